Source: an optimization exercise on an open RTL-to-GDS flow (aim: small area). Production flows keep margins and buffers that such runs may drop. Where RTL was checked, it was by simulation tests only, not by an equivalence proof against the original. Order is by start time. A run may have started before the one above it ended, and the first run may already hold edits. Some runs may be left out. An edit can pass the tests and still lose a function that they never use. No functional check of the RTL was part of run 3. No activity file was given, so power comes from the tool's default toggle rates.

## flow/design.v

```verilog
module seg7 (in,out);
	input wire [3:0] in;
	output reg [7:0] out;
	wire [1:0] wire_part;
	reg [5:0] reg_part;
	assign wire_part[1] = 1; 
	assign wire_part[0] = (in[3]&in[2]&(~in[1])&(~in[0])) | ((~in[3])&in[2]&in[1]&in[0]) | ((~in[3])&(~in[2])&(~in[1]));
	always @ (in[3:0]) begin
		case ({in[3],in[2],in[1],in[0]})
			4'b0000: begin
				reg_part = 6'b000000;
				out = {wire_part,reg_part};
			end
			4'b0001: begin
				reg_part = 6'b111001;
				out = {wire_part,reg_part};
			end
			4'b0010: begin
				reg_part = 6'b100100;
				out = {wire_part,reg_part};
			end
			4'b0011: begin
				reg_part = 6'b110000;
				out = {wire_part,reg_part};
			end
			4'b0100: begin
				reg_part = 6'b011001;
				out = {wire_part,reg_part};
			end
			4'b0101: begin
				reg_part = 6'b010010;
				out = {wire_part,reg_part};
			end
			4'b0110: begin
				reg_part = 6'b000010;
				out = {wire_part,reg_part};
			end
			4'b0111: begin
				reg_part = 6'b111000;
				out = {wire_part,reg_part};
			end
			4'b1000: begin
				reg_part = 6'b000000;
				out = {wire_part,reg_part};
			end
			4'b1001: begin
				reg_part = 6'b011000;
				out = {wire_part,reg_part};
			end
			4'b1010: begin
				reg_part = 6'b001000;
				out = {wire_part,reg_part};
			end
			4'b1011: begin
				reg_part = 6'b000011;
				out = {wire_part,reg_part};
			end
			4'b1100: begin
				reg_part = 6'b000110;
				out = {wire_part,reg_part};
			end
			4'b1101: begin
				reg_part = 6'b100001;
				out = {wire_part,reg_part};
			end
			4'b1110: begin
				reg_part = 6'b000110;
				out = {wire_part,reg_part};
			end
			4'b1111: begin
				reg_part = 6'b001110;
				out = {wire_part,reg_part};
			end
		endcase
	end
endmodule
module BCDconvert (bin, nothing, sign, hunBCD, tenBCD, oneBCD);
	input [9:0] bin;
	input [0:0] nothing;
	output reg [7:0] hunBCD, tenBCD, oneBCD;
	output reg [7:0] sign;
	wire [21:0] word;
	reg [21:0] bin2shift;
	reg [9:0] posbin;
	reg [3:0] hun, ten, one;
	wire [7:0] hunD, tenD, oneD;
	assign word = {4'b0000, 4'b0000, 4'b0000, posbin};
	seg7 a0 (.in(one), .out(oneD));
	seg7 a1 (.in(ten), .out(tenD));
	seg7 a2 (.in(hun), .out(hunD));
	always @(*) begin
		posbin = 10'd0;
		bin2shift = 22'd0;
		one = 4'd0;
		ten = 4'd0;
		hun = 4'd0;
		if (! nothing) begin
			if (bin[9] == 1'b1) begin
				sign = 8'b10111111;
				posbin = -bin;
			end else begin
				posbin = bin;
				sign = 8'd255;
			end
			bin2shift = word;
			if (bin2shift[21:18] >= 4'd5) 
				bin2shift[21:18] = bin2shift[21:18] + 4'd3;
			if (bin2shift[17:14] >= 4'd5)
				bin2shift[17:14] = bin2shift[17:14] + 4'd3;
			if (bin2shift[13:10] >= 4'd5)
				bin2shift[13:10] = bin2shift[13:10] + 4'd3;
			bin2shift = bin2shift << 1;
			if (bin2shift[21:18] >= 4'd5) 
				bin2shift[21:18] = bin2shift[21:18] + 4'd3;
			if (bin2shift[17:14] >= 4'd5)
				bin2shift[17:14] = bin2shift[17:14] + 4'd3;
			if (bin2shift[13:10] >= 4'd5)
				bin2shift[13:10] = bin2shift[13:10] + 4'd3;
			bin2shift = bin2shift << 1;
			if (bin2shift[21:18] >= 4'd5) 
				bin2shift[21:18] = bin2shift[21:18] + 4'd3;
			if (bin2shift[17:14] >= 4'd5)
				bin2shift[17:14] = bin2shift[17:14] + 4'd3;
			if (bin2shift[13:10] >= 4'd5)
				bin2shift[13:10] = bin2shift[13:10] + 4'd3;
			bin2shift = bin2shift << 1;
			if (bin2shift[21:18] >= 4'd5) 
				bin2shift[21:18] = bin2shift[21:18] + 4'd3;
			if (bin2shift[17:14] >= 4'd5)
				bin2shift[17:14] = bin2shift[17:14] + 4'd3;
			if (bin2shift[13:10] >= 4'd5)
				bin2shift[13:10] = bin2shift[13:10] + 4'd3;
			bin2shift = bin2shift << 1;
			if (bin2shift[21:18] >= 4'd5) 
				bin2shift[21:18] = bin2shift[21:18] + 4'd3;
			if (bin2shift[17:14] >= 4'd5)
				bin2shift[17:14] = bin2shift[17:14] + 4'd3;
			if (bin2shift[13:10] >= 4'd5)
				bin2shift[13:10] = bin2shift[13:10] + 4'd3;
			bin2shift = bin2shift << 1;
			if (bin2shift[21:18] >= 4'd5) 
				bin2shift[21:18] = bin2shift[21:18] + 4'd3;
			if (bin2shift[17:14] >= 4'd5)
				bin2shift[17:14] = bin2shift[17:14] + 4'd3;
			if (bin2shift[13:10] >= 4'd5)
				bin2shift[13:10] = bin2shift[13:10] + 4'd3;
			bin2shift = bin2shift << 1;
			if (bin2shift[21:18] >= 4'd5) 
				bin2shift[21:18] = bin2shift[21:18] + 4'd3;
			if (bin2shift[17:14] >= 4'd5)
				bin2shift[17:14] = bin2shift[17:14] + 4'd3;
			if (bin2shift[13:10] >= 4'd5)
				bin2shift[13:10] = bin2shift[13:10] + 4'd3;
			bin2shift = bin2shift << 1;
			if (bin2shift[21:18] >= 4'd5) 
				bin2shift[21:18] = bin2shift[21:18] + 4'd3;
			if (bin2shift[17:14] >= 4'd5)
				bin2shift[17:14] = bin2shift[17:14] + 4'd3;
			if (bin2shift[13:10] >= 4'd5)
				bin2shift[13:10] = bin2shift[13:10] + 4'd3;
			bin2shift = bin2shift << 1;
			if (bin2shift[21:18] >= 4'd5) 
				bin2shift[21:18] = bin2shift[21:18] + 4'd3;
			if (bin2shift[17:14] >= 4'd5)
				bin2shift[17:14] = bin2shift[17:14] + 4'd3;
			if (bin2shift[13:10] >= 4'd5)
				bin2shift[13:10] = bin2shift[13:10] + 4'd3;
			bin2shift = bin2shift << 1;
			if (bin2shift[21:18] >= 4'd5) 
				bin2shift[21:18] = bin2shift[21:18] + 4'd3;
			if (bin2shift[17:14] >= 4'd5)
				bin2shift[17:14] = bin2shift[17:14] + 4'd3;
			if (bin2shift[13:10] >= 4'd5)
				bin2shift[13:10] = bin2shift[13:10] + 4'd3;
			bin2shift = bin2shift << 1;
			one = bin2shift[13:10];
			ten = bin2shift[17:14];
			hun = bin2shift[21:18];
			hunBCD = hunD;
			tenBCD = tenD;
			oneBCD = oneD;
		end
		else begin
			 sign = 8'b10111111;
			 hunBCD = 8'b10111111;
			 tenBCD = 8'b10111111;
			 oneBCD = 8'b10111111;
	   end
	end
endmodule
module ram( clock, address, data_out);
	input clock;
	input [7:0] address;  
	output reg [11:0] data_out;
	reg [11:0] mem[255:0];
	initial begin
		mem[0]    = 12'b0010_0100_0111;
		mem[1]    = 12'b0010_0100_0111;
		mem[2]    = 12'b0010_0100_0111;
		mem[3]    = 12'b0010_0100_0111;
		mem[4]    = 12'b0010_0100_0111;
		mem[5]    = 12'b0010_0100_0111;
		mem[6]    = 12'b0010_0100_0111;
		mem[7]    = 12'b0010_0100_0111;
		mem[8]    = 12'b0010_0100_0111;
		mem[9]    = 12'b0010_0100_0111;
		mem[10]    = 12'b0010_0100_0111;
		mem[11]    = 12'b0010_0100_0111;
		mem[12]    = 12'b0010_0100_0111;
		mem[13]    = 12'b0010_0100_0111;
		mem[14]    = 12'b0010_0100_0111;
		mem[15]    = 12'b0010_0100_0111;
		mem[16]    = 12'b0010_0100_0111;
		mem[17]    = 12'b0010_0100_0111;
		mem[18]    = 12'b0010_0100_0111;
		mem[19]    = 12'b0010_0100_0111;
		mem[20]    = 12'b0010_0100_0111;
		mem[21]    = 12'b0010_0100_0111;
		mem[22]    = 12'b0010_0100_0111;
		mem[23]    = 12'b0010_0100_0111;
		mem[24]    = 12'b0010_0100_0111;
		mem[25]    = 12'b0010_0100_0111;
		mem[26]    = 12'b0010_0100_0111;
		mem[27]    = 12'b0010_0100_0111;
		mem[28]    = 12'b0010_0100_0111;
		mem[29]    = 12'b0010_0100_0111;
		mem[30]    = 12'b0010_0100_0111;
		mem[31]    = 12'b0010_0100_0111;
		mem[32]    = 12'b0010_0100_0111;
		mem[33]    = 12'b0010_0100_0111;
		mem[34]    = 12'b0010_0100_0111;
		mem[35]    = 12'b0010_0100_0111;
		mem[36]    = 12'b0010_0100_0111;
		mem[37]    = 12'b0010_0100_0111;
		mem[38]    = 12'b0010_0100_0111;
		mem[39]    = 12'b0010_0100_0111;
		mem[40]    = 12'b0010_0100_0111;
		mem[41]    = 12'b0010_0100_0111;
		mem[42]    = 12'b0010_0100_0111;
		mem[43]    = 12'b0010_0100_0111;
		mem[44]    = 12'b0010_0100_0111;
		mem[45]    = 12'b0010_0100_0111;
		mem[46]    = 12'b0010_0100_0111;
		mem[47]    = 12'b0010_0100_0111;
		mem[48]    = 12'b0010_0100_0111;
		mem[49]    = 12'b0010_0100_0111;
		mem[50]    = 12'b0010_0100_0111;
		mem[51]    = 12'b0010_0100_0111;
		mem[52]    = 12'b0010_0100_0111;
		mem[53]    = 12'b0010_0100_0111;
		mem[54]    = 12'b0010_0100_0111;
		mem[55]    = 12'b0010_0100_0111;
		mem[56]    = 12'b0010_0100_0111;
		mem[57]    = 12'b0010_0100_0111;
		mem[58]    = 12'b0010_0100_0111;
		mem[59]    = 12'b0010_0100_0111;
		mem[60]    = 12'b0010_0100_0111;
		mem[61]    = 12'b0010_0100_0111;
		mem[62]    = 12'b0010_0100_0111;
		mem[63]    = 12'b0010_0100_0111;
		mem[64]    = 12'b1000_1000_1000;
		mem[65]    = 12'b1000_1000_1000;
		mem[66]    = 12'b1000_1000_1000;
		mem[67]    = 12'b1000_1000_1000;
		mem[68]    = 12'b1000_1000_1000;
		mem[69]    = 12'b1000_1000_1000;
		mem[70]    = 12'b0010_0100_0111;
		mem[71]    = 12'b0010_0100_0111;
		mem[72]    = 12'b0010_0100_0111;
		mem[73]    = 12'b0010_0100_0111;
		mem[74]    = 12'b1000_1000_1000;
		mem[75]    = 12'b1000_1000_1000;
		mem[76]    = 12'b1000_1000_1000;
		mem[77]    = 12'b1000_1000_1000;
		mem[78]    = 12'b1000_1000_1000;
		mem[79]    = 12'b1000_1000_1000;
		mem[80]    = 12'b1000_1000_1000;
		mem[81]    = 12'b1000_1000_1000;
		mem[82]    = 12'b1000_1000_1000;
		mem[83]    = 12'b1000_1000_1000;
		mem[84]    = 12'b1000_1000_1000;
		mem[85]    = 12'b1000_1000_1000;
		mem[86]    = 12'b0010_0100_0111;
		mem[87]    = 12'b0010_0100_0111;
		mem[88]    = 12'b0010_0100_0111;
		mem[89]    = 12'b0010_0100_0111;
		mem[90]    = 12'b1000_1000_1000;
		mem[91]    = 12'b1000_1000_1000;
		mem[92]    = 12'b1000_1000_1000;
		mem[93]    = 12'b1000_1000_1000;
		mem[94]    = 12'b1000_1000_1000;
		mem[95]    = 12'b1000_1000_1000;
		mem[96]    = 12'b1000_1000_1000;
		mem[97]    = 12'b1000_1000_1000;
		mem[98]    = 12'b1000_1000_1000;
		mem[99]    = 12'b1000_1000_1000;
		mem[100]    = 12'b1000_1000_1000;
		mem[101]    = 12'b1000_1000_1000;
		mem[102]    = 12'b0010_0100_0111;
		mem[103]    = 12'b0010_0100_0111;
		mem[104]    = 12'b0010_0100_0111;
		mem[105]    = 12'b0010_0100_0111;
		mem[106]    = 12'b1000_1000_1000;
		mem[107]    = 12'b1000_1000_1000;
		mem[108]    = 12'b1000_1000_1000;
		mem[109]    = 12'b1000_1000_1000;
		mem[110]    = 12'b1000_1000_1000;
		mem[111]    = 12'b1000_1000_1000;
		mem[112]    = 12'b1000_1000_1000;
		mem[113]    = 12'b1000_1000_1000;
		mem[114]    = 12'b1000_1000_1000;
		mem[115]    = 12'b1000_1000_1000;
		mem[116]    = 12'b1000_1000_1000;
		mem[117]    = 12'b1000_1000_1000;
		mem[118]    = 12'b0010_0100_0111;
		mem[119]    = 12'b0010_0100_0111;
		mem[120]    = 12'b0010_0100_0111;
		mem[121]    = 12'b0010_0100_0111;
		mem[122]    = 12'b1000_1000_1000;
		mem[123]    = 12'b1000_1000_1000;
		mem[124]    = 12'b1000_1000_1000;
		mem[125]    = 12'b1000_1000_1000;
		mem[126]    = 12'b1000_1000_1000;
		mem[127]    = 12'b1000_1000_1000;
		mem[128]    = 12'b1000_1000_1000;
		mem[129]    = 12'b1000_1000_1000;
		mem[130]    = 12'b1000_1000_1000;
		mem[131]    = 12'b1000_1000_1000;
		mem[132]    = 12'b1000_1000_1000;
		mem[133]    = 12'b1000_1000_1000;
		mem[134]    = 12'b0010_0100_0111;
		mem[135]    = 12'b0010_0100_0111;
		mem[136]    = 12'b0010_0100_0111;
		mem[137]    = 12'b0010_0100_0111;
		mem[138]    = 12'b1000_1000_1000;
		mem[139]    = 12'b1000_1000_1000;
		mem[140]    = 12'b1000_1000_1000;
		mem[141]    = 12'b1000_1000_1000;
		mem[142]    = 12'b1000_1000_1000;
		mem[143]    = 12'b1000_1000_1000;
		mem[144]    = 12'b1000_1000_1000;
		mem[145]    = 12'b1000_1000_1000;
		mem[146]    = 12'b1000_1000_1000;
		mem[147]    = 12'b1000_1000_1000;
		mem[148]    = 12'b1000_1000_1000;
		mem[149]    = 12'b1000_1000_1000;
		mem[150]    = 12'b0010_0100_0111;
		mem[151]    = 12'b0010_0100_0111;
		mem[152]    = 12'b0010_0100_0111;
		mem[153]    = 12'b0010_0100_0111;
		mem[154]    = 12'b1000_1000_1000;
		mem[155]    = 12'b1000_1000_1000;
		mem[156]    = 12'b1000_1000_1000;
		mem[157]    = 12'b1000_1000_1000;
		mem[158]    = 12'b1000_1000_1000;
		mem[159]    = 12'b1000_1000_1000;
		mem[160]    = 12'b1000_1000_1000;
		mem[161]    = 12'b1000_1000_1000;
		mem[162]    = 12'b1000_1000_1000;
		mem[163]    = 12'b1000_1000_1000;
		mem[164]    = 12'b1000_1000_1000;
		mem[165]    = 12'b1000_1000_1000;
		mem[166]    = 12'b0010_0100_0111;
		mem[167]    = 12'b0010_0100_0111;
		mem[168]    = 12'b0010_0100_0111;
		mem[169]    = 12'b0010_0100_0111;
		mem[170]    = 12'b1000_1000_1000;
		mem[171]    = 12'b1000_1000_1000;
		mem[172]    = 12'b1000_1000_1000;
		mem[173]    = 12'b1000_1000_1000;
		mem[174]    = 12'b1000_1000_1000;
		mem[175]    = 12'b1000_1000_1000;
		mem[176]    = 12'b1000_1000_1000;
		mem[177]    = 12'b1000_1000_1000;
		mem[178]    = 12'b1000_1000_1000;
		mem[179]    = 12'b1000_1000_1000;
		mem[180]    = 12'b1000_1000_1000;
		mem[181]    = 12'b1000_1000_1000;
		mem[182]    = 12'b0010_0100_0111;
		mem[183]    = 12'b0010_0100_0111;
		mem[184]    = 12'b0010_0100_0111;
		mem[185]    = 12'b0010_0100_0111;
		mem[186]    = 12'b1000_1000_1000;
		mem[187]    = 12'b1000_1000_1000;
		mem[188]    = 12'b1000_1000_1000;
		mem[189]    = 12'b1000_1000_1000;
		mem[190]    = 12'b1000_1000_1000;
		mem[191]    = 12'b1000_1000_1000;
		mem[192]    = 12'b0010_0100_0111;
		mem[193]    = 12'b0010_0100_0111;
		mem[194]    = 12'b0010_0100_0111;
		mem[195]    = 12'b0010_0100_0111;
		mem[196]    = 12'b0010_0100_0111;
		mem[197]    = 12'b0010_0100_0111;
		mem[198]    = 12'b0010_0100_0111;
		mem[199]    = 12'b0010_0100_0111;
		mem[200]    = 12'b0010_0100_0111;
		mem[201]    = 12'b0010_0100_0111;
		mem[202]    = 12'b1000_1000_1000;
		mem[203]    = 12'b1000_1000_1000;
		mem[204]    = 12'b1000_1000_1000;
		mem[205]    = 12'b1000_1000_1000;
		mem[206]    = 12'b1000_1000_1000;
		mem[207]    = 12'b1000_1000_1000;
		mem[208]    = 12'b0010_0100_0111;
		mem[209]    = 12'b0010_0100_0111;
		mem[210]    = 12'b0010_0100_0111;
		mem[211]    = 12'b0010_0100_0111;
		mem[212]    = 12'b0010_0100_0111;
		mem[213]    = 12'b0010_0100_0111;
		mem[214]    = 12'b0010_0100_0111;
		mem[215]    = 12'b0010_0100_0111;
		mem[216]    = 12'b0010_0100_0111;
		mem[217]    = 12'b0010_0100_0111;
		mem[218]    = 12'b1000_1000_1000;
		mem[219]    = 12'b1000_1000_1000;
		mem[220]    = 12'b1000_1000_1000;
		mem[221]    = 12'b1000_1000_1000;
		mem[222]    = 12'b1000_1000_1000;
		mem[223]    = 12'b1000_1000_1000;
		mem[224]    = 12'b0010_0100_0111;
		mem[225]    = 12'b0010_0100_0111;
		mem[226]    = 12'b0010_0100_0111;
		mem[227]    = 12'b0010_0100_0111;
		mem[228]    = 12'b0010_0100_0111;
		mem[229]    = 12'b0010_0100_0111;
		mem[230]    = 12'b0010_0100_0111;
		mem[231]    = 12'b0010_0100_0111;
		mem[232]    = 12'b0010_0100_0111;
		mem[233]    = 12'b0010_0100_0111;
		mem[234]    = 12'b1000_1000_1000;
		mem[235]    = 12'b1000_1000_1000;
		mem[236]    = 12'b1000_1000_1000;
		mem[237]    = 12'b1000_1000_1000;
		mem[238]    = 12'b1000_1000_1000;
		mem[239]    = 12'b1000_1000_1000;
		mem[240]    = 12'b0010_0100_0111;
		mem[241]    = 12'b0010_0100_0111;
		mem[242]    = 12'b0010_0100_0111;
		mem[243]    = 12'b0010_0100_0111;
		mem[244]    = 12'b0010_0100_0111;
		mem[245]    = 12'b0010_0100_0111;
		mem[246]    = 12'b0010_0100_0111;
		mem[247]    = 12'b0010_0100_0111;
		mem[248]    = 12'b0010_0100_0111;
		mem[249]    = 12'b0010_0100_0111;
		mem[250]    = 12'b1000_1000_1000;
		mem[251]    = 12'b1000_1000_1000;
		mem[252]    = 12'b1000_1000_1000;
		mem[253]    = 12'b1000_1000_1000;
		mem[254]    = 12'b1000_1000_1000;
		mem[255]    = 12'b1000_1000_1000;
	end
	always @(posedge clock) begin
		data_out <= mem[address];  
	end
endmodule 
module vga_controller (pixel_clk, reset_n, h_sync, v_sync, disp_ena, column, row);
	input pixel_clk;
	input reset_n;
	output reg h_sync;
	output reg v_sync;
	output reg disp_ena;
	output reg [9:0] column;
	output reg [9:0] row;
	reg  [9:0] h_count, v_count;
	wire [9:0] h_next, v_next;
	assign h_next = (h_count < 10'd799) ? h_count + 10'd1 : 10'd0;
	assign v_next = (h_count < 10'd799) ? v_count :
	                ((v_count < 10'd524) ? v_count + 10'd1 : 10'd0);
	always @(posedge pixel_clk) begin
		if (!reset_n) begin
			h_count  <= 10'd0;
			v_count  <= 10'd0;
			h_sync   <= 1'b1;
			v_sync   <= 1'b1;
			disp_ena <= 1'b0;
			column   <= 10'd0;
			row      <= 10'd0;
		end else begin
			h_count <= h_next;
			v_count <= v_next;
			h_sync  <= (h_next < 10'd656) || (h_next >= 10'd752);
			v_sync  <= (v_next < 10'd490) || (v_next >= 10'd492);
			if (h_next < 10'd640) column <= h_next;
			if (v_next < 10'd480) row    <= v_next;
			disp_ena <= (h_next < 10'd640) && (v_next < 10'd480);
		end
	end
endmodule
module smoothFilter (clock, reset_n, enable, select, data_x, data_update, smooth_out);
	input clock;
	input reset_n;
	input enable;
	input [1:0] select;
	input [15:0] data_x;
	input [0:0] data_update;
	output reg [32:0] smooth_out;
	reg [32:0] sum;
	reg [32:0] smooth_c, smooth_hold;
	reg [255:0] shiftreg, shiftreg_c;
	always @(posedge clock) begin
		if (!reset_n) begin
			shiftreg    <= 256'd0;
			smooth_hold <= 33'd0;
		end else begin
			shiftreg <= shiftreg_c;
			if (enable == 1'b0)
				smooth_hold <= smooth_c;
		end
	end
	always @(*) begin
	   if (data_update) begin
			shiftreg_c = (shiftreg << 16) + {240'd0, data_x}; 
		end
		else begin
			shiftreg_c = shiftreg;
		end
	end
	always @(*) begin
		sum = 33'd0;
		case (select) 
			2'b00: smooth_c = shiftreg[15:0]; 
			2'b01: begin 
				sum = shiftreg[15:0] + shiftreg[31:16];
				smooth_c = sum >> 1; end
			2'b10: begin
				sum = shiftreg[15:0] + shiftreg[31:16] + shiftreg[47:32] + shiftreg[63:48];
				smooth_c = sum >> 2; end
			default: begin
				sum = shiftreg[15:0] + shiftreg[31:16] + shiftreg[47:32] + shiftreg[63:48]
						+ shiftreg[79:64] + shiftreg[95:80] + shiftreg[111:96] + shiftreg[127:112]
						+ shiftreg[143:128] + shiftreg[159:144] + shiftreg[175:160] + shiftreg[191:176]
						+ shiftreg[207:192] + shiftreg[223:208] + shiftreg[239:224] + shiftreg[255:240];
				smooth_c = sum >> 4; end
		endcase
		if (enable == 1'b0)
			smooth_out = smooth_c;
		else
			smooth_out = smooth_hold;
	end
endmodule
module accel_display(
	input 		          		clk,         
	input 		          		reset_n,
	input 		     [1:0]		SW,
	input 		          		data_update,
	input 		     [15:0]		data_x,
	input 		     [15:0]		data_y,
	output		     [7:0]		HEX0,
	output		     [7:0]		HEX1,
	output		     [7:0]		HEX2,
	output		     [7:0]		HEX3,
	output		reg  [3:0]		VGA_B,
	output		reg  [3:0]		VGA_G,
	output		reg          	VGA_HS,
	output		reg  [3:0]		VGA_R,
	output		reg          	VGA_VS
);
	wire [32:0] smooth_outx, smooth_outy;
	reg  [9:0] pixel_x1, pixel_x2; 
	wire [9:0] x1, x2;
	reg  [9:0] pixel_y1, pixel_y2;
	wire [9:0] y1, y2;
	reg  [7:0] addr;
	wire [11:0] colors;
	reg  [0:0] en;
	reg  [0:0] en_q;
	reg  [9:0] count;
	wire [9:0]  col, row;
	reg  [3:0]   red, green, blue;
	wire  h_sync, v_sync;
	wire  disp_ena;
	smoothFilter x_axis (.clock(clk), .reset_n(reset_n), .enable(VGA_HS), .select(SW[1:0]), .data_x(data_x), 
	                     .data_update(data_update), .smooth_out(smooth_outx));
	smoothFilter y_axis (.clock(clk), .reset_n(reset_n), .enable(VGA_VS), .select(SW[1:0]), .data_x(data_y), 
	                     .data_update(data_update), .smooth_out(smooth_outy));
	BCDconvert BCD_x (.bin(count), .nothing(1'b0), .sign(HEX3), 
	                  .hunBCD(HEX2), .tenBCD(HEX1), .oneBCD(HEX0));
	always @(posedge clk) begin
		if (disp_ena == 1'b1) begin
			VGA_R <= red;
			VGA_B <= blue;
			VGA_G <= green;
		end else begin
			VGA_R <= 4'd0;
			VGA_B <= 4'd0;
			VGA_G <= 4'd0;
		end
		VGA_HS <= h_sync;
		VGA_VS <= v_sync;
	end
	vga_controller control (.pixel_clk(clk), .reset_n(reset_n), .h_sync (h_sync),
                           .v_sync(v_sync), .disp_ena(disp_ena), .column(col), .row(row));
	ram  memory (.clock(clk), .address(addr) , .data_out(colors));
	assign x1 = 10'd311 + smooth_outx[9:0];
	assign x2 = 10'd326 + smooth_outx[9:0];
	assign y1 = 10'd231 + smooth_outy[9:0];
	assign y2 = 10'd246 + smooth_outy[9:0];
	always @(*) begin 
		pixel_x1 = x1;
		pixel_x2 = x2;
	end
	always @(*) begin
		if (y1[9] == 1'b1) begin
			pixel_y1 = 10'd0;
			pixel_y2 = 10'd15;
		end
		else if (y2 >= 10'd479) begin
			pixel_y1 = 10'd464;
			pixel_y2 = 10'd479;
		end
		else begin
			pixel_y1 = y1;
			pixel_y2 = y2;
		end
	end
	always @(posedge clk) begin
		if (!reset_n) begin
			en_q  <= 1'b0;
			count <= 10'd0;
		end else begin
			en_q <= en;
			if (en && !en_q)
				count <= count + 10'd1;
		end
	end
	always @(*) begin
		addr = (row[9:0] - pixel_y1)*16 + (col[9:0] - pixel_x1);
		en   = (pixel_y1 == 10'd0 || pixel_y2 == 10'd479 || pixel_x1 == 10'd55 || pixel_x2 == 10'b1000110000);
	   if ( (col[9:0] >= pixel_x1) && (col[9:0] <= pixel_x2) && (row[9:0] >= pixel_y1 ) && (row[9:0] <= pixel_y2) ) begin
			red     = colors [11:8]; 
			green   = colors [7:4];
			blue    = colors [3:0];
		end
		else begin                                                                             
			if (en) begin
				red     = 4'hf;  
				green   = 4'h0;
				blue    = 4'h0;
			end else begin
				red     = 4'h0;  
				green   = 4'h0;
				blue    = 4'h0;
			end
		end
	end
endmodule
```

## flow/run.sh

```bash
#!/bin/bash
# synth_recipe.tcl (not shown) runs the flow's synth.tcl, then flattens the netlist and writes it again
# the make line also repeats each setting of config.mk as NAME=value (left out here)
make -C /OpenROAD-flow-scripts/flow DESIGN_CONFIG=/design/flow/config.mk WORK_HOME=/design/flow/orfs CLKGATE_MAP_FILE= SYNTH_SCRIPT=/design/flow/synth_recipe.tcl finish
```

## flow/config.mk

```make
export PLATFORM = sky130hd
export DESIGN_NAME = accel_display
export DESIGN_NICKNAME = accel_display
export VERILOG_FILES = /design/flow/design.v
export SDC_FILE = /design/flow/constraint.sdc
export NUM_CORES = 4
export LEC_CHECK = 0
export CAP_MARGIN = 20
export CORE_MARGIN = 2
export CORE_UTILIZATION = 40
export PLACE_DENSITY = 0.6
export SLEW_MARGIN = 20
```

## flow/constraint.sdc

```tcl
create_clock -name core_clock -period 20.0 [get_ports {clk}]
set_input_delay 4.0000 -clock core_clock [delete_from_list [all_inputs] [get_ports {clk}]]
set_output_delay 4.0000 -clock core_clock [all_outputs]
set_load 0.01 [all_outputs]
```

==> results of run 1 <==
==> area by class of cell <==
cell class	count	area share, %
sequential	531	27.8
tap	1144	3.75
multi-input combinational	2455	56.5
inverter	462	4.56
clock buffer	79	4.46
timing repair buffer	83	2.11
clock inverter	28	0.812
==> report_power, final <==
group | switching (mW) | internal, mW
clock | 0.461 | 0.662
combinational | 0.121 | 0.0830
sequential | 0.0103 | 1.07
==> cells by family (layout without fill, tap and decap cells) <==
family	Yosys count	count (layout)	synth area share, %
AND/OR/NAND/NOR	899	899	11.4
buffers and inverters	620	652	6.99
flip-flops	531	531	30.7
multiplexers	490	490	14.4
adder cells (fa/ha/maj)	468	468	23.5
AO/OA/AOI/OAI	412	412	8.24
XOR/XNOR	173	173	4.63
other	2	13	0.0217
==> synthesized netlist by cell type, types with 6 or more instances <==
| library cell | n |
|---|---|
| sky130_fd_sc_hd__nand3_1 | 33 |
| sky130_fd_sc_hd__fa_1 | 304 |
| sky130_fd_sc_hd__a211o_1 | 8 |
| sky130_fd_sc_hd__clkbuf_1 | 92 |
| sky130_fd_sc_hd__or2_2 | 7 |
| sky130_fd_sc_hd__a21o_1 | 45 |
| sky130_fd_sc_hd__nor3_1 | 27 |
| sky130_fd_sc_hd__inv_1 | 457 |
| sky130_fd_sc_hd__xnor2_1 | 121 |
| sky130_fd_sc_hd__nand4_1 | 18 |
| sky130_fd_sc_hd__a211oi_1 | 12 |
| sky130_fd_sc_hd__nor4_1 | 7 |
| sky130_fd_sc_hd__or4_1 | 8 |
| sky130_fd_sc_hd__dfxtp_1 | 531 |
| sky130_fd_sc_hd__nor3b_1 | 6 |
| sky130_fd_sc_hd__xor2_1 | 45 |
| sky130_fd_sc_hd__or3_1 | 15 |
| sky130_fd_sc_hd__nand2_1 | 105 |
| sky130_fd_sc_hd__o21bai_1 | 12 |
| sky130_fd_sc_hd__buf_2 | 7 |
| sky130_fd_sc_hd__o21a_1 | 16 |
| sky130_fd_sc_hd__buf_1 | 39 |
| sky130_fd_sc_hd__a21boi_0 | 7 |
| sky130_fd_sc_hd__and2_1 | 12 |
| sky130_fd_sc_hd__o22ai_1 | 9 |
| sky130_fd_sc_hd__ha_1 | 163 |
| sky130_fd_sc_hd__o31ai_1 | 9 |
| sky130_fd_sc_hd__o21ai_0 | 70 |
| sky130_fd_sc_hd__a2111oi_0 | 6 |
| sky130_fd_sc_hd__a31oi_1 | 19 |
| sky130_fd_sc_hd__buf_4 | 18 |
| sky130_fd_sc_hd__mux2_2 | 8 |
| sky130_fd_sc_hd__mux2i_1 | 473 |
| sky130_fd_sc_hd__nor2_1 | 576 |
| sky130_fd_sc_hd__nor2b_1 | 17 |
| sky130_fd_sc_hd__nand2b_1 | 25 |
| sky130_fd_sc_hd__and3_1 | 14 |
| sky130_fd_sc_hd__a21oi_1 | 106 |
==> per-stage QoR <==
stage / cell area (sq um) / utilization [%]
after detailed placement: 36200 / 42.4
after CTS: 38200 / 44.7
after global placement: 36200 / 42.4
after floorplan: 34600 / -
final: 38200 / 44.7
after global routing: 38200 / 44.7
==> flip-flops by register name, summed over array words and instances, names as in the netlist, 2 cells and up <==
register,cells
count,10
x_axis.shiftreg,224
VGA_R,3
y_axis.smooth_hold,10
control.column,10
memory.data_out,2
control.h_count,10
control.v_count,10
x_axis.smooth_hold,10
y_axis.shiftreg,224
control.row,10
==> critical path: cells and delay by family, from the launching register on <==
family                   cells  cell delay [ns]
adder cells (fa/ha/maj)      9             2.11
multiplexers                 1             0.29
AO/OA/AOI/OAI                9             1.89
XOR/XNOR                     5             2.08
flip-flops                   1             0.61
buffers and inverters        5             1.13
AND/OR/NAND/NOR             18             3.28
==> layer usage <==
metal	part of all wire, %	wire length [um]	vias to the layer above
li1	-	-	11800
met1	49	32500	11100
met2	47	31100	219
met3	3.0	1980	77
met4	1.7	1130	0
met5	0	0	-
==> path summary, 6_finish.rpt <==
check / cells past startpoint / slack [ns] / from / end
min reg2reg: 0 / 0.32 / control.v_sync / VGA_VS
max: 47 / 3.98 / count[0] / HEX1[3]
max reg2reg: 45 / 7.24 / y_axis.shiftreg[0] / memory.data_out[9]
min: 0 / 0.32 / control.v_sync / VGA_VS
==> Implementation_results.wiki, run 1 <==
{| class="wikitable"
! Metric !! Value
|-
| Run status || complete, no violations
|-
| Shortest period the worst path allows || ~16 ns
|-
| Final non-filler cell total || ~4800
|-
| IO Pins || 83
|-
| Dominant cell type by count on the critical path || sky130_fd_sc_hd__ha_1
|-
| CP max stage cell || sky130_fd_sc_hd__xnor2_1
|-
| Most common library cell in the layout ignoring fill and taps || sky130_fd_sc_hd__nor2_1
|-
| Via density per instance || roughly 4.8
|-
| Overall routed net length || ~67 mm
|-
| Static leakage || 17.4 nW
|-
| Final RePlAce weighted congestion || around 0.8
|-
| Multi-input combinational cell area || roughly 22000 sq um
|-
| Clock root cell || sky130_fd_sc_hd__clkbuf_16
|-
| Type of the setup path with the least slack || reg2out
|-
| Global-route met3 utilization || roughly 2.0%
|-
| Met1 demand-to-capacity share in global routing || between 20 and 25%
|-
| Fraction of post-synthesis cell area in the top cell type by area || a little under a third
|-
| Sinks on the clock net || 531
|-
| Share of the clock period used by the worst path || ~80%
|-
| DP Wirelength || a little under 50 mm
|-
| Total number of yosys warnings || 6
|-
| Total design power || 2.40 mW
|-
| Relative area change from synthesis to final layout || 10.5%
|-
| DR DRC count || 0
|-
| Worst clock skew on the final layout || 0.0337 ns
|-
| Number of placed cells counting well taps || 4675
|-
| Clock latency at the later pin of the worst-skew pair || around 0.64 ns
|-
| Worst min path class || reg2reg
|-
| Number of distinct library cells after synthesis || approximately 110
|-
| Final max-slew violation count || 0
|-
| Setup Total Neg Slack || 0 ns
|-
| TritonCTS clock tree || done
|-
| Final setup violation count || 0
|-
| Nets || a little over 4000
|-
| Maximum count of clock buffers along a single path || 3
|-
| Worst vdd ir || around 0.00007 V
|-
| Antenna Cells || 0
|-
| Setup repair bufs after CTS || 0
|-
| Count of mapped cells out of synthesis || around 3600
|-
| Slew @ Worst Pin || 1.14 ns
|-
| Starting density of the core || 40.5%
|-
| Number of DRC violations after detailed-routing iteration 0 || between 800 and 900
|-
| Maximum number of pins on one net before global-route repair || 156
|-
| PortBufs || 66
|-
| Met2 GRT Util || between 20 and 30%
|-
| Vias post-DR || 23200
|-
| Startpoint types || flop
|-
| Total routing usage reported by global routing || between 10% and 20%
|-
| Normalized max-slew margin || between 20% and 30%
|-
| Most area-consuming cells after synthesis || sky130_fd_sc_hd__dfxtp_1, sky130_fd_sc_hd__fa_1, sky130_fd_sc_hd__mux2i_1
|-
| Hold Buf Count CTS || 0
|-
| First-pass GRT wire length || between 100 and 150 mm
|-
| Wire per inst || ~14 um
|-
| Filler Cells Inserted || roughly 8400
|-
| Commonest cells after routing, fill and taps aside || sky130_fd_sc_hd__nor2_1, sky130_fd_sc_hd__dfxtp_1, sky130_fd_sc_hd__mux2i_1, sky130_fd_sc_hd__inv_1, sky130_fd_sc_hd__fa_1
|-
| Proportion of layout cells with a drive suffix above 1 || 5.14%
|-
| Final worst slack || roughly 4 ns
|-
| Hold slack final || around 0.32 ns
|-
| Clock-pin slew on the worst setup and hold paths || ~0.060 ns
|-
| Number of synthesized flops with an enable pin || 0
|-
| Remaining number of nets flagged by the antenna check after routing || 0
|-
| Cell taking the most area after synthesis || sky130_fd_sc_hd__dfxtp_1
|-
| Maximum capacitance violations || 0
|-
| Critical path data required time || around 16 ns
|-
| Post-placement worst setup slack || approximately 4.7 ns
|-
| Register area || ~11000 sq um
|-
| Arrival time worst endpoint || ~12 ns
|-
| Sequential cell area fraction in the yosys report || 30.7%
|-
| Antenna violations before repair || 0
|-
| Vias in the first global route || ~23000
|-
| Cell area power density || 62.9 nW/um^2
|-
| Overall die area || a little under 90000 sq um
|-
| Crit end category || output pin
|-
| H-tree levels || 2
|-
| Main synth FF type || sky130_fd_sc_hd__dfxtp_1
|-
| Peak-usage layer in the global routing report || met2
|-
| Number of iterations in the first detailed-routing pass || 4
|-
| DIE WIDTH || between 200 and 300 um
|-
| Y dimension of the die || 298 um
|-
| Synthesized area per cell || just under 10 sq um
|-
| FP Rows || between 100 and 150
|-
| Final number of hold-violating endpoints || 0
|-
| Async set or reset register ratio after synthesis || 0%
|-
| Overflow after GRT || 0
|-
| CTS Buf Count || 60
|-
| Area of the core || roughly 85000 sq um
|-
| Combined area of all synthesized cells || about 35000 sq um
|-
| Stage delay of the slowest cell on the critical path || 0.79 ns
|-
| Resize count post-CTS || 0
|-
| Synthesized flop and latch total || about 530
|-
| Unrepaired setup endpoints after global routing || false
|-
| Peak Freq || between 60 and 70 MHz
|-
| Largest fanout on the critical path || 15
|}
==> inputs of run 2 (changes only) <==
==> flow/design.v (replaced) <==
module seg7 (in, out);
	input [3:0] in;
	output reg [7:0] out;
	always @(*) begin
		case (in)
			4'd0: out = 8'b11000000;
			4'd1: out = 8'b11111001;
			4'd2: out = 8'b10100100;
			4'd3: out = 8'b10110000;
			4'd4: out = 8'b10011001;
			4'd5: out = 8'b10010010;
			4'd6: out = 8'b10000010;
			4'd7: out = 8'b11111000;
			4'd8: out = 8'b10000000;
			4'd9: out = 8'b10011000;
			4'd10: out = 8'b10001000;
			4'd11: out = 8'b10000011;
			4'd12: out = 8'b11000110;
			4'd13: out = 8'b10100001;
			4'd14: out = 8'b10000110;
			default: out = 8'b10001110;
		endcase
	end
endmodule
module BCDconvert (clock, reset_n, inc, sign, hunBCD, tenBCD, oneBCD);
	input clock;
	input reset_n;
	input inc;
	output [7:0] sign, hunBCD, tenBCD, oneBCD;
	reg       neg;
	reg [2:0] hun;
	reg [3:0] ten, one;
	wire is511 = (hun == 3'd5) && (ten == 4'd1) && (one == 4'd1);
	wire is1   = (hun == 3'd0) && (ten == 4'd0) && (one == 4'd1);
	always @(posedge clock) begin
		if (!reset_n) begin
			neg <= 1'b0;
			hun <= 3'd0;
			ten <= 4'd0;
			one <= 4'd0;
		end else if (inc) begin
			if (!neg) begin
				neg <= is511;
				if (one == 4'd9) begin
					one <= 4'd0;
					if (ten == 4'd9) begin
						ten <= 4'd0;
						hun <= hun + 3'd1;
					end else
						ten <= ten + 4'd1;
				end else
					one <= one + 4'd1;
			end else begin
				neg <= !is1;
				if (one == 4'd0) begin
					one <= 4'd9;
					if (ten == 4'd0) begin
						ten <= 4'd9;
						hun <= hun - 3'd1;
					end else
						ten <= ten - 4'd1;
				end else
					one <= one - 4'd1;
			end
		end
	end
	seg7 a0 (.in(one), .out(oneBCD));
	seg7 a1 (.in(ten), .out(tenBCD));
	seg7 a2 (.in({1'b0, hun}), .out(hunBCD));
	assign sign = neg ? 8'b10111111 : 8'b11111111;
endmodule
module ram (clock, address, data_out);
	input clock;
	input [7:0] address;
	output reg data_out;
	wire [3:0] r = address[7:4];
	wire [3:0] c = address[3:0];
	wire mid  = (r >= 4'd4) && (r <= 4'd11);
	wire low  = (r >= 4'd12);
	wire grey = (mid && ((c <= 4'd5) || (c >= 4'd10))) || (low && (c >= 4'd10));
	always @(posedge clock)
		data_out <= grey;
endmodule
module vga_controller (pixel_clk, reset_n, h_sync, v_sync, disp_ena, column, row);
	input pixel_clk;
	input reset_n;
	output h_sync;
	output v_sync;
	output disp_ena;
	output [9:0] column;
	output [9:0] row;
	reg  [9:0] h_count, v_count;
	reg        first;
	wire       h_end = (h_count == 10'd799);
	wire       h_blank = h_count[9] & (h_count[8] | h_count[7]);    
	wire       v_blank = v_count[9] | (&v_count[8:5]);              
	always @(posedge pixel_clk) begin
		first <= !reset_n;
		if (!reset_n) begin
			h_count <= 10'd0;
			v_count <= 10'd0;
		end else begin
			h_count <= h_end ? 10'd0 : h_count + 10'd1;
			if (h_end)
				v_count <= (v_count == 10'd524) ? 10'd0 : v_count + 10'd1;
		end
	end
	assign h_sync   = !((h_count >= 10'd656) && (h_count < 10'd752));
	assign v_sync   = !((v_count >= 10'd490) && (v_count < 10'd492));
	assign disp_ena = !first && !h_blank && !v_blank;
	assign column   = h_blank ? 10'd639 : h_count;
	assign row      = v_blank ? 10'd479 : v_count;
endmodule
module smoothFilter (clock, reset_n, enable, select, data_in, data_update, full, smooth_out);
	input clock;
	input reset_n;
	input enable;
	input [1:0] select;
	input [13:0] data_in;
	input data_update;
	input full;
	output [9:0] smooth_out;
	reg [223:0] shiftreg;
	reg [13:0] acc;
	reg [9:0] smooth_hold;
	reg [9:0] smooth_c;
	always @(posedge clock) begin
		if (data_update)
			shiftreg <= {shiftreg[209:0], data_in};
		if (!reset_n) begin
			shiftreg[11:0]  <= 12'd0;
			shiftreg[25:14] <= 12'd0;
			shiftreg[39:28] <= 12'd0;
			shiftreg[53:42] <= 12'd0;
		end
	end
	always @(posedge clock) begin
		if (!reset_n)
			acc <= 14'd0;
		else if (data_update)
			acc <= acc + data_in - (full ? shiftreg[223:210] : 14'd0);
	end
	wire [11:0] sum01 = shiftreg[11:0] + shiftreg[25:14];
	wire [11:0] sum23 = shiftreg[39:28] + shiftreg[53:42];
	wire [11:0] sum4  = sum01 + sum23;
	always @(*) begin
		case (select)
			2'b00: smooth_c = shiftreg[9:0];
			2'b01: smooth_c = sum01[10:1];
			2'b10: smooth_c = sum4[11:2];
			default: smooth_c = acc[13:4];
		endcase
	end
	always @(posedge clock) begin
		if (!reset_n)
			smooth_hold <= 10'd0;
		else if (!enable)
			smooth_hold <= smooth_c;
	end
	assign smooth_out = enable ? smooth_hold : smooth_c;
endmodule
module accel_display(
	input 		          		clk,         
	input 		          		reset_n,
	input 		     [1:0]		SW,
	input 		          		data_update,
	input 		     [15:0]		data_x,
	input 		     [15:0]		data_y,
	output		     [7:0]		HEX0,
	output		     [7:0]		HEX1,
	output		     [7:0]		HEX2,
	output		     [7:0]		HEX3,
	output		     [3:0]		VGA_B,
	output		     [3:0]		VGA_G,
	output		reg          	VGA_HS,
	output		     [3:0]		VGA_R,
	output		reg          	VGA_VS
);
	wire [9:0] fx, fy;
	wire [9:0] col, row;
	wire h_sync, v_sync, disp_ena;
	wire grey;
	reg [3:0] nsamp;
	reg       full;
	always @(posedge clk) begin
		if (!reset_n) begin
			nsamp <= 4'd0;
			full  <= 1'b0;
		end else if (data_update) begin
			nsamp <= nsamp + 4'd1;
			if (nsamp == 4'd15)
				full <= 1'b1;
		end
	end
	smoothFilter x_axis (.clock(clk), .reset_n(reset_n), .enable(VGA_HS), .select(SW), .data_in(data_x[13:0]),
	                     .data_update(data_update), .full(full), .smooth_out(fx));
	smoothFilter y_axis (.clock(clk), .reset_n(reset_n), .enable(VGA_VS), .select(SW), .data_in(data_y[13:0]),
	                     .data_update(data_update), .full(full), .smooth_out(fy));
	vga_controller control (.pixel_clk(clk), .reset_n(reset_n), .h_sync(h_sync),
	                        .v_sync(v_sync), .disp_ena(disp_ena), .column(col), .row(row));
	wire [9:0] x1 = 10'd311 + fx;
	wire [9:0] y1 = 10'd231 + fy;
	wire       y_lo = y1[9];                  
	wire       y_hi = !y1[9] && (y1 >= 10'd464);  
	wire [9:0] py1 = y_lo ? 10'd0 : (y_hi ? 10'd464 : y1);
	wire en = y_lo || (y1 == 10'd0) || y_hi || (x1 == 10'd55) || (x1 == 10'd545);
	wire [9:0] dcol = col - x1;
	wire [9:0] drow = row - py1;
	wire in_x = (dcol[9:4] == 6'd0) && !(x1 > 10'd1008);   
	wire in_y = (drow[9:4] == 6'd0);
	wire [7:0] addr = {drow[3:0] + dcol[7:4], dcol[3:0]};
	ram memory (.clock(clk), .address(addr), .data_out(grey));
	reg c_red, c_blue, c_grey;
	always @(posedge clk) begin
		c_red  <= disp_ena && !(in_x && in_y) && en;
		c_blue <= disp_ena && in_x && in_y && !grey;
		c_grey <= disp_ena && in_x && in_y && grey;
		VGA_HS <= h_sync;
		VGA_VS <= v_sync;
	end
	assign VGA_R = {c_red | c_grey, c_red, c_red | c_blue, c_red};
	assign VGA_G = {c_grey, c_blue, 2'b00};
	assign VGA_B = {c_grey, c_blue, c_blue, c_blue};
	reg en_q;
	always @(posedge clk) begin
		if (!reset_n)
			en_q <= 1'b0;
		else
			en_q <= en;
	end
	BCDconvert BCD_x (.clock(clk), .reset_n(reset_n), .inc(en && !en_q), .sign(HEX3),
	                  .hunBCD(HEX2), .tenBCD(HEX1), .oneBCD(HEX0));
endmodule
==> Implementation_results.wiki, run 2 <==
{| class="wikitable"
! Metric !! Value
|-
| Overall routed net length || 51.7 mm
|-
| Antenna Cells || 0
|-
| Hold Buf Count CTS || 0
|-
| Maximum count of clock buffers along a single path || 3
|-
| Proportion of layout cells with a drive suffix above 1 || around 7.4%
|-
| Overall die area || 68400 sq um
|-
| Via density per instance || 5.01
|-
| Vias post-DR || ~16000
|-
| Y dimension of the die || 262 um
|-
| Number of iterations in the first detailed-routing pass || 5
|-
| Biggest registers after layout || x_axis.shiftreg x224, y_axis.shiftreg x224
|-
| Filler Cells Inserted || just under 6000
|-
| CTS Buf Count || approximately 60
|-
| Total design power || roughly 2.8 mW
|-
| Sinks on the clock net || roughly 560
|-
| Crit end category || flop
|-
| Final RePlAce weighted congestion || 0.852
|-
| Wire per inst || ~16 um
|-
| Main synth FF type || sky130_fd_sc_hd__edfxtp_1
|-
| Most common library cell in the layout ignoring fill and taps || sky130_fd_sc_hd__edfxtp_1
|-
| Maximum number of pins on one net before global-route repair || roughly 190
|-
| DIE WIDTH || about 260 um
|-
| Most area-consuming cells after synthesis || sky130_fd_sc_hd__edfxtp_1, sky130_fd_sc_hd__dfxtp_1, sky130_fd_sc_hd__ha_1
|-
| Area of the core || about 66000 sq um
|-
| Unrepaired setup endpoints after global routing || false
|-
| Fraction of post-synthesis cell area in the top cell type by area || between 30% and 40%
|-
| Final setup violation count || 0
|-
| Worst vdd ir || roughly 0.000075 V
|-
| Relative area change from synthesis to final layout || 13.3%
|-
| Worst min path class || reg2reg
|-
| Slew @ Worst Pin || roughly 1 ns
|-
| First-pass GRT wire length || around 84 mm
|-
| Run status || complete, no violations
|-
| Startpoint types || primary input
|-
| Setup Total Neg Slack || 0 ns
|-
| Shortest period the worst path allows || just over 10 ns
|-
| IO Pins || between 80 and 90
|-
| Resize count post-CTS || 0
|-
| Vias in the first global route || between 15000 and 20000
|-
| Antenna violations before repair || 0
|-
| Critical path data required time || slightly above 20 ns
|-
| Peak Freq || around 99 MHz
|-
| Synthesized flop and latch total || about 560
|-
| Cell area power density || 94.3 nW/um^2
|-
| Normalized max-slew margin || about a third
|-
| Number of synthesized flops with an enable pin || roughly 350
|-
| Final max-slew violation count || 0
|-
| Clock latency at the later pin of the worst-skew pair || roughly 0.64 ns
|-
| Share of the clock period used by the worst path || between 50% and 60%
|-
| DR DRC count || 0
|-
| Worst clock skew on the final layout || approximately 0.059 ns
|-
| Most frequent cell after synthesis || sky130_fd_sc_hd__edfxtp_1
|-
| PortBufs || 66
|-
| Number of distinct library cells after synthesis || 114
|-
| Total routing usage reported by global routing || roughly 15%
|-
| Synthesized area per cell || roughly 12 sq um
|-
| Maximum capacitance violations || 0
|-
| Number of DRC violations after detailed-routing iteration 0 || 910
|-
| Sequential cell area fraction in the yosys report || about 56%
|-
| Final number of hold-violating endpoints || 0
|-
| Setup repair bufs after CTS || 0
|-
| Nets || approximately 2500
|-
| Overflow after GRT || 0
|-
| DP Wirelength || 34.8 mm
|-
| TritonCTS clock tree || done
|-
| Largest fanout on the critical path || 35
|-
| Static leakage || 12.2 nW
|-
| Count of mapped cells out of synthesis || around 2300
|-
| FP Rows || 94
|-
| Arrival time worst endpoint || approximately 11 ns
|-
| Type of the setup path with the least slack || in2reg
|-
| Combined area of all synthesized cells || ~27000 sq um
|-
| Commonest cells after routing, fill and taps aside || sky130_fd_sc_hd__edfxtp_1, sky130_fd_sc_hd__inv_1, sky130_fd_sc_hd__nor2_1, sky130_fd_sc_hd__dfxtp_1, sky130_fd_sc_hd__mux2i_1
|-
| Commonest cells post-synth || sky130_fd_sc_hd__edfxtp_1, sky130_fd_sc_hd__inv_1, sky130_fd_sc_hd__nor2_1
|-
| Cell taking the most area after synthesis || sky130_fd_sc_hd__edfxtp_1
|-
| Async set or reset register ratio after synthesis || 0%
|-
| Starting density of the core || around two fifths
|-
| Remaining number of nets flagged by the antenna check after routing || 0
|-
| Clock-pin slew on the worst setup and hold paths || about 0.060 ns
|-
| Total number of yosys warnings || 6
|-
| H-tree levels || 2
|-
| Clock root cell || sky130_fd_sc_hd__clkbuf_16
|}
-- run 2: changes by cell type after synthesis, moves of 28 or more --
| cell | previous run | this run |
|---|---|---|
| sky130_fd_sc_hd__fa_1 | 304 | 53 |
| sky130_fd_sc_hd__dfxtp_1 | 531 | 210 |
| sky130_fd_sc_hd__clkbuf_1 | 92 | 38 |
| sky130_fd_sc_hd__xnor2_1 | 121 | 59 |
| sky130_fd_sc_hd__inv_1 | 457 | 257 |
| sky130_fd_sc_hd__edfxtp_1 | 0 | 352 |
| sky130_fd_sc_hd__and2_1 | 12 | 40 |
| sky130_fd_sc_hd__nor2_1 | 576 | 228 |
| sky130_fd_sc_hd__mux2i_1 | 473 | 130 |
| sky130_fd_sc_hd__ha_1 | 163 | 116 |
-- run 2: where the power goes --
part | internal, mW | leakage, nW | switching (mW)
sequential | 1.30 | 5.18 | 0.0387
combinational | 0.145 | 6.04 | 0.200
clock | 0.672 | 1.03 | 0.474
total | 2.12 | 12.2 | 0.713
-- run 2: cells by family (layout without fill, tap and decap cells) --
group / count (synthesis) / after routing / synth area share (%)
AND/OR/NAND/NOR: 586 / 586 / 10.7
XOR/XNOR: 100 / 100 / 3.30
flip-flops: 562 / 562 / 55.7
multiplexers: 137 / 137 / 5.25
adder cells (fa/ha/maj): 169 / 169 / 9.47
other: 2 / 12 / 0.0283
buffers and inverters: 353 / 451 / 5.43
AO/OA/AOI/OAI: 368 / 368 / 10.1
-- run 2: through the flow --
stage / utilization (%) / cell area (sq um) / hold WS (ns) / cells / setup WS, ns
floorplan: - / 26600 / 0.400 / 2287 / 11.12
global placement: 42.5 / 28000 / 0.401 / 3137 / 9.38
detailed placement: 42.5 / 28000 / 0.405 / 3137 / 9.28
CTS: 45.7 / 30100 / 0.360 / 3249 / 9.90
global route: 45.7 / 30100 / 0.364 / 3249 / 9.31
finish: 45.7 / 30100 / 0.364 / 3249 / 9.88
-- run 2: final cells by class --
class | count | area [sq um] | area share (%)
flip-flops and latches | 562 | 14800 | 49.2
multi-input cells | 1372 | 10400 | 34.5
clock buffers | 74 | 1660 | 5.52
well taps | 864 | 1080 | 3.60
inverters | 264 | 996 | 3.31
repair buffers | 75 | 753 | 2.51
clock inverters | 38 | 429 | 1.43
-- run 2: worst paths after layout --
path                         from                    to  slack [ns]  cells past startpoint
max                         SW[0]                 c_red        9.88                     27
min          y_axis.shiftreg[107]  y_axis.shiftreg[121]        0.36                      0
max reg2reg    y_axis.shiftreg[0]                 c_red       11.67                     34
min reg2reg  y_axis.shiftreg[107]  y_axis.shiftreg[121]        0.36                      0
-- run 2: metal layers --
layer	vias up	routed length [um]	global-route usage, %
met5	-	0	0
met4	0	1410	5.11
met3	92	1910	2.29
met2	271	23100	24.0
met1	7871	25300	21.3
li1	8051	-	-
-- run 2: critical path: stages --
cell	delay, ns
sky130_fd_sc_hd__clkdlybuf4s50_1	0.46
sky130_fd_sc_hd__buf_4	0.41
sky130_fd_sc_hd__nand2b_1	0.37
sky130_fd_sc_hd__nor2_1	0.49
sky130_fd_sc_hd__nand2_1	0.10
sky130_fd_sc_hd__mux2i_1	0.28
sky130_fd_sc_hd__o32ai_1	0.27
sky130_fd_sc_hd__o21ba_2	0.27
sky130_fd_sc_hd__o221a_2	0.25
sky130_fd_sc_hd__o211a_2	0.31
sky130_fd_sc_hd__nor3_1	0.25
sky130_fd_sc_hd__ha_1	0.19
sky130_fd_sc_hd__inv_1	0.06
sky130_fd_sc_hd__fa_1	0.39
sky130_fd_sc_hd__nand2_1	0.08
sky130_fd_sc_hd__nand2_1	0.05
sky130_fd_sc_hd__a21oi_1	0.21
sky130_fd_sc_hd__o21ai_0	0.13
sky130_fd_sc_hd__a21oi_1	0.23
sky130_fd_sc_hd__inv_1	0.07
sky130_fd_sc_hd__a21oi_1	0.19
sky130_fd_sc_hd__nor4bb_1	0.32
sky130_fd_sc_hd__a21oi_1	0.07
sky130_fd_sc_hd__o21ai_0	0.27
sky130_fd_sc_hd__nand3_1	0.09
sky130_fd_sc_hd__or4_1	0.57
sky130_fd_sc_hd__nor3b_1	0.18
==> inputs of run 3 (changes only) <==
--- a/flow/design.v
+++ b/flow/design.v
@@ -4,19 +4,28 @@
 	always @(*) begin
+		casez (in)
+			4'b0000: out = 8'b11000000;
+			4'b0001: out = 8'b11111001;
+			4'b0010: out = 8'b10100100;
+			4'b0011: out = 8'b10110000;
+			4'b0100: out = 8'b10011001;
+			4'b0101: out = 8'b10010010;
+			4'b0110: out = 8'b10000010;
+			4'b0111: out = 8'b11111000;
+			4'b1??0: out = 8'b10000000;
+			default: out = 8'b10011000;
+		endcase
+	end
+endmodule
+module seg7h (in, out);
+	input [2:0] in;
+	output reg [7:0] out;
+	always @(*) begin
 		case (in)
-			4'd0: out = 8'b11000000;
-			4'd1: out = 8'b11111001;
-			4'd2: out = 8'b10100100;
-			4'd3: out = 8'b10110000;
-			4'd4: out = 8'b10011001;
-			4'd5: out = 8'b10010010;
-			4'd6: out = 8'b10000010;
-			4'd7: out = 8'b11111000;
-			4'd8: out = 8'b10000000;
-			4'd9: out = 8'b10011000;
-			4'd10: out = 8'b10001000;
-			4'd11: out = 8'b10000011;
-			4'd12: out = 8'b11000110;
-			4'd13: out = 8'b10100001;
-			4'd14: out = 8'b10000110;
-			default: out = 8'b10001110;
+			3'd0: out = 8'b11000000;
+			3'd1: out = 8'b11111001;
+			3'd2: out = 8'b10100100;
+			3'd3: out = 8'b10110000;
+			3'd4: out = 8'b10011001;
+			3'd5: out = 8'b10010010;
+			default: out = 8'b11000000;
 		endcase
@@ -68,3 +77,3 @@
 	seg7 a1 (.in(ten), .out(tenBCD));
-	seg7 a2 (.in({1'b0, hun}), .out(hunBCD));
+	seg7h a2 (.in(hun), .out(hunBCD));
 	assign sign = neg ? 8'b10111111 : 8'b11111111;
@@ -113,3 +122,3 @@
 endmodule
-module smoothFilter (clock, reset_n, enable, select, data_in, data_update, full, smooth_out);
+module smoothFilter (clock, reset_n, enable, select, valid, data_in, data_update, smooth_out);
 	input clock;
@@ -118,35 +127,41 @@
 	input [1:0] select;
+	input valid;
 	input [13:0] data_in;
 	input data_update;
-	input full;
 	output [9:0] smooth_out;
-	reg [223:0] shiftreg;
-	reg [13:0] acc;
+	reg [13:0] psum;
+	reg [223:0] past;     
 	reg [9:0] smooth_hold;
 	reg [9:0] smooth_c;
+	reg [13:0] old;
+	always @(posedge clock) begin
+		if (!reset_n)
+			psum <= 14'd0;
+		else if (data_update)
+			psum <= psum + data_in;
+	end
 	always @(posedge clock) begin
 		if (data_update)
-			shiftreg <= {shiftreg[209:0], data_in};
-		if (!reset_n) begin
-			shiftreg[11:0]  <= 12'd0;
-			shiftreg[25:14] <= 12'd0;
-			shiftreg[39:28] <= 12'd0;
-			shiftreg[53:42] <= 12'd0;
-		end
-	end
-	always @(posedge clock) begin
-		if (!reset_n)
-			acc <= 14'd0;
-		else if (data_update)
-			acc <= acc + data_in - (full ? shiftreg[223:210] : 14'd0);
-	end
-	wire [11:0] sum01 = shiftreg[11:0] + shiftreg[25:14];
-	wire [11:0] sum23 = shiftreg[39:28] + shiftreg[53:42];
-	wire [11:0] sum4  = sum01 + sum23;
+			past <= {past[209:0], psum};
+	end
 	always @(*) begin
 		case (select)
-			2'b00: smooth_c = shiftreg[9:0];
-			2'b01: smooth_c = sum01[10:1];
-			2'b10: smooth_c = sum4[11:2];
-			default: smooth_c = acc[13:4];
+			2'b00: old[9:0] = past[9:0];
+			2'b01: old[9:0] = past[23:14];
+			2'b10: old[9:0] = past[51:42];
+			default: old[9:0] = past[219:210];
+		endcase
+		old[10] = select[1] ? (select[0] ? past[220] : past[52]) : past[24];
+		old[11] = select[0] ? past[221] : past[53];
+		old[13:12] = past[223:222];
+		if (!valid)
+			old = 14'd0;
+	end
+	wire [13:0] diff = psum - old;
+	always @(*) begin
+		case (select)
+			2'b00: smooth_c = diff[9:0];
+			2'b01: smooth_c = diff[10:1];
+			2'b10: smooth_c = diff[11:2];
+			default: smooth_c = diff[13:4];
 		endcase
@@ -194,6 +209,15 @@
 	end
-	smoothFilter x_axis (.clock(clk), .reset_n(reset_n), .enable(VGA_HS), .select(SW), .data_in(data_x[13:0]),
-	                     .data_update(data_update), .full(full), .smooth_out(fx));
-	smoothFilter y_axis (.clock(clk), .reset_n(reset_n), .enable(VGA_VS), .select(SW), .data_in(data_y[13:0]),
-	                     .data_update(data_update), .full(full), .smooth_out(fy));
+	reg valid;
+	always @(*) begin
+		case (SW)
+			2'b00: valid = full || (nsamp != 4'd0);
+			2'b01: valid = full || (nsamp >= 4'd2);
+			2'b10: valid = full || (nsamp >= 4'd4);
+			default: valid = full;
+		endcase
+	end
+	smoothFilter x_axis (.clock(clk), .reset_n(reset_n), .enable(VGA_HS), .select(SW), .valid(valid),
+	                     .data_in(data_x[13:0]), .data_update(data_update), .smooth_out(fx));
+	smoothFilter y_axis (.clock(clk), .reset_n(reset_n), .enable(VGA_VS), .select(SW), .valid(valid),
+	                     .data_in(data_y[13:0]), .data_update(data_update), .smooth_out(fy));
 	vga_controller control (.pixel_clk(clk), .reset_n(reset_n), .h_sync(h_sync),
--- a/flow/config.mk
+++ b/flow/config.mk
@@ -7,2 +7,3 @@
 export LEC_CHECK = 0
+export ABC_AREA = 1
 export CAP_MARGIN = 20
@@ -10,2 +11,3 @@
 export CORE_UTILIZATION = 40
+export CTS_BUF_LIST = sky130_fd_sc_hd__clkbuf_4 sky130_fd_sc_hd__clkbuf_8
 export PLACE_DENSITY = 0.6
==> Implementation_results.wiki, run 3 <==
{| class="wikitable"
! Metric !! Value
|-
| Stage delay of the slowest cell on the critical path || roughly 0.55 ns
|-
| Run status || complete, no violations
|-
| Most frequent cell after synthesis || sky130_fd_sc_hd__edfxtp_1
|-
| Final setup violation count || 0
|-
| Vias in the first global route || about 15000
|-
| Peak Freq || between 80 and 90 MHz
|-
| Type of the setup path with the least slack || in2reg
|-
| Worst clock skew on the final layout || around 0.025 ns
|-
| Hold slack final || slightly below 0.4 ns
|-
| Number of DRC violations after detailed-routing iteration 0 || between 1000 and 1500
|-
| Clock root cell || sky130_fd_sc_hd__clkbuf_8
|-
| Number of synthesized flops with an enable pin || between 400 and 500
|-
| Commonest cells after routing, fill and taps aside || sky130_fd_sc_hd__edfxtp_1, sky130_fd_sc_hd__nand2_1, sky130_fd_sc_hd__inv_1, sky130_fd_sc_hd__nor2_1, sky130_fd_sc_hd__nand3_1
|-
| Number of placed cells counting well taps || around 2900
|-
| Post-placement worst setup slack || 7.82 ns
|-
| Normalized max-slew margin || a little under 30%
|-
| Antenna Cells || 0
|-
| Clock-pin slew on the worst setup and hold paths || about 0.06 ns
|-
| Final Cell Area || between 20000 and 30000 sq um
|-
| DIE WIDTH || 248 um
|-
| Worst r2r dst || memory.data_out
|-
| Unrepaired setup endpoints after global routing || false
|-
| Remaining number of nets flagged by the antenna check after routing || 0
|-
| Share of the clock period used by the worst path || between 50% and 60%
|-
| Sequential cell area fraction in the yosys report || 64.6%
|-
| Commonest cells post-synth || sky130_fd_sc_hd__edfxtp_1, sky130_fd_sc_hd__nand2_1, sky130_fd_sc_hd__inv_1
|-
| Worst vdd ir || around 0.000064 V
|-
| Final RePlAce weighted congestion || between 0.8 and 0.9
|-
| Reg2Reg Setup Slack || around 13 ns
|-
| Shortest period the worst path allows || between 10 and 15 ns
|-
| Relative area change from synthesis to final layout || 14.0%
|-
| DR DRC count || 0
|-
| Arrival time worst endpoint || roughly 12 ns
|-
| Biggest registers after layout || x_axis.past x224, y_axis.past x224
|-
| Maximum count of clock buffers along a single path || 3
|-
| Area of the core || ~60000 sq um
|-
| Nets || 2385
|-
| Sinks on the clock net || approximately 540
|-
| Vias post-DR || roughly 15000
|-
| Cell taking the most area after synthesis || sky130_fd_sc_hd__edfxtp_1
|-
| Main synth FF type || sky130_fd_sc_hd__edfxtp_1
|-
| Antenna violations before repair || 0
|-
| Dominant cell type by count on the critical path || sky130_fd_sc_hd__nand2_1
|-
| Most area-consuming cells after synthesis || sky130_fd_sc_hd__edfxtp_1, sky130_fd_sc_hd__dfxtp_1, sky130_fd_sc_hd__nand2_1
|-
| H-tree levels || 3
|-
| R2r startpoint || nsamp[1]
|-
| Total design power || ~2.6 mW
|-
| Number of iterations in the first detailed-routing pass || 5
|-
| Area of placed instances || between 20000 and 30000 sq um
|-
| FP Rows || 89
|-
| Maximum number of pins on one net before global-route repair || ~100
|-
| Async set or reset register ratio after synthesis || 0%
|-
| Number of distinct library cells after synthesis || 57
|-
| Setup repair bufs after CTS || 0
|-
| CP Capture Point || memory.data_out
|-
| CTS Buf Count || between 80 and 90
|-
| First-pass GRT wire length || ~77 mm
|-
| Final non-filler cell total || 3091
|-
| Count of mapped cells out of synthesis || 2131
|-
| DP Wirelength || around 31 mm
|-
| Proportion of layout cells with a drive suffix above 1 || 10.7%
|-
| Resize count post-CTS || 0
|-
| Most common library cell in the layout ignoring fill and taps || sky130_fd_sc_hd__edfxtp_1
|-
| Maximum capacitance violations || 0
|-
| Combined area of all synthesized cells || roughly 24000 sq um
|-
| Overall routed net length || 47.8 mm
|-
| Hold Buf Count CTS || 0
|-
| Setup Total Neg Slack || 0 ns
|-
| Total number of yosys warnings || 7
|-
| Static leakage || around 11 nW
|-
| Largest fanout on the critical path || 38
|-
| Critical path data required time || approximately 21 ns
|-
| Post-route core utilization || about 46%
|-
| PortBufs || 66
|-
| Wire per inst || around 15 um
|-
| TritonCTS clock tree || done
|-
| Startpoint types || primary input
|-
| Clock latency at the later pin of the worst-skew pair || between 0.6 and 0.7 ns
|-
| Via density per instance || between 4 and 5
|-
| Final max-slew violation count || 0
|-
| Overflow after GRT || 0
|-
| Reg2reg path depth || 40
|-
| Final number of hold-violating endpoints || 0
|-
| IO Pins || 83
|-
| Critical path launch point || SW[0]
|-
| Y dimension of the die || between 200 and 250 um
|-
| Overall die area || about 60000 sq um
|-
| Crit end category || flop
|-
| Filler Cells Inserted || between 5000 and 6000
|-
| Slew @ Worst Pin || between 1 and 1.5 ns
|-
| Synthesized flop and latch total || between 500 and 600
|-
| Synthesized area per cell || roughly 11 sq um
|-
| CP max stage cell || sky130_fd_sc_hd__clkdlybuf4s50_1
|-
| Total routing usage reported by global routing || between 10% and 20%
|-
| Worst min path class || reg2reg
|-
| Fraction of post-synthesis cell area in the top cell type by area || between 50% and 60%
|-
| Final worst slack || 8.51 ns
|-
| Starting density of the core || between 40 and 50%
|-
| Cell area power density || approximately 100 nW/um^2
|}
==> run 3: kinds of logic (layout without fill, tap and decap cells) <==
logic type,count (synthesis),in the layout,share of synthesized area (%)
xor gates and xnor gates,52,52,1.95
other,2,12,0.0317
AOI/OAI and AO/OA,231,231,5.51
and+or+nand+nor,893,893,17.0
DFF,541,541,64.6
buffers and inverters,311,488,5.38
adders and majority gates,101,101,5.52
==> run 3: final cells by class <==
type	count	area, sq um	share of cell area, %
Sequential cell	541	15300	56.6
Multi-Input combinational cell	1289	7170	26.5
Clock inverter	41	427	1.58
Inverter	249	937	3.46
Timing Repair Buffer	79	767	2.84
Tap cell	773	967	3.58
Clock buffer	119	1470	5.43
==> run 3: worst min-delay path by stage <==
stage | from | endpoint | slack, ns | cells past startpoint
after floorplan | memory.data_out | c_blue | 0.39 | 1
after global placement | y_axis.past[181] | y_axis.past[195] | 0.40 | 0
after detailed placement | x_axis.past[127] | x_axis.past[141] | 0.40 | 0
after CTS | x_axis.past[178] | x_axis.past[192] | 0.40 | 0
after global routing | y_axis.past[109] | y_axis.past[123] | 0.42 | 0
final | x_axis.past[178] | x_axis.past[192] | 0.40 | 0
==> run 3: power breakdown <==
group          switching, mW  leakage [nW]  total (mW)  internal, mW
Clock                  0.439         0.986        1.02         0.585
Sequential            0.0299          5.17        1.32          1.30
Combinational          0.191          5.06       0.285        0.0940
Total                  0.660          11.2        2.63          1.97
==> run 3: critical path, delay by kind of cell <==
family | cells | cell delay, ns
AOI/OAI and AO/OA | 6 | 1.08
buffers and inverters | 9 | 2.18
adders and majority gates | 7 | 2.01
xor gates and xnor gates | 3 | 0.57
and+or+nand+nor | 18 | 2.22
==> run 3: per-layer routing <==
| layer | track usage (%) | vias up | part of all wire [%] |
|---|---|---|---|
| met3 | 3.47 | 87 | 4.5 |
| met2 | 25.9 | 306 | 47 |
| li1 | - | 7487 | - |
| met5 | 0 | - | 0 |
| met4 | 5.64 | 0 | 2.3 |
| met1 | 20.9 | 7220 | 46 |
==> inputs of run 4 (changes only) <==
--- a/flow/design.v
+++ b/flow/design.v
@@ -98,9 +98,10 @@
 	output disp_ena;
-	output [9:0] column;
-	output [9:0] row;
-	reg  [9:0] h_count, v_count;
+	output [9:0] column;    
+	output [9:0] row;       
+	reg  [9:0] hc, vc;      
 	reg        first;
-	wire       h_end = (h_count == 10'd799);
-	wire       h_blank = h_count[9] & (h_count[8] | h_count[7]);    
-	wire       v_blank = v_count[9] | (&v_count[8:5]);              
+	wire       h_end   = (hc == 10'd488);                   
+	wire       v_end   = (vc == 10'd293);                   
+	wire       h_blank = (hc >= 10'd329) && (hc <= 10'd488);  
+	wire       v_blank = (vc >= 10'd249) && (vc <= 10'd293);  
 	always @(posedge pixel_clk) begin
@@ -108,15 +109,15 @@
 		if (!reset_n) begin
-			h_count <= 10'd0;
-			v_count <= 10'd0;
+			hc <= 10'd713;
+			vc <= 10'd793;
 		end else begin
-			h_count <= h_end ? 10'd0 : h_count + 10'd1;
+			hc <= h_end ? 10'd713 : hc + 10'd1;
 			if (h_end)
-				v_count <= (v_count == 10'd524) ? 10'd0 : v_count + 10'd1;
+				vc <= v_end ? 10'd793 : vc + 10'd1;
 		end
 	end
-	assign h_sync   = !((h_count >= 10'd656) && (h_count < 10'd752));
-	assign v_sync   = !((v_count >= 10'd490) && (v_count < 10'd492));
+	assign h_sync   = !((hc >= 10'd345) && (hc < 10'd441));    
+	assign v_sync   = !((vc == 10'd259) || (vc == 10'd260));   
 	assign disp_ena = !first && !h_blank && !v_blank;
-	assign column   = h_blank ? 10'd639 : h_count;
-	assign row      = v_blank ? 10'd479 : v_count;
+	assign column   = h_end ? 10'd328 : hc;
+	assign row      = v_end ? 10'd248 : vc;
 endmodule
@@ -224,11 +225,9 @@
 	                        .v_sync(v_sync), .disp_ena(disp_ena), .column(col), .row(row));
-	wire [9:0] x1 = 10'd311 + fx;
-	wire [9:0] y1 = 10'd231 + fy;
-	wire       y_lo = y1[9];                  
-	wire       y_hi = !y1[9] && (y1 >= 10'd464);  
-	wire [9:0] py1 = y_lo ? 10'd0 : (y_hi ? 10'd464 : y1);
-	wire en = y_lo || (y1 == 10'd0) || y_hi || (x1 == 10'd55) || (x1 == 10'd545);
-	wire [9:0] dcol = col - x1;
-	wire [9:0] drow = row - py1;
-	wire in_x = (dcol[9:4] == 6'd0) && !(x1 > 10'd1008);   
+	wire y_lo = (fy >= 10'd281) && (fy <= 10'd792);   
+	wire y_hi = (fy >= 10'd233) && (fy <= 10'd280);   
+	wire [9:0] q = y_lo ? 10'd793 : (y_hi ? 10'd233 : fy);    
+	wire en = y_lo || y_hi || (fy == 10'd793) || (fx == 10'd768) || (fx == 10'd234);
+	wire [9:0] dcol = col - fx;    
+	wire [9:0] drow = row - q;     
+	wire in_x = (dcol[9:4] == 6'd0) && !((fx >= 10'd698) && (fx <= 10'd712));   
 	wire in_y = (drow[9:4] == 6'd0);
==> flow/flow/run.sh (new file) <==
#!/bin/bash
# Layout flow: the standard ORFS flow with smaller port buffers, a clock
# tree of smaller buffers without dummy loads, and power (size) recovery
# after global routing. Each step's full output stays in orfs/logs; make's
# own output goes to flow_make.log here.
set -euo pipefail
cd "$(dirname "$0")/.."
export BUFFER_PORTS_ARGS="-buffer_cell sky130_fd_sc_hd__buf_1"
export CTS_ARGS="-sink_clustering_enable -repair_clock_nets -dont_use_dummy_load -buf_list sky130_fd_sc_hd__clkbuf_8 -sink_clustering_size 20 -sink_clustering_max_diameter 60"
export RECOVER_POWER=100
bash standard.sh > flow_make.log 2>&1
==> flow/standard.sh (new file) <==
#!/bin/bash
# synth_recipe.tcl (not shown) runs the flow's synth.tcl, then flattens the netlist and writes it again
# the make line also repeats each setting of config.mk as NAME=value (left out here)
make -C /OpenROAD-flow-scripts/flow DESIGN_CONFIG=/design/flow/config.mk WORK_HOME=/design/flow/orfs CLKGATE_MAP_FILE= SYNTH_SCRIPT=/design/flow/synth_recipe.tcl "${@:-finish}"
--- a/flow/config.mk
+++ b/flow/config.mk
@@ -10,5 +10,4 @@
 export CORE_MARGIN = 2
-export CORE_UTILIZATION = 40
-export CTS_BUF_LIST = sky130_fd_sc_hd__clkbuf_4 sky130_fd_sc_hd__clkbuf_8
-export PLACE_DENSITY = 0.6
+export CORE_UTILIZATION = 60
+export PLACE_DENSITY = 0.75
 export SLEW_MARGIN = 20
removed: flow/run.sh
==> Implementation_results.wiki, run 4 <==
{| class="wikitable"
! Metric !! Value
|-
| Run status || complete, but fails checks
|-
| Most common library cell in the layout ignoring fill and taps || sky130_fd_sc_hd__edfxtp_1
|-
| Y dimension of the die || 201 um
|-
| Type of the setup path with the least slack || in2reg
|-
| Sinks on the clock net || roughly 540
|-
| Cell area power density || 85.2 nW/um^2
|-
| Overall die area || a little over 40000 sq um
|-
| Final setup violation count || 0
|-
| Stage delay of the slowest cell on the critical path || 3.55 ns
|-
| Commonest cells post-synth || sky130_fd_sc_hd__edfxtp_1, sky130_fd_sc_hd__nand2_1, sky130_fd_sc_hd__inv_1
|-
| Overflow after GRT || 0
|-
| Biggest registers after layout || x_axis.past x224, y_axis.past x224
|-
| Peak Freq || 78.0 MHz
|-
| First-pass GRT wire length || 68.9 mm
|-
| Number of iterations in the first detailed-routing pass || 5
|-
| Crit end category || flop
|-
| Hold Buf Count CTS || 0
|-
| Synthesized area per cell || 11.3 sq um
|-
| Remaining number of nets flagged by the antenna check after routing || 0
|-
| Relative area change from synthesis to final layout || 4.61%
|-
| Antenna Cells || 0
|-
| DR DRC count || 0
|-
| Filler Cells Inserted || 3047
|-
| Number of synthesized flops with an enable pin || ~450
|-
| Total routing usage reported by global routing || a little over a fifth
|-
| Overall routed net length || approximately 43 mm
|-
| PortBufs || 66
|-
| Fraction of post-synthesis cell area in the top cell type by area || a little under three fifths
|-
| Resize count post-CTS || 0
|-
| Main synth FF type || sky130_fd_sc_hd__edfxtp_1
|-
| Via density per instance || around 5.4
|-
| Clock latency at the later pin of the worst-skew pair || between 0.6 and 0.7 ns
|-
| Maximum number of pins on one net before global-route repair || just over 100
|-
| Maximum count of clock buffers along a single path || 3
|-
| Most frequent cell after synthesis || sky130_fd_sc_hd__edfxtp_1
|-
| Synthesized flop and latch total || approximately 540
|-
| CTS Buf Count || 39
|-
| Startpoint types || primary input
|-
| Commonest cells after routing, fill and taps aside || sky130_fd_sc_hd__edfxtp_1, sky130_fd_sc_hd__nand2_1, sky130_fd_sc_hd__inv_1, sky130_fd_sc_hd__nor2_1, sky130_fd_sc_hd__nand3_1
|-
| Final max-slew violation count || 534
|-
| Count of mapped cells out of synthesis || ~2100
|-
| Final non-filler cell total || ~2600
|-
| Critical path data required time || ~21 ns
|-
| DP Wirelength || roughly 28 mm
|-
| Total design power || 2.09 mW
|-
| FP Rows || slightly above 70
|-
| Worst min path class || reg2reg
|-
| Final number of hold-violating endpoints || 0
|-
| Final RePlAce weighted congestion || 0.881
|-
| Maximum capacitance violations || 7
|-
| Wire per inst || between 15 and 20 um
|-
| Clock-pin slew on the worst setup and hold paths || ~0.10 ns
|-
| Arrival time worst endpoint || about 13 ns
|-
| Number of DRC violations after detailed-routing iteration 0 || roughly 970
|-
| Antenna violations before repair || 0
|-
| CP max stage cell || sky130_fd_sc_hd__clkbuf_1
|-
| Normalized max-slew margin || -218%
|-
| Number of distinct library cells after synthesis || 53
|-
| IO Pins || 83
|-
| Violated checks || capacitance limit, slew limit
|-
| TritonCTS clock tree || done
|-
| Clock root cell || sky130_fd_sc_hd__clkbuf_8
|-
| Area of the core || a little under 40000 sq um
|-
| Most area-consuming cells after synthesis || sky130_fd_sc_hd__edfxtp_1, sky130_fd_sc_hd__dfxtp_1, sky130_fd_sc_hd__nand2_1
|-
| Largest fanout on the critical path || about 100
|-
| Vias in the first global route || about 14000
|-
| Shortest period the worst path allows || approximately 13 ns
|-
| Area of placed instances || 24100 sq um
|-
| DIE WIDTH || ~200 um
|-
| Slew @ Worst Pin || around 4.8 ns
|-
| Proportion of layout cells with a drive suffix above 1 || around 4%
|-
| Async set or reset register ratio after synthesis || 0%
|-
| Worst clock skew on the final layout || a little over 0.06 ns
|-
| Unrepaired setup endpoints after global routing || false
|-
| Final Cell Area || around 24000 sq um
|-
| Worst vdd ir || approximately 0.000068 V
|-
| Sequential cell area fraction in the yosys report || about two thirds
|-
| H-tree levels || 2
|-
| Dominant cell type by count on the critical path || sky130_fd_sc_hd__clkbuf_1
|-
| Combined area of all synthesized cells || 23400 sq um
|-
| Static leakage || between 9 and 10 nW
|-
| Vias post-DR || around 14000
|-
| Share of the clock period used by the worst path || between 60% and 70%
|-
| Cell taking the most area after synthesis || sky130_fd_sc_hd__edfxtp_1
|-
| Nets || between 2000 and 2500
|-
| Total number of yosys warnings || 7
|-
| Number of placed cells counting well taps || 2610
|-
| Critical Path, Cell by Cell || clkbuf_1 -> clkbuf_1 -> clkbuf_1 -> nor2_1 -> nor2_1 -> o21ai_0 -> inv_1
|-
| Starting density of the core || between 60% and 70%
|-
| Setup Total Neg Slack || 0 ns
|-
| Setup repair bufs after CTS || 0
|}
## run 4: critical path: cells and delay by family
family	cells	cell delay, ns
simple gates	2	0.32
compound gates	1	0.10
buf+inv	4	8.79
## run 4: logic make-up (layout without fill, tap and decap cells)
kind of cell | Yosys count | count (layout) | synth area share (%)
AND/OR/NAND/NOR | 826 | 826 | 15.7
flip-flops | 541 | 541 | 65.4
buffers and inverters | 311 | 356 | 5.42
AO/OA/AOI/OAI | 248 | 248 | 6.03
adder cells (fa/ha/maj) | 100 | 100 | 5.54
XOR/XNOR | 48 | 48 | 1.80
other | 2 | 12 | 0.0321
## run 4: cell type report
class	count	area (sq um)	area share (%)
multi-input combinational	1234	6770	27.7
inverter	237	891	3.64
clock buffer	39	537	2.19
tap	518	648	2.65
timing repair buffer	80	319	1.30
sequential	541	15300	62.6
## run 4: path summary, 6_finish.rpt
check	slack [ns]	to	start	cells after the start
min reg2reg	0.38	y_axis.past[136]	y_axis.past[122]	0
max	7.18	x_axis.psum[10]	data_update	7
max reg2reg	12.56	c_blue	nsamp[1]	43
min	0.38	y_axis.past[136]	y_axis.past[122]	0
## run 4: per-layer routing
layer  global-route usage (%)  wire length, um  vias to the layer above
met5                        0                0                        -
met4                     6.99             1160                        0
met3                     3.87             1980                       80
met2                     35.5            20300                      322
met1                     28.7            19500                     6874
li1                         -                -                     7140
## run 4: power breakdown
group / leakage [nW] / internal, mW / switching (mW)
logic: 4.48 / 0.0875 / 0.179
clock network: 0.280 / 0.176 / 0.314
registers: 5.17 / 1.30 / 0.0313
## run 4: stage by stage
| step | worst slack (ns) | hold slack (ns) | util (%) |
|---|---|---|---|
| 2_1_floorplan | 10.46 | 0.392 | - |
| 4_1_cts | 9.54 | 0.382 | 63.8 |
| 5_1_grt | 5.95 | 0.385 | 63.5 |
| 3_3_place_gp | 9.01 | 0.401 | 62.4 |
| 6_report | 7.18 | 0.380 | 63.5 |
| 3_5_place_dp | 8.95 | 0.405 | 62.4 |
==> inputs of run 5 (changes only) <==
--- a/flow/flow/run.sh
+++ b/flow/flow/run.sh
@@ -8,3 +8,3 @@
 export BUFFER_PORTS_ARGS="-buffer_cell sky130_fd_sc_hd__buf_1"
-export CTS_ARGS="-sink_clustering_enable -repair_clock_nets -dont_use_dummy_load -buf_list sky130_fd_sc_hd__clkbuf_8 -sink_clustering_size 20 -sink_clustering_max_diameter 60"
+export CTS_ARGS="-sink_clustering_enable -repair_clock_nets -dont_use_dummy_load -buf_list {sky130_fd_sc_hd__clkbuf_8 sky130_fd_sc_hd__clkbuf_16} -sink_clustering_size 30 -sink_clustering_max_diameter 100"
 export RECOVER_POWER=100
==> Implementation_results.wiki, run 5 <==
{| class="wikitable"
! Metric !! Value
|-
| CTS Buf Count || 22
|-
| Vias in the first global route || between 10000 and 15000
|-
| Resize count post-CTS || 0
|-
| Cell taking the most area after synthesis || sky130_fd_sc_hd__edfxtp_1
|-
| Total design power || about 2.1 mW
|-
| Most common library cell in the layout ignoring fill and taps || sky130_fd_sc_hd__edfxtp_1
|-
| Sequential cell area fraction in the yosys report || roughly 65%
|-
| R2r startpoint || nsamp[1]
|-
| Startpoint types || primary input
|-
| Static leakage || 9.92 nW
|-
| P_int || between 1.5 and 2 mW
|-
| Sinks on the clock net || 541
|-
| Antenna violations before repair || 0
|-
| Overall routed net length || ~43 mm
|-
| Antenna Cells || 0
|-
| Setup repair bufs after CTS || 0
|-
| Maximum capacitance violations || 7
|-
| Launch point of the worst hold path || y_axis.past[122]
|-
| Number of synthesized flops with an enable pin || 448
|-
| Crit end category || flop
|-
| Peak Freq || 77.6 MHz
|-
| Setup Total Neg Slack || 0 ns
|-
| H-tree levels || 1
|-
| Share of the clock period used by the worst path || roughly 64%
|-
| Violated checks || capacitance limit, slew limit
|-
| Number of iterations in the first detailed-routing pass || 6
|-
| Normalized max-slew margin || -217%
|-
| Final RePlAce weighted congestion || between 0.8 and 0.9
|-
| Worst clock skew on the final layout || ~0.032 ns
|-
| Final number of hold-violating endpoints || 0
|-
| Synthesized flop and latch total || around 540
|-
| Overall die area || between 40000 and 50000 sq um
|-
| Number of DRC violations after detailed-routing iteration 0 || 990
|-
| Maximum count of clock buffers along a single path || 3
|-
| Wire per inst || between 15 and 20 um
|-
| Run status || complete, but fails checks
|-
| Commonest cells after routing, fill and taps aside || sky130_fd_sc_hd__edfxtp_1, sky130_fd_sc_hd__nand2_1, sky130_fd_sc_hd__inv_1, sky130_fd_sc_hd__nor2_1, sky130_fd_sc_hd__nand3_1
|-
| Synthesized area per cell || around 11 sq um
|-
| Part of the total power dissipated in sequential elements || 63.2%
|-
| Via density per instance || 5.46
|-
| PortBufs || 66
|-
| Reg2Reg Setup Slack || about 13 ns
|-
| Starting density of the core || between 60 and 70%
|-
| Count of mapped cells out of synthesis || around 2100
|-
| Clock latency at the later pin of the worst-skew pair || between 0.5 and 0.6 ns
|-
| Clock power frac || 24.0%
|-
| Remaining number of nets flagged by the antenna check after routing || 0
|-
| Min-Delay Endpoint || y_axis.past[136]
|-
| Async set or reset register ratio after synthesis || 0%
|-
| Nets || roughly 2300
|-
| Main synth FF type || sky130_fd_sc_hd__edfxtp_1
|-
| Shortest period the worst path allows || between 10 and 15 ns
|-
| Hold Buf Count CTS || 0
|-
| Most frequent cell after synthesis || sky130_fd_sc_hd__edfxtp_1
|-
| TritonCTS clock tree || done
|-
| Y dimension of the die || 201 um
|-
| FP Rows || around 70
|-
| Worst r2r dst || c_blue
|-
| Unrepaired setup endpoints after global routing || false
|-
| Critical path data required time || around 20 ns
|-
| Clock-pin slew on the worst setup and hold paths || about 0.10 ns
|-
| Total routing usage reported by global routing || about a fifth
|-
| First-pass GRT wire length || 68.9 mm
|-
| Worst min path class || reg2reg
|-
| Fraction of post-synthesis cell area in the top cell type by area || between 50% and 60%
|-
| Cell area power density || about 86 nW/um^2
|-
| Biggest registers after layout || x_axis.past x224, y_axis.past x224
|-
| Final setup violation count || 0
|-
| Area of the core || about 39000 sq um
|-
| Proportion of layout cells with a drive suffix above 1 || under 10%
|-
| Cells on Worst Hold Path || 0
|-
| IO Pins || between 80 and 90
|-
| Largest fanout on the critical path || around 100
|-
| Vias post-DR || around 14000
|-
| Final max-slew violation count || about 530
|-
| Total net switching power || around 520 uW
|-
| Clock root cell || sky130_fd_sc_hd__clkbuf_16
|-
| Combined area of all synthesized cells || approximately 23000 sq um
|-
| Commonest cells post-synth || sky130_fd_sc_hd__edfxtp_1, sky130_fd_sc_hd__nand2_1, sky130_fd_sc_hd__inv_1
|-
| Slew @ Worst Pin || ~4.8 ns
|-
| Overflow after GRT || 0
|-
| Arrival time worst endpoint || between 10 and 15 ns
|-
| Fraction of power spent switching nets || 24.6%
|-
| Worst vdd ir || just under 0.00008 V
|-
| Most area-consuming cells after synthesis || sky130_fd_sc_hd__edfxtp_1, sky130_fd_sc_hd__dfxtp_1, sky130_fd_sc_hd__nand2_1
|-
| DR DRC count || 0
|-
| Total number of yosys warnings || 7
|-
| Relative area change from synthesis to final layout || 4.67%
|-
| DP Wirelength || around 28 mm
|-
| Type of the setup path with the least slack || in2reg
|-
| Reg2reg path depth || 43
|-
| Maximum number of pins on one net before global-route repair || 102
|-
| Comb power frac || about an eighth
|-
| DIE WIDTH || 201 um
|-
| Number of distinct library cells after synthesis || 53
|}
==> run 5: cell counts after synthesis <==
No cell type changed its count.
==> run 5: layer usage <==
| layer | part of all wire, % | wire (um) | up-vias | global-route usage (%) |
|---|---|---|---|---|
| li1 | - | - | 7114 | - |
| met1 | 46 | 19700 | 6897 | 28.8 |
| met2 | 48 | 20800 | 286 | 36.5 |
| met3 | 3.4 | 1470 | 62 | 2.33 |
| met4 | 2.4 | 1020 | 0 | 5.12 |
| met5 | 0 | 0 | - | 0 |
==> run 5: worst max-delay path, stage by stage <==
cell	delay, ns
sky130_fd_sc_hd__clkbuf_1	2.09
sky130_fd_sc_hd__clkbuf_1	3.07
sky130_fd_sc_hd__clkbuf_1	3.55
sky130_fd_sc_hd__nor2_1	0.17
sky130_fd_sc_hd__nor2_1	0.20
sky130_fd_sc_hd__o21ai_0	0.10
sky130_fd_sc_hd__inv_1	0.08
==> run 5: layout make-up <==
cell class / instances / area (sq um)
multi-input combinational: 1234 / 6770
fill: 3017 / 14100
clock buffer: 22 / 551
inverter: 237 / 891
timing repair buffer: 80 / 319
sequential: 541 / 15300
tap: 518 / 648
==> run 5: worst max-delay path by stage <==
stage,slack (ns),endpoint,startpoint
finish,7.11,x_axis.psum[8],data_update
CTS,9.49,c_blue,SW[1]
global route,5.83,x_axis.psum[7],data_update
global placement,9.01,c_grey,SW[1]
floorplan,10.46,memory.data_out,SW[0]
detailed placement,8.95,c_blue,SW[1]
==> run 5: stage by stage <==
step                hold WS, ns  instances  util [%]  worst slack, ns  instance area (sq um)
floorplan                 0.392       2086         -            10.46                  23400
global placement          0.401       2610      62.4             9.01                  24100
detailed placement        0.405       2610      62.4             8.95                  24100
CTS                       0.402       2632      63.8             9.49                  24600
global route              0.416       2632      63.5             5.83                  24500
finish                    0.394       2632      63.5             7.11                  24500
==> run 5: logic make-up after synthesis <==
family | Yosys count | share of synthesized area, %
flops | 541 | 65.4
compound gates | 248 | 6.03
xor+xnor | 48 | 1.80
other cells | 2 | 0.0321
buf+inv | 311 | 5.42
simple gates | 826 | 15.7
fa+ha+maj | 100 | 5.54
==> run 5: power by group through the flow <==
stage | combinational, mW | clock (mW) | sequential (mW)
6_report | 0.268 | 0.504 | 1.33
3_3_place_gp | 0.257 | 0 | 1.35
2_1_floorplan | 0.199 | 0 | 1.33
5_1_grt | 0.305 | 0.557 | 1.34
4_1_cts | 0.267 | 0.524 | 1.33
3_5_place_dp | 0.265 | 0 | 1.35
==> inputs of run 6 (changes only) <==
==> flow/run.sh (new file) <==
#!/bin/bash
# synth_recipe.tcl (not shown) runs the flow's synth.tcl, then flattens the netlist and writes it again
# the make line also repeats each setting of config.mk as NAME=value (left out here)
make -C /OpenROAD-flow-scripts/flow DESIGN_CONFIG=/design/flow/config.mk WORK_HOME=/design/flow/orfs CLKGATE_MAP_FILE= SYNTH_SCRIPT=/design/flow/synth_recipe.tcl finish
--- a/flow/config.mk
+++ b/flow/config.mk
@@ -11,2 +11,5 @@
 export CORE_UTILIZATION = 60
+export CTS_BUF_LIST = sky130_fd_sc_hd__clkbuf_8
+export CTS_CLUSTER_DIAMETER = 60
+export CTS_CLUSTER_SIZE = 20
 export PLACE_DENSITY = 0.75
removed: flow/flow/run.sh
removed: flow/standard.sh
==> Implementation_results.wiki, run 6 <==
{| class="wikitable"
! Metric !! Value
|-
| Run status || complete, no violations
|-
| Setup repair bufs after CTS || 0
|-
| Vias post-DR || between 10000 and 15000
|-
| Worst vdd ir || 0.0000700 V
|-
| FP Rows || 72
|-
| Fraction of the mapped netlist area in compound gates || 6.03%
|-
| Stage delay of the slowest cell on the critical path || slightly below 0.5 ns
|-
| Sinks on the clock net || approximately 540
|-
| Worst min path class || reg2reg
|-
| Cell area power density || roughly 88 nW/um^2
|-
| Most area-consuming cells after synthesis || sky130_fd_sc_hd__edfxtp_1, sky130_fd_sc_hd__dfxtp_1, sky130_fd_sc_hd__nand2_1
|-
| Filler Cells Inserted || 2976
|-
| Peak Freq || around 95 MHz
|-
| Launch point of the worst hold path || x_axis.past[35]
|-
| Maximum count of clock buffers along a single path || 3
|-
| Starting density of the core || about three fifths
|-
| Fraction of power spent switching nets || a little over a quarter
|-
| Vias in the first global route || 14200
|-
| Sequential cell area fraction in the yosys report || between 60% and 70%
|-
| Async set or reset register ratio after synthesis || 0%
|-
| Relative area change from synthesis to final layout || 8.52%
|-
| Hold Buf Count CTS || 0
|-
| Y dimension of the die || roughly 200 um
|-
| Number of synthesized flops with an enable pin || roughly 450
|-
| Clock latency at the later pin of the worst-skew pair || around 0.66 ns
|-
| Most frequent cell after synthesis || sky130_fd_sc_hd__edfxtp_1
|-
| Fraction of post-synthesis cell area in the top cell type by area || between 50% and 60%
|-
| CP Buf/Inv Count || 11
|-
| Clock root cell || sky130_fd_sc_hd__clkbuf_8
|-
| Combined area of all synthesized cells || ~23000 sq um
|-
| Setup Total Neg Slack || 0 ns
|-
| Remaining number of nets flagged by the antenna check after routing || 0
|-
| Normalized max-slew margin || roughly 41%
|-
| Arrival time worst endpoint || approximately 11 ns
|-
| Overflow after GRT || 0
|-
| Reg2reg path depth || 38
|-
| Crit end category || flop
|-
| Cells on Worst Hold Path || 0
|-
| Total design power || ~2.2 mW
|-
| Antenna Cells || 0
|-
| TritonCTS clock tree || done
|-
| Final number of hold-violating endpoints || 0
|-
| Overall die area || roughly 41000 sq um
|-
| Worst clock skew on the final layout || 0.0507 ns
|-
| Comb power frac || 12.4%
|-
| Largest family of logic cells by synthesized area || simple AND/OR/NAND/NOR gates
|-
| DP Wirelength || roughly 28 mm
|-
| Static leakage || ~10 nW
|-
| Number of iterations in the first detailed-routing pass || 5
|-
| Clock-pin slew on the worst setup and hold paths || roughly 0.11 ns
|-
| Nets || 2268
|-
| DR DRC count || 0
|-
| Min-Delay Endpoint || x_axis.past[49]
|-
| Largest fanout on the critical path || 40
|-
| Type of the setup path with the least slack || in2reg
|-
| Total routing usage reported by global routing || between 20% and 30%
|-
| Antenna violations before repair || 0
|-
| Maximum capacitance violations || 0
|-
| Final RePlAce weighted congestion || roughly 0.88
|-
| Worst r2r dst || memory.data_out
|-
| Synthesized flop and latch total || about 540
|-
| Via density per instance || ~5.4
|-
| CP max stage cell || sky130_fd_sc_hd__clkdlybuf4s50_1
|-
| Wire per inst || between 15 and 20 um
|-
| Fraction of synthesized area in multiplexers || 0%
|-
| Number of DRC violations after detailed-routing iteration 0 || between 900 and 1000
|-
| Total number of yosys warnings || 7
|-
| Most common library cell in the layout ignoring fill and taps || sky130_fd_sc_hd__edfxtp_1
|-
| Number of distinct library cells after synthesis || 53
|-
| Synthesized area per cell || approximately 11 sq um
|-
| P_int || ~1.6 mW
|-
| R2r startpoint || nsamp[1]
|-
| Maximum number of pins on one net before global-route repair || 210
|-
| Reg2Reg Setup Slack || 13.62 ns
|-
| Clock power frac || roughly 28%
|-
| Main synth FF type || sky130_fd_sc_hd__edfxtp_1
|-
| Simple-gate portion of the synthesized area || ~16%
|-
| DIE WIDTH || about 200 um
|-
| Final setup violation count || 0
|-
| Startpoint types || primary input
|-
| Cell family contributing the most delay on the critical path || buffers and inverters
|-
| Critical path data required time || between 20 and 25 ns
|-
| First-pass GRT wire length || between 70 and 80 mm
|-
| Biggest registers after layout || x_axis.past x224, y_axis.past x224
|-
| Commonest cells after routing, fill and taps aside || sky130_fd_sc_hd__edfxtp_1, sky130_fd_sc_hd__nand2_1, sky130_fd_sc_hd__inv_1, sky130_fd_sc_hd__nor2_1, sky130_fd_sc_hd__nand3_1
|-
| Total net switching power || ~580 uW
|-
| Xor and xnor fraction of the mapped netlist area || approximately 1.8%
|-
| Shortest period the worst path allows || 10.57 ns
|-
| Adder and majority cell fraction of the synthesized area || 5.54%
|-
| CTS Buf Count || 40
|-
| Share of the clock period used by the worst path || between 50 and 60%
|-
| Resize count post-CTS || 0
|-
| H-tree levels || 2
|-
| Final max-slew violation count || 0
|-
| Unrepaired setup endpoints after global routing || false
|-
| Cell taking the most area after synthesis || sky130_fd_sc_hd__edfxtp_1
|-
| IO Pins || 83
|-
| Part of the total power dissipated in sequential elements || between 50% and 60%
|-
| Overall routed net length || ~44 mm
|-
| Commonest cells post-synth || sky130_fd_sc_hd__edfxtp_1, sky130_fd_sc_hd__nand2_1, sky130_fd_sc_hd__inv_1
|-
| Area of the core || approximately 39000 sq um
|-
| Proportion of layout cells with a drive suffix above 1 || between 5 and 6%
|-
| Slew @ Worst Pin || a little under 0.9 ns
|-
| Count of mapped cells out of synthesis || between 2000 and 2500
|-
| PortBufs || 66
|}
-- run 6: cell types whose count changed in the layout (fill, tap and decap cells not counted), sizes merged --
cell / delta
buf: -57
clkbuf: +9
clkinv: +4
clkinvlp: +3
inv: +20
clkdlybuf4s50: +65
bufinv: +3
-- run 6: layer usage --
layer / vias up / wire length (um) / global-route usage (%)
met2: 342 / 20700 / 36.1
met5: - / 0 / 0
met4: 0 / 1220 / 7.64
met1: 6962 / 19600 / 28.9
li1: 7192 / - / -
met3: 85 / 2120 / 4.10
-- run 6: how the worst max path moves through the flow --
stage	from	end	slack, ns	cells past startpoint
2_1_floorplan	SW[0]	memory.data_out	10.46	42
3_3_place_gp	SW[0]	memory.data_out	8.87	41
3_5_place_dp	SW[1]	memory.data_out	8.75	41
4_1_cts	SW[1]	memory.data_out	9.40	41
5_1_grt	SW[1]	memory.data_out	8.83	41
6_report	SW[1]	memory.data_out	9.43	41
-- run 6: cell type report --
class	count	area, sq um	share of cell area, %
multi-input combinational	1234	6860	27.0
clock buffer	42	578	2.28
inverter	237	893	3.52
sequential	541	15300	60.3
timing repair buffer	77	788	3.10
clock inverter	30	318	1.25
tap	518	648	2.55
-- run 6: cell families (layout without fill, tap and decap cells) --
| logic type | Yosys count | in the layout |
|---|---|---|
| AND/OR/NAND/NOR | 826 | 826 |
| flip-flops | 541 | 541 |
| buffers and inverters | 311 | 386 |
| AO/OA/AOI/OAI | 248 | 248 |
| adder cells (fa/ha/maj) | 100 | 100 |
| XOR/XNOR | 48 | 48 |
| other | 2 | 12 |
-- run 6: metrics by stage --
stage	std cells	util [%]	worst slack, ns	hold slack, ns	cell area [sq um]
floorplan	2086	-	10.46	0.392	23400
global placement	2606	63.5	8.87	0.400	24500
detailed placement	2606	63.5	8.75	0.405	24500
CTS	2678	65.8	9.40	0.418	25400
global route	2679	65.9	8.83	0.418	25400
finish	2679	65.9	9.43	0.419	25400
-- run 6: power groups by stage --
stage	clock, mW	combinational (mW)	sequential [mW]
2_1_floorplan	0	0.199	1.33
3_3_place_gp	0	0.263	1.35
3_5_place_dp	0	0.272	1.35
4_1_cts	0.646	0.273	1.32
5_1_grt	0.686	0.313	1.33
6_report	0.625	0.275	1.32
==> inputs of run 7 (changes only) <==
==> flow/flow/run.sh (new file) <==
#!/bin/bash
# Layout flow: the standard ORFS flow, with
#  - the combinational logic of the standard synthesis re-mapped by ABC for
#    area (flip-flops kept as they are: same instances, names and cells),
#  - port buffers of the smallest buffer,
#  - a clock tree of clkbuf_8 without dummy loads.
# Each tool's full output goes to a log file here (the ORFS steps also keep
# theirs under orfs/logs).
set -euo pipefail
W=$(pwd)
export BUFFER_PORTS_ARGS="-buffer_cell sky130_fd_sc_hd__buf_1"
export CTS_ARGS="-sink_clustering_enable -repair_clock_nets -dont_use_dummy_load -buf_list sky130_fd_sc_hd__clkbuf_8 -sink_clustering_size 20 -sink_clustering_max_diameter 60"
bash standard.sh synth > "$W/synth_make.log" 2>&1
RES="$W/orfs/results/$FLOW_PLATFORM/accel_display/base"
cp "$RES/1_2_yosys.v" "$W/standard_synth.v"
LIB="$FLOW_HOME/platforms/$FLOW_PLATFORM/lib/sky130_fd_sc_hd__tt_025C_1v80.lib" \
NETLIST="$W/standard_synth.v" TOP="$FLOW_TOP" ABCSCRIPT="$W/flow/resyn.abc" \
OUT="$W/resyn.v" yosys -c "$W/flow/resyn.tcl" > "$W/resyn.log" 2>&1
cp "$W/resyn.v" "$RES/1_2_yosys.v"
rm -f "$RES/1_synth.odb" "$RES/1_synth.sdc"
bash standard.sh > "$W/layout_make.log" 2>&1
==> flow/flow/resyn.abc (new file) <==
strash
dch -f
map -a
mfs2
strash
dch -f
map -a
mfs2
strash
dch -f
map -a
mfs2
strash
dch -f
map -a
mfs2
strash
dch -f
map -a
topo
dnsize -c
==> flow/flow/resyn.tcl (new file) <==
# Re-map the combinational logic of the standard synthesis for area.
# Flip-flops and tie cells stay as they are (same instances, names and
# types); every other cell is turned back into logic and mapped again by ABC.
yosys -import
set lib $::env(LIB)
read_liberty -ignore_miss_func $lib
read_verilog $::env(NETLIST)
hierarchy -top $::env(TOP)
# flip-flops, latches, tie cells and anything else ABC cannot map stay as cells
blackbox *__df* *__edf* *__sdf* *__sedf* *__dl* *__sdl* *__conb* *__tap* *__fill* *__decap* *__diode* *__probe* *__lpflow* *__ebuf* *__einv* *__clkdlybuf* *__dlygate* *__dlymetal*
flatten
opt_clean -purge
stat -liberty $lib
abc -liberty $lib -dont_use sky130_fd_sc_hd__probe_p_8 -dont_use sky130_fd_sc_hd__probec_p_8 -dont_use sky130_fd_sc_hd__lpflow_* -script $::env(ABCSCRIPT)
opt_clean -purge
hilomap -singleton -hicell sky130_fd_sc_hd__conb_1 HI -locell sky130_fd_sc_hd__conb_1 LO
yosys rename -enumerate
stat -liberty $lib
check
write_verilog -noattr -noexpr -nohex -nodec $::env(OUT)
==> flow/standard.sh (new file) <==
#!/bin/bash
# synth_recipe.tcl (not shown) runs the flow's synth.tcl, then flattens the netlist and writes it again
# the make line also repeats each setting of config.mk as NAME=value (left out here)
make -C /OpenROAD-flow-scripts/flow DESIGN_CONFIG=/design/flow/config.mk WORK_HOME=/design/flow/orfs CLKGATE_MAP_FILE= SYNTH_SCRIPT=/design/flow/synth_recipe.tcl "${@:-finish}"
--- a/flow/config.mk
+++ b/flow/config.mk
@@ -11,5 +11,2 @@
 export CORE_UTILIZATION = 60
-export CTS_BUF_LIST = sky130_fd_sc_hd__clkbuf_8
-export CTS_CLUSTER_DIAMETER = 60
-export CTS_CLUSTER_SIZE = 20
 export PLACE_DENSITY = 0.75
removed: flow/run.sh
==> Implementation_results.wiki, run 7 <==
{| class="wikitable"
! Metric !! Value
|-
| Proportion of layout cells with a drive suffix above 1 || 4.67%
|-
| Critical path data required time || 20.45 ns
|-
| PortBufs || between 60 and 70
|-
| Remaining number of nets flagged by the antenna check after routing || 0
|-
| Total number of yosys warnings || 7
|-
| First-pass GRT wire length || ~60 mm
|-
| Sinks on the clock net || 541
|-
| Type of the setup path with the least slack || in2reg
|-
| Stage delay of the slowest cell on the critical path || a little over 0.8 ns
|-
| Setup Total Neg Slack || 0 ns
|-
| Unrepaired setup endpoints after global routing || false
|-
| Synthesized area per cell || about 13 sq um
|-
| Post-placement worst setup slack || 6.30 ns
|-
| FP Rows || 67
|-
| Hold Buf Count CTS || 0
|-
| Clock-pin slew on the worst setup and hold paths || approximately 0.1 ns
|-
| Part of the total power dissipated in sequential elements || between 60% and 70%
|-
| Area of the core || 33700 sq um
|-
| Final setup violation count || 0
|-
| Final number of hold-violating endpoints || 0
|-
| Maximum number of pins on one net before global-route repair || 199
|-
| Filler Cells Inserted || between 2000 and 2500
|-
| DR DRC count || 0
|-
| Combined area of all synthesized cells || 20700 sq um
|-
| Comb power frac || 7.3%
|-
| Relative area change from synthesis to final layout || 7.17%
|-
| R2r startpoint || nsamp[3]
|-
| IO Pins || a little over 80
|-
| Final Cell Area || 22100 sq um
|-
| Launch point of the worst hold path || y_axis.past[11]
|-
| Worst vdd ir || 0.0000801 V
|-
| Run status || complete, no violations
|-
| CP max stage cell || sky130_fd_sc_hd__clkinv_1
|-
| Static leakage || slightly below 8 nW
|-
| Final worst slack || around 6.7 ns
|-
| Total design power || between 1.5 and 2 mW
|-
| Fraction of power spent switching nets || between 20% and 30%
|-
| Count of mapped cells out of synthesis || approximately 1700
|-
| Nets || about 1800
|-
| Wire per inst || approximately 17 um
|-
| Via density per instance || approximately 5.6
|-
| H-tree levels || 2
|-
| Overall routed net length || around 37 mm
|-
| Share of the clock period used by the worst path || around 66%
|-
| Min-Delay Endpoint || y_axis.past[25]
|-
| DP Wirelength || about 24 mm
|-
| Worst clock skew on the final layout || 0.0591 ns
|-
| Number of iterations in the first detailed-routing pass || 7
|-
| Reg2Reg Setup Slack || approximately 12 ns
|-
| Clock root cell || sky130_fd_sc_hd__clkbuf_8
|-
| Shortest period the worst path allows || about 13 ns
|-
| Setup repair bufs after CTS || 0
|-
| Number of DRC violations after detailed-routing iteration 0 || a little under 1000
|-
| Maximum capacitance violations || 0
|-
| Most common library cell in the layout ignoring fill and taps || sky130_fd_sc_hd__edfxtp_1
|-
| Hold slack final || 0.349 ns
|-
| Commonest cells after routing, fill and taps aside || sky130_fd_sc_hd__edfxtp_1, sky130_fd_sc_hd__nand2_1, sky130_fd_sc_hd__nor2_1, sky130_fd_sc_hd__clkinv_1, sky130_fd_sc_hd__o21ai_0
|-
| Normalized max-slew margin || ~25%
|-
| Maximum count of clock buffers along a single path || 3
|-
| Area of placed instances || approximately 22000 sq um
|-
| Total routing usage reported by global routing || 21.0%
|-
| Crit end category || flop
|-
| Worst r2r dst || memory.data_out
|-
| TritonCTS clock tree || done
|-
| DIE WIDTH || 190 um
|-
| Slew @ Worst Pin || approximately 1.1 ns
|-
| P_int || roughly 1.5 mW
|-
| Vias post-DR || between 10000 and 15000
|-
| Biggest registers after layout || x_axis.past x224, y_axis.past x224
|-
| Arrival time worst endpoint || 13.73 ns
|-
| Largest fanout on the critical path || 33
|-
| CTS Buf Count || 38
|-
| Starting density of the core || 61.3%
|-
| Clock power frac || 24.7%
|-
| Worst min path class || reg2reg
|-
| Total net switching power || ~440 uW
|-
| Overall die area || 35900 sq um
|-
| Cells on Worst Hold Path || 0
|-
| Y dimension of the die || roughly 190 um
|-
| Clock latency at the later pin of the worst-skew pair || 0.59 ns
|-
| Antenna violations before repair || 0
|-
| Final RePlAce weighted congestion || 0.873
|-
| Resize count post-CTS || 0
|-
| Overflow after GRT || 0
|-
| Reg2reg path depth || 43
|-
| Vias in the first global route || 11800
|-
| Final max-slew violation count || 0
|-
| Dominant cell type by count on the critical path || sky130_fd_sc_hd__nand2_1
|-
| Cell area power density || about 88 nW/um^2
|-
| Peak Freq || roughly 75 MHz
|-
| Startpoint types || primary input
|}
[run 7: power by group through the flow]
stage               registers [mW]  logic (mW)  clock network [mW]
CTS                           1.32       0.142               0.500
global placement              1.34       0.136                   0
floorplan                     1.33      0.0898                   0
finish                        1.32       0.142               0.480
detailed placement            1.34       0.142                   0
global route                  1.33       0.160               0.536
[run 7: worst max-delay path, delay by kind of cell]
family / cells / cell delay (ns)
AO/OA/AOI/OAI: 16 / 2.86
AND/OR/NAND/NOR: 22 / 3.41
buffers and inverters: 9 / 2.89
XOR/XNOR: 3 / 0.56
[run 7: final cells by class]
cell class / count / area (sq um) / area share (%)
flip-flops and latches: 541 / 15300 / 69.1
multi-input cells: 953 / 4770 / 21.5
inverters: 167 / 627 / 2.83
well taps: 448 / 561 / 2.53
clock buffers: 38 / 523 / 2.36
repair buffers: 78 / 355 / 1.60
diodes: 1 / 2.50 / 0.0113
[run 7: worst max-delay path by stage]
stage | from | end | slack [ns] | cells past startpoint
after floorplan | SW[1] | memory.data_out | 8.73 | 46
after global placement | SW[0] | memory.data_out | 6.35 | 50
after detailed placement | SW[1] | memory.data_out | 6.30 | 50
after CTS | SW[1] | memory.data_out | 6.84 | 50
after global routing | SW[0] | memory.data_out | 5.56 | 51
final | SW[1] | memory.data_out | 6.72 | 50
[run 7: routing by layer]
layer | vias up | wire length, um | part of all wire [%] | global-route usage [%]
met5 | - | 0 | 0 | 0
met2 | 313 | 17300 | 46 | 33.4
met1 | 5916 | 17100 | 46 | 30.1
li1 | 6099 | - | - | -
met3 | 78 | 1850 | 4.9 | 2.93
met4 | 0 | 1100 | 2.9 | 7.45
[run 7: per-stage QoR]
stage | util (%) | std cells
after global placement | 64.2 | 2187
after CTS | 65.7 | 2225
final | 65.7 | 2226
after global routing | 65.7 | 2225
after floorplan | - | 1661
after detailed placement | 64.2 | 2187
==> inputs of run 8 (changes only) <==
==> flow/flow/run.sh (replaced) <==
#!/bin/bash
# Layout flow: the standard ORFS flow, with
#  - the combinational logic of the standard synthesis re-mapped by ABC for
#    area, with a few ABC scripts, keeping the smallest result (flip-flops
#    stay as they are: same instances, names and cells),
#  - port buffers of the smallest buffer,
#  - a clock tree without dummy loads.
# Each tool's full output goes to a log file here (the ORFS steps also keep
# theirs under orfs/logs).
set -euo pipefail
W=$(pwd)
export BUFFER_PORTS_ARGS="-buffer_cell sky130_fd_sc_hd__buf_1"
export CTS_ARGS="-sink_clustering_enable -repair_clock_nets -dont_use_dummy_load -buf_list sky130_fd_sc_hd__clkbuf_8 -sink_clustering_size 20 -sink_clustering_max_diameter 60"
bash standard.sh synth > "$W/synth_make.log" 2>&1
RES="$W/orfs/results/$FLOW_PLATFORM/accel_display/base"
cp "$RES/1_2_yosys.v" "$W/standard_synth.v"
for i in 1 2 3 4; do
  LIB="$FLOW_HOME/platforms/$FLOW_PLATFORM/lib/sky130_fd_sc_hd__tt_025C_1v80.lib" \
  NETLIST="$W/standard_synth.v" TOP="$FLOW_TOP" ABCSCRIPT="$W/flow/resyn$i.abc" \
  OUT="$W/resyn$i.v" yosys -c "$W/flow/resyn.tcl" > "$W/resyn$i.log" 2>&1 &
done
wait || true
best=""
bestarea=""
for i in 1 2 3 4; do
  [[ -s "$W/resyn$i.v" ]] || continue
  a=$(grep "Chip area" "$W/resyn$i.log" | tail -1 | awk '{print $NF}')
  [[ -n "$a" ]] || continue
  if [[ -z "$best" ]] || awk -v a="$a" -v b="$bestarea" 'BEGIN{exit !(a<b)}'; then
    best=$i; bestarea=$a
  fi
done
echo "resynthesis: script $best, area $bestarea" > "$W/resyn_choice.log"
if [[ -n "$best" ]]; then
  cp "$W/resyn$best.v" "$RES/1_2_yosys.v"
  rm -f "$RES/1_synth.odb" "$RES/1_synth.sdc"
fi
bash standard.sh > "$W/layout_make.log" 2>&1
==> flow/flow/resyn1.abc (new file) <==
strash
dch -f
map -a
mfs2
strash
dch -f
map -a
mfs2
strash
dch -f
map -a
mfs2
strash
dch -f
map -a
mfs2
strash
dch -f
map -a
topo
dnsize -c
==> flow/flow/resyn2.abc (new file) <==
strash
dch -f
map -a
mfs2
strash
dch -f
map -a
mfs2
strash
dch -f
map -a
topo
dnsize -c
==> flow/flow/resyn3.abc (new file) <==
strash
&get -n
&dch -f
&nf -a
&put
mfs2
strash
dch -f
map -a
mfs2
strash
dch -f
map -a
mfs2
strash
dch -f
map -a
topo
dnsize -c
==> flow/flow/resyn4.abc (new file) <==
strash
dch -f
map -a
mfs2
strash
dch -f
map -a
mfs2
strash
dch -f
map -a
mfs2
strash
dch -f
map -a
mfs2
strash
dch -f
map -a
mfs2
strash
dch -f
map -a
mfs2
strash
dch -f
map -a
topo
dnsize -c
--- a/flow/config.mk
+++ b/flow/config.mk
@@ -10,4 +10,4 @@
 export CORE_MARGIN = 2
-export CORE_UTILIZATION = 60
-export PLACE_DENSITY = 0.75
+export CORE_UTILIZATION = 65
+export PLACE_DENSITY = 0.8
 export SLEW_MARGIN = 20
removed: flow/flow/resyn.abc
==> Implementation_results.wiki, run 8 <==
{| class="wikitable"
! Metric !! Value
|-
| Total number of yosys warnings || 7
|-
| Final worst slack || ~7.2 ns
|-
| Resize count post-CTS || 0
|-
| Antenna Cells || 0
|-
| Final RePlAce weighted congestion || 0.867
|-
| Overflow after GRT || 0
|-
| DP Wirelength || between 20 and 25 mm
|-
| Relative area change from synthesis to final layout || 6.91%
|-
| CTS Buf Count || 38
|-
| Combined area of all synthesized cells || between 20000 and 25000 sq um
|-
| Arrival time worst endpoint || ~13 ns
|-
| Biggest registers after layout || x_axis.past x224, y_axis.past x224
|-
| P_int || 1.51 mW
|-
| Setup Total Neg Slack || 0 ns
|-
| Comb power frac || 7.4%
|-
| Dominant cell type by count on the critical path || sky130_fd_sc_hd__nand2_1
|-
| Total routing usage reported by global routing || a little under a quarter
|-
| Setup repair bufs after CTS || 0
|-
| FP Rows || between 60 and 70
|-
| Static leakage || approximately 7.8 nW
|-
| Worst min path class || reg2reg
|-
| Multi-input combinational cell area || approximately 4800 sq um
|-
| Maximum count of clock buffers along a single path || 3
|-
| Clock root cell || sky130_fd_sc_hd__clkbuf_8
|-
| Number of DRC violations after detailed-routing iteration 0 || between 1000 and 1500
|-
| DIE WIDTH || around 180 um
|-
| Y dimension of the die || roughly 180 um
|-
| Most common library cell in the layout ignoring fill and taps || sky130_fd_sc_hd__edfxtp_1
|-
| Shortest period the worst path allows || 12.82 ns
|-
| Share of the clock period used by the worst path || 64.1%
|-
| Synthesized area per cell || 12.5 sq um
|-
| Type of the setup path with the least slack || in2reg
|-
| Antenna violations before repair || 0
|-
| Starting density of the core || between 60% and 70%
|-
| Remaining number of nets flagged by the antenna check after routing || 0
|-
| H-tree levels || 2
|-
| Hold slack final || ~0.38 ns
|-
| Reg2reg path depth || 40
|-
| Proportion of layout cells with a drive suffix above 1 || ~4.8%
|-
| First-pass GRT wire length || approximately 59 mm
|-
| Final setup violation count || 0
|-
| Final Cell Area || 22100 sq um
|-
| Worst vdd ir || roughly 0.000085 V
|-
| Hold Buf Count CTS || 0
|-
| Unrepaired setup endpoints after global routing || false
|-
| Clock latency at the later pin of the worst-skew pair || ~0.6 ns
|-
| Clock power frac || approximately 25%
|-
| Run status || complete, no violations
|-
| IO Pins || between 80 and 90
|-
| Filler Cells Inserted || between 2000 and 2500
|-
| DR DRC count || 0
|-
| Vias post-DR || around 13000
|-
| Overall routed net length || about 38 mm
|-
| Post-placement worst setup slack || 6.80 ns
|-
| Largest fanout on the critical path || 33
|-
| Register area || about 15000 sq um
|-
| Fraction of power spent switching nets || between 20% and 30%
|-
| Critical path data required time || around 20 ns
|-
| Stage delay of the slowest cell on the critical path || roughly 0.8 ns
|-
| Count of mapped cells out of synthesis || between 1500 and 2000
|-
| Slew @ Worst Pin || roughly 0.99 ns
|-
| Part of the total power dissipated in sequential elements || 68.1%
|-
| Total net switching power || 433 uW
|-
| Clock-pin slew on the worst setup and hold paths || 0.11 ns
|-
| Final number of hold-violating endpoints || 0
|-
| Maximum number of pins on one net before global-route repair || slightly above 100
|-
| Cells on Worst Hold Path || 0
|-
| Wire per inst || roughly 17 um
|-
| TritonCTS clock tree || done
|-
| Maximum capacitance violations || 0
|-
| Normalized max-slew margin || 32.1%
|-
| Vias in the first global route || between 10000 and 15000
|-
| Area of the core || about 31000 sq um
|-
| Number of iterations in the first detailed-routing pass || 6
|-
| Via density per instance || 5.78
|-
| Nets || roughly 1800
|-
| Peak Freq || approximately 80 MHz
|-
| Sinks on the clock net || roughly 540
|-
| Crit end category || flop
|-
| Worst clock skew on the final layout || between 0.07 and 0.08 ns
|-
| Overall die area || 33200 sq um
|-
| Area of placed instances || about 22000 sq um
|-
| Commonest cells after routing, fill and taps aside || sky130_fd_sc_hd__edfxtp_1, sky130_fd_sc_hd__nand2_1, sky130_fd_sc_hd__nor2_1, sky130_fd_sc_hd__clkinv_1, sky130_fd_sc_hd__o21ai_0
|-
| Final max-slew violation count || 0
|-
| PortBufs || 66
|-
| Cell area power density || 87.7 nW/um^2
|-
| Startpoint types || primary input
|-
| CP max stage cell || sky130_fd_sc_hd__a2111oi_0
|}
-- run 8: layout make-up --
type	instances	share of cell area, %
Sequential cell	541	69.3
Timing Repair Buffer	80	1.64
Clock buffer	38	2.37
Multi-Input combinational cell	953	21.6
Tap cell	402	2.28
Inverter	167	2.84
-- run 8: worst max-delay path, delay by kind of cell --
family	cells	cell delay, ns
and+or+nand+nor	25	4.01
AOI/OAI and AO/OA	13	2.73
buffers and inverters	9	2.40
xor gates and xnor gates	1	0.09
-- run 8: power by group through the flow --
stage / Sequential (mW) / Clock (mW) / Combinational, mW
after floorplan: 1.33 / 0 / 0.0898
after global placement: 1.34 / 0 / 0.135
after detailed placement: 1.34 / 0 / 0.142
after CTS: 1.32 / 0.490 / 0.142
after global routing: 1.33 / 0.527 / 0.161
final: 1.32 / 0.475 / 0.143
-- run 8: per-layer routing --
layer | track usage [%] | vias to the layer above | part of all wire (%)
li1 | - | 6083 | -
met2 | 36.8 | 394 | 47
met1 | 32.2 | 6044 | 44
met5 | 0 | - | 0
met4 | 8.06 | 0 | 3.1
met3 | 3.35 | 94 | 6.1
-- run 8: final timing paths --
path,start,endpoint,slack (ns)
max,SW[1],c_blue,7.18
max reg2reg,nsamp[3],c_blue,11.33
min reg2reg,x_axis.past[86],x_axis.past[100],0.38
min,x_axis.past[86],x_axis.past[100],0.38
-- run 8: stage by stage --
stage / power (mW) / cells / utilization (%)
floorplan: 1.42 / 1661 / -
global placement: 1.48 / 2143 / 68.7
detailed placement: 1.49 / 2143 / 68.7
CTS: 1.95 / 2181 / 70.4
global route: 2.01 / 2181 / 70.4
finish: 1.94 / 2181 / 70.4
==> inputs of run 9 (changes only) <==
==> flow/flow/run.sh (replaced) <==
#!/bin/bash
# Layout flow: the standard ORFS flow, with
#  - the combinational logic of the standard synthesis re-mapped by ABC for
#    area (flip-flops kept as they are: same instances, names and cells),
#  - port buffers of the smallest buffer,
#  - a clock tree of clkbuf_8 without dummy loads.
# Each tool's full output goes to a log file here (the ORFS steps also keep
# theirs under orfs/logs).
set -euo pipefail
W=$(pwd)
export BUFFER_PORTS_ARGS="-buffer_cell sky130_fd_sc_hd__buf_1"
export CTS_ARGS="-sink_clustering_enable -repair_clock_nets -dont_use_dummy_load -buf_list sky130_fd_sc_hd__clkbuf_16 -sink_clustering_size 30 -sink_clustering_max_diameter 80"
bash standard.sh synth > "$W/synth_make.log" 2>&1
RES="$W/orfs/results/$FLOW_PLATFORM/accel_display/base"
cp "$RES/1_2_yosys.v" "$W/standard_synth.v"
LIB="$FLOW_HOME/platforms/$FLOW_PLATFORM/lib/sky130_fd_sc_hd__tt_025C_1v80.lib" \
NETLIST="$W/standard_synth.v" TOP="$FLOW_TOP" ABCSCRIPT="$W/flow/resyn.abc" \
OUT="$W/resyn.v" yosys -c "$W/flow/resyn.tcl" > "$W/resyn.log" 2>&1
cp "$W/resyn.v" "$RES/1_2_yosys.v"
rm -f "$RES/1_synth.odb" "$RES/1_synth.sdc"
bash standard.sh > "$W/layout_make.log" 2>&1
==> flow/flow/resyn.abc (new file) <==
strash
dch -f
map -a
mfs2
strash
dch -f
map -a
mfs2
strash
dch -f
map -a
mfs2
strash
dch -f
map -a
mfs2
strash
dch -f
map -a
topo
dnsize -c
--- a/flow/config.mk
+++ b/flow/config.mk
@@ -10,4 +10,4 @@
 export CORE_MARGIN = 2
-export CORE_UTILIZATION = 65
-export PLACE_DENSITY = 0.8
+export CORE_UTILIZATION = 60
+export PLACE_DENSITY = 0.75
 export SLEW_MARGIN = 20
removed: flow/flow/resyn1.abc
removed: flow/flow/resyn2.abc
removed: flow/flow/resyn3.abc
removed: flow/flow/resyn4.abc
==> Implementation_results.wiki, run 9 <==
{| class="wikitable"
! Metric !! Value
|-
| Run status || complete, no violations
|-
| Shortest period the worst path allows || around 13 ns
|-
| Final max-slew violation count || 0
|-
| DP Wirelength || between 20 and 25 mm
|-
| Worst clock skew on the final layout || 0.0479 ns
|-
| CTS Buf Count || 24
|-
| Setup repair bufs after CTS || 0
|-
| H-tree levels || 1
|-
| Crit end category || flop
|-
| Maximum count of clock buffers along a single path || 3
|-
| Combined area of all synthesized cells || 20700 sq um
|-
| Resize count post-CTS || 0
|-
| Worst min path class || reg2reg
|-
| Setup Total Neg Slack || 0 ns
|-
| DR DRC count || 0
|-
| CP Buf/Inv Count || 9
|-
| Nets || approximately 1800
|-
| Worst vdd ir || 0.0000728 V
|-
| Starting density of the core || roughly three fifths
|-
| Maximum capacitance violations || 0
|-
| CP max stage cell || sky130_fd_sc_hd__clkinv_1
|-
| Final number of hold-violating endpoints || 0
|-
| Hold Buf Count CTS || 0
|-
| Clock-pin slew on the worst setup and hold paths || between 0.1 and 0.15 ns
|-
| Synthesized area per cell || 12.5 sq um
|-
| Biggest registers after layout || x_axis.past x224, y_axis.past x224
|-
| Static leakage || around 7.8 nW
|-
| Met1 demand-to-capacity share in global routing || 30.0%
|-
| Critical path data required time || ~20 ns
|-
| First-pass GRT wire length || ~60 mm
|-
| PortBufs || 66
|-
| Met2 GRT Util || between 30% and 40%
|-
| Overall routed net length || around 38 mm
|-
| FP Rows || 67
|-
| Total number of yosys warnings || 7
|-
| Largest fanout on the critical path || 33
|-
| Antenna violations before repair || 0
|-
| Stage delay of the slowest cell on the critical path || between 0.8 and 0.9 ns
|-
| Number of iterations in the first detailed-routing pass || 5
|-
| Overflow after GRT || 0
|-
| Cell area power density || 89.4 nW/um^2
|-
| Peak-usage layer in the global routing report || met2
|-
| Clock root cell || sky130_fd_sc_hd__clkbuf_16
|-
| Maximum number of pins on one net before global-route repair || 199
|-
| Wire per inst || 17.2 um
|-
| Type of the setup path with the least slack || in2reg
|-
| Cell family contributing the most delay on the critical path || simple AND/OR/NAND/NOR gates
|-
| Peak Freq || around 76 MHz
|-
| Sinks on the clock net || around 540
|-
| Relative area change from synthesis to final layout || 7.54%
|-
| Commonest cells after routing, fill and taps aside || sky130_fd_sc_hd__edfxtp_1, sky130_fd_sc_hd__nand2_1, sky130_fd_sc_hd__nor2_1, sky130_fd_sc_hd__clkinv_1, sky130_fd_sc_hd__o21ai_0
|-
| Final worst slack || ~6.8 ns
|-
| TritonCTS clock tree || done
|-
| Count of mapped cells out of synthesis || about 1700
|-
| IO Pins || 83
|-
| DIE WIDTH || around 190 um
|-
| Global-route met3 utilization || 2.20%
|-
| Slew @ Worst Pin || about 1.2 ns
|-
| Arrival time worst endpoint || about 14 ns
|-
| Via density per instance || 5.62
|-
| Normalized max-slew margin || 20.7%
|-
| Total routing usage reported by global routing || a little over a fifth
|-
| Area of placed instances || approximately 22000 sq um
|-
| Final Cell Area || 22200 sq um
|-
| Area of the core || roughly 34000 sq um
|-
| Share of the clock period used by the worst path || roughly two thirds
|-
| Number of DRC violations after detailed-routing iteration 0 || ~1100
|-
| Post-placement worst setup slack || about 6.3 ns
|-
| Final non-filler cell total || 2212
|-
| Y dimension of the die || 190 um
|-
| Unrepaired setup endpoints after global routing || false
|-
| Clock latency at the later pin of the worst-skew pair || roughly 0.57 ns
|-
| Final RePlAce weighted congestion || between 0.8 and 0.9
|-
| Reg2Reg Setup Slack || about 12 ns
|-
| Overall die area || ~36000 sq um
|-
| Number of placed cells counting well taps || ~2200
|-
| Startpoint types || primary input
|-
| Dominant cell type by count on the critical path || sky130_fd_sc_hd__nand2_1
|-
| Vias in the first global route || approximately 12000
|-
| Proportion of layout cells with a drive suffix above 1 || approximately 3.9%
|-
| Final setup violation count || 0
|-
| Remaining number of nets flagged by the antenna check after routing || 0
|-
| Vias post-DR || roughly 12000
|-
| Most common library cell in the layout ignoring fill and taps || sky130_fd_sc_hd__edfxtp_1
|}
[run 9: final timing paths]
kind / startpoint / to / depth (start not counted)
worst min register to register: y_axis.past[63] / y_axis.past[77] / 0
worst max-delay path: SW[1] / memory.data_out / 50
worst min-delay path: y_axis.past[63] / y_axis.past[77] / 0
worst max register to register: nsamp[3] / memory.data_out / 43
[run 9: cell type report]
| class | count | area [sq um] |
|---|---|---|
| flip-flops and latches | 541 | 15300 |
| fillers | 2486 | 11500 |
| multi-input cells | 953 | 4770 |
| inverters | 167 | 627 |
| clock buffers | 24 | 601 |
| well taps | 448 | 561 |
| repair buffers | 78 | 355 |
| diodes | 1 | 2.50 |
[run 9: power by group]
group	total [mW]	switching, mW	internal [mW]
clock	0.525	0.309	0.215
combinational	0.143	0.0990	0.0437
sequential	1.32	0.0298	1.29
total	1.99	0.438	1.55
[run 9: per-stage QoR]
| stage | total power [mW] | hold WS [ns] | util [%] |
|---|---|---|---|
| CTS | 2.00 | 0.387 | 65.9 |
| global route | 2.06 | 0.404 | 65.9 |
| floorplan | 1.42 | 0.393 | - |
| global placement | 1.48 | 0.401 | 64.2 |
| detailed placement | 1.49 | 0.405 | 64.2 |
| finish | 1.99 | 0.392 | 66.0 |
[run 9: layer usage]
metal  share of wire [%]  routed length, um
met5                   0                  0
met4                 3.0               1140
met3                 4.7               1800
met2                  47              17800
met1                  45              17200
[run 9: worst register-to-register path: cells and delay by family (launching register included)]
kind	cells	cell delay, ns
and+or+nand+nor	20	3.23
AOI/OAI and AO/OA	16	2.88
DFF	1	0.36
xor gates and xnor gates	3	0.56
buffers and inverters	4	1.23
==> inputs of run 10 (changes only) <==
--- a/flow/flow/run.sh
+++ b/flow/flow/run.sh
@@ -11,3 +11,3 @@
 export BUFFER_PORTS_ARGS="-buffer_cell sky130_fd_sc_hd__buf_1"
-export CTS_ARGS="-sink_clustering_enable -repair_clock_nets -dont_use_dummy_load -buf_list sky130_fd_sc_hd__clkbuf_16 -sink_clustering_size 30 -sink_clustering_max_diameter 80"
+export CTS_ARGS="-sink_clustering_enable -repair_clock_nets -dont_use_dummy_load -buf_list sky130_fd_sc_hd__clkbuf_4 -sink_clustering_size 9 -sink_clustering_max_diameter 40"
 bash standard.sh synth > "$W/synth_make.log" 2>&1
==> Implementation_results.wiki, run 10 <==
{| class="wikitable"
! Metric !! Value
|-
| Maximum count of clock buffers along a single path || 3
|-
| Maximum number of pins on one net before global-route repair || 199
|-
| Final Cell Area || about 22000 sq um
|-
| Number of placed cells counting well taps || between 2000 and 2500
|-
| Final RePlAce weighted congestion || between 0.8 and 0.9
|-
| Final worst slack || between 6 and 7 ns
|-
| Post-route core utilization || around 66%
|-
| Worst min path class || reg2reg
|-
| Reg2Reg Setup Slack || 11.59 ns
|-
| Overall die area || around 36000 sq um
|-
| Area of the core || ~34000 sq um
|-
| Reg2reg path depth || 43
|-
| Proportion of layout cells with a drive suffix above 1 || 6.67%
|-
| Nets || 1854
|-
| IO Pins || 83
|-
| Clock-pin slew on the worst setup and hold paths || ~0.09 ns
|-
| Cells on Worst Hold Path || 0
|-
| Final setup violation count || 0
|-
| Final non-filler cell total || about 2300
|-
| DR DRC count || 0
|-
| TritonCTS clock tree || done
|-
| First-pass GRT wire length || about 61 mm
|-
| R2r startpoint || nsamp[3]
|-
| Antenna violations before repair || 1
|-
| Stage delay of the slowest cell on the critical path || approximately 0.8 ns
|-
| CP max stage cell || sky130_fd_sc_hd__clkinv_1
|-
| Shortest period the worst path allows || ~13 ns
|-
| PortBufs || 66
|-
| Maximum capacitance violations || 0
|-
| Unrepaired setup endpoints after global routing || false
|-
| Final number of hold-violating endpoints || 0
|-
| Via density per instance || 5.61
|-
| Most common library cell in the layout ignoring fill and taps || sky130_fd_sc_hd__edfxtp_1
|-
| Startpoint types || primary input
|-
| Clock latency at the later pin of the worst-skew pair || about 0.76 ns
|-
| DIE WIDTH || roughly 190 um
|-
| DP Wirelength || roughly 24 mm
|-
| Total design power || 1.97 mW
|-
| Largest fanout on the critical path || 33
|-
| Commonest cells after routing, fill and taps aside || sky130_fd_sc_hd__edfxtp_1, sky130_fd_sc_hd__nand2_1, sky130_fd_sc_hd__nor2_1, sky130_fd_sc_hd__clkinv_1, sky130_fd_sc_hd__o21ai_0
|-
| Total number of yosys warnings || 7
|-
| H-tree levels || 3
|-
| Min-Delay Endpoint || x_axis.past[80]
|-
| Synthesized area per cell || roughly 13 sq um
|-
| Peak Freq || between 70 and 80 MHz
|-
| Hold slack final || roughly 0.37 ns
|-
| Combined area of all synthesized cells || ~21000 sq um
|-
| Setup repair bufs after CTS || 0
|-
| FP Rows || 67
|-
| Share of the clock period used by the worst path || approximately 65%
|-
| Overall routed net length || between 30 and 40 mm
|-
| Static leakage || ~7.8 nW
|-
| Vias post-DR || 12700
|-
| Normalized max-slew margin || about a quarter
|-
| Total routing usage reported by global routing || ~22%
|-
| Relative area change from synthesis to final layout || 7.40%
|-
| Arrival time worst endpoint || approximately 14 ns
|-
| Clock root cell || sky130_fd_sc_hd__clkbuf_4
|-
| Run status || complete, no violations
|-
| Slew @ Worst Pin || ~1.1 ns
|-
| CTS Buf Count || 76
|-
| Hold Buf Count CTS || 0
|-
| Sinks on the clock net || between 500 and 600
|-
| Number of DRC violations after detailed-routing iteration 0 || about 1000
|-
| Dominant cell type by count on the critical path || sky130_fd_sc_hd__nand2_1
|-
| Remaining number of nets flagged by the antenna check after routing || 0
|-
| Vias in the first global route || roughly 12000
|-
| Final max-slew violation count || 0
|-
| Wire per inst || roughly 17 um
|-
| Number of iterations in the first detailed-routing pass || 5
|-
| Count of mapped cells out of synthesis || ~1700
|-
| Type of the setup path with the least slack || in2reg
|-
| Starting density of the core || approximately three fifths
|-
| Worst r2r dst || memory.data_out
|-
| Crit end category || flop
|-
| Cell area power density || a little under 90 nW/um^2
|-
| Launch point of the worst hold path || x_axis.past[66]
|-
| Worst vdd ir || about 0.000065 V
|-
| Biggest registers after layout || x_axis.past x224, y_axis.past x224
|-
| Y dimension of the die || around 190 um
|-
| Post-placement worst setup slack || roughly 6.3 ns
|-
| Overflow after GRT || 0
|-
| Critical path data required time || around 21 ns
|-
| Setup Total Neg Slack || 0 ns
|-
| Worst clock skew on the final layout || roughly 0.086 ns
|-
| Area of placed instances || about 22000 sq um
|-
| Resize count post-CTS || 0
|}
-- run 10: how the worst max path moves through the flow --
stage / from / endpoint / slack, ns / cells after the start
2_1_floorplan: SW[1] / memory.data_out / 8.73 / 46
3_3_place_gp: SW[0] / memory.data_out / 6.35 / 50
3_5_place_dp: SW[1] / memory.data_out / 6.30 / 50
4_1_cts: SW[1] / memory.data_out / 7.08 / 50
5_1_grt: SW[0] / memory.data_out / 5.79 / 51
6_report: SW[1] / memory.data_out / 6.94 / 50
-- run 10: cell type report --
class / count / area (sq um)
Sequential cell: 541 / 15300
Tap cell: 448 / 561
Clock buffer: 76 / 571
Inverter: 167 / 627
Multi-Input combinational cell: 953 / 4770
Antenna cell: 1 / 2.50
Fill cell: 2542 / 11500
Timing Repair Buffer: 78 / 355
-- run 10: power breakdown --
part	switching, mW	internal [mW]
sequential	0.0294	1.29
clock	0.333	0.175
combinational	0.0986	0.0437
-- run 10: layer usage --
metal	part of all wire (%)	global-route usage, %	up-vias	wire (um)
li1	-	-	6200	-
met1	45	30.6	6003	17500
met2	46	33.6	413	17700
met3	5.9	4.78	85	2270
met4	3.1	8.77	0	1180
met5	0	0	-	0
-- run 10: worst max-delay path: cells and delay by family --
kind / cells / cell delay (ns)
XOR/XNOR: 3 / 0.56
AO/OA/AOI/OAI: 16 / 2.87
AND/OR/NAND/NOR: 22 / 3.40
buffers and inverters: 9 / 2.83
==> inputs of run 11 (changes only) <==
--- a/flow/flow/run.sh
+++ b/flow/flow/run.sh
@@ -11,3 +11,3 @@
 export BUFFER_PORTS_ARGS="-buffer_cell sky130_fd_sc_hd__buf_1"
-export CTS_ARGS="-sink_clustering_enable -repair_clock_nets -dont_use_dummy_load -buf_list sky130_fd_sc_hd__clkbuf_4 -sink_clustering_size 9 -sink_clustering_max_diameter 40"
+export CTS_ARGS="-sink_clustering_enable -repair_clock_nets -dont_use_dummy_load -buf_list {sky130_fd_sc_hd__clkbuf_4 sky130_fd_sc_hd__clkbuf_8} -sink_clustering_size 12 -sink_clustering_max_diameter 50"
 bash standard.sh synth > "$W/synth_make.log" 2>&1
==> Implementation_results.wiki, run 11 <==
{| class="wikitable"
! Metric !! Value
|-
| Post-route core utilization || between 60 and 70%
|-
| Maximum capacitance violations || 0
|-
| Vias in the first global route || roughly 12000
|-
| Cell area power density || 91.0 nW/um^2
|-
| Setup Total Neg Slack || 0 ns
|-
| Comb power frac || 7.0%
|-
| Dominant cell type by count on the critical path || sky130_fd_sc_hd__nand2_1
|-
| Worst clock skew on the final layout || 0.0622 ns
|-
| Fraction of power spent switching nets || 22.6%
|-
| Combined area of all synthesized cells || ~21000 sq um
|-
| Worst r2r dst || memory.data_out
|-
| Total design power || around 2.0 mW
|-
| Reg2Reg Setup Slack || 11.61 ns
|-
| Worst min path class || reg2reg
|-
| CP max stage cell || sky130_fd_sc_hd__clkinv_1
|-
| Share of the clock period used by the worst path || 65.9%
|-
| Number of iterations in the first detailed-routing pass || 5
|-
| Resize count post-CTS || 0
|-
| Synthesized area per cell || 12.5 sq um
|-
| Clock latency at the later pin of the worst-skew pair || 0.64 ns
|-
| Slew @ Worst Pin || 1.04 ns
|-
| Run status || complete, no violations
|-
| Sinks on the clock net || ~540
|-
| Antenna Cells || 0
|-
| Multi-input combinational cell area || ~4800 sq um
|-
| Maximum count of clock buffers along a single path || 3
|-
| Proportion of layout cells with a drive suffix above 1 || around 5.5%
|-
| Overall die area || about 36000 sq um
|-
| Wire per inst || between 15 and 20 um
|-
| Crit end category || flop
|-
| Antenna violations before repair || 0
|-
| Register area || 15300 sq um
|-
| DR DRC count || 0
|-
| R2r startpoint || nsamp[3]
|-
| Vias post-DR || about 12000
|-
| Clock power frac || 28.1%
|-
| Via density per instance || 5.57
|-
| Static leakage || a little under 8 nW
|-
| Biggest registers after layout || x_axis.past x224, y_axis.past x224
|-
| Final setup violation count || 0
|-
| Top layer reached by signal wires || met4
|-
| Part of the total power dissipated in sequential elements || approximately two thirds
|-
| Overall routed net length || 38.0 mm
|-
| Remaining number of nets flagged by the antenna check after routing || 0
|-
| Reg2reg path depth || 43
|-
| Launch point of the worst hold path || y_axis.past[11]
|-
| Cells on Worst Hold Path || 0
|-
| CP Buf/Inv Count || 9
|-
| Met1 Routed Length || between 15 and 20 mm
|-
| Min-Delay Endpoint || y_axis.past[25]
|-
| Clock root cell || sky130_fd_sc_hd__clkbuf_8
|-
| Peak Freq || ~76 MHz
|-
| Total number of yosys warnings || 7
|-
| Number of DRC violations after detailed-routing iteration 0 || roughly 1100
|-
| Normalized max-slew margin || 30.4%
|-
| Final number of hold-violating endpoints || 0
|-
| Nets || 1832
|-
| Cell family contributing the most delay on the critical path || simple AND/OR/NAND/NOR gates
|-
| CTS Buf Count || 54
|-
| Total routing usage reported by global routing || 21.5%
|-
| Starting density of the core || between 60% and 70%
|-
| Setup repair bufs after CTS || 0
|-
| DIE WIDTH || around 190 um
|-
| Maximum number of pins on one net before global-route repair || roughly 200
|-
| Hold Buf Count CTS || 0
|-
| PortBufs || 66
|-
| Met3 wirelength from detailed routing || about 1.9 mm
|-
| Relative area change from synthesis to final layout || 8.22%
|-
| DP Wirelength || approximately 24 mm
|-
| P_int || approximately 1.6 mW
|-
| H-tree levels || 2
|-
| Stage delay of the slowest cell on the critical path || 0.80 ns
|-
| Filler Cells Inserted || 2485
|-
| First-pass GRT wire length || approximately 60 mm
|-
| Unrepaired setup endpoints after global routing || false
|-
| Commonest cells after routing, fill and taps aside || sky130_fd_sc_hd__edfxtp_1, sky130_fd_sc_hd__nand2_1, sky130_fd_sc_hd__nor2_1, sky130_fd_sc_hd__clkinv_1, sky130_fd_sc_hd__o21ai_0
|-
| Shortest period the worst path allows || approximately 13 ns
|-
| Final max-slew violation count || 0
|-
| Y dimension of the die || ~190 um
|-
| Largest fanout on the critical path || 33
|-
| IO Pins || 83
|-
| Worst vdd ir || between 0.00006 and 0.00007 V
|-
| TritonCTS clock tree || done
|-
| Clock-pin slew on the worst setup and hold paths || ~0.07 ns
|-
| Final RePlAce weighted congestion || 0.873
|-
| Arrival time worst endpoint || 13.72 ns
|-
| Type of the setup path with the least slack || in2reg
|-
| Overflow after GRT || 0
|-
| Count of mapped cells out of synthesis || ~1700
|-
| Total net switching power || 461 uW
|-
| Most common library cell in the layout ignoring fill and taps || sky130_fd_sc_hd__edfxtp_1
|-
| Routed met2 length || approximately 18 mm
|-
| Critical path data required time || 20.54 ns
|-
| Startpoint types || primary input
|-
| FP Rows || 67
|-
| Area of the core || 33700 sq um
|}
==> run 11: changes by cell type in the layout (fill, tap and decap cells not counted), sizes merged <==
cell / change
clkbuf: -22
diode: -1
==> run 11: layout make-up <==
cell class | instances | area share (%)
Tap cell | 448 | 2.51
Multi-Input combinational cell | 953 | 21.3
Inverter | 167 | 2.80
Clock buffer | 54 | 3.32
Timing Repair Buffer | 78 | 1.59
Sequential cell | 541 | 68.5
==> run 11: how the worst max path moves through the flow <==
| stage | startpoint | endpoint | slack, ns | cells after the start |
|---|---|---|---|---|
| finish | SW[1] | memory.data_out | 6.82 | 50 |
| global placement | SW[0] | memory.data_out | 6.35 | 50 |
| floorplan | SW[1] | memory.data_out | 8.73 | 46 |
| detailed placement | SW[1] | memory.data_out | 6.30 | 50 |
| CTS | SW[1] | memory.data_out | 6.95 | 50 |
| global route | SW[0] | memory.data_out | 5.67 | 51 |
==> run 11: power groups by stage <==
stage,Combinational (mW),Sequential [mW],Clock [mW]
5_1_grt,0.160,1.33,0.633
3_5_place_dp,0.142,1.34,0
6_report,0.142,1.32,0.572
3_3_place_gp,0.136,1.34,0
2_1_floorplan,0.0898,1.33,0
4_1_cts,0.142,1.32,0.594
==> run 11: through the flow <==
step	setup WS, ns	hold WS (ns)	std cells	area [sq um]
6_report	6.82	0.391	2241	22400
5_1_grt	5.67	0.406	2241	22400
4_1_cts	6.95	0.391	2241	22400
3_5_place_dp	6.30	0.405	2187	21600
3_3_place_gp	6.35	0.401	2187	21600
2_1_floorplan	8.73	0.393	1661	20700
==> run 11: layer usage <==
layer  GRT usage, %  vias up
met3           4.37       77
met2           33.5      338
met1           30.5     5946
li1               -     6127
met5              0        -
met4           7.78        0
==> inputs of run 12 (changes only) <==
==> flow/flow/run.sh (replaced) <==
#!/bin/bash
# Layout flow: the standard ORFS flow, with
#  - the combinational logic of the standard synthesis re-mapped by ABC for
#    area, with six ABC scripts, keeping the smallest result (flip-flops
#    stay as they are: same instances, names and cells),
#  - port buffers of the smallest buffer,
#  - a clock tree without dummy loads.
# Each tool's full output goes to a log file here (the ORFS steps also keep
# theirs under orfs/logs).
set -euo pipefail
W=$(pwd)
export BUFFER_PORTS_ARGS="-buffer_cell sky130_fd_sc_hd__buf_1"
export CTS_ARGS="-sink_clustering_enable -repair_clock_nets -dont_use_dummy_load -buf_list sky130_fd_sc_hd__clkbuf_8 -sink_clustering_size 20 -sink_clustering_max_diameter 60"
bash standard.sh synth > "$W/synth_make.log" 2>&1
RES="$W/orfs/results/$FLOW_PLATFORM/accel_display/base"
cp "$RES/1_2_yosys.v" "$W/standard_synth.v"
for i in 1 2 3 4 5 6; do
  LIB="$FLOW_HOME/platforms/$FLOW_PLATFORM/lib/sky130_fd_sc_hd__tt_025C_1v80.lib" \
  NETLIST="$W/standard_synth.v" TOP="$FLOW_TOP" ABCSCRIPT="$W/flow/resyn$i.abc" \
  OUT="$W/resyn$i.v" yosys -c "$W/flow/resyn.tcl" > "$W/resyn$i.log" 2>&1 &
done
wait || true
best=""
bestarea=""
for i in 1 2 3 4 5 6; do
  [[ -s "$W/resyn$i.v" ]] || continue
  a=$(grep "Chip area" "$W/resyn$i.log" | tail -1 | awk '{print $NF}')
  [[ -n "$a" ]] || continue
  if [[ -z "$best" ]] || awk -v a="$a" -v b="$bestarea" 'BEGIN{exit !(a<b)}'; then
    best=$i; bestarea=$a
  fi
done
echo "resynthesis: script $best, area $bestarea" > "$W/resyn_choice.log"
if [[ -n "$best" ]]; then
  cp "$W/resyn$best.v" "$RES/1_2_yosys.v"
  rm -f "$RES/1_synth.odb" "$RES/1_synth.sdc"
fi
bash standard.sh > "$W/layout_make.log" 2>&1
==> flow/flow/resyn1.abc (new file) <==
strash
dch -f
map -a
mfs2
strash
dch -f
map -a
mfs2
strash
dch -f
map -a
mfs2
strash
dch -f
map -a
mfs2
strash
dch -f
map -a
topo
dnsize -c
==> flow/flow/resyn2.abc (new file) <==
strash
dch -f
map -a
mfs2
strash
dch -f
map -a
mfs2
strash
dch -f
map -a
topo
dnsize -c
==> flow/flow/resyn3.abc (new file) <==
strash
&get -n
&dch -f
&nf -a
&put
mfs2
strash
dch -f
map -a
mfs2
strash
dch -f
map -a
mfs2
strash
dch -f
map -a
topo
dnsize -c
==> flow/flow/resyn4.abc (new file) <==
strash
dch -f
map -a
mfs2
strash
dch -f
map -a
mfs2
strash
dch -f
map -a
mfs2
strash
dch -f
map -a
mfs2
strash
dch -f
map -a
mfs2
strash
dch -f
map -a
mfs2
strash
dch -f
map -a
topo
dnsize -c
==> flow/flow/resyn5.abc (new file) <==
strash
&get -n
&synch2
&put
strash
dch -f
map -a
mfs2
strash
dch -f
map -a
mfs2
strash
dch -f
map -a
mfs2
strash
dch -f
map -a
mfs2
strash
dch -f
map -a
topo
dnsize -c
==> flow/flow/resyn6.abc (new file) <==
strash
&get -n
&synch2
&put
strash
dch -f
map -a
mfs2
strash
dch -f
map -a
mfs2
strash
dch -f
map -a
mfs2
strash
dch -f
map -a
mfs2
strash
dch -f
map -a
mfs2
strash
dch -f
map -a
mfs2
strash
dch -f
map -a
topo
dnsize -c
removed: flow/flow/resyn.abc
==> Implementation_results.wiki, run 12 <==
{| class="wikitable"
! Metric !! Value
|-
| Biggest registers after layout || x_axis.past x224, y_axis.past x224
|-
| Final max-slew violation count || 0
|-
| CP max stage cell || sky130_fd_sc_hd__clkinv_1
|-
| Cell area power density || 87.6 nW/um^2
|-
| Worst clock skew on the final layout || between 0.06 and 0.07 ns
|-
| Proportion of layout cells with a drive suffix above 1 || between 3 and 4%
|-
| Sinks on the clock net || approximately 540
|-
| FP Rows || between 60 and 70
|-
| DR DRC count || 0
|-
| Setup Total Neg Slack || 0 ns
|-
| Wire per inst || ~17 um
|-
| Y dimension of the die || 189 um
|-
| Most common library cell in the layout ignoring fill and taps || sky130_fd_sc_hd__edfxtp_1
|-
| Total routing usage reported by global routing || 21.3%
|-
| Remaining number of nets flagged by the antenna check after routing || 0
|-
| Final RePlAce weighted congestion || between 0.8 and 0.9
|-
| Post-placement worst setup slack || 8.00 ns
|-
| Commonest cells after routing, fill and taps aside || sky130_fd_sc_hd__edfxtp_1, sky130_fd_sc_hd__nor2_1, sky130_fd_sc_hd__nand2_1, sky130_fd_sc_hd__clkinv_1, sky130_fd_sc_hd__o21ai_0
|-
| Maximum count of clock buffers along a single path || 3
|-
| Setup repair bufs after CTS || 0
|-
| Starting density of the core || 61.1%
|-
| Filler Cells Inserted || 2490
|-
| Resize count post-CTS || 0
|-
| Via density per instance || around 5.6
|-
| Worst min path class || reg2reg
|-
| Maximum capacitance violations || 0
|-
| Clock root cell || sky130_fd_sc_hd__clkbuf_8
|-
| Unrepaired setup endpoints after global routing || false
|-
| Shortest period the worst path allows || between 10 and 15 ns
|-
| Worst vdd ir || between 0.00006 and 0.00007 V
|-
| Synthesized area per cell || around 12 sq um
|-
| Total design power || just under 2 mW
|-
| Final setup violation count || 0
|-
| Final worst slack || ~8.5 ns
|-
| Number of DRC violations after detailed-routing iteration 0 || between 1000 and 1500
|-
| DIE WIDTH || approximately 190 um
|-
| Nets || around 1800
|-
| Peak Freq || around 87 MHz
|-
| DP Wirelength || between 20 and 25 mm
|-
| Register area || roughly 15000 sq um
|-
| Final non-filler cell total || 2242
|-
| Total number of yosys warnings || 7
|-
| Crit end category || flop
|-
| PortBufs || 66
|-
| Share of the clock period used by the worst path || a little under three fifths
|-
| CTS Buf Count || 36
|-
| Hold Buf Count CTS || 0
|-
| Slew @ Worst Pin || 0.890 ns
|-
| H-tree levels || 2
|-
| Number of iterations in the first detailed-routing pass || 6
|-
| Relative area change from synthesis to final layout || 7.29%
|-
| Vias in the first global route || 12000
|-
| Final number of hold-violating endpoints || 0
|-
| Largest fanout on the critical path || 24
|-
| Startpoint types || primary input
|-
| Clock latency at the later pin of the worst-skew pair || 0.59 ns
|-
| Overall routed net length || 38.0 mm
|-
| Type of the setup path with the least slack || in2reg
|-
| Combined area of all synthesized cells || ~20000 sq um
|-
| Overall die area || roughly 36000 sq um
|-
| Clock-pin slew on the worst setup and hold paths || roughly 0.11 ns
|-
| IO Pins || 83
|-
| Vias post-DR || 12600
|-
| Overflow after GRT || 0
|-
| Area of placed instances || 21600 sq um
|-
| Post-route core utilization || between 60 and 70%
|-
| Normalized max-slew margin || about 40%
|-
| Number of placed cells counting well taps || around 2200
|-
| First-pass GRT wire length || roughly 60 mm
|-
| Maximum number of pins on one net before global-route repair || roughly 210
|-
| Final Cell Area || roughly 22000 sq um
|-
| Run status || complete, no violations
|-
| Static leakage || around 7.7 nW
|-
| Multi-input combinational cell area || approximately 4600 sq um
|-
| Critical path data required time || around 20 ns
|-
| Arrival time worst endpoint || approximately 12 ns
|-
| Count of mapped cells out of synthesis || roughly 1700
|-
| Stage delay of the slowest cell on the critical path || approximately 0.72 ns
|-
| Dominant cell type by count on the critical path || sky130_fd_sc_hd__nand2_1
|-
| TritonCTS clock tree || done
|-
| Antenna violations before repair || 0
|-
| Hold slack final || about 0.35 ns
|-
| Area of the core || roughly 34000 sq um
|}
[run 12: area by class of cell]
type / instances / area share [%]
Tap cell: 448 / 2.54
Timing Repair Buffer: 81 / 1.83
Multi-Input combinational cell: 948 / 20.9
Clock buffer: 36 / 2.24
Sequential cell: 541 / 69.3
Inverter: 187 / 3.18
Antenna cell: 1 / 0.0113
[run 12: report_power, final]
| group | leakage [nW] | internal (mW) | total, mW | switching, mW |
|---|---|---|---|---|
| Clock | 0.259 | 0.163 | 0.473 | 0.310 |
| Sequential | 5.17 | 1.29 | 1.32 | 0.0278 |
| Combinational | 2.24 | 0.0409 | 0.145 | 0.104 |
[run 12: worst max-delay path: cells and delay by family]
| kind | cells | cell delay (ns) |
|---|---|---|
| AOI/OAI and AO/OA | 11 | 2.08 |
| xor gates and xnor gates | 1 | 0.24 |
| buffers and inverters | 8 | 2.30 |
| and+or+nand+nor | 22 | 3.26 |
[run 12: layer usage]
metal | vias to the layer above | wire [um] | share of wire, % | track usage, %
li1 | 6160 | - | - | -
met1 | 6027 | 17400 | 46 | 30.5
met2 | 355 | 17500 | 46 | 34.2
met3 | 92 | 1820 | 4.8 | 2.47
met4 | 0 | 1250 | 3.3 | 7.99
met5 | - | 0 | 0 | 0
[run 12: final timing paths]
path                   startpoint               to  slack (ns)  depth (start not counted)
setup / recovery            SW[1]     BCD_x.hun[1]        8.54                         42
hold / removal    y_axis.past[39]  y_axis.past[53]        0.35                          0
setup reg to reg         nsamp[3]     BCD_x.hun[1]       12.84                         39
hold reg to reg   y_axis.past[39]  y_axis.past[53]        0.35                          0
==> inputs of run 13 (changes only) <==
--- a/flow/design.v
+++ b/flow/design.v
@@ -123,3 +123,3 @@
 endmodule
-module smoothFilter (clock, reset_n, enable, select, valid, data_in, data_update, smooth_out);
+module smoothFilter (clock, reset_n, enable, select, valid, data_in, data_update, smooth_live, smooth_hold);
 	input clock;
@@ -131,6 +131,6 @@
 	input data_update;
-	output [9:0] smooth_out;
+	output [9:0] smooth_live;    
+	output reg [9:0] smooth_hold;    
 	reg [13:0] psum;
 	reg [223:0] past;     
-	reg [9:0] smooth_hold;
 	reg [9:0] smooth_c;
@@ -175,3 +175,3 @@
 	end
-	assign smooth_out = enable ? smooth_hold : smooth_c;
+	assign smooth_live = smooth_c;
 endmodule
@@ -194,3 +194,3 @@
 );
-	wire [9:0] fx, fy;
+	wire [9:0] lx, ly, hx, hy;    
 	wire [9:0] col, row;
@@ -220,14 +220,16 @@
 	smoothFilter x_axis (.clock(clk), .reset_n(reset_n), .enable(VGA_HS), .select(SW), .valid(valid),
-	                     .data_in(data_x[13:0]), .data_update(data_update), .smooth_out(fx));
+	                     .data_in(data_x[13:0]), .data_update(data_update), .smooth_live(lx), .smooth_hold(hx));
 	smoothFilter y_axis (.clock(clk), .reset_n(reset_n), .enable(VGA_VS), .select(SW), .valid(valid),
-	                     .data_in(data_y[13:0]), .data_update(data_update), .smooth_out(fy));
+	                     .data_in(data_y[13:0]), .data_update(data_update), .smooth_live(ly), .smooth_hold(hy));
 	vga_controller control (.pixel_clk(clk), .reset_n(reset_n), .h_sync(h_sync),
 	                        .v_sync(v_sync), .disp_ena(disp_ena), .column(col), .row(row));
-	wire y_lo = (fy >= 10'd281) && (fy <= 10'd792);   
-	wire y_hi = (fy >= 10'd233) && (fy <= 10'd280);   
-	wire [9:0] q = y_lo ? 10'd793 : (y_hi ? 10'd233 : fy);    
-	wire en = y_lo || y_hi || (fy == 10'd793) || (fx == 10'd768) || (fx == 10'd234);
-	wire [9:0] dcol = col - fx;    
+	wire y_lo = (hy >= 10'd281) && (hy <= 10'd792);   
+	wire y_hi = (hy >= 10'd233) && (hy <= 10'd280);   
+	wire [9:0] q = y_lo ? 10'd793 : (y_hi ? 10'd233 : hy);    
+	wire en_x = VGA_HS ? ((hx == 10'd768) || (hx == 10'd234)) : ((lx == 10'd768) || (lx == 10'd234));
+	wire en_y = VGA_VS ? ((hy >= 10'd233) && (hy <= 10'd793)) : ((ly >= 10'd233) && (ly <= 10'd793));
+	wire en = en_x || en_y;
+	wire [9:0] dcol = col - hx;    
 	wire [9:0] drow = row - q;     
-	wire in_x = (dcol[9:4] == 6'd0) && !((fx >= 10'd698) && (fx <= 10'd712));   
+	wire in_x = (dcol[9:4] == 6'd0) && !((hx >= 10'd698) && (hx <= 10'd712));   
 	wire in_y = (drow[9:4] == 6'd0);
--- a/flow/flow/run.sh
+++ b/flow/flow/run.sh
@@ -12,3 +12,3 @@
 export BUFFER_PORTS_ARGS="-buffer_cell sky130_fd_sc_hd__buf_1"
-export CTS_ARGS="-sink_clustering_enable -repair_clock_nets -dont_use_dummy_load -buf_list sky130_fd_sc_hd__clkbuf_8 -sink_clustering_size 20 -sink_clustering_max_diameter 60"
+export CTS_ARGS="-sink_clustering_enable -repair_clock_nets -dont_use_dummy_load -buf_list sky130_fd_sc_hd__clkbuf_8 -sink_clustering_size 18 -sink_clustering_max_diameter 55"
 bash standard.sh synth > "$W/synth_make.log" 2>&1
==> Implementation_results.wiki, run 13 <==
{| class="wikitable"
! Metric !! Value
|-
| Antenna violations before repair || 1
|-
| Launch point of the worst hold path || x_axis.past[54]
|-
| Largest fanout on the critical path || 17
|-
| Shortest period the worst path allows || roughly 11 ns
|-
| DP Wirelength || roughly 24 mm
|-
| Final number of hold-violating endpoints || 0
|-
| Filler Cells Inserted || 2437
|-
| Min-Delay Endpoint || x_axis.past[68]
|-
| Clock latency at the later pin of the worst-skew pair || between 0.6 and 0.7 ns
|-
| Area of placed instances || 21500 sq um
|-
| IO Pins || 83
|-
| Relative area change from synthesis to final layout || 7.50%
|-
| Biggest registers after layout || x_axis.past x224, y_axis.past x224
|-
| Remaining number of nets flagged by the antenna check after routing || 0
|-
| Worst r2r dst || BCD_x.hun[2]
|-
| Stage delay of the slowest cell on the critical path || 0.77 ns
|-
| Worst vdd ir || slightly below 0.00007 V
|-
| CP max stage cell || sky130_fd_sc_hd__nor2_1
|-
| DIE WIDTH || between 150 and 200 um
|-
| Final non-filler cell total || between 2000 and 2500
|-
| H-tree levels || 2
|-
| Worst clock skew on the final layout || approximately 0.060 ns
|-
| Cell area power density || 89.5 nW/um^2
|-
| Dominant cell type by count on the critical path || sky130_fd_sc_hd__nand2_1
|-
| Run status || complete, no violations
|-
| Number of DRC violations after detailed-routing iteration 0 || 954
|-
| Setup repair bufs after CTS || 0
|-
| Arrival time worst endpoint || roughly 11 ns
|-
| Hold Buf Count CTS || 0
|-
| Unrepaired setup endpoints after global routing || false
|-
| Setup Total Neg Slack || 0 ns
|-
| Maximum number of pins on one net before global-route repair || just under 100
|-
| R2r startpoint || nsamp[1]
|-
| Multi-input combinational cell area || about 4600 sq um
|-
| Area of the core || 33600 sq um
|-
| Final Cell Area || roughly 22000 sq um
|-
| Vias in the first global route || around 12000
|-
| Cells on Worst Hold Path || 0
|-
| Overflow after GRT || 0
|-
| Wire per inst || approximately 17 um
|-
| Register area || between 15000 and 20000 sq um
|-
| Synthesized area per cell || roughly 13 sq um
|-
| Post-placement worst setup slack || between 8 and 9 ns
|-
| Sinks on the clock net || roughly 540
|-
| FP Rows || 67
|-
| Vias post-DR || between 10000 and 15000
|-
| Count of mapped cells out of synthesis || approximately 1600
|-
| Most common library cell in the layout ignoring fill and taps || sky130_fd_sc_hd__edfxtp_1
|-
| Worst min path class || reg2reg
|-
| Starting density of the core || about three fifths
|-
| Combined area of all synthesized cells || just over 20000 sq um
|-
| Final setup violation count || 0
|-
| Overall routed net length || 37.0 mm
|-
| Overall die area || 35700 sq um
|-
| Clock root cell || sky130_fd_sc_hd__clkbuf_8
|-
| Startpoint types || primary input
|-
| Total number of yosys warnings || 7
|-
| Reg2Reg Setup Slack || ~14 ns
|-
| Final max-slew violation count || 0
|-
| Nets || between 1500 and 2000
|-
| Share of the clock period used by the worst path || a little over half
|-
| CTS Buf Count || 41
|-
| Maximum capacitance violations || 0
|-
| First-pass GRT wire length || around 60 mm
|-
| Final worst slack || 9.30 ns
|-
| Number of placed cells counting well taps || 2182
|-
| PortBufs || 66
|-
| Type of the setup path with the least slack || in2reg
|-
| Peak Freq || 93.5 MHz
|-
| Reg2reg path depth || 35
|-
| Total design power || around 2.0 mW
|-
| Crit end category || flop
|-
| Static leakage || 7.73 nW
|-
| Number of iterations in the first detailed-routing pass || 6
|-
| Via density per instance || 5.62
|-
| Final RePlAce weighted congestion || 0.907
|-
| DR DRC count || 0
|-
| Critical path data required time || slightly above 20 ns
|-
| Y dimension of the die || 189 um
|-
| Antenna Cells || 0
|-
| Slew @ Worst Pin || around 1.1 ns
|-
| Normalized max-slew margin || 29.7%
|-
| Maximum count of clock buffers along a single path || 3
|-
| Resize count post-CTS || 0
|-
| Total routing usage reported by global routing || 21.0%
|-
| Clock-pin slew on the worst setup and hold paths || about 0.1 ns
|-
| Proportion of layout cells with a drive suffix above 1 || around 4.3%
|-
| TritonCTS clock tree || done
|-
| Commonest cells after routing, fill and taps aside || sky130_fd_sc_hd__edfxtp_1, sky130_fd_sc_hd__nor2_1, sky130_fd_sc_hd__nand2_1, sky130_fd_sc_hd__clkinv_1, sky130_fd_sc_hd__a21oi_1
|}
-- run 13: cell types whose count changed in the layout (fill, tap and decap cells not counted), sizes merged, moves of 5 or more --
cell    change
nor2       -47
clkinv     -27
nand2      +22
a21oi      +19
o22ai      +18
o21ai      -14
nor3        +9
o211ai      -7
o221ai      -7
clkbuf      +6
nand3       +6
or2         +5
-- run 13: stage by stage --
step | hold WS [ns] | utilization, %
after floorplan | 0.395 | -
final | 0.374 | 65.6
after global placement | 0.400 | 63.9
after detailed placement | 0.405 | 63.9
after global routing | 0.377 | 65.6
after CTS | 0.375 | 65.6
-- run 13: where the power goes --
group	internal, mW	switching, mW	leakage, nW	total (mW)
logic	0.0473	0.114	2.27	0.161
clock network	0.184	0.312	0.295	0.497
registers	1.29	0.0278	5.17	1.32
-- run 13: cell type report --
cell class / count / area share, %
Inverter: 160 / 2.72
Multi-Input combinational cell: 951 / 21.1
Timing Repair Buffer: 82 / 1.71
Clock buffer: 41 / 2.56
Sequential cell: 541 / 69.4
Tap cell: 448 / 2.54
-- run 13: how the worst max path moves through the flow --
stage                      from            to  slack (ns)
after floorplan           SW[1]  BCD_x.hun[2]       10.18
final                     SW[1]  BCD_x.hun[2]        9.30
after CTS                 SW[1]  BCD_x.hun[2]        9.58
after global placement    SW[1]  BCD_x.hun[2]        9.08
after detailed placement  SW[1]  BCD_x.hun[2]        8.94
after global routing      SW[1]  BCD_x.hun[2]        8.55
-- run 13: per-layer routing --
metal  track usage, %  vias to the layer above  wire, um
met5                0                        -        14
met4             7.21                        2       959
met3             3.82                       71      1960
met2             32.6                      337     16700
met1             30.4                     5941     17400
li1                 -                     6153         -
-- run 13: critical path: cells and delay by family --
| kind | cells | cell delay, ns |
|---|---|---|
| AOI/OAI and AO/OA | 12 | 2.80 |
| buffers and inverters | 8 | 2.22 |
| xor gates and xnor gates | 1 | 0.14 |
| and+or+nand+nor | 15 | 2.05 |
==> inputs of run 14 (changes only) <==
--- a/flow/flow/run.sh
+++ b/flow/flow/run.sh
@@ -3,3 +3,3 @@
 #  - the combinational logic of the standard synthesis re-mapped by ABC for
-#    area, with six ABC scripts, keeping the smallest result (flip-flops
+#    area, with seven ABC scripts, keeping the smallest result (flip-flops
 #    stay as they are: same instances, names and cells),
@@ -16,3 +16,3 @@
 cp "$RES/1_2_yosys.v" "$W/standard_synth.v"
-for i in 1 2 3 4 5 6; do
+for i in 1 2 3 4 5 6 7; do
   LIB="$FLOW_HOME/platforms/$FLOW_PLATFORM/lib/sky130_fd_sc_hd__tt_025C_1v80.lib" \
@@ -24,3 +24,3 @@
 bestarea=""
-for i in 1 2 3 4 5 6; do
+for i in 1 2 3 4 5 6 7; do
   [[ -s "$W/resyn$i.v" ]] || continue
==> flow/flow/resyn7.abc (new file) <==
strash
&get -n
&synch2
&put
strash
dch -f
map -a
mfs2
strash
dch -f
map -a
mfs2
strash
dch -f
map -a
mfs2
strash
dch -f
map -a
mfs2
strash
dch -f
map -a
mfs2
strash
dch -f
map -a
mfs2
strash
dch -f
map -a
mfs2
strash
dch -f
map -a
mfs2
strash
dch -f
map -a
topo
dnsize -c
==> Implementation_results.wiki, run 14 <==
{| class="wikitable"
! Metric !! Value
|-
| Overall routed net length || 37.3 mm
|-
| Worst vdd ir || roughly 0.000071 V
|-
| Biggest registers after layout || x_axis.past x224, y_axis.past x224
|-
| CTS Buf Count || 41
|-
| Cell area power density || slightly below 90 nW/um^2
|-
| Most common library cell in the layout ignoring fill and taps || sky130_fd_sc_hd__edfxtp_1
|-
| FP Rows || 67
|-
| Remaining number of nets flagged by the antenna check after routing || 0
|-
| Post-route core utilization || between 60% and 70%
|-
| Comb power frac || between 7 and 8%
|-
| Final number of hold-violating endpoints || 0
|-
| Share of the clock period used by the worst path || 52.1%
|-
| Startpoint types || primary input
|-
| Hold Buf Count CTS || 0
|-
| Vias post-DR || 12600
|-
| Sinks on the clock net || roughly 540
|-
| Part of the total power dissipated in sequential elements || 67.0%
|-
| Resize count post-CTS || 0
|-
| Relative area change from synthesis to final layout || 7.55%
|-
| Overflow after GRT || 0
|-
| Setup Total Neg Slack || 0 ns
|-
| Number of iterations in the first detailed-routing pass || 6
|-
| Clock-pin slew on the worst setup and hold paths || around 0.10 ns
|-
| CP max stage cell || sky130_fd_sc_hd__clkinv_1
|-
| Peak Freq || about 96 MHz
|-
| Synthesized area per cell || around 13 sq um
|-
| Number of DRC violations after detailed-routing iteration 0 || ~1200
|-
| PortBufs || 66
|-
| DP Wirelength || between 20 and 25 mm
|-
| Via density per instance || about 5.7
|-
| Crit end category || flop
|-
| Worst min path class || reg2reg
|-
| Starting density of the core || just over 60%
|-
| Combined area of all synthesized cells || just over 20000 sq um
|-
| Filler Cells Inserted || between 2000 and 2500
|-
| Count of mapped cells out of synthesis || 1631
|-
| Total routing usage reported by global routing || roughly a fifth
|-
| Commonest cells after routing, fill and taps aside || sky130_fd_sc_hd__edfxtp_1, sky130_fd_sc_hd__nor2_1, sky130_fd_sc_hd__nand2_1, sky130_fd_sc_hd__clkinv_1, sky130_fd_sc_hd__a21oi_1
|-
| Proportion of layout cells with a drive suffix above 1 || under 10%
|-
| Maximum number of pins on one net before global-route repair || ~170
|-
| Final RePlAce weighted congestion || 0.889
|-
| Fraction of power spent switching nets || a little under a quarter
|-
| Normalized max-slew margin || a little over a third
|-
| Type of the setup path with the least slack || in2reg
|-
| IO Pins || 83
|-
| Slew @ Worst Pin || ~0.96 ns
|-
| Final worst slack || 9.58 ns
|-
| Clock power frac || 25.1%
|-
| Area of the core || approximately 34000 sq um
|-
| Largest fanout on the critical path || 22
|-
| Clock root cell || sky130_fd_sc_hd__clkbuf_8
|-
| Unrepaired setup endpoints after global routing || false
|-
| P_int || between 1.5 and 2 mW
|-
| DIE WIDTH || ~190 um
|-
| Final setup violation count || 0
|-
| Worst clock skew on the final layout || 0.0765 ns
|-
| Total number of yosys warnings || 7
|-
| Overall die area || around 36000 sq um
|-
| Setup repair bufs after CTS || 0
|-
| Nets || 1802
|-
| Shortest period the worst path allows || roughly 10 ns
|-
| Run status || complete, no violations
|-
| Y dimension of the die || 189 um
|-
| Maximum count of clock buffers along a single path || 3
|-
| First-pass GRT wire length || slightly below 60 mm
|-
| Clock latency at the later pin of the worst-skew pair || 0.59 ns
|-
| Static leakage || ~7.7 nW
|-
| Total net switching power || 447 uW
|-
| Dominant cell type by count on the critical path || sky130_fd_sc_hd__nand2_1
|-
| Post-placement worst setup slack || just over 9 ns
|-
| Arrival time worst endpoint || about 11 ns
|-
| Wire per inst || 16.9 um
|-
| TritonCTS clock tree || done
|-
| DR DRC count || 0
|-
| Final max-slew violation count || 0
|-
| Antenna violations before repair || 1
|-
| Critical path data required time || 20.41 ns
|-
| Stage delay of the slowest cell on the critical path || between 0.6 and 0.7 ns
|-
| Vias in the first global route || about 12000
|-
| Maximum capacitance violations || 0
|-
| H-tree levels || 2
|}
## run 14: cell types whose count changed in the layout (fill, tap and decap cells not counted), moves of 5 or more
cell                      before  now
sky130_fd_sc_hd__nand3_1      37   28
sky130_fd_sc_hd__nor3_1       42   37
sky130_fd_sc_hd__o22ai_1      48   42
sky130_fd_sc_hd__or2_2        14    9
sky130_fd_sc_hd__or3_2         1    6
## run 14: final cells by class
| type | instances | area, sq um | share of cell area (%) |
|---|---|---|---|
| flip-flops and latches | 541 | 15300 | 69.5 |
| multi-input cells | 938 | 4610 | 20.9 |
| inverters | 162 | 608 | 2.76 |
| clock buffers | 41 | 564 | 2.56 |
| well taps | 448 | 561 | 2.54 |
| repair buffers | 81 | 382 | 1.73 |
| diodes | 1 | 2.50 | 0.0114 |
## run 14: power groups by stage
stage	sequential [mW]	combinational (mW)	clock (mW)
after global placement	1.34	0.147	0
final	1.32	0.154	0.494
after detailed placement	1.34	0.152	0
after CTS	1.32	0.153	0.513
after floorplan	1.33	0.0966	0
after global routing	1.33	0.172	0.548
## run 14: worst max-delay path, delay by kind of cell
kind / cells / cell delay (ns)
AO/OA/AOI/OAI: 14 / 2.19
buffers and inverters: 6 / 1.96
AND/OR/NAND/NOR: 22 / 2.67
## run 14: path summary, 6_finish.rpt
path,startpoint,end,slack (ns),cells after the start
worst max-delay path,SW[0],BCD_x.hun[2],9.58,42
worst min-delay path,x_axis.past[83],x_axis.past[97],0.37,0
worst max register to register,nsamp[1],BCD_x.hun[2],13.61,40
worst min register to register,x_axis.past[83],x_axis.past[97],0.37,0
## run 14: metrics by stage
| stage | power (mW) | hold slack [ns] | instance area (sq um) | instances |
|---|---|---|---|---|
| floorplan | 1.43 | 0.395 | 20500 | 1641 |
| global placement | 1.49 | 0.401 | 21500 | 2170 |
| detailed placement | 1.50 | 0.405 | 21500 | 2170 |
| CTS | 1.99 | 0.370 | 22000 | 2211 |
| global route | 2.05 | 0.371 | 22000 | 2212 |
| finish | 1.97 | 0.368 | 22000 | 2212 |
## run 14: layer usage
| layer | vias to the layer above | part of all wire [%] | track usage, % |
|---|---|---|---|
| met5 | - | 0 | 0 |
| met4 | 0 | 2.8 | 7.45 |
| met3 | 82 | 5.5 | 3.43 |
| met2 | 374 | 47 | 33.7 |
| met1 | 6041 | 45 | 30.0 |
| li1 | 6096 | - | - |

==> afterwards: timing with drivers on the ports <==
The results above use ideal ports. As a check the final layouts listed here were re-extracted and re-timed, cells and wires unchanged.
Step 1, drivers: a clkbuf_16 drives clk and a buf_2 each remaining input, both assumed.
Step 2 adds t to the input delays and takes it off the output delays; t is the mean of the earliest and latest rising clock arrival at the registers after step 1. Input paths then give back, and output paths get back, about the clock's delay inside the block.
Three values: ideal ports, drivers, drivers and shift; two values: the first two.
run	t, ns	slack for setup (ns)	slew at the worst register clock pin (ns)
run 1	0.688	3.983 / 3.917 / 4.604	0.06 / 0.06
run 2	0.675	9.884 / 9.921 / 9.246	0.07 / 0.07
run 3	0.712	8.514 / 8.518 / 7.806	0.07 / 0.07
run 4	0.649	7.181 / 7.185 / 6.536	0.11 / 0.11
run 5	0.601	7.111 / 7.120 / 6.518	0.11 / 0.11
run 6	0.683	9.427 / 9.441 / 8.757	0.12 / 0.12
run 7	0.609	6.719 / 6.743 / 6.134	0.12 / 0.12
run 8	0.578	7.178 / 7.201 / 6.623	0.12 / 0.12
run 9	0.602	6.773 / 6.799 / 6.197	0.11 / 0.11
run 10	0.758	6.941 / 6.958 / 6.200	0.11 / 0.11
run 11	0.662	6.821 / 6.843 / 6.181	0.09 / 0.09
run 12	0.601	8.536 / 8.528 / 7.926	0.12 / 0.12
run 13	0.635	9.304 / 9.284 / 8.650	0.11 / 0.11
run 14	0.605	9.583 / 9.604 / 8.999	0.11 / 0.11
For run 10, which loses most, drivers alone change the setup slack by +0.017 ns; drivers and shift together by -0.741 ns.
